What follows belongs to an exercise in optimizing a design on an open flow for small area, a short achievable clock period and few clock cycles per item; a production flow would make more cautious choices. RTL that was checked went through simulation tests only; none was proved equivalent to the original. Runs are listed by start time; runs that overlapped did not see each other's results, and the first one shown may already differ from the original design. The series may have gaps, and a smaller design here may also do less where the tests do not look. Only the layout flow was run in runs 2 to 7, 10 to 12, 17 and 21; the RTL was not checked for function there.

File: flow/config.mk
export PLATFORM = sky130hd
export DESIGN_NAME = sha256
export DESIGN_NICKNAME = sha256
export VERILOG_FILES = /design/flow/design.v
export SDC_FILE = /design/flow/constraint.sdc
export NUM_CORES = 4
export LEC_CHECK = 0
export CAP_MARGIN = 20
export CORE_MARGIN = 2
export CORE_UTILIZATION = 40
export SLEW_MARGIN = 20
File: flow/constraint.sdc
create_clock -name core_clock -period 10.0 [get_ports {Clk}]
set_input_delay 2.0000 -clock core_clock [delete_from_list [all_inputs] [get_ports {Clk}]]
set_output_delay 2.0000 -clock core_clock [all_outputs]
set_load 0.01 [all_outputs]
File: flow/design.v
module k_constants (Addr, K);    
    input [5:0] Addr;
    output [31:0] K;
    reg [31:0] current_k;
    assign K = current_k;
    always @ (Addr) begin : addr_mux
        case(Addr)
          00: current_k = 32'h428a2f98;    01: current_k = 32'h71374491;
          02: current_k = 32'hb5c0fbcf;    03: current_k = 32'he9b5dba5;
          04: current_k = 32'h3956c25b;    05: current_k = 32'h59f111f1;
          06: current_k = 32'h923f82a4;    07: current_k = 32'hab1c5ed5;
          08: current_k = 32'hd807aa98;    09: current_k = 32'h12835b01;
          10: current_k = 32'h243185be;    11: current_k = 32'h550c7dc3;
          12: current_k = 32'h72be5d74;    13: current_k = 32'h80deb1fe;
          14: current_k = 32'h9bdc06a7;    15: current_k = 32'hc19bf174;
          16: current_k = 32'he49b69c1;    17: current_k = 32'hefbe4786;
          18: current_k = 32'h0fc19dc6;    19: current_k = 32'h240ca1cc;
          20: current_k = 32'h2de92c6f;    21: current_k = 32'h4a7484aa;
          22: current_k = 32'h5cb0a9dc;    23: current_k = 32'h76f988da;
          24: current_k = 32'h983e5152;    25: current_k = 32'ha831c66d;
          26: current_k = 32'hb00327c8;    27: current_k = 32'hbf597fc7;
          28: current_k = 32'hc6e00bf3;    29: current_k = 32'hd5a79147;
          30: current_k = 32'h06ca6351;    31: current_k = 32'h14292967;
          32: current_k = 32'h27b70a85;    33: current_k = 32'h2e1b2138;
          34: current_k = 32'h4d2c6dfc;    35: current_k = 32'h53380d13;
          36: current_k = 32'h650a7354;    37: current_k = 32'h766a0abb;
          38: current_k = 32'h81c2c92e;    39: current_k = 32'h92722c85;
          40: current_k = 32'ha2bfe8a1;    41: current_k = 32'ha81a664b;
          42: current_k = 32'hc24b8b70;    43: current_k = 32'hc76c51a3;
          44: current_k = 32'hd192e819;    45: current_k = 32'hd6990624;
          46: current_k = 32'hf40e3585;    47: current_k = 32'h106aa070;
          48: current_k = 32'h19a4c116;    49: current_k = 32'h1e376c08;
          50: current_k = 32'h2748774c;    51: current_k = 32'h34b0bcb5;
          52: current_k = 32'h391c0cb3;    53: current_k = 32'h4ed8aa4a;
          54: current_k = 32'h5b9cca4f;    55: current_k = 32'h682e6ff3;
          56: current_k = 32'h748f82ee;    57: current_k = 32'h78a5636f;
          58: current_k = 32'h84c87814;    59: current_k = 32'h8cc70208;
          60: current_k = 32'h90befffa;    61: current_k = 32'ha4506ceb;
          62: current_k = 32'hbef9a3f7;    63: current_k = 32'hc67178f2;
        endcase
    end
endmodule
module calc_w (Round, WArray, WOut);
    input       [ 5:0]        Round;
    input       [15:0] [31:0] WArray;
    output reg  [31:0]        WOut;
    wire [31:0]  I, J, K, P, Q, R, S0, S1;
    assign I  = {WArray[ 1][ 6:0], WArray[ 1][31: 7]};  
    assign J  = {WArray[ 1][17:0], WArray[ 1][31:18]};  
    assign K  =  WArray[ 1] >> 3;                       
    assign P  = {WArray[14][16:0], WArray[14][31:17]};  
    assign Q  = {WArray[14][18:0], WArray[14][31:19]};  
    assign R  =  WArray[14] >> 10;                      
    assign S0 = (I ^ J ^ K);
    assign S1 = (P ^ Q ^ R);
    always @(*) begin
        if (Round < 16) begin                           
            WOut <= WArray[Round];                      
        end else begin
            WOut <= (WArray[0] + S0) + (WArray[9] + S1);
        end
    end
endmodule
module hash_algorithm (Clk, Reset, Win, Kin, Ain, Bin, Cin, Din, Ein, Fin, Gin, Hin, Aout, Bout, Cout, Dout, Eout, Fout, Gout, Hout);
    input             Clk, Reset;
    input      [31:0] Win, Kin, Ain, Bin, Cin, Din, Ein, Fin, Gin, Hin;
    output reg [31:0] Aout, Bout, Cout, Dout, Eout, Fout, Gout, Hout;
    wire [31:0] ch_out;
    wire [31:0] E1_out;
    wire [31:0] ma_out;
    wire [31:0] E0_out;
    wire [31:0] add_d;
    wire [31:0] add_step_0;
    wire [31:0] add_step_1;
    wire [31:0] add_step_2;
    wire [31:0] add_step_3;
    wire [31:0] add_step_4;
    wire [31:0] add_step_5;
    assign add_step_0 = Hin        + Win;
    assign add_step_1 = E1_out     + ch_out;
    assign add_step_2 = add_step_0 + add_step_1;
    assign add_step_3 = add_step_2 + Kin;
    assign add_d      = add_step_3 + Din;
    assign add_step_4 = ma_out     + E0_out;
    assign add_step_5 = add_step_3 + add_step_4;
    choose_function   ch (Ein, Fin, Gin, ch_out);
    E1_function       E1 (Ein, E1_out);
    majority_function ma (Ain, Bin, Cin, ma_out);
    E0_function       E0 (Ain, E0_out);
    always @ (posedge Clk ,negedge Reset) begin
        if (!Reset) begin
            {Aout, Bout, Cout, Dout, Eout, Fout, Gout, Hout} <= {8{32'b0}};
        end else begin
            Aout <= add_step_5;  
            Bout <= Ain;         
            Cout <= Bin;         
            Dout <= Cin;         
            Eout <= add_d;       
            Fout <= Ein;         
            Gout <= Fin;         
            Hout <= Gin;         
        end
    end
endmodule
module majority_function (A, B, C, MaOut);
    input [31:0] A, B, C;
    output [31:0] MaOut;
    genvar i;
    generate
        for (i = 0; i < 32; i = i + 1) begin : Bitwise_Majority
            ma_1_bit ma (A[i], B[i], C[i], MaOut[i]);
        end
    endgenerate
endmodule
module ma_1_bit (A, B, C, MaOut);
    input A, B, C;
    output MaOut;
    assign MaOut = (A & B) ^ (A & C) ^ (B & C);
endmodule
module E0_function (A, E0Out);
    input [31:0] A;
    output [31:0] E0Out;
    wire [31:0] rr_2;
    wire [31:0] rr_13;
    wire [31:0] rr_22;
    assign rr_2  = {A[ 1:0], A[31: 2]};  
    assign rr_13 = {A[12:0], A[31:13]};  
    assign rr_22 = {A[21:0], A[31:22]};  
    assign E0Out = (rr_2 ^ rr_13 ^ rr_22);
endmodule
module E1_function (E, E1Out);
    input  [31:0] E;
    output [31:0] E1Out;
    wire [31:0] rr_6;
    wire [31:0] rr_11;
    wire [31:0] rr_25;
    assign rr_6  = {E[ 5:0], E[31: 6]};  
    assign rr_11 = {E[10:0], E[31:11]};  
    assign rr_25 = {E[24:0], E[31:25]};  
    assign E1Out = (rr_6 ^ rr_11 ^ rr_25);
endmodule
module choose_function (E, F, G, ChOut);
    input [31:0] E, F, G;
    output [31:0] ChOut;
    genvar i;
    generate
        for (i = 0; i < 32; i = i + 1) begin : Bitwise_Mux
            mux_1_bit m (E[i], {F[i], G[i]}, ChOut[i]);
        end
    endgenerate
endmodule
module mux_1_bit (s, in, out);
    input s;
    input [1:0] in;
    output out;
    assign out = in[s];
endmodule
module sha256 (Clk, Reset, Start, Chunk, Digest, DigestReady
    );
    parameter   SHA256_A0       =   32'h6a09e667;
    parameter   SHA256_B0       =   32'hbb67ae85;
    parameter   SHA256_C0       =   32'h3c6ef372;
    parameter   SHA256_D0       =   32'ha54ff53a;
    parameter   SHA256_E0       =   32'h510e527f;
    parameter   SHA256_F0       =   32'h9b05688c;
    parameter   SHA256_G0       =   32'h1f83d9ab;
    parameter   SHA256_H0       =   32'h5be0cd19;
    parameter   READY           =   3'b001,
                HASHING         =   3'b010,
                DIGEST_READY    =   3'b100;
    input              Clk;                      
    input              Reset;                    
    input              Start;                    
    input      [511:0] Chunk;                    
    output reg         DigestReady;              
    output reg [255:0] Digest;                   
    reg [2:0] Q_present, Q_next;
    reg  [31:0] a_in, b_in, c_in, d_in, e_in, f_in, g_in, h_in;
    wire [31:0] a_out, b_out, c_out, d_out, e_out, f_out, g_out, h_out;
    reg [5:0] round;                             
    reg [15:0] [31:0] w_array;                   
    wire [31:0] k, w;                            
    reg update_en;                               
    k_constants    kc (round, k);
    calc_w         cw (round, w_array, w);
    hash_algorithm ha (Clk, Reset, w, k, a_in, b_in, c_in, d_in, e_in, f_in, g_in, h_in,
                       a_out, b_out, c_out, d_out, e_out, f_out, g_out, h_out);
    always @ (posedge Clk, negedge Reset) begin
        if (!Reset) begin
            Q_present <= READY;
        end else begin
            Q_present <= Q_next;
        end
    end
    always @(*) begin
        case (Q_present)
            READY        : if (Start)          Q_next <= HASHING;      else Q_next <= READY;
            HASHING      : if (round == 6'd63) Q_next <= DIGEST_READY; else Q_next <= HASHING;
            DIGEST_READY : Q_next <= READY;
            default      : Q_next <= READY;
        endcase
    end
    always @(*) begin
        if (update_en) begin
            {a_in, b_in, c_in, d_in, e_in, f_in, g_in, h_in}
            <= {a_out, b_out, c_out, d_out, e_out, f_out, g_out, h_out};
        end else begin
            {a_in, b_in, c_in, d_in, e_in, f_in, g_in, h_in}
            <= {SHA256_A0, SHA256_B0, SHA256_C0, SHA256_D0, SHA256_E0, SHA256_F0, SHA256_G0, SHA256_H0};
        end
    end
    always @ (posedge Clk, negedge Reset) begin
        if (!Reset) begin
            {w_array, round, Digest, DigestReady, update_en} <= 0;
        end else begin
            case (Q_present)
                READY : begin
                    round <= 6'd0;
                    if (Start) begin
                        DigestReady <= 1'b0;             
                        w_array[00] <= Chunk[511:480];    w_array[01] <= Chunk[479:448];
                        w_array[02] <= Chunk[447:416];    w_array[03] <= Chunk[415:384];
                        w_array[04] <= Chunk[383:352];    w_array[05] <= Chunk[351:320];
                        w_array[06] <= Chunk[319:288];    w_array[07] <= Chunk[287:256];
                        w_array[08] <= Chunk[255:224];    w_array[09] <= Chunk[223:192];
                        w_array[10] <= Chunk[191:160];    w_array[11] <= Chunk[159:128];
                        w_array[12] <= Chunk[127:096];    w_array[13] <= Chunk[095:064];
                        w_array[14] <= Chunk[063:032];    w_array[15] <= Chunk[031:000];
                    end
                end
                HASHING : begin
                    update_en <= (round != 63);          
                    round     <= round + 6'd1;           
                    if (round > 15)                      
                        w_array[15:0] <= {w, w_array[15:1]};
                end
                DIGEST_READY : begin                     
                    Digest <= {(a_out + SHA256_A0), (b_out + SHA256_B0), (c_out + SHA256_C0), (d_out + SHA256_D0),
                               (e_out + SHA256_E0), (f_out + SHA256_F0), (g_out + SHA256_G0), (h_out + SHA256_H0)};
                    DigestReady <= 1'b1;                 
                end
            endcase
        end
    end
endmodule
File: flow/run.sh
#!/bin/bash
# synth_recipe.tcl (not shown) runs the flow's synth.tcl, then flattens the netlist and writes it again
# the make line also repeats each setting of config.mk as NAME=value (left out here)
make -C /OpenROAD-flow-scripts/flow DESIGN_CONFIG=/design/flow/config.mk WORK_HOME=/design/flow/orfs CLKGATE_MAP_FILE= SYNTH_SCRIPT=/design/flow/synth_recipe.tcl finish
==> impl_metrics.yaml, run 1 <==
critical_path:
  end_kind: "flop"
  worstSetupPathType: "reg2reg"
  path_max_fanout: 7
  crit_top_cell: "a21oi_1"
  arrival_ns: 10.16
  reg2reg_slack_ns: 0.50
  cp_slowest_cell: "fa_1"
  start_kind: "flop"
  crit_required_ns: 10.66
  cp_slowest_stage_delay_ns: 0.59
synth:
  ys_warn_count: 4
  ys_seq_area_share_pct: 39.70
  synth_cell_types: 86
  ys.flop_type: "dfrtp_1"
  synth_edf_count: 0
  synth_area_mm2: 0.06525
  synth_seq_cells: 1035
  syn_inst: 7449
  syn-num-nets: 8322
  ys_async_sr_fraction_pct: 100.0
  synth.avg_cell_area_um2: 8.759
placed_design:
  gp_congestion: 0.9779
  portBuffers: 771
  dpl.hpwl_um: 223700
timing:
  tightestPinTransition_ns: 1.139
  finalSetupViolations: 0
  skew_ns: 0.1069
  slew_headroom_pct: 24.05
  min_period_ns: 9.497
  hold_viol: 0
  final_max_slew_viol_count: 0
  fin_crit_sh_pct: 94.97
  fmax_mhz: 105.3
  fin_tns_setup_ns: 0
  rsz0062_at_grt: "no"
clock_tree:
  cts_sinks: 1035
  clock_path_buffers: 3
  cts_hold_buffers: 0
  post_cts_resized: 0
  cts_made_buffers: 114
  clk_pin_slew_ns: 0.07
  htreeDepth: 3
  insertion_delay_ns: 0.81
  post-cts-setup-buffers: 0
  cts_tree: "yes"
  root_buffer: "clkbuf_16"
die:
  num_rows: 148
  start_util_pct: 40.18
  die_area_mm2: 0.1664
  core_area_mm2: 0.1624
  die_w_um: 407.9
  die_h_um: 407.9
  io-pin-count: 772
finish:
  multi_input_area_mm2: 0.03609
  utilization_pct: 48.34
  final_nets: 8762
  drive_above_1_share_pct: 5.623
  fillers: 15610
  syn_to_final_growth_pct: 20.33
  layout_common_cells: "nand2_1 (1489), dfrtp_1 (1028), clkdlybuf4s50_1 (770), nor2_1 (724), a31oi_1 (521)"
  regArea_mm2: 0.02592
  final_common_cell: "nand2_1"
grt:
  antenna_found_initial: 31
  grt_max_degree: 258
  grt_pass1_vias: 55340
  globalRoute.totalOverflow: 0
  grt_use_total_pct: 33.31
  grt_pass1_wl_um: 402600
outcome:
  status: "complete, no violations"
hold_path:
  hold_path.class: "reg2reg"
route:
  ant_nets: 0
  vias_per_cell: 5.643
  route.detailed.wl_per_inst_um: 27.81
  drt_iter0_drc: 6642
  drc: 0
  first_pass_iters: 6
  wl_um: 282900
  vias: 57400
flow_run:
  cap_violations: 0
[final timing paths]
kind                               from           end  cells past startpoint
hold reg to reg              Digest[86]    Digest[86]                      2
setup reg to reg           w_array[468]   ha.Eout[31]                     35
setup / recovery           w_array[468]   ha.Eout[31]                     35
min in group asynchronous         Reset    Digest[50]                      1
hold / removal               Digest[86]    Digest[86]                      2
max in group asynchronous         Reset  w_array[367]                      3
[synth_stat cells (7+ instances only)]
master | count | area, um^2
a31oi_1 | 521 | 3259
buf_2 | 15 | 75.07
fa_1 | 189 | 3784
inv_1 | 315 | 1182
a21boi_1 | 7 | 52.55
nor3_1 | 67 | 335.3
a211oi_1 | 29 | 217.7
a21boi_0 | 9 | 67.56
nand2_1 | 1491 | 5597
ha_1 | 169 | 2115
a211o_1 | 7 | 61.31
nor4_1 | 11 | 68.82
buf_1 | 43 | 161.4
o21bai_1 | 27 | 202.7
o31a_1 | 7 | 61.31
nand3_1 | 41 | 205.2
o21ai_0 | 325 | 1627
a21oi_1 | 259 | 1296
o311ai_0 | 15 | 131.4
xnor2_1 | 379 | 3319
a221o_1 | 7 | 70.07
o21a_1 | 46 | 345.3
o211ai_1 | 17 | 127.6
a21o_1 | 53 | 397.9
o221ai_1 | 34 | 297.8
or2_2 | 7 | 43.79
or3_1 | 24 | 150.1
or4_1 | 9 | 67.56
o31ai_1 | 33 | 247.7
a311oi_1 | 8 | 70.07
nor2_1 | 725 | 2721
dfrtp_1 | 1034 | 25870
nand4_1 | 20 | 125.1
o22ai_1 | 25 | 156.4
xor2_1 | 191 | 1673
mux2_2 | 11 | 123.9
and3_1 | 19 | 118.9
and2_1 | 163 | 1020
nor2b_1 | 50 | 312.8
o21ai_1 | 113 | 565.5
mux2i_1 | 107 | 1071
clkbuf_1 | 494 | 1854
nand3b_1 | 7 | 52.55
nand2b_1 | 140 | 875.8
mux4_2 | 101 | 2275
[state kept, by name (all words and copies together), names as in the netlist]
register	flops
ha.Hout	32
w_array	512
DigestReady	1
ha.Gout	32
ha.Aout	32
update_en	1
round	6
ha.Cout	32
ha.Dout	32
ha.Fout	32
Digest	256
Q_present	3
ha.Eout	32
ha.Bout	32
[stage by stage]
stage | setup WS (ns) | cells | hold WS, ns | area (um^2)
final | 0.5033 | 10170 | 0.4762 | 78510
after global routing | 0.009881 | 10160 | 0.4947 | 78490
after CTS | 0.5602 | 10160 | 0.4777 | 78480
after detailed placement | 0.5910 | 9948 | 0.4620 | 74620
after global placement | 0.4995 | 9948 | 0.4583 | 74620
after floorplan | 1.424 | 7449 | 0.4311 | 65250
[critical path, delay by kind of cell, from the launching register on]
kind / cells / cell delay, ns
xor+xnor: 5 / 1.25
buf+inv: 2 / 0.09
fa+ha+maj: 7 / 3.08
flops: 1 / 0.49
simple gates: 4 / 0.87
compound gates: 17 / 3.60
[kinds of logic after synthesis]
logic type	Yosys count	synth area share [%]
AOI/OAI and AO/OA	1593	14.93
buffers and inverters	873	5.053
adders and majority gates	364	9.132
DFF	1035	39.70
xor gates and xnor gates	571	7.686
muxes	219	5.318
and+or+nand+nor	2794	18.18
[metal layers]
metal | share of wire [%] | track usage, %
met1 | 41 | 44.00
met2 | 45 | 52.72
met3 | 7.5 | 5.941
met4 | 5.8 | 16.52
met5 | 0.071 | 0
[final cells by class]
cell class / instances / area share, %
timing repair buffer: 877 / 11.06
antenna: 12 / 0.03825
sequential: 1035 / 33.02
clock inverter: 58 / 0.8287
inverter: 320 / 1.530
tap: 2175 / 3.466
multi-input combinational: 5541 / 45.97
clock buffer: 154 / 4.093
Testbench counts, summed over its fixed seeds: cycles 16,896, hashes 256.
Power of run 1 is not shown: default switching activity piles up to over one toggle a cycle in this logic, so the estimate is an artifact.
==> run 2, diff against run 1 <==
==> flow/design.v (replaced) <==
module k_constants (Addr, K);    
    input [5:0] Addr;
    output [31:0] K;
    reg [31:0] current_k;
    assign K = current_k;
    always @ (Addr) begin : addr_mux
        case(Addr)
          00: current_k = 32'h428a2f98;    01: current_k = 32'h71374491;
          02: current_k = 32'hb5c0fbcf;    03: current_k = 32'he9b5dba5;
          04: current_k = 32'h3956c25b;    05: current_k = 32'h59f111f1;
          06: current_k = 32'h923f82a4;    07: current_k = 32'hab1c5ed5;
          08: current_k = 32'hd807aa98;    09: current_k = 32'h12835b01;
          10: current_k = 32'h243185be;    11: current_k = 32'h550c7dc3;
          12: current_k = 32'h72be5d74;    13: current_k = 32'h80deb1fe;
          14: current_k = 32'h9bdc06a7;    15: current_k = 32'hc19bf174;
          16: current_k = 32'he49b69c1;    17: current_k = 32'hefbe4786;
          18: current_k = 32'h0fc19dc6;    19: current_k = 32'h240ca1cc;
          20: current_k = 32'h2de92c6f;    21: current_k = 32'h4a7484aa;
          22: current_k = 32'h5cb0a9dc;    23: current_k = 32'h76f988da;
          24: current_k = 32'h983e5152;    25: current_k = 32'ha831c66d;
          26: current_k = 32'hb00327c8;    27: current_k = 32'hbf597fc7;
          28: current_k = 32'hc6e00bf3;    29: current_k = 32'hd5a79147;
          30: current_k = 32'h06ca6351;    31: current_k = 32'h14292967;
          32: current_k = 32'h27b70a85;    33: current_k = 32'h2e1b2138;
          34: current_k = 32'h4d2c6dfc;    35: current_k = 32'h53380d13;
          36: current_k = 32'h650a7354;    37: current_k = 32'h766a0abb;
          38: current_k = 32'h81c2c92e;    39: current_k = 32'h92722c85;
          40: current_k = 32'ha2bfe8a1;    41: current_k = 32'ha81a664b;
          42: current_k = 32'hc24b8b70;    43: current_k = 32'hc76c51a3;
          44: current_k = 32'hd192e819;    45: current_k = 32'hd6990624;
          46: current_k = 32'hf40e3585;    47: current_k = 32'h106aa070;
          48: current_k = 32'h19a4c116;    49: current_k = 32'h1e376c08;
          50: current_k = 32'h2748774c;    51: current_k = 32'h34b0bcb5;
          52: current_k = 32'h391c0cb3;    53: current_k = 32'h4ed8aa4a;
          54: current_k = 32'h5b9cca4f;    55: current_k = 32'h682e6ff3;
          56: current_k = 32'h748f82ee;    57: current_k = 32'h78a5636f;
          58: current_k = 32'h84c87814;    59: current_k = 32'h8cc70208;
          60: current_k = 32'h90befffa;    61: current_k = 32'ha4506ceb;
          62: current_k = 32'hbef9a3f7;    63: current_k = 32'hc67178f2;
        endcase
    end
endmodule
module calc_w (W0, W1, W9, W14, WOut);
    input  [31:0] W0, W1, W9, W14;
    output [31:0] WOut;
    wire [31:0] s0 = {W1[6:0], W1[31:7]} ^ {W1[17:0], W1[31:18]} ^ (W1 >> 3);
    wire [31:0] s1 = {W14[16:0], W14[31:17]} ^ {W14[18:0], W14[31:19]} ^ (W14 >> 10);
    assign WOut = W0 + s0 + W9 + s1;
endmodule
module hash_algorithm (HKW, DHKW, A, B, C, E, F, G, AOut, EOut);
    input  [31:0] HKW, DHKW, A, B, C, E, F, G;
    output [31:0] AOut, EOut;
    wire [31:0] s1  = {E[5:0], E[31:6]} ^ {E[10:0], E[31:11]} ^ {E[24:0], E[31:25]};
    wire [31:0] ch  = (E & F) ^ (~E & G);
    wire [31:0] s0  = {A[1:0], A[31:2]} ^ {A[12:0], A[31:13]} ^ {A[21:0], A[31:22]};
    wire [31:0] maj = (A & B) | (C & (A | B));
    assign EOut = DHKW + s1 + ch;
    assign AOut = HKW + s1 + ch + s0 + maj;
endmodule
module sha256 (Clk, Reset, Start, Chunk, Digest, DigestReady);
    input          Clk;
    input          Reset;
    input          Start;
    input  [511:0] Chunk;
    output [255:0] Digest;
    output reg     DigestReady;
    localparam [31:0] H0A = 32'h6a09e667, H0B = 32'hbb67ae85,
                      H0C = 32'h3c6ef372, H0D = 32'ha54ff53a,
                      H0E = 32'h510e527f, H0F = 32'h9b05688c,
                      H0G = 32'h1f83d9ab, H0H = 32'h5be0cd19;
    reg         busy;                  
    reg  [5:0]  kidx;                  
    reg  [31:0] a, b, c, d, e, f, g, h;
    reg  [31:0] hkw, dhkw;             
    reg  [31:0] w [0:15];              
    wire [31:0] k, w_new, a_new, e_new;
    wire        last = busy && (kidx == 6'd0);    
    k_constants    kc (kidx, k);
    calc_w         cw (w[0], w[1], w[9], w[14], w_new);
    hash_algorithm ha (hkw, dhkw, a, b, c, e, f, g, a_new, e_new);
    wire [31:0] pre_w = busy ? w[1] : Chunk[511:480];
    wire [31:0] pre_h = busy ? g    : H0H;
    wire [31:0] pre_d = busy ? c    : H0D;
    wire [31:0] pre_hkw = pre_h + k + pre_w;
    always @(posedge Clk, negedge Reset) begin
        if (!Reset) begin
            busy        <= 1'b0;
            kidx        <= 6'd0;
            DigestReady <= 1'b0;
        end else begin
            if (busy) begin
                kidx <= kidx + 6'd1;           
                if (last) begin
                    kidx        <= 6'd0;
                    busy        <= 1'b0;
                    DigestReady <= 1'b1;
                end
            end else if (Start) begin
                busy        <= 1'b1;
                kidx        <= 6'd1;
                DigestReady <= 1'b0;
            end
        end
    end
    integer i;
    always @(posedge Clk) begin
        hkw  <= pre_hkw;
        dhkw <= pre_h + k + pre_w + pre_d;
        if (busy) begin
            for (i = 0; i < 15; i = i + 1) w[i] <= w[i + 1];
            w[15] <= w_new;
            {a, b, c, d} <= {a_new, a, b, c};
            {e, f, g, h} <= {e_new, e, f, g};
        end else begin
            for (i = 0; i < 16; i = i + 1) w[i] <= Chunk[511 - 32*i -: 32];
            if (Start) begin
                {a, b, c, d} <= {H0A, H0B, H0C, H0D};
                {e, f, g, h} <= {H0E, H0F, H0G, H0H};
            end
        end
    end
    assign Digest = {a + H0A, b + H0B, c + H0C, d + H0D,
                     e + H0E, f + H0F, g + H0G, h + H0H};
endmodule
--- a/flow/config.mk
+++ b/flow/config.mk
@@ -6,6 +6,8 @@
 export NUM_CORES = 4
 export LEC_CHECK = 0
+export ABC_CLOCK_PERIOD_IN_PS = 3000
 export CAP_MARGIN = 20
 export CORE_MARGIN = 2
 export CORE_UTILIZATION = 40
+export SETUP_SLACK_MARGIN = 5
 export SLEW_MARGIN = 20
==> impl_metrics.yaml, run 2 <==
outcome:
  status: "complete, no violations"
synth:
  synth.avg_cell_area_um2: 10.49
  synth_area_mm2: 0.05051
  ys.flop_type: "dfxtp_1"
  ys_seq_area_share_pct: 38.44
  ys_async_sr_fraction_pct: 0.9524
  synth_seq_cells: 840
  synth_edf_count: 256
  ys_warn_count: 4
  synth_top_area_share_pct: 22.83
  ys_top_cells_by_area: "dfxtp_1 (23%), edfxtp_1 (15%), mux2_2 (12%)"
  synth_most_common_cell: "dfxtp_1"
  syn-num-nets: 5732
  yosys-top-cells-count: "dfxtp_1 (576), mux2_2 (520), inv_1 (417), xnor2_1 (379), edfxtp_1 (256)"
  yosys.area.top_type: "dfxtp_1"
  syn_inst: 4816
  synth_cell_types: 114
die:
  die_area_mm2: 0.1291
  die_h_um: 359.4
  core_area_mm2: 0.1254
  num_rows: 130
  die_w_um: 359.4
  io-pin-count: 772
  start_util_pct: 40.28
clock_tree:
  clk_pin_slew_ns: 0.06
  insertion_delay_ns: 0.74
  root_buffer: "clkbuf_16"
  cts_tree: "yes"
  cts_hold_buffers: 0
  clock_path_buffers: 3
  htreeDepth: 3
  cts_sinks: 840
  cts_made_buffers: 96
critical_path:
  crit_required_ns: 10.63
  start_kind: "flop"
  worstSetupPathType: "reg2reg"
  reg2reg_slack_ns: 3.56
  arrival_ns: 7.07
  path_max_fanout: 5
  cp_slowest_cell: "fa_1"
  end_kind: "flop"
  cp_slowest_stage_delay_ns: 0.45
  crit_top_cell: "buf_6"
route:
  vias: 41510
  route.detailed.wl_per_inst_um: 27.82
  drc: 0
  wl_um: 214600
  first_pass_iters: 6
  drt_iter0_drc: 3878
  vias_per_cell: 5.383
  ant_nets: 0
timing:
  fmax_mhz: 155.4
  min_period_ns: 6.436
  finalWorstSetupSlack_ns: 3.564
  tightestPinTransition_ns: 1.176
  fin_tns_setup_ns: 0
  fin_hold_ws_ns: 0.4247
  finalSetupViolations: 0
  rsz0062_at_grt: "yes"
  skew_ns: 0.07234
  fin_crit_sh_pct: 64.36
  slew_headroom_pct: 21.05
  final_max_slew_viol_count: 0
  hold_viol: 0
grt:
  grt_pass1_vias: 40940
  globalRoute.totalOverflow: 0
  grt_pass1_wl_um: 298200
  grt_use_total_pct: 32.07
  grt_max_degree: 142
  antenna_found_initial: 42
finish:
  final_common_cell: "clkdlybuf4s50_1"
  syn_to_final_growth_pct: 40.58
  largest_reg_flops: 512
  top_register: "w"
  final_nets: 6879
  instances_no_fill: 7711
  layout_common_cells: "clkdlybuf4s50_1 (588), dfxtp_1 (569), mux2_2 (514), inv_1 (398), buf_4 (312)"
  drive_above_1_share_pct: 32.24
placed_design:
  portBuffers: 771
  dp_cells: 7058
  dp_worst_setup_slack_ns: 2.595
  gp_congestion: 0.9557
  dpl.hpwl_um: 164200
flow_run:
  cap_violations: 0
hold_path:
  hold_path.class: "reg2reg"
run 2: worst max-delay path, delay by kind of cell (launching register included):
kind / cells / cell delay [ns]
adder cells (fa/ha/maj): 5 / 1.74
buffers and inverters: 6 / 0.87
XOR/XNOR: 1 / 0.14
AO/OA/AOI/OAI: 9 / 2.07
AND/OR/NAND/NOR: 6 / 1.14
flip-flops: 1 / 0.37
run 2: layout make-up:
class                      count  area, um^2
clock inverter                49       673.1
timing repair buffer        1273       11840
fill                       10880       54390
tap                         1650        2064
multi-input combinational   3333       32610
clock buffer                 129        2743
sequential                   840       19440
timing repair inverter         1       5.005
antenna                       18       45.04
inverter                     418        1600
run 2: path summary, 6_finish.rpt:
path | start | to | depth (start not counted)
min in group asynchronous | Reset | DigestReady | 1
worst max register to register | kidx[1] | dhkw[30] | 27
worst max-delay path | kidx[1] | dhkw[30] | 27
worst min register to register | w[13][5] | w[12][5] | 1
max in group asynchronous | Reset | kidx[4] | 1
worst min-delay path | w[13][5] | w[12][5] | 1
run 2: logic make-up (layout without fill, tap and decap cells):
logic type / count (synthesis) / after routing / synth area share, %
multiplexers: 554 / 554 / 12.47
AND/OR/NAND/NOR: 973 / 973 / 9.675
AO/OA/AOI/OAI: 779 / 779 / 10.28
buffers and inverters: 643 / 1870 / 4.845
flip-flops: 840 / 840 / 38.44
XOR/XNOR: 595 / 595 / 10.48
other: 0 / 18 / 0
adder cells (fa/ha/maj): 432 / 432 / 13.80
run 2: metrics by stage:
stage / util, % / instance area, um^2
6_report: 56.63 / 71010
5_1_grt: 56.61 / 71000
4_1_cts: 54.25 / 68030
3_5_place_dp: 47.91 / 60090
3_3_place_gp: 47.91 / 60080
2_1_floorplan: - / 50800
run 2: what timing repair did:
item                                    in CTS  in global routing
endpoints found under the setup margin     255                236
gates cloned                                 1                  0
setup buffers                              317                139
endpoints found under the hold margin        0                  0
pin swaps                                  230                250
gates resized for setup                   1178                448
run 2: layer usage:
metal	part of all wire (%)	track usage [%]	up-vias	wire length [um]
li1	-	-	18790	-
met1	44	45.41	20850	94560
met2	45	49.30	1628	95490
met3	9.4	8.332	225	20180
met4	2.0	6.304	18	4203
met5	0.060	0	-	128
Power of run 2 is left out for the same reason.
==> run 3, diff against run 2 <==
--- a/flow/design.v
+++ b/flow/design.v
@@ -46,5 +46,8 @@
     wire [31:0] s0 = {W1[6:0], W1[31:7]} ^ {W1[17:0], W1[31:18]} ^ (W1 >> 3);
     wire [31:0] s1 = {W14[16:0], W14[31:17]} ^ {W14[18:0], W14[31:19]} ^ (W14 >> 10);
-    assign WOut = W0 + s0 + W9 + s1;
+    wire [31:0] x1s, x1c, x2s, x2c;
+    csa32 c1 (W0, W9, s0, x1s, x1c);
+    csa32 c2 (x1s, x1c, s1, x2s, x2c);
+    assign WOut = x2s + x2c;
 endmodule
 module hash_algorithm (HKW, DHKW, A, B, C, E, F, G, AOut, EOut);
@@ -55,6 +58,19 @@
     wire [31:0] s0  = {A[1:0], A[31:2]} ^ {A[12:0], A[31:13]} ^ {A[21:0], A[31:22]};
     wire [31:0] maj = (A & B) | (C & (A | B));
-    assign EOut = DHKW + s1 + ch;
-    assign AOut = HKW + s1 + ch + s0 + maj;
+    wire [31:0] es, ec;
+    csa32 ce (DHKW, s1, ch, es, ec);
+    assign EOut = es + ec;
+    wire [31:0] x1s, x1c, x2s, x2c, x3s, x3c;
+    csa32 c1 (HKW, ch, maj, x1s, x1c);
+    csa32 c2 (x1s, x1c, s1, x2s, x2c);
+    csa32 c3 (x2s, x2c, s0, x3s, x3c);
+    assign AOut = x3s + x3c;
+endmodule
+module csa32 (X, Y, Z, S, C);
+    input  [31:0] X, Y, Z;
+    output [31:0] S, C;
+    wire [31:0] m = (X & Y) | (Z & (X | Y));
+    assign S = X ^ Y ^ Z;
+    assign C = {m[30:0], 1'b0};
 endmodule
 module sha256 (Clk, Reset, Start, Chunk, Digest, DigestReady);
@@ -69,28 +85,29 @@
                       H0E = 32'h510e527f, H0F = 32'h9b05688c,
                       H0G = 32'h1f83d9ab, H0H = 32'h5be0cd19;
+    localparam [31:0] K0  = 32'h428a2f98, K1  = 32'h71374491;
     reg         busy;                  
-    reg  [5:0]  kidx;                  
+    reg  [5:0]  cnt;                   
+    reg  [31:0] kreg;                  
     reg  [31:0] a, b, c, d, e, f, g, h;
     reg  [31:0] hkw, dhkw;             
     reg  [31:0] w [0:15];              
     wire [31:0] k, w_new, a_new, e_new;
-    wire        last = busy && (kidx == 6'd0);    
-    k_constants    kc (kidx, k);
+    wire        last = busy && (cnt == 6'd1);     
+    k_constants    kc (cnt, k);
     calc_w         cw (w[0], w[1], w[9], w[14], w_new);
     hash_algorithm ha (hkw, dhkw, a, b, c, e, f, g, a_new, e_new);
-    wire [31:0] pre_w = busy ? w[1] : Chunk[511:480];
-    wire [31:0] pre_h = busy ? g    : H0H;
-    wire [31:0] pre_d = busy ? c    : H0D;
-    wire [31:0] pre_hkw = pre_h + k + pre_w;
+    wire [31:0] p1s, p1c, p2s, p2c;
+    csa32 p1 (g, kreg, w[1], p1s, p1c);
+    csa32 p2 (p1s, p1c, c, p2s, p2c);
+    wire [31:0] w0 = Chunk[511:480];
     always @(posedge Clk, negedge Reset) begin
         if (!Reset) begin
             busy        <= 1'b0;
-            kidx        <= 6'd0;
+            cnt         <= 6'd2;
             DigestReady <= 1'b0;
         end else begin
+            cnt <= busy ? cnt + 6'd1 : 6'd2;
             if (busy) begin
-                kidx <= kidx + 6'd1;           
                 if (last) begin
-                    kidx        <= 6'd0;
                     busy        <= 1'b0;
                     DigestReady <= 1'b1;
@@ -98,5 +115,4 @@
             end else if (Start) begin
                 busy        <= 1'b1;
-                kidx        <= 6'd1;
                 DigestReady <= 1'b0;
             end
@@ -105,7 +121,8 @@
     integer i;
     always @(posedge Clk) begin
-        hkw  <= pre_hkw;
-        dhkw <= pre_h + k + pre_w + pre_d;
         if (busy) begin
+            kreg <= last ? K0 : k;
+            hkw  <= p1s + p1c;
+            dhkw <= p2s + p2c;
             for (i = 0; i < 15; i = i + 1) w[i] <= w[i + 1];
             w[15] <= w_new;
@@ -113,4 +130,7 @@
             {e, f, g, h} <= {e_new, e, f, g};
         end else begin
+            kreg <= Start ? K1 : K0;
+            hkw  <= w0 + (H0H + K0);
+            dhkw <= w0 + (H0D + H0H + K0);
             for (i = 0; i < 16; i = i + 1) w[i] <= Chunk[511 - 32*i -: 32];
             if (Start) begin
--- a/flow/config.mk
+++ b/flow/config.mk
@@ -10,4 +10,4 @@
 export CORE_MARGIN = 2
 export CORE_UTILIZATION = 40
-export SETUP_SLACK_MARGIN = 5
+export SETUP_SLACK_MARGIN = 0
 export SLEW_MARGIN = 20
==> impl_metrics.yaml, run 3 <==
outcome:
  status: "complete, no violations"
route:
  drt_iter0_drc: 3678
  vias_per_cell: 5.426
  wl_um: 222600
  drt-met1-wl_um: 81020
  dr_wl_met3_um: 15140
  first_pass_iters: 6
  route.detailed.wl_per_inst_um: 28.86
  routed.top_layer: "met5"
  drc: 0
  ant_nets: 0
  vias: 41850
  dr_wl_met2_um: 111700
finish:
  multi_input_area_mm2: 0.03086
  layout_common_cells: "clkdlybuf4s50_1 (771), dfxtp_1 (608), mux2_2 (504), xnor2_1 (428), inv_1 (394)"
  final_common_cell: "clkdlybuf4s50_1"
  finalInstanceArea_mm2: 0.06626
  syn_to_final_growth_pct: 24.10
  largest_reg_flops: 512
  fillers: 12280
  instances_no_fill: 7713
  regArea_mm2: 0.02007
  top_register: "w"
  final_nets: 6820
  drive_above_1_share_pct: 12.93
critical_path:
  end_kind: "output port"
  path_cells: "inv_1 > ha_1 > nor2b_1 > o21a_1 > o21ai_1 > a21oi_1 > o31ai_1 > a21oi_1 > or4_1 > o21ai_1 > xnor2_1 > clkdlybuf4s50_1"
  start_kind: "flop"
  worstSetupPathType: "reg2out"
  arrival_ns: 4.36
  cp_slowest_cell: "clkdlybuf4s50_1"
  cp_slowest_stage_delay_ns: 0.56
  crit_required_ns: 8.00
  path_max_fanout: 4
  path_buf_inv: 2
  critPathTopFamily: "compound AO/OA/AOI/OAI gates"
  reg2reg_slack_ns: 4.10
flow_run:
  cap_violations: 0
synth:
  ys_seq_area_share_pct: 37.57
  ys_async_sr_fraction_pct: 0.9174
  synth_area_mm2: 0.05339
  synth_seq_cells: 872
  syn_inst: 5193
  synth_cell_types: 103
  ys.flop_type: "dfxtp_1"
  yosys.area.top_type: "dfxtp_1"
  synth_most_common_cell: "dfxtp_1"
  synth_edf_count: 256
  yosys-top-cells-count: "dfxtp_1 (608), mux2_2 (504), xnor2_1 (428), inv_1 (395), nand2_1 (289)"
  ys_top_cells_by_area: "dfxtp_1 (23%), edfxtp_1 (14%), mux2_2 (11%)"
  ys_warn_count: 4
  syn-num-nets: 6164
  synth_top_area_share_pct: 22.80
  synth.avg_cell_area_um2: 10.28
timing:
  finalSetupViolations: 0
  slew_headroom_pct: 23.68
  finalWorstSetupSlack_ns: 3.642
  fin_crit_sh_pct: 63.58
  final_max_slew_viol_count: 0
  fmax_mhz: 157.3
  fin_tns_setup_ns: 0
  hold_viol: 0
  skew_ns: 0.04335
  min_period_ns: 6.358
  tightestPinTransition_ns: 1.133
  rsz0062_at_grt: "no"
clock_tree:
  cts_sinks: 872
  cts_hold_buffers: 0
  cts_made_buffers: 98
  htreeDepth: 3
  clk_pin_slew_ns: 0.06
  clock_path_buffers: 3
  root_buffer: "clkbuf_16"
  post_cts_resized: 0
  cts_tree: "yes"
  insertion_delay_ns: 0.76
  post-cts-setup-buffers: 0
die:
  die_w_um: 369.4
  core_area_mm2: 0.1330
  die_h_um: 369.4
  start_util_pct: 40.16
  io-pin-count: 772
  die_area_mm2: 0.1364
  num_rows: 134
hold_path:
  hold_path.class: "reg2reg"
placed_design:
  dp_worst_setup_slack_ns: 4.189
  placed_area_mm2: 0.06269
  gp_congestion: 0.9720
  portBuffers: 771
  dpl.hpwl_um: 179100
  dp_cells: 7517
grt:
  grt_pass1_vias: 42110
  grt_use_total_pct: 31.78
  grt_pass1_wl_um: 307900
  globalRoute.totalOverflow: 0
  antenna_found_initial: 35
  grt_max_degree: 228
[run 3: cell count changes after synthesis, moves of 13 or more]
cell	previous run	this run
maj3_1	31	18
mux2_2	520	504
xnor2_1	379	428
ha_1	182	203
nand2_1	246	289
inv_1	417	395
fa_1	219	253
nor2_1	225	270
dfxtp_1	576	608
o21ai_0	167	192
clkbuf_1	196	222
nor3_1	66	79
and3_1	25	38
[run 3: layout make-up]
cell class / count / area share, %
clock inverter: 40 / 0.8403
clock buffer: 143 / 4.494
timing repair buffer: 808 / 12.14
antenna: 13 / 0.04910
inverter: 400 / 2.266
sequential: 872 / 30.29
multi-input combinational: 3669 / 46.58
tap: 1768 / 3.339
[run 3: path summary, 6_finish.rpt]
| kind | end | startpoint | cells past startpoint |
|---|---|---|---|
| worst min register to register | w[12][8] | w[13][8] | 1 |
| worst max register to register | a[30] | e[1] | 16 |
| worst max-delay path | Digest[62] | g[0] | 12 |
| worst min-delay path | w[12][8] | w[13][8] | 1 |
| max in group asynchronous | busy | Reset | 1 |
| min in group asynchronous | DigestReady | Reset | 1 |
[run 3: routing by layer]
metal	global-route usage [%]	up-vias
met1	35.55	20550
li1	-	19090
met2	55.90	1716
met5	0	-
met3	6.289	474
met4	18.67	26
[run 3: metrics by stage]
step / hold slack (ns) / util (%)
2_1_floorplan: 0.4329 / -
3_3_place_gp: 0.4354 / 47.15
3_5_place_dp: 0.4383 / 47.15
4_1_cts: 0.4405 / 49.81
5_1_grt: 0.4533 / 49.83
6_report: 0.4402 / 49.84
[run 3: kinds of logic (layout without fill, tap and decap cells)]
group / count (synthesis) / after routing / share of synthesized area [%]
AO/OA/AOI/OAI: 854 / 854 / 10.48
buffers and inverters: 652 / 1391 / 4.633
XOR/XNOR: 650 / 650 / 10.66
AND/OR/NAND/NOR: 1147 / 1147 / 10.64
adder cells (fa/ha/maj): 474 / 474 / 14.58
multiplexers: 544 / 544 / 11.43
flip-flops: 872 / 872 / 37.57
other: 0 / 13 / 0
Power of run 3 is left out for the same reason.
==> run 4, diff against run 3 <==
--- a/flow/config.mk
+++ b/flow/config.mk
@@ -10,4 +10,4 @@
 export CORE_MARGIN = 2
 export CORE_UTILIZATION = 40
-export SETUP_SLACK_MARGIN = 0
+export SETUP_SLACK_MARGIN = 5
 export SLEW_MARGIN = 20
==> impl_metrics.yaml, run 4 <==
grt:
  grt_use_total_pct: 32.28
  grt_pass1_vias: 43320
  antenna_found_initial: 35
  globalRoute.totalOverflow: 0
  grt_pass1_wl_um: 313500
  grt_max_degree: 226
route:
  vias_per_cell: 5.432
  ant_nets: 0
  wl_um: 229700
  vias: 43780
  drt_iter0_drc: 4245
  route.detailed.wl_per_inst_um: 28.50
  first_pass_iters: 6
  drc: 0
synth:
  synth_seq_cells: 872
  ys_seq_area_share_pct: 37.57
  yosys.area.top_type: "dfxtp_1"
  synth.avg_cell_area_um2: 10.28
  syn-num-nets: 6164
  synth_area_mm2: 0.05339
  ys_top_cells_by_area: "dfxtp_1 (23%), edfxtp_1 (14%), mux2_2 (11%)"
  ys_warn_count: 4
  syn_inst: 5193
  synth_most_common_cell: "dfxtp_1"
  synth_top_area_share_pct: 22.80
  synth_edf_count: 256
  ys.flop_type: "dfxtp_1"
  yosys-top-cells-count: "dfxtp_1 (608), mux2_2 (504), xnor2_1 (428), inv_1 (395), nand2_1 (289)"
  ys_async_sr_fraction_pct: 0.9174
  synth_cell_types: 103
timing:
  skew_ns: 0.05919
  rsz0062_at_grt: "yes"
  fmax_mhz: 182.3
  final_max_slew_viol_count: 0
  min_period_ns: 5.487
  fin_crit_sh_pct: 54.87
  slew_headroom_pct: 21.30
  tightestPinTransition_ns: 1.168
  fin_tns_setup_ns: 0
  hold_viol: 0
  finalSetupViolations: 0
clock_tree:
  htreeDepth: 3
  cts_tree: "yes"
  insertion_delay_ns: 0.75
  clock_path_buffers: 3
  cts_made_buffers: 98
  root_buffer: "clkbuf_16"
  cts_sinks: 872
  cts_hold_buffers: 0
  clk_pin_slew_ns: 0.07
flow_run:
  cap_violations: 0
finish:
  instances_no_fill: 8060
  final_common_cell: "clkdlybuf4s50_1"
  top_register: "w"
  drive_above_1_share_pct: 24.02
  layout_common_cells: "clkdlybuf4s50_1 (609), dfxtp_1 (596), mux2_2 (503), xnor2_1 (400), inv_1 (385)"
  fillers: 11960
  syn_to_final_growth_pct: 31.40
  final_nets: 7165
  largest_reg_flops: 512
critical_path:
  cp_slowest_stage_delay_ns: 0.46
  timing.critical_path.from: "d[1]"
  rr_worst_depth: 22
  cp_slowest_cell: "edfxtp_1"
  timing.rr.end: "a[29]"
  arrival_ns: 3.49
  path_cells: "ha_2 > or4_4 > a311oi_4 > o211ai_2 > a31oi_4 > nor2b_2 > o21a_4 > o211a_4 > o21ai_2 > xor2_1 > buf_2"
  start_kind: "flop"
  end_kind: "output port"
  crit_required_ns: 8.00
  worstSetupPathType: "reg2out"
  reg2reg_slack_ns: 4.65
  path_max_fanout: 3
  r2r-start: "g[1]"
  worstSetupEndpoint: "Digest[159]"
outcome:
  status: "complete, no violations"
placed_design:
  gp_congestion: 0.9932
  dpl.hpwl_um: 177600
  portBuffers: 771
  dp_cells: 7519
hold_path:
  hold_path.class: "reg2reg"
die:
  core_area_mm2: 0.1330
  die_area_mm2: 0.1364
  die_w_um: 369.4
  num_rows: 134
  start_util_pct: 40.16
  die_h_um: 369.4
  io-pin-count: 772
run 4: cell counts after synthesis:
Identical to the previous run, type by type.
run 4: worst min path at each step:
stage	from	endpoint	slack [ns]	cells past startpoint
global placement	w[3][28]	w[2][28]	0.44	1
floorplan	w[11][0]	w[10][0]	0.43	1
global route	w[7][31]	w[6][31]	0.46	1
detailed placement	w[4][22]	w[3][22]	0.44	1
CTS	w[7][31]	w[6][31]	0.45	1
finish	w[13][13]	w[12][13]	0.45	1
run 4: worst max-delay path: cells and delay by family, from the launching register on:
family	cells	cell delay, ns
compound gates	6	1.23
simple gates	2	0.53
flops	1	0.46
fa+ha+maj	1	0.22
xor+xnor	1	0.16
buf+inv	1	0.15
run 4: cell families (layout without fill, tap and decap cells):
group,after synthesis,after routing,share of synthesized area (%)
fa+ha+maj,474,474,14.58
simple gates,1147,1147,10.64
compound gates,854,854,10.48
mux,544,544,11.43
buf+inv,652,1734,4.633
xor+xnor,650,650,10.66
other cells,0,17,0
flops,872,872,37.57
run 4: timing repair:
item | 4_1_cts | 5_1_grt
setup buffers | 233 | 110
endpoints found under the setup margin | 196 | 181
gates resized for setup | 672 | 312
pin swaps | 120 | 136
run 4: through the flow:
step                util (%)  setup slack, ns  instance area [um^2]  hold slack (ns)
floorplan                  -            5.213                 53400           0.4329
global placement       47.14            4.273                 62680           0.4364
detailed placement     47.14            4.186                 62680           0.4384
CTS                    51.43            4.478                 68380           0.4498
global route           52.75            4.363                 70140           0.4610
finish                 52.77            4.513                 70160           0.4536
run 4: area by class of cell:
class	instances	area, um^2	area share, %
Clock buffer	134	2741	3.907
Timing Repair Buffer	1153	10250	14.61
Sequential cell	872	20090	28.63
Multi-Input combinational cell	3669	32660	46.55
Antenna cell	17	42.54	0.06064
Clock inverter	47	663.1	0.9452
Tap cell	1768	2212	3.153
Inverter	400	1501	2.140
run 4: metal layers:
layer | GRT usage, % | vias to the layer above | part of all wire (%)
met1 | 36.98 | 21480 | 37
met2 | 56.04 | 2004 | 50
met5 | 0 | - | 0.057
li1 | - | 19760 | -
met4 | 19.11 | 20 | 6.8
met3 | 5.890 | 518 | 6.8
Power of run 4 is left out for the same reason.
==> run 5, diff against run 4 <==
==> flow/flow/run.sh (new file) <==
#!/bin/bash
# The standard layout (standard.sh), with the port buffers inserted
# before placement made from the smallest buffer instead of the resizer's
# default pick. Everything else is the standard ORFS flow.
set -euo pipefail
bash standard.sh "BUFFER_PORTS_ARGS=-buffer_cell sky130_fd_sc_hd__buf_1" finish > standard_flow.log 2>&1
==> flow/standard.sh (new file) <==
#!/bin/bash
# synth_recipe.tcl (not shown) runs the flow's synth.tcl, then flattens the netlist and writes it again
# the make line also repeats each setting of config.mk as NAME=value (left out here)
make -C /OpenROAD-flow-scripts/flow DESIGN_CONFIG=/design/flow/config.mk WORK_HOME=/design/flow/orfs CLKGATE_MAP_FILE= SYNTH_SCRIPT=/design/flow/synth_recipe.tcl "${@:-finish}"
removed: flow/run.sh
==> impl_metrics.yaml, run 5 <==
route:
  vias_per_cell: 5.453
  dr_wl_met3_um: 16030
  vias: 44110
  route.detailed.wl_per_inst_um: 28.44
  wl_um: 230100
  drc: 0
  first_pass_iters: 8
  ant_nets: 0
  dr_wl_met2_um: 114100
  routed.top_layer: "met5"
  drt_iter0_drc: 4006
  drt-met1-wl_um: 83670
die:
  num_rows: 134
  core_area_mm2: 0.1330
  die_w_um: 369.4
  io-pin-count: 772
  die_area_mm2: 0.1364
  die_h_um: 369.4
  start_util_pct: 40.16
critical_path:
  crit_required_ns: 8.00
  worstSetupPathType: "reg2out"
  path_max_fanout: 4
  start_kind: "flop"
  arrival_ns: 3.45
  end_kind: "output port"
clock_tree:
  htreeDepth: 3
  cts_made_buffers: 98
  cts_hold_buffers: 0
  insertion_delay_ns: 0.79
  cts_sinks: 872
  clock_path_buffers: 3
  root_buffer: "clkbuf_16"
  cts_tree: "yes"
  clk_pin_slew_ns: 0.07
synth:
  ys.flop_type: "dfxtp_1"
  yosys.area.top_type: "dfxtp_1"
  synth_edf_count: 256
  synth_cell_types: 103
  syn-num-nets: 6164
  ys_async_sr_fraction_pct: 0.9174
  synth_top_area_share_pct: 22.80
  synth_most_common_cell: "dfxtp_1"
  yosys-top-cells-count: "dfxtp_1 (608), mux2_2 (504), xnor2_1 (428), inv_1 (395), nand2_1 (289)"
  ys_top_cells_by_area: "dfxtp_1 (23%), edfxtp_1 (14%), mux2_2 (11%)"
  synth_seq_cells: 872
  ys_warn_count: 4
  synth.avg_cell_area_um2: 10.28
  ys_seq_area_share_pct: 37.57
  syn_inst: 5193
  synth_area_mm2: 0.05339
finish:
  layout_common_cells: "buf_1 (680), dfxtp_1 (599), mux2_2 (504), xnor2_1 (407), inv_1 (385)"
  drive_above_1_share_pct: 23.45
  fillers: 12350
  syn_to_final_growth_pct: 23.70
  largest_reg_flops: 512
  multi_input_area_mm2: 0.03237
  regArea_mm2: 0.02008
  final_common_cell: "buf_1"
  top_register: "w"
  final_nets: 7207
flow_run:
  cap_violations: 0
timing:
  tightestPinTransition_ns: 1.282
  skew_ns: 0.1099
  hold_viol: 0
  min_period_ns: 5.448
  rsz0062_at_grt: "yes"
  fmax_mhz: 183.5
  fin_tns_setup_ns: 0
  finalSetupViolations: 0
  final_max_slew_viol_count: 0
  fin_crit_sh_pct: 54.48
  slew_headroom_pct: 13.65
placed_design:
  gp_congestion: 1.016
  portBuffers: 771
  dpl.hpwl_um: 179100
hold_path:
  hold_path.class: "reg2reg"
grt:
  grt_max_degree: 180
  grt_pass1_vias: 43390
  antenna_found_initial: 24
  grt_pass1_wl_um: 314200
  grt_use_total_pct: 32.43
  globalRoute.totalOverflow: 0
outcome:
  status: "complete, no violations"
==> run 5: cell counts after synthesis <==
Identical to the previous run, type by type.
==> run 5: final cells by class <==
type / instances / share of cell area [%]
clock inverter: 54 / 1.070
multi-input combinational: 3669 / 49.01
inverter: 400 / 2.281
tap: 1768 / 3.349
clock buffer: 122 / 4.033
antenna: 10 / 0.03789
timing repair buffer: 1195 / 9.817
sequential: 872 / 30.41
==> run 5: path summary, 6_finish.rpt <==
| kind | startpoint | end | slack (ns) | depth (start not counted) |
|---|---|---|---|---|
| worst max-delay path | d[1] | Digest[159] | 4.55 | 11 |
| max in group asynchronous | Reset | busy | 8.46 | 1 |
| worst min-delay path | w[11][7] | w[10][7] | 0.41 | 1 |
| worst min register to register | w[11][7] | w[10][7] | 0.41 | 1 |
| worst max register to register | g[1] | a[27] | 4.82 | 20 |
| min in group asynchronous | Reset | cnt[4] | 1.15 | 1 |
==> run 5: cell families (layout without fill, tap and decap cells) <==
kind of cell / Yosys count / count (layout) / synth area share (%)
AO/OA/AOI/OAI: 854 / 854 / 10.48
XOR/XNOR: 650 / 650 / 10.66
adder cells (fa/ha/maj): 474 / 474 / 14.58
buffers and inverters: 652 / 1771 / 4.633
flip-flops: 872 / 872 / 37.57
multiplexers: 544 / 544 / 11.43
other: 0 / 10 / 0
AND/OR/NAND/NOR: 1147 / 1147 / 10.64
==> run 5: stage by stage <==
step	instance area, um^2	util [%]	hold slack [ns]	instances	setup slack (ns)
2_1_floorplan	53400	-	0.4329	5193	5.213
3_3_place_gp	57960	43.60	0.4361	7535	4.247
3_5_place_dp	57960	43.60	0.4395	7535	4.159
4_1_cts	64230	48.31	0.4131	7951	4.557
5_1_grt	66030	49.67	0.4381	8085	4.451
6_report	66050	49.68	0.4147	8090	4.552
==> run 5: timing repair <==
item / in CTS / in global routing
pin swaps: 105 / 125
gates cloned: 0 / 0
buffers inserted: 240 / 129
endpoints found under the setup margin: 148 / 125
gates resized for setup: 297 / 230
==> run 5: worst max-delay path, stage by stage (launching register included) <==
cell	delay (ns)
edfxtp_1	0.50
ha_2	0.23
or4_4	0.45
a311oi_4	0.27
o211ai_2	0.16
a31oi_4	0.19
nor2b_2	0.08
o21a_4	0.20
o211a_4	0.24
o21ai_2	0.12
xor2_1	0.15
buf_2	0.15
==> run 5: per-layer routing <==
layer / GRT usage, % / vias up
met5: 0 / -
met4: 18.53 / 8
met3: 5.516 / 555
met2: 56.89 / 2107
met1: 37.16 / 21590
li1: - / 19850
Power of run 5 is left out for the same reason.
==> run 6, diff against run 5 <==
--- a/flow/design.v
+++ b/flow/design.v
@@ -60,10 +60,10 @@
     wire [31:0] es, ec;
     csa32 ce (DHKW, s1, ch, es, ec);
-    assign EOut = es + ec;
+    add32 ae (es, ec, EOut);
     wire [31:0] x1s, x1c, x2s, x2c, x3s, x3c;
     csa32 c1 (HKW, ch, maj, x1s, x1c);
     csa32 c2 (x1s, x1c, s1, x2s, x2c);
     csa32 c3 (x2s, x2c, s0, x3s, x3c);
-    assign AOut = x3s + x3c;
+    add32 aa (x3s, x3c, AOut);
 endmodule
 module csa32 (X, Y, Z, S, C);
@@ -73,4 +73,33 @@
     assign S = X ^ Y ^ Z;
     assign C = {m[30:0], 1'b0};
+endmodule
+module add32 (A, B, S);
+    input  [31:0] A, B;
+    output [31:0] S;
+    wire [31:0] g [1:5];
+    wire [31:0] p [1:5];
+    wire [31:0] t = A | B;
+    wire [31:0] x = A ^ B;
+    assign g[1][0] = A[0] & B[0];
+    assign p[1][0] = t[0];
+    genvar l, i;
+    generate
+        for (i = 1; i < 32; i = i + 1) begin : first
+            assign g[1][i] = (A[i] & B[i]) | ((t[i] & A[i-1]) & B[i-1]);
+            assign p[1][i] = t[i] & t[i-1];
+        end
+        for (l = 1; l < 5; l = l + 1) begin : level
+            for (i = 0; i < 32; i = i + 1) begin : node
+                if (i >= (1 << l)) begin : merge
+                    assign g[l+1][i] = g[l][i] | (p[l][i] & g[l][i - (1 << l)]);
+                    assign p[l+1][i] = p[l][i] & p[l][i - (1 << l)];
+                end else begin : pass
+                    assign g[l+1][i] = g[l][i];
+                    assign p[l+1][i] = p[l][i];
+                end
+            end
+        end
+    endgenerate
+    assign S = x ^ {g[5][30:0], 1'b0};
 endmodule
 module sha256 (Clk, Reset, Start, Chunk, Digest, DigestReady);
==> impl_metrics.yaml, run 6 <==
clock_tree:
  root_buffer: "clkbuf_16"
  cts_hold_buffers: 0
  insertion_delay_ns: 0.79
  clk_pin_slew_ns: 0.06
  cts_made_buffers: 98
  cts_tree: "yes"
  clock_path_buffers: 3
  cts_sinks: 872
  htreeDepth: 3
synth:
  synth_area_mm2: 0.05414
  synth_seq_cells: 872
  syn-num-nets: 6330
  ys_async_sr_fraction_pct: 0.9174
  ys_top_cells_by_area: "dfxtp_1 (22%), edfxtp_1 (14%), mux2_2 (10%)"
  yosys-top-cells-count: "dfxtp_1 (608), mux2_2 (501), inv_1 (463), xnor2_1 (417), nor2_1 (308)"
  synth_most_common_cell: "dfxtp_1"
  synth.avg_cell_area_um2: 10.21
  syn_inst: 5305
  ys_seq_area_share_pct: 37.05
  synth_edf_count: 256
  synth_cell_types: 98
  ys_warn_count: 5
  yosys.area.top_type: "dfxtp_1"
  ys.flop_type: "dfxtp_1"
  synth_top_area_share_pct: 22.48
timing:
  final_max_slew_viol_count: 0
  slew_headroom_pct: 21.52
  fmax_mhz: 182.6
  hold_viol: 0
  rsz0062_at_grt: "yes"
  fin_crit_sh_pct: 54.76
  min_period_ns: 5.476
  fin_tns_setup_ns: 0
  tightestPinTransition_ns: 1.169
  skew_ns: 0.09859
  fin_hold_ws_ns: 0.3952
  finalSetupViolations: 0
finish:
  largest_reg_flops: 512
  final_common_cell: "buf_1"
  finalInstanceArea_mm2: 0.06778
  layout_common_cells: "buf_1 (665), dfxtp_1 (593), mux2_2 (501), inv_1 (449), xnor2_1 (373)"
  drive_above_1_share_pct: 24.15
  regArea_mm2: 0.02011
  fillers: 12270
  multi_input_area_mm2: 0.03374
  final_nets: 7358
  top_register: "w"
  syn_to_final_growth_pct: 25.19
hold_path:
  hp-start: "w[15][1]"
  hold_path.class: "reg2reg"
  whs_endpoint: "w[14][1]"
  min_path_cells: 1
critical_path:
  path_max_fanout: 4
  r2r-start: "b[1]"
  start_kind: "flop"
  reg2reg_slack_ns: 4.62
  end_kind: "output port"
  crit_required_ns: 8.00
  timing.rr.end: "a[26]"
  worstSetupPathType: "reg2out"
  arrival_ns: 3.48
  rr_worst_depth: 20
grt:
  globalRoute.totalOverflow: 0
  grt_pass1_vias: 44100
  antenna_found_initial: 36
  grt_pass1_wl_um: 318300
  grt_max_degree: 194
  grt_use_total_pct: 32.35
die:
  die_h_um: 371.9
  num_rows: 134
  die_area_mm2: 0.1383
  die_w_um: 371.9
  start_util_pct: 40.41
  core_area_mm2: 0.1340
  io-pin-count: 772
route:
  vias_per_cell: 5.380
  first_pass_iters: 6
  wl_um: 232000
  vias: 44120
  route.detailed.wl_per_inst_um: 28.29
  drc: 0
  drt_iter0_drc: 3631
  ant_nets: 0
flow_run:
  cap_violations: 0
outcome:
  status: "complete, no violations"
placed_design:
  gp_congestion: 1.010
  dpl.hpwl_um: 181800
  portBuffers: 771
  placed_area_mm2: 0.05862
run 6: cell types whose count changed after synthesis, moves of 16 or more:
| cell | delta |
|---|---|
| nor2_1 | +38 |
| and3_1 | -16 |
| inv_1 | +68 |
| a21o_1 | -30 |
| ha_1 | +56 |
| xor2_1 | +21 |
| nand3_1 | -19 |
run 6: area by class of cell:
class | instances | area share, %
multi-input cells | 3711 | 49.78
clock inverters | 38 | 0.8381
diodes | 16 | 0.05907
inverters | 465 | 2.592
clock buffers | 146 | 4.152
flip-flops and latches | 872 | 29.66
repair buffers | 1185 | 9.647
well taps | 1768 | 3.264
run 6: per-layer routing:
| layer | global-route usage [%] | share of wire [%] |
|---|---|---|
| met5 | 0 | 0.045 |
| met4 | 18.44 | 6.4 |
| met3 | 6.205 | 6.6 |
| met2 | 56.23 | 50 |
| met1 | 37.12 | 37 |
run 6: cells by family after synthesis:
| kind of cell | after synthesis | share of synthesized area (%) |
|---|---|---|
| compound gates | 849 | 10.04 |
| xor+xnor | 660 | 10.68 |
| fa+ha+maj | 527 | 15.58 |
| buf+inv | 722 | 5.087 |
| flops | 872 | 37.05 |
| mux | 543 | 11.36 |
| simple gates | 1132 | 10.20 |
run 6: repair_timing:
item	4_1_cts	5_1_grt
endpoints found under the setup margin	179	156
pin swaps	126	160
gates cloned	0	0
resized for setup	443	276
setup buffers	241	128
run 6: per-stage QoR:
step                setup WS [ns]  util [%]  instances
finish                      4.524     50.60       8201
global route                4.392     50.59       8197
CTS                         4.423     48.91       8057
detailed placement          3.993     43.76       7632
global placement            4.089     43.76       7632
floorplan                   5.086         -       5305
run 6: how the worst max path moves through the flow:
stage,cells after the start,end,startpoint,slack [ns]
floorplan,13,Digest[254],a[0],5.09
global placement,17,a[30],a[4],4.09
detailed placement,17,a[30],a[4],3.99
CTS,13,Digest[94],f[3],4.42
global route,12,Digest[189],c[2],4.39
finish,12,Digest[189],c[1],4.52
run 6: worst max-delay path: stages, from the launching register on:
cell,delay [ns]
edfxtp_1,0.44
ha_2,0.22
a21oi_2,0.16
nor3b_4,0.29
o21ai_4,0.12
a31oi_4,0.29
a21boi_4,0.10
o41ai_4,0.29
nor3b_4,0.33
nor2_4,0.09
o41ai_2,0.19
o21ai_1,0.11
clkbuf_2,0.14
Power of run 6 is left out for the same reason.
==> run 7, diff against run 6 <==
--- a/flow/design.v
+++ b/flow/design.v
@@ -60,10 +60,10 @@
     wire [31:0] es, ec;
     csa32 ce (DHKW, s1, ch, es, ec);
-    add32 ae (es, ec, EOut);
+    assign EOut = es + ec;
     wire [31:0] x1s, x1c, x2s, x2c, x3s, x3c;
     csa32 c1 (HKW, ch, maj, x1s, x1c);
     csa32 c2 (x1s, x1c, s1, x2s, x2c);
     csa32 c3 (x2s, x2c, s0, x3s, x3c);
-    add32 aa (x3s, x3c, AOut);
+    assign AOut = x3s + x3c;
 endmodule
 module csa32 (X, Y, Z, S, C);
@@ -73,33 +73,4 @@
     assign S = X ^ Y ^ Z;
     assign C = {m[30:0], 1'b0};
-endmodule
-module add32 (A, B, S);
-    input  [31:0] A, B;
-    output [31:0] S;
-    wire [31:0] g [1:5];
-    wire [31:0] p [1:5];
-    wire [31:0] t = A | B;
-    wire [31:0] x = A ^ B;
-    assign g[1][0] = A[0] & B[0];
-    assign p[1][0] = t[0];
-    genvar l, i;
-    generate
-        for (i = 1; i < 32; i = i + 1) begin : first
-            assign g[1][i] = (A[i] & B[i]) | ((t[i] & A[i-1]) & B[i-1]);
-            assign p[1][i] = t[i] & t[i-1];
-        end
-        for (l = 1; l < 5; l = l + 1) begin : level
-            for (i = 0; i < 32; i = i + 1) begin : node
-                if (i >= (1 << l)) begin : merge
-                    assign g[l+1][i] = g[l][i] | (p[l][i] & g[l][i - (1 << l)]);
-                    assign p[l+1][i] = p[l][i] & p[l][i - (1 << l)];
-                end else begin : pass
-                    assign g[l+1][i] = g[l][i];
-                    assign p[l+1][i] = p[l][i];
-                end
-            end
-        end
-    endgenerate
-    assign S = x ^ {g[5][30:0], 1'b0};
 endmodule
 module sha256 (Clk, Reset, Start, Chunk, Digest, DigestReady);
==> flow/flow/run.sh (replaced) <==
#!/bin/bash
# The standard layout (standard.sh), with the port buffers inserted
# before placement made from the smallest buffer instead of the resizer's
# default pick. Everything else is the standard ORFS flow.
set -euo pipefail
bash standard.sh "BUFFER_PORTS_ARGS=-buffer_cell sky130_fd_sc_hd__buf_1" SETUP_SLACK_MARGIN=6.5 finish > standard_flow.log 2>&1
==> impl_metrics.yaml, run 7 <==
outcome:
  status: "complete, no violations"
synth:
  synth_cell_types: 103
  ys_top_cells_by_area: "dfxtp_1 (23%), edfxtp_1 (14%), mux2_2 (11%)"
  yosys-top-cells-count: "dfxtp_1 (608), mux2_2 (504), xnor2_1 (428), inv_1 (395), nand2_1 (289)"
  synth.avg_cell_area_um2: 10.28
  synth_seq_cells: 872
  ys_warn_count: 4
  yosys.area.top_type: "dfxtp_1"
  ys.flop_type: "dfxtp_1"
  synth_top_area_share_pct: 22.80
  synth_edf_count: 256
  ys_async_sr_fraction_pct: 0.9174
  ys_seq_area_share_pct: 37.57
  synth_most_common_cell: "dfxtp_1"
  synth_area_mm2: 0.05339
  syn-num-nets: 6164
  syn_inst: 5193
clock_tree:
  root_buffer: "clkbuf_16"
  clk_pin_slew_ns: 0.06
  htreeDepth: 3
  cts_hold_buffers: 0
  cts_made_buffers: 96
  cts_sinks: 872
  clock_path_buffers: 3
  cts_tree: "yes"
  insertion_delay_ns: 0.75
critical_path:
  cp_slowest_cell: "or4_4"
  r2r-start: "a[1]"
  cp_slowest_stage_delay_ns: 0.46
  start_kind: "flop"
  path_buf_inv: 1
  path_max_fanout: 2
  critPathTopFamily: "compound AO/OA/AOI/OAI gates"
  timing.critical_path.from: "d[2]"
  worstSetupEndpoint: "Digest[159]"
  crit_required_ns: 8.00
  rr_worst_depth: 23
  worstSetupPathType: "reg2out"
  end_kind: "output port"
  arrival_ns: 3.61
  cp.depth: 11
  reg2reg_slack_ns: 4.78
  path_cells: "ha_2 > or4_4 > a311oi_4 > o211ai_2 > a31oi_4 > nor2b_2 > o21a_4 > o211a_4 > o21ai_4 > xor2_4 > buf_6"
  timing.rr.end: "a[27]"
grt:
  globalRoute.totalOverflow: 0
  antenna_found_initial: 42
  grt_pass1_vias: 45050
  grt_use_total_pct: 32.89
  grt_pass1_wl_um: 321100
  grt_max_degree: 202
finish:
  finalInstanceArea_mm2: 0.07345
  top_register: "w"
  largest_reg_flops: 512
  instances_no_fill: 8337
  syn_to_final_growth_pct: 37.56
  final_common_cell: "dfxtp_1"
  layout_common_cells: "dfxtp_1 (577), buf_1 (523), mux2_2 (492), buf_4 (391), inv_1 (369)"
  drive_above_1_share_pct: 36.89
  final_nets: 7441
timing:
  tightestPinTransition_ns: 1.191
  fin_hold_ws_ns: 0.4517
  slew_headroom_pct: 20.62
  fin_tns_setup_ns: 0
  min_period_ns: 5.611
  skew_ns: 0.06219
  fin_crit_sh_pct: 56.11
  rsz0062_at_grt: "yes"
  finalSetupViolations: 0
  fmax_mhz: 178.2
  final_max_slew_viol_count: 0
  hold_viol: 0
die:
  io-pin-count: 772
  start_util_pct: 40.16
  die_w_um: 369.4
  num_rows: 134
  die_area_mm2: 0.1364
  core_area_mm2: 0.1330
  die_h_um: 369.4
route:
  drc: 0
  vias: 45250
  route.detailed.wl_per_inst_um: 28.17
  drt_iter0_drc: 4047
  first_pass_iters: 8
  ant_nets: 0
  vias_per_cell: 5.427
  wl_um: 234900
placed_design:
  dpl.hpwl_um: 173900
  gp_congestion: 0.9919
  placed_area_mm2: 0.05943
  dp_cells: 7519
  portBuffers: 771
hold_path:
  hold_path.class: "reg2reg"
flow_run:
  cap_violations: 0
==> run 7: cell families (layout without fill, tap and decap cells) <==
| kind of cell | count (synthesis) | count (layout) | synth area share [%] |
|---|---|---|---|
| muxes | 544 | 544 | 11.43 |
| adders and majority gates | 474 | 474 | 14.58 |
| AOI/OAI and AO/OA | 854 | 854 | 10.48 |
| xor gates and xnor gates | 650 | 650 | 10.66 |
| buffers and inverters | 652 | 2004 | 4.633 |
| and+or+nand+nor | 1147 | 1149 | 10.64 |
| DFF | 872 | 872 | 37.57 |
| other | 0 | 22 | 0 |
==> run 7: worst register-to-register path, stage by stage (launching register included) <==
cell      delay [ns]
edfxtp_1        0.45
buf_4           0.17
buf_6           0.10
buf_6           0.12
buf_6           0.12
nand2_4         0.06
nand2_4         0.05
o21ai_4         0.07
fa_1            0.48
fa_1            0.50
fa_1            0.49
inv_1           0.04
ha_2            0.19
inv_2           0.06
fa_2            0.23
nor2b_4         0.05
o31a_1          0.27
o41a_1          0.36
o2111a_2        0.35
a31o_4          0.29
nand3_4         0.10
a31oi_4         0.09
nor3_2          0.19
o21ai_1         0.09
==> run 7: metrics by stage <==
step	setup WS, ns	util (%)
global placement	4.783	44.70
global route	4.288	55.23
floorplan	5.503	-
detailed placement	4.720	44.70
finish	4.389	55.24
CTS	4.373	52.73
==> run 7: worst min-delay path by stage <==
stage                    from         to  slack [ns]  cells past startpoint
floorplan             w[2][8]    w[1][8]        0.43                      1
global placement     w[4][31]   w[3][31]        0.44                      1
detailed placement  w[13][22]  w[12][22]        0.44                      1
CTS                 w[12][10]  w[11][10]        0.45                      1
global route          w[5][2]    w[4][2]        0.46                      1
finish              w[12][10]  w[11][10]        0.45                      1
==> run 7: final cells by class <==
type	instances	area (um^2)
clock inverter	43	474.2
fill	11500	59510
multi-input combinational	3671	36750
sequential	872	20170
inverter	400	1524
timing repair buffer	1429	9548
tap	1768	2212
antenna	22	55.05
clock buffer	132	2720
==> run 7: what timing repair did <==
action,in CTS,in global routing
cloned,4,0
setup endpoints to repair,541,512
setup buffers,429,188
pin swaps,372,255
resized for setup,1043,405
==> run 7: routing by layer <==
layer / share of wire [%] / track usage [%] / vias up
met2: 49 / 56.10 / 2153
met4: 6.9 / 20.19 / 14
li1: - / - / 20280
met1: 36 / 37.85 / 22160
met3: 7.4 / 6.606 / 642
met5: 0.037 / 0 / -
Power of run 7 is left out for the same reason.
==> run 8, diff against run 7 <==
--- a/flow/design.v
+++ b/flow/design.v
@@ -85,5 +85,6 @@
                       H0E = 32'h510e527f, H0F = 32'h9b05688c,
                       H0G = 32'h1f83d9ab, H0H = 32'h5be0cd19;
-    localparam [31:0] K0  = 32'h428a2f98, K1  = 32'h71374491;
+    localparam [31:0] K0  = 32'h428a2f98, K1  = 32'h71374491,
+                      K63 = 32'hc67178f2;
     reg         busy;                  
     reg  [5:0]  cnt;                   
@@ -97,7 +98,9 @@
     calc_w         cw (w[0], w[1], w[9], w[14], w_new);
     hash_algorithm ha (hkw, dhkw, a, b, c, e, f, g, a_new, e_new);
-    wire [31:0] p1s, p1c, p2s, p2c;
+    wire [31:0] p1s, p1c, p2s, p2c, p3s, p3c;
+    wire [31:0] dfix = (cnt == 6'd0) ? H0E - H0A : 32'd0;
     csa32 p1 (g, kreg, w[1], p1s, p1c);
     csa32 p2 (p1s, p1c, c, p2s, p2c);
+    csa32 p3 (p2s, p2c, dfix, p3s, p3c);
     wire [31:0] w0 = Chunk[511:480];
     always @(posedge Clk, negedge Reset) begin
@@ -122,11 +125,16 @@
     always @(posedge Clk) begin
         if (busy) begin
-            kreg <= last ? K0 : k;
+            kreg <= last ? K0 : (cnt == 6'd63) ? K63 + H0A : k;
             hkw  <= p1s + p1c;
-            dhkw <= p2s + p2c;
+            dhkw <= p3s + p3c;
             for (i = 0; i < 15; i = i + 1) w[i] <= w[i + 1];
             w[15] <= w_new;
-            {a, b, c, d} <= {a_new, a, b, c};
-            {e, f, g, h} <= {e_new, e, f, g};
+            if (last) begin
+                {a, b, c, d} <= {a_new, a + H0B, b + H0C, c + H0D};
+                {e, f, g, h} <= {e_new, e + H0F, f + H0G, g + H0H};
+            end else begin
+                {a, b, c, d} <= {a_new, a, b, c};
+                {e, f, g, h} <= {e_new, e, f, g};
+            end
         end else begin
             kreg <= Start ? K1 : K0;
@@ -140,5 +148,4 @@
         end
     end
-    assign Digest = {a + H0A, b + H0B, c + H0C, d + H0D,
-                     e + H0E, f + H0F, g + H0G, h + H0H};
+    assign Digest = {a, b, c, d, e, f, g, h};
 endmodule
==> flow/flow/run.sh (replaced) <==
#!/bin/bash
# The standard layout (standard.sh), with the port buffers inserted
# before placement made from the smallest buffer instead of the resizer's
# default pick. Everything else is the standard ORFS flow.
set -euo pipefail
bash standard.sh "BUFFER_PORTS_ARGS=-buffer_cell sky130_fd_sc_hd__buf_1" finish > standard_flow.log 2>&1
--- a/flow/config.mk
+++ b/flow/config.mk
@@ -9,5 +9,7 @@
 export CAP_MARGIN = 20
 export CORE_MARGIN = 2
-export CORE_UTILIZATION = 40
+export CORE_UTILIZATION = 45
+export CTS_CLUSTER_DIAMETER = 80
+export CTS_CLUSTER_SIZE = 20
 export SETUP_SLACK_MARGIN = 5
 export SLEW_MARGIN = 20
==> impl_metrics.yaml, run 8 <==
route:
  ant_nets: 0
  vias_per_cell: 5.675
  wl_um: 222600
  drt_iter0_drc: 4286
  route.detailed.wl_per_inst_um: 28.90
  drc: 0
  vias: 43720
  first_pass_iters: 6
clock_tree:
  cts_tree: "yes"
  cts_sinks: 872
  cts_made_buffers: 59
  htreeDepth: 2
  insertion_delay_ns: 0.73
  cts_hold_buffers: 0
  clk_pin_slew_ns: 0.09
  root_buffer: "clkbuf_16"
  clock_path_buffers: 3
hold_path:
  hold_path.class: "reg2reg"
  min_path_cells: 1
  whs_endpoint: "w[6][6]"
  hp-start: "w[7][6]"
synth:
  syn-num-nets: 6353
  ys_top_cells_by_area: "dfxtp_1 (23%), edfxtp_1 (14%), mux2_2 (11%)"
  synth_area_mm2: 0.05367
  synth_edf_count: 256
  synth_most_common_cell: "dfxtp_1"
  yosys-top-cells-count: "dfxtp_1 (608), mux2_2 (508), inv_1 (467), xnor2_1 (396), nand2_1 (359)"
  ys_async_sr_fraction_pct: 0.9174
  yosys.area.top_type: "dfxtp_1"
  ys_seq_area_share_pct: 37.37
  ys_warn_count: 4
  synth_cell_types: 102
  synth_top_area_share_pct: 22.68
  syn_inst: 5365
  synth_seq_cells: 872
  ys.flop_type: "dfxtp_1"
  synth.avg_cell_area_um2: 10.00
critical_path:
  crit_required_ns: 10.46
  path_max_fanout: 8
  cp_slowest_cell: "edfxtp_1"
  cp_slowest_stage_delay_ns: 0.65
  crit_top_cell: "xnor2_1"
  r2r-start: "e[30]"
  end_kind: "flop"
  rr_worst_depth: 14
  arrival_ns: 5.38
  start_kind: "flop"
  path_buf_inv: 1
  critPathTopFamily: "simple AND/OR/NAND/NOR gates"
  reg2reg_slack_ns: 5.08
  timing.rr.end: "e[30]"
  worstSetupPathType: "reg2reg"
  path_cells: "xnor2_1 > xnor2_1 > fa_1 > ha_1 > nand3_1 > a2bb2oi_1 > a2111oi_0 > buf_4 > nor4_1 > o21ai_0 > nor2_1 > o21ai_0 > xnor2_1 > nand2_1"
grt:
  globalRoute.totalOverflow: 0
  grt_use_total_pct: 35.33
  grt_pass1_wl_um: 308700
  antenna_found_initial: 31
  grt_max_degree: 186
  grt_pass1_vias: 42560
timing:
  fmax_mhz: 203.3
  fin_crit_sh_pct: 49.19
  final_max_slew_viol_count: 0
  rsz0062_at_grt: "yes"
  fin_tns_setup_ns: 0
  slew_headroom_pct: 26.09
  finalWorstSetupSlack_ns: 5.081
  finalSetupViolations: 0
  skew_ns: 0.05089
  min_period_ns: 4.919
  hold_viol: 0
  tightestPinTransition_ns: 1.109
outcome:
  status: "complete, no violations"
finish:
  final_nets: 7098
  syn_to_final_growth_pct: 13.82
  drive_above_1_share_pct: 14.70
  layout_common_cells: "buf_1 (771), dfxtp_1 (598), mux2_2 (508), inv_1 (456), xnor2_1 (396)"
  largest_reg_flops: 512
  final_common_cell: "buf_1"
  instances_no_fill: 7704
  top_register: "w"
placed_design:
  dp_worst_setup_slack_ns: 4.734
  portBuffers: 771
  gp_congestion: 1.005
  dpl.hpwl_um: 175900
  dp_cells: 7438
die:
  die_w_um: 349.4
  io-pin-count: 772
  start_util_pct: 45.39
  num_rows: 126
  die_h_um: 349.4
  core_area_mm2: 0.1182
  die_area_mm2: 0.1221
flow_run:
  cap_violations: 0
run 8: cell count changes in the layout (fill, tap and decap cells not counted), sizes merged, moves of 31 or more:
cell,previous run,this run
and2,99,24
inv,399,478
nand2,289,359
nor2,271,305
clkbuf,137,69
xnor2,428,396
buf,1422,968
o21ai,216,298
xor2,222,160
a21oi,224,304
nand2b,147,36
or3,23,54
run 8: layout make-up:
type / instances / area, um^2
Antenna cell: 24 / 60.06
Clock buffer: 69 / 1568
Clock inverter: 26 / 317.8
Fill cell: 11060 / 57150
Inverter: 469 / 1780
Multi-Input combinational cell: 3740 / 30950
Sequential cell: 872 / 20080
Tap cell: 1536 / 1922
Timing Repair Buffer: 968 / 4409
run 8: what timing repair did:
| action | in CTS | in global routing |
|---|---|---|
| setup buffers | 27 | 120 |
| setup endpoints to repair | 23 | 30 |
| gates resized for setup | 14 | 54 |
| pin swaps | 1 | 6 |
run 8: how the worst max path moves through the flow:
stage	endpoint	slack, ns	start	depth (start not counted)
after floorplan	a[27]	5.20	e[18]	18
after global placement	a[27]	4.75	e[18]	17
after detailed placement	a[27]	4.73	g[3]	17
after CTS	a[27]	4.98	e[19]	16
after global routing	a[29]	4.99	g[20]	16
final	e[30]	5.08	e[30]	14
run 8: layer usage:
layer / wire (um) / vias up / global-route usage (%)
li1: - / 19910 / -
met1: 82540 / 21250 / 40.87
met2: 107400 / 2050 / 60.66
met3: 17000 / 503 / 6.793
met4: 15650 / 10 / 21.09
met5: 67 / - / 0
run 8: cells by family after synthesis:
logic type                 after synthesis  synth area share [%]
xor gates and xnor gates               556                 9.073
and+or+nand+nor                       1126                 9.756
buffers and inverters                  753                 5.315
muxes                                  555                 11.63
AOI/OAI and AO/OA                     1014                 11.85
DFF                                    872                 37.37
adders and majority gates              489                 15.00
run 8: stage by stage:
stage	area [um^2]	utilization [%]	hold WS [ns]
6_report	61090	51.67	0.4432
5_1_grt	61080	51.66	0.4553
4_1_cts	59980	50.73	0.4556
3_5_place_dp	57830	48.91	0.4385
3_3_place_gp	57830	48.91	0.4354
2_1_floorplan	53680	-	0.4329
Testbench counts for the RTL of run 8, summed over its fixed seeds: cycles 16,640, hashes 256.
Power of run 8 is left out for the same reason.
==> run 9, diff against run 8 <==
--- a/flow/config.mk
+++ b/flow/config.mk
@@ -9,7 +9,5 @@
 export CAP_MARGIN = 20
 export CORE_MARGIN = 2
-export CORE_UTILIZATION = 45
-export CTS_CLUSTER_DIAMETER = 80
-export CTS_CLUSTER_SIZE = 20
+export CORE_UTILIZATION = 40
 export SETUP_SLACK_MARGIN = 5
 export SLEW_MARGIN = 20
==> impl_metrics.yaml, run 9 <==
placed_design:
  dp_cells: 7667
  dpl.hpwl_um: 174500
  gp_congestion: 1.029
  portBuffers: 771
finish:
  layout_common_cells: "buf_1 (771), dfxtp_1 (602), mux2_2 (508), inv_1 (457), xnor2_1 (393)"
  largest_reg_flops: 512
  top_register: "w"
  final_nets: 7127
  instances_no_fill: 8014
  final_common_cell: "buf_1"
  syn_to_final_growth_pct: 17.39
  drive_above_1_share_pct: 15.55
hold_path:
  whs_endpoint: "w[14][19]"
  hold_path.class: "reg2reg"
  min_path_cells: 1
  hp-start: "w[15][19]"
synth:
  synth_most_common_cell: "dfxtp_1"
  synth.avg_cell_area_um2: 10.00
  syn_inst: 5365
  ys_top_cells_by_area: "dfxtp_1 (23%), edfxtp_1 (14%), mux2_2 (11%)"
  yosys-top-cells-count: "dfxtp_1 (608), mux2_2 (508), inv_1 (467), xnor2_1 (396), nand2_1 (359)"
  synth_seq_cells: 872
  synth_edf_count: 256
  ys_seq_area_share_pct: 37.37
  syn-num-nets: 6353
  ys_warn_count: 4
  yosys.area.top_type: "dfxtp_1"
  ys_async_sr_fraction_pct: 0.9174
  synth_area_mm2: 0.05367
  synth_top_area_share_pct: 22.68
  ys.flop_type: "dfxtp_1"
  synth_cell_types: 102
die:
  start_util_pct: 40.27
  die_area_mm2: 0.1371
  die_h_um: 370.3
  die_w_um: 370.3
  io-pin-count: 772
  core_area_mm2: 0.1333
  num_rows: 134
timing:
  fin_hold_ws_ns: 0.4343
  fmax_mhz: 203.4
  slew_headroom_pct: 28.06
  finalSetupViolations: 0
  tightestPinTransition_ns: 1.079
  min_period_ns: 4.917
  final_max_slew_viol_count: 0
  skew_ns: 0.08636
  fin_tns_setup_ns: 0
  rsz0062_at_grt: "yes"
  hold_viol: 0
  fin_crit_sh_pct: 49.17
grt:
  globalRoute.totalOverflow: 0
  antenna_found_initial: 30
  grt_pass1_wl_um: 307900
  grt_use_total_pct: 31.36
  grt_pass1_vias: 43200
  grt_max_degree: 161
clock_tree:
  root_buffer: "clkbuf_16"
  insertion_delay_ns: 0.78
  cts_made_buffers: 99
  clock_path_buffers: 3
  clk_pin_slew_ns: 0.07
  cts_tree: "yes"
  cts_sinks: 872
  htreeDepth: 3
route:
  drt_iter0_drc: 4268
  route.detailed.wl_per_inst_um: 27.71
  ant_nets: 0
  vias_per_cell: 5.493
  wl_um: 222100
  first_pass_iters: 6
  drc: 0
  vias: 44020
critical_path:
  reg2reg_slack_ns: 5.08
  path_max_fanout: 8
  arrival_ns: 5.38
  worstSetupPathType: "reg2reg"
  r2r-start: "e[30]"
  start_kind: "flop"
  end_kind: "flop"
  timing.rr.end: "e[30]"
  crit_required_ns: 10.46
  rr_worst_depth: 14
flow_run:
  cap_violations: 0
outcome:
  status: "complete, no violations"
-- run 9: cells by family (layout without fill, tap and decap cells) --
kind of cell    count (synthesis)  after routing  share of synthesized area, %
flops                         872            872                         37.37
fa+ha+maj                     489            489                         15.00
xor+xnor                      556            556                         9.073
other cells                     0             22                             0
compound gates               1014           1014                         11.85
buf+inv                       753           1612                         5.315
mux                           555            555                         11.63
simple gates                 1126           1126                         9.756
-- run 9: critical path: stages (launching register included) --
cell       delay, ns
edfxtp_1        0.75
xnor2_1         0.22
xnor2_2         0.35
fa_1            0.49
ha_1            0.36
nand3_1         0.10
a2bb2oi_1       0.35
a2111oi_0       0.19
buf_4           0.19
nor4_1          0.54
o21ai_0         0.21
nor2_1          0.39
o21ai_0         0.24
xnor2_1         0.18
nand2_1         0.07
-- run 9: layout make-up --
type                       instances  area (um^2)
fill                           12780        70280
multi-input combinational       3740        31000
sequential                       872        20080
timing repair buffer             957         4319
clock buffer                     127         2736
tap                             1768         2212
inverter                         469         1784
clock inverter                    59        824.5
antenna                           22        55.05
-- run 9: worst max path at each step --
stage,from,end,slack [ns],cells past startpoint
6_report,e[30],e[30],5.08,14
5_1_grt,b[1],a[27],4.96,18
4_1_cts,g[11],a[28],4.95,18
3_5_place_dp,g[13],a[28],4.58,17
3_3_place_gp,g[13],a[28],4.68,17
2_1_floorplan,e[18],a[27],5.20,18
-- run 9: what timing repair did --
action	CTS	global route
pin swaps	3	3
endpoints found under the setup margin	29	36
hold buffers	0	0
gates resized for setup	18	53
buffers inserted	43	96
-- run 9: routing by layer --
layer / global-route usage [%] / vias to the layer above / wire (um)
met4: 19.35 / 6 / 15510
met3: 6.304 / 504 / 17540
li1: - / 20020 / -
met5: 0 / - / 44
met2: 52.34 / 2210 / 105800
met1: 37.00 / 21290 / 83210
-- run 9: through the flow --
stage | cell area (um^2) | setup WS [ns] | utilization, %
final | 63010 | 5.083 | 47.27
after global routing | 63000 | 4.961 | 47.27
after CTS | 62050 | 4.955 | 46.55
after detailed placement | 58100 | 4.582 | 43.59
after global placement | 58100 | 4.684 | 43.59
after floorplan | 53680 | 5.198 | -
Power of run 9 is left out for the same reason.
==> run 10, diff against run 9 <==
--- a/flow/design.v
+++ b/flow/design.v
@@ -131,9 +131,9 @@
             w[15] <= w_new;
             if (last) begin
-                {a, b, c, d} <= {a_new, a + H0B, b + H0C, c + H0D};
-                {e, f, g, h} <= {e_new, e + H0F, f + H0G, g + H0H};
+                {b, c, d} <= {a + H0B, b + H0C, c + H0D};
+                {f, g, h} <= {e + H0F, f + H0G, g + H0H};
             end else begin
-                {a, b, c, d} <= {a_new, a, b, c};
-                {e, f, g, h} <= {e_new, e, f, g};
+                {b, c, d} <= {a, b, c};
+                {f, g, h} <= {e, f, g};
             end
         end else begin
@@ -143,9 +143,15 @@
             for (i = 0; i < 16; i = i + 1) w[i] <= Chunk[511 - 32*i -: 32];
             if (Start) begin
-                {a, b, c, d} <= {H0A, H0B, H0C, H0D};
-                {e, f, g, h} <= {H0E, H0F, H0G, H0H};
+                {b, c, d} <= {H0B, H0C, H0D};
+                {f, g, h} <= {H0F, H0G, H0H};
             end
         end
     end
+    wire [31:0] a_idle = (a & ~{32{Start}}) | (H0A & {32{Start}});
+    wire [31:0] e_idle = (e & ~{32{Start}}) | (H0E & {32{Start}});
+    always @(posedge Clk) begin
+        a <= busy ? a_new : a_idle;
+        e <= busy ? e_new : e_idle;
+    end
     assign Digest = {a, b, c, d, e, f, g, h};
 endmodule
--- a/flow/config.mk
+++ b/flow/config.mk
@@ -9,5 +9,7 @@
 export CAP_MARGIN = 20
 export CORE_MARGIN = 2
-export CORE_UTILIZATION = 40
+export CORE_UTILIZATION = 45
+export CTS_CLUSTER_DIAMETER = 80
+export CTS_CLUSTER_SIZE = 20
 export SETUP_SLACK_MARGIN = 5
 export SLEW_MARGIN = 20
==> impl_metrics.yaml, run 10 <==
clock_tree:
  cts_hold_buffers: 0
  clk_pin_slew_ns: 0.09
  cts_made_buffers: 60
  cts_tree: "yes"
  clock_path_buffers: 3
  htreeDepth: 2
  root_buffer: "clkbuf_16"
  cts_sinks: 872
  insertion_delay_ns: 0.75
placed_design:
  gp_congestion: 1.062
  dp_worst_setup_slack_ns: 4.505
  dp_cells: 7496
  portBuffers: 771
  dpl.hpwl_um: 179100
critical_path:
  crit_required_ns: 10.59
  timing.rr.end: "a[24]"
  arrival_ns: 5.55
  path_buf_inv: 3
  start_kind: "flop"
  rr_worst_depth: 18
  critPathTopFamily: "compound AO/OA/AOI/OAI gates"
  timing.critical_path.from: "b[2]"
  end_kind: "flop"
  cp.depth: 18
  cp_slowest_stage_delay_ns: 0.53
  reg2reg_slack_ns: 5.04
  r2r-start: "b[2]"
  path_max_fanout: 3
  worstSetupPathType: "reg2reg"
  path_cells: "a21o_1 > o21ai_2 > fa_1 > inv_1 > fa_1 > inv_1 > fa_1 > inv_1 > ha_1 > a211o_1 > a21oi_4 > o211ai_4 > a221o_1 > a311oi_2 > or3_4 > a21oi_2 > or3_1 > a32o_1"
  cp_slowest_cell: "fa_1"
  worstSetupEndpoint: "a[24]"
synth:
  yosys.area.top_type: "dfxtp_1"
  synth_top_area_share_pct: 25.20
  ys_seq_area_share_pct: 36.38
  ys_warn_count: 4
  synth_most_common_cell: "dfxtp_1"
  synth.avg_cell_area_um2: 9.851
  ys_top_cells_by_area: "dfxtp_1 (25%), edfxtp_1 (11%), mux2_2 (11%)"
  synth_edf_count: 192
  syn_inst: 5419
  synth_cell_types: 100
  synth_seq_cells: 872
  yosys-top-cells-count: "dfxtp_1 (672), mux2_2 (499), inv_1 (497), xnor2_1 (338), nand2_1 (318)"
  synth_area_mm2: 0.05338
  ys_async_sr_fraction_pct: 0.9174
  ys.flop_type: "dfxtp_1"
  syn-num-nets: 6407
timing:
  finalWorstSetupSlack_ns: 5.039
  fmax_mhz: 201.6
  fin_tns_setup_ns: 0
  fin_crit_sh_pct: 49.61
  skew_ns: 0.06698
  slew_headroom_pct: 19.74
  finalSetupViolations: 0
  min_period_ns: 4.961
  hold_viol: 0
  tightestPinTransition_ns: 1.204
  fin_hold_ws_ns: 0.4542
  final_max_slew_viol_count: 0
  rsz0062_at_grt: "yes"
die:
  die_w_um: 348.4
  num_rows: 126
  core_area_mm2: 0.1179
  die_h_um: 348.4
  io-pin-count: 772
  start_util_pct: 45.27
  die_area_mm2: 0.1214
grt:
  grt_pass1_vias: 43200
  globalRoute.totalOverflow: 0
  grt_pass1_wl_um: 313600
  grt_use_total_pct: 36.29
  grt_max_degree: 203
  global_route.usage.met1_pct: 42.42
  antenna_found_initial: 39
  grt_use_met2_pct: 60.13
  grtUsageMet3_pct: 7.029
  grt-busiest-layer: "met2"
route:
  ant_nets: 0
  vias: 44380
  route.detailed.wl_per_inst_um: 29.22
  wl_um: 226300
  drt_iter0_drc: 4137
  drc: 0
  first_pass_iters: 5
  vias_per_cell: 5.729
finish:
  layout_common_cells: "buf_1 (771), dfxtp_1 (630), mux2_2 (499), inv_1 (488), xnor2_1 (338)"
  drive_above_1_share_pct: 15.62
  final_nets: 7142
  instances_no_fill: 7747
  fillers: 11100
  syn_to_final_growth_pct: 14.84
  final_common_cell: "buf_1"
  largest_reg_flops: 512
  top_register: "w"
flow_run:
  cap_violations: 0
hold_path:
  hold_path.class: "reg2reg"
outcome:
  status: "complete, no violations"
-- run 10: changes by cell type after synthesis, moves of 11 or more --
| cell | before | now |
|---|---|---|
| inv_1 | 467 | 497 |
| edfxtp_1 | 256 | 192 |
| o31ai_1 | 13 | 24 |
| dfxtp_1 | 608 | 672 |
| a21o_1 | 66 | 92 |
| nand2_1 | 359 | 318 |
| mux2i_1 | 43 | 57 |
| o21ai_1 | 16 | 32 |
| xnor2_1 | 396 | 338 |
| xor2_1 | 160 | 210 |
| and3_1 | 51 | 35 |
-- run 10: how the worst min path moves through the flow --
stage | to | start | slack (ns) | cells past startpoint
floorplan | w[10][0] | w[11][0] | 0.43 | 1
global placement | w[7][31] | w[8][31] | 0.44 | 1
detailed placement | w[5][28] | w[6][28] | 0.44 | 1
CTS | w[12][28] | w[13][28] | 0.45 | 1
global route | w[9][29] | w[10][29] | 0.47 | 1
finish | w[12][28] | w[13][28] | 0.45 | 1
-- run 10: final cells by class --
class                   instances  area (um^2)  share of cell area, %
well taps                    1536         1922                  3.135
inverters                     500         1897                  3.094
clock inverters                30        434.2                 0.7082
flip-flops and latches        872        19520                  31.84
clock buffers                  68         1541                  2.514
multi-input cells            3750        31430                  51.27
diodes                         21        52.55                0.08572
repair buffers                970         4509                  7.355
-- run 10: repair_timing --
action | in CTS | in global routing
pin swaps | 1 | 28
setup endpoints to repair | 32 | 33
buffers inserted | 64 | 68
resized for setup | 66 | 122
-- run 10: logic make-up (layout without fill, tap and decap cells) --
| group | count (synthesis) | in the layout | share of synthesized area, % |
|---|---|---|---|
| fa+ha+maj | 490 | 490 | 15.10 |
| xor+xnor | 548 | 548 | 8.991 |
| other cells | 0 | 21 | 0 |
| mux | 562 | 562 | 11.83 |
| buf+inv | 797 | 1568 | 5.695 |
| compound gates | 1067 | 1067 | 12.53 |
| flops | 872 | 872 | 36.38 |
| simple gates | 1083 | 1083 | 9.478 |
-- run 10: stage by stage --
step | utilization [%] | area [um^2]
floorplan | - | 53390
global placement | 48.87 | 57630
detailed placement | 48.87 | 57630
CTS | 51.14 | 60300
global route | 51.98 | 61300
finish | 51.99 | 61310
-- run 10: routing by layer --
metal / vias to the layer above / wire (um)
met1: 21650 / 83710
met3: 550 / 17870
li1: 20000 / -
met2: 2178 / 106200
met4: 6 / 18530
met5: - / 35
Power of run 10 is left out for the same reason.
==> run 11, diff against run 10 <==
==> flow/flow/run.sh (replaced) <==
#!/bin/bash
# The standard layout (standard.sh), with the port buffers inserted
# before placement made from the smallest buffer instead of the resizer's
# default pick. Everything else is the standard ORFS flow.
set -euo pipefail
bash standard.sh "BUFFER_PORTS_ARGS=-buffer_cell sky130_fd_sc_hd__buf_1" SETUP_SLACK_MARGIN=6 finish > standard_flow.log 2>&1
==> impl_metrics.yaml, run 11 <==
finish:
  syn_to_final_growth_pct: 22.44
  layout_common_cells: "buf_1 (768), dfxtp_1 (606), mux2_2 (496), inv_1 (459), buf_4 (316)"
  drive_above_1_share_pct: 23.36
  final_common_cell: "buf_1"
  top_register: "w"
  final_nets: 7326
  largest_reg_flops: 512
  fillers: 10830
die:
  die_w_um: 348.4
  io-pin-count: 772
  core_area_mm2: 0.1179
  num_rows: 126
  die_h_um: 348.4
  die_area_mm2: 0.1214
  start_util_pct: 45.27
clock_tree:
  cts_hold_buffers: 0
  cts_sinks: 872
  root_buffer: "clkbuf_16"
  htreeDepth: 2
  clock_path_buffers: 3
  cts_tree: "yes"
  clk_pin_slew_ns: 0.09
  cts_made_buffers: 60
  insertion_delay_ns: 0.73
synth:
  yosys.area.top_type: "dfxtp_1"
  ys.flop_type: "dfxtp_1"
  ys_async_sr_fraction_pct: 0.9174
  ys_top_cells_by_area: "dfxtp_1 (25%), edfxtp_1 (11%), mux2_2 (11%)"
  synth_top_area_share_pct: 25.20
  synth_seq_cells: 872
  synth_cell_types: 100
  ys_warn_count: 4
  synth.avg_cell_area_um2: 9.851
  synth_edf_count: 192
  syn_inst: 5419
  ys_seq_area_share_pct: 36.38
  syn-num-nets: 6407
  synth_most_common_cell: "dfxtp_1"
  yosys-top-cells-count: "dfxtp_1 (672), mux2_2 (499), inv_1 (497), xnor2_1 (338), nand2_1 (318)"
  synth_area_mm2: 0.05338
critical_path:
  cp_slowest_stage_delay_ns: 0.53
  cp_slowest_cell: "fa_1"
  rr_worst_depth: 18
  worstSetupPathType: "reg2reg"
  start_kind: "flop"
  path_cells: "a21o_1 > o21ai_0 > fa_1 > inv_1 > fa_1 > inv_1 > fa_1 > inv_1 > ha_4 > nand2_1 > o21ai_1 > a221o_1 > a221o_1 > a311oi_2 > or3_1 > a21oi_1 > or3_1 > a32o_1"
  crit_required_ns: 10.61
  path_max_fanout: 6
  reg2reg_slack_ns: 5.20
  arrival_ns: 5.41
  end_kind: "flop"
  timing.rr.end: "a[24]"
  r2r-start: "c[12]"
timing:
  fmax_mhz: 208.4
  skew_ns: 0.04727
  tightestPinTransition_ns: 1.084
  rsz0062_at_grt: "yes"
  hold_viol: 0
  fin_crit_sh_pct: 47.98
  finalSetupViolations: 0
  fin_tns_setup_ns: 0
  min_period_ns: 4.798
  final_max_slew_viol_count: 0
  slew_headroom_pct: 27.70
route:
  first_pass_iters: 6
  drt_iter0_drc: 3704
  route.detailed.wl_per_inst_um: 30.80
  ant_nets: 0
  drc: 0
  wl_um: 244300
  vias_per_cell: 5.739
  vias: 45530
grt:
  antenna_found_initial: 42
  grt_max_degree: 171
  globalRoute.totalOverflow: 0
  grt_pass1_vias: 44710
  grt_pass1_wl_um: 334900
  grt_use_total_pct: 38.99
hold_path:
  whs_endpoint: "w[7][26]"
  hold_path.class: "reg2reg"
  hp-start: "w[8][26]"
  min_path_cells: 1
placed_design:
  portBuffers: 771
  gp_congestion: 1.044
  dpl.hpwl_um: 188300
flow_run:
  cap_violations: 0
outcome:
  status: "complete, no violations"
run 11: cell counts after synthesis:
No cell type changed its count.
run 11: worst max-delay path, delay by kind of cell, from the launching register on:
kind,cells,cell delay (ns)
adder cells (fa/ha/maj),4,1.82
AND/OR/NAND/NOR,3,0.54
AO/OA/AOI/OAI,8,1.63
buffers and inverters,3,0.20
flip-flops,1,0.47
run 11: routing by layer:
layer / up-vias / track usage [%] / routed length [um]
li1: 20370 / - / -
met1: 22340 / 44.20 / 89040
met2: 2178 / 65.90 / 117000
met3: 622 / 7.605 / 17430
met4: 20 / 27.67 / 20710
met5: - / 0 / 126
run 11: layout make-up:
class	instances	area [um^2]	share of cell area [%]
timing repair buffer	1154	6145	9.400
multi-input combinational	3750	33770	51.67
inverter	500	1894	2.898
clock inverter	25	349.1	0.5341
antenna	26	65.06	0.09954
tap	1536	1922	2.940
sequential	872	19650	30.06
clock buffer	70	1569	2.400
run 11: cell families after synthesis:
family          synth area share, %
flops                         36.38
simple gates                  9.478
mux                           11.83
buf+inv                       5.695
xor+xnor                      8.991
compound gates                12.53
fa+ha+maj                     15.10
run 11: worst max-delay path by stage:
stage	cells after the start	to	startpoint	slack, ns
2_1_floorplan	18	a[24]	c[2]	5.31
3_3_place_gp	17	a[30]	g[2]	4.44
3_5_place_dp	18	a[24]	c[6]	4.46
4_1_cts	18	a[24]	e[10]	5.17
5_1_grt	17	a[24]	g[2]	5.02
6_report	18	a[24]	c[12]	5.20
run 11: metrics by stage:
| step | util, % | hold WS [ns] | cell area, um^2 | worst slack (ns) | instances |
|---|---|---|---|---|---|
| final | 55.43 | 0.4527 | 65370 | 5.202 | 7933 |
| after global routing | 55.42 | 0.4632 | 65360 | 5.021 | 7929 |
| after CTS | 54.14 | 0.4570 | 63850 | 5.165 | 7842 |
| after detailed placement | 49.03 | 0.4387 | 57820 | 4.459 | 7492 |
| after global placement | 49.02 | 0.4353 | 57810 | 4.441 | 7492 |
| after floorplan | - | 0.4329 | 53750 | 5.312 | 5419 |
run 11: what timing repair did:
action / CTS / global route
hold endpoints to repair: 0 / 0
pin swaps: 189 / 140
setup buffers: 255 / 65
gates resized for setup: 526 / 183
endpoints found under the setup margin: 143 / 177
Power of run 11 is left out for the same reason.
==> run 12, diff against run 11 <==
==> flow/flow/run.sh (replaced) <==
#!/bin/bash
# The standard layout (standard.sh), with the port buffers inserted
# before placement made from the smallest buffer instead of the resizer's
# default pick. Everything else is the standard ORFS flow.
set -euo pipefail
bash standard.sh "BUFFER_PORTS_ARGS=-buffer_cell sky130_fd_sc_hd__buf_1" finish > standard_flow.log 2>&1
--- a/flow/config.mk
+++ b/flow/config.mk
@@ -12,4 +12,4 @@
 export CTS_CLUSTER_DIAMETER = 80
 export CTS_CLUSTER_SIZE = 20
-export SETUP_SLACK_MARGIN = 5
+export SETUP_SLACK_MARGIN = 4.5
 export SLEW_MARGIN = 20
==> impl_metrics.yaml, run 12 <==
die:
  core_area_mm2: 0.1179
  die_h_um: 348.4
  start_util_pct: 45.27
  die_w_um: 348.4
  die_area_mm2: 0.1214
  io-pin-count: 772
  num_rows: 126
critical_path:
  path_cells: "mux2i_1 > fa_1 > inv_1 > fa_1 > inv_1 > fa_1 > inv_1 > ha_1 > and4_1 > a2bb2oi_2 > o211ai_2 > a221o_1 > a311oi_1 > or3_1 > a21oi_1 > or3_1 > a32o_1"
  cp.depth: 17
  end_kind: "flop"
  worstSetupEndpoint: "a[24]"
  cp_slowest_cell: "dfxtp_1"
  arrival_ns: 6.02
  reg2reg_slack_ns: 4.58
  rr_worst_depth: 17
  crit_required_ns: 10.59
  timing.critical_path.from: "e[5]"
  critPathTopFamily: "adder cells"
  r2r-start: "e[5]"
  timing.rr.end: "a[24]"
  worstSetupPathType: "reg2reg"
  path_buf_inv: 3
  path_max_fanout: 10
  cp_slowest_stage_delay_ns: 0.81
  start_kind: "flop"
grt:
  grt_use_total_pct: 36.67
  antenna_found_initial: 33
  grt_max_degree: 197
  grt_pass1_vias: 42630
  grt_pass1_wl_um: 316500
  globalRoute.totalOverflow: 0
synth:
  ys_top_cells_by_area: "dfxtp_1 (25%), edfxtp_1 (11%), mux2_2 (11%)"
  synth_cell_types: 100
  synth.avg_cell_area_um2: 9.851
  synth_seq_cells: 872
  synth_edf_count: 192
  synth_top_area_share_pct: 25.20
  synth_most_common_cell: "dfxtp_1"
  syn-num-nets: 6407
  yosys.area.top_type: "dfxtp_1"
  ys_async_sr_fraction_pct: 0.9174
  syn_inst: 5419
  yosys-top-cells-count: "dfxtp_1 (672), mux2_2 (499), inv_1 (497), xnor2_1 (338), nand2_1 (318)"
  ys_warn_count: 4
  ys_seq_area_share_pct: 36.38
  ys.flop_type: "dfxtp_1"
  synth_area_mm2: 0.05338
route:
  dr_wl_met3_um: 18300
  first_pass_iters: 5
  ant_nets: 0
  drt-met1-wl_um: 84360
  dr_wl_met2_um: 109800
  drc: 0
  vias_per_cell: 5.711
  vias: 43590
  drt_iter0_drc: 4158
  wl_um: 228700
  routed.top_layer: "met5"
  route.detailed.wl_per_inst_um: 29.96
clock_tree:
  insertion_delay_ns: 0.75
  cts_sinks: 872
  clk_pin_slew_ns: 0.09
  htreeDepth: 2
  clock_path_buffers: 3
  root_buffer: "clkbuf_16"
  cts_made_buffers: 60
  cts_tree: "yes"
  cts_hold_buffers: 0
placed_design:
  dpl.hpwl_um: 183500
  gp_congestion: 1.058
  portBuffers: 771
  dp_worst_setup_slack_ns: 4.008
finish:
  drive_above_1_share_pct: 12.28
  syn_to_final_growth_pct: 12.10
  final_common_cell: "buf_1"
  layout_common_cells: "buf_1 (771), dfxtp_1 (669), mux2_2 (499), inv_1 (496), xnor2_1 (338)"
  final_nets: 7032
  largest_reg_flops: 512
  top_register: "w"
  utilization_pct: 50.75
timing:
  fin_crit_sh_pct: 54.24
  hold_viol: 0
  finalSetupViolations: 0
  fin_tns_setup_ns: 0
  rsz0062_at_grt: "yes"
  finalWorstSetupSlack_ns: 4.576
  slew_headroom_pct: 21.71
  tightestPinTransition_ns: 1.174
  final_max_slew_viol_count: 0
  skew_ns: 0.06655
  min_period_ns: 5.424
  fmax_mhz: 184.4
flow_run:
  cap_violations: 0
outcome:
  status: "complete, no violations"
hold_path:
  hold_path.class: "reg2reg"
==> run 12: cell types whose count changed in the layout (fill, tap and decap cells not counted), sizes merged <==
cell | previous run | this run
clkinv | 11 | 10
clkinvlp | 5 | 0
clkbuf | 71 | 70
diode | 26 | 20
inv | 508 | 514
buf | 1153 | 860
==> run 12: how the worst min path moves through the flow <==
stage | cells past startpoint | start | end
final | 1 | w[2][29] | w[1][29]
after global routing | 1 | w[11][1] | w[10][1]
after CTS | 1 | w[2][29] | w[1][29]
after detailed placement | 1 | w[13][8] | w[12][8]
after global placement | 1 | w[15][27] | w[14][27]
after floorplan | 1 | w[11][0] | w[10][0]
==> run 12: per-stage QoR <==
step                      instance area, um^2  hold slack [ns]  std cells
after floorplan                         53390           0.4329       5419
after global placement                  57670           0.4364       7501
after detailed placement                57670           0.4388       7501
after CTS                               59630           0.4576       7596
after global routing                    59830           0.4643       7627
final                                   59840           0.4553       7633
==> run 12: cell type report <==
type                    count  area [um^2]
diodes                     20        50.05
repair buffers            860         3612
fillers                 11370        58080
multi-input cells        3750        30980
well taps                1536         1922
flip-flops and latches    872        19430
inverters                 500         1889
clock inverters            25        379.1
clock buffers              70         1579
==> run 12: layer usage <==
metal,up-vias,track usage [%]
met2,2080,61.92
li1,19760,-
met3,505,7.733
met1,21230,42.55
met4,14,22.68
met5,-,0
==> run 12: worst reg2reg max path, delay by kind of cell (launching register included) <==
kind,cells,cell delay [ns]
AOI/OAI and AO/OA,6,1.38
adders and majority gates,4,1.63
buffers and inverters,3,0.15
DFF,1,0.81
muxes,1,0.62
and+or+nand+nor,3,0.73
==> run 12: cells by family after synthesis <==
logic type               synth area share (%)
AND/OR/NAND/NOR                         9.478
AO/OA/AOI/OAI                           12.53
flip-flops                              36.38
buffers and inverters                   5.695
multiplexers                            11.83
XOR/XNOR                                8.991
adder cells (fa/ha/maj)                 15.10
==> run 12: timing repair <==
action / in CTS / in global routing
pin swaps: 0 / 0
gates resized for setup: 2 / 12
buffers inserted: 0 / 17
endpoints found under the setup margin: 10 / 15
Power of run 12 is left out for the same reason.
==> run 13, diff against run 12 <==
--- a/flow/design.v
+++ b/flow/design.v
@@ -51,6 +51,6 @@
     assign WOut = x2s + x2c;
 endmodule
-module hash_algorithm (HKW, DHKW, A, B, C, E, F, G, AOut, EOut);
-    input  [31:0] HKW, DHKW, A, B, C, E, F, G;
+module hash_algorithm (HKW, A, B, C, D, E, F, G, AOut, EOut);
+    input  [31:0] HKW, A, B, C, D, E, F, G;
     output [31:0] AOut, EOut;
     wire [31:0] s1  = {E[5:0], E[31:6]} ^ {E[10:0], E[31:11]} ^ {E[24:0], E[31:25]};
@@ -58,7 +58,8 @@
     wire [31:0] s0  = {A[1:0], A[31:2]} ^ {A[12:0], A[31:13]} ^ {A[21:0], A[31:22]};
     wire [31:0] maj = (A & B) | (C & (A | B));
-    wire [31:0] es, ec;
-    csa32 ce (DHKW, s1, ch, es, ec);
-    assign EOut = es + ec;
+    wire [31:0] e1s, e1c, e2s, e2c;
+    csa32 ce1 (HKW, s1, ch, e1s, e1c);
+    csa32 ce2 (e1s, e1c, D, e2s, e2c);
+    assign EOut = e2s + e2c;
     wire [31:0] x1s, x1c, x2s, x2c, x3s, x3c;
     csa32 c1 (HKW, ch, maj, x1s, x1c);
@@ -87,20 +88,20 @@
     localparam [31:0] K0  = 32'h428a2f98, K1  = 32'h71374491,
                       K63 = 32'hc67178f2;
+    localparam [31:0] DFIX = H0E - H0A;    
     reg         busy;                  
     reg  [5:0]  cnt;                   
     reg  [31:0] kreg;                  
     reg  [31:0] a, b, c, d, e, f, g, h;
-    reg  [31:0] hkw, dhkw;             
+    reg  [31:0] hkw;                   
     reg  [31:0] w [0:15];              
     wire [31:0] k, w_new, a_new, e_new;
     wire        last = busy && (cnt == 6'd1);     
+    wire        r62  = busy && (cnt == 6'd0);     
     k_constants    kc (cnt, k);
     calc_w         cw (w[0], w[1], w[9], w[14], w_new);
-    hash_algorithm ha (hkw, dhkw, a, b, c, e, f, g, a_new, e_new);
-    wire [31:0] p1s, p1c, p2s, p2c, p3s, p3c;
-    wire [31:0] dfix = (cnt == 6'd0) ? H0E - H0A : 32'd0;
+    hash_algorithm ha (hkw, a, b, c, d, e, f, g, a_new, e_new);
+    wire [31:0] p1s, p1c;
     csa32 p1 (g, kreg, w[1], p1s, p1c);
-    csa32 p2 (p1s, p1c, c, p2s, p2c);
-    csa32 p3 (p2s, p2c, dfix, p3s, p3c);
+    wire [31:0] d_add = c + (last ? H0D : DFIX);
     wire [31:0] w0 = Chunk[511:480];
     always @(posedge Clk, negedge Reset) begin
@@ -127,10 +128,12 @@
             kreg <= last ? K0 : (cnt == 6'd63) ? K63 + H0A : k;
             hkw  <= p1s + p1c;
-            dhkw <= p3s + p3c;
             for (i = 0; i < 15; i = i + 1) w[i] <= w[i + 1];
             w[15] <= w_new;
             if (last) begin
-                {b, c, d} <= {a + H0B, b + H0C, c + H0D};
+                {b, c, d} <= {a + H0B, b + H0C, d_add};
                 {f, g, h} <= {e + H0F, f + H0G, g + H0H};
+            end else if (r62) begin
+                {b, c, d} <= {a, b, d_add};
+                {f, g, h} <= {e, f, g};
             end else begin
                 {b, c, d} <= {a, b, c};
@@ -140,5 +143,4 @@
             kreg <= Start ? K1 : K0;
             hkw  <= w0 + (H0H + K0);
-            dhkw <= w0 + (H0D + H0H + K0);
             for (i = 0; i < 16; i = i + 1) w[i] <= Chunk[511 - 32*i -: 32];
             if (Start) begin
--- a/flow/config.mk
+++ b/flow/config.mk
@@ -12,4 +12,4 @@
 export CTS_CLUSTER_DIAMETER = 80
 export CTS_CLUSTER_SIZE = 20
-export SETUP_SLACK_MARGIN = 4.5
+export SETUP_SLACK_MARGIN = 5
 export SLEW_MARGIN = 20
==> impl_metrics.yaml, run 13 <==
synth:
  ys_warn_count: 4
  ys_seq_area_share_pct: 37.61
  synth_cell_types: 92
  syn_inst: 4941
  synth_area_mm2: 0.04994
  synth_top_area_share_pct: 25.66
  synth_most_common_cell: "dfxtp_1"
  synth_edf_count: 192
  synth_seq_cells: 840
  synth.avg_cell_area_um2: 10.11
  ys_top_cells_by_area: "dfxtp_1 (26%), edfxtp_1 (12%), mux2_2 (11%)"
  ys.flop_type: "dfxtp_1"
  syn-num-nets: 5880
  ys_async_sr_fraction_pct: 0.9524
  yosys-top-cells-count: "dfxtp_1 (640), mux2_2 (502), inv_1 (407), nand2_1 (309), xnor2_1 (304)"
  yosys.area.top_type: "dfxtp_1"
finish:
  utilization_pct: 51.96
  top_register: "w"
  instances_no_fill: 7201
  largest_reg_flops: 512
  final_nets: 6593
  layout_common_cells: "buf_1 (771), dfxtp_1 (586), mux2_2 (502), inv_1 (401), nand2_1 (306)"
  drive_above_1_share_pct: 15.89
  syn_to_final_growth_pct: 14.83
  final_common_cell: "buf_1"
placed_design:
  portBuffers: 771
  dpl.hpwl_um: 158600
  dp_cells: 6977
  gp_congestion: 0.9901
critical_path:
  worstSetupPathType: "reg2reg"
  path_buf_inv: 3
  path_max_fanout: 5
  timing.rr.end: "a[27]"
  path_cells: "mux2i_2 > inv_1 > fa_1 > inv_1 > fa_1 > fa_1 > inv_1 > ha_1 > o211ai_1 > o21a_1 > or2_2 > a31oi_2 > o21ai_2 > nand2_2 > a2111o_1 > o221a_2"
  rr_worst_depth: 16
  arrival_ns: 5.50
  end_kind: "flop"
  cp_slowest_cell: "edfxtp_1"
  reg2reg_slack_ns: 5.09
  critPathTopFamily: "adder cells"
  r2r-start: "g[20]"
  crit_required_ns: 10.59
  start_kind: "flop"
  cp_slowest_stage_delay_ns: 0.65
timing:
  slew_headroom_pct: 21.99
  hold_viol: 0
  fin_tns_setup_ns: 0
  fin_hold_ws_ns: 0.4506
  fin_crit_sh_pct: 49.07
  tightestPinTransition_ns: 1.166
  min_period_ns: 4.907
  finalSetupViolations: 0
  rsz0062_at_grt: "yes"
  final_max_slew_viol_count: 0
  fmax_mhz: 203.8
  skew_ns: 0.02379
clock_tree:
  root_buffer: "clkbuf_16"
  cts_tree: "yes"
  clock_path_buffers: 3
  htreeDepth: 2
  cts_sinks: 840
  clk_pin_slew_ns: 0.09
  cts_made_buffers: 55
  cts_hold_buffers: 0
  insertion_delay_ns: 0.70
die:
  core_area_mm2: 0.1104
  die_area_mm2: 0.1136
  die_w_um: 337.1
  start_util_pct: 45.25
  io-pin-count: 772
  num_rows: 122
  die_h_um: 337.1
route:
  ant_nets: 0
  vias_per_cell: 5.691
  wl_um: 202700
  drc: 0
  first_pass_iters: 7
  drt_iter0_drc: 3995
  vias: 40980
  route.detailed.wl_per_inst_um: 28.15
grt:
  antenna_found_initial: 43
  grt_use_total_pct: 34.73
  grt_max_degree: 186
  grt_pass1_wl_um: 282800
  grt_pass1_vias: 39590
  globalRoute.totalOverflow: 0
outcome:
  status: "complete, no violations"
hold_path:
  min_path_cells: 1
  whs_endpoint: "w[11][6]"
  hp-start: "w[12][6]"
  hold_path.class: "reg2reg"
flow_run:
  cap_violations: 0
## run 13: logic make-up (layout without fill, tap and decap cells)
logic type / after synthesis / count (layout) / share of synthesized area, %
AND/OR/NAND/NOR: 971 / 971 / 9.073
XOR/XNOR: 503 / 503 / 8.822
other: 0 / 31 / 0
AO/OA/AOI/OAI: 962 / 962 / 12.17
flip-flops: 840 / 840 / 37.61
adder cells (fa/ha/maj): 442 / 442 / 14.74
buffers and inverters: 671 / 1412 / 5.059
multiplexers: 552 / 552 / 12.52
## run 13: worst max-delay path by stage
stage	to	slack, ns	cells after the start	from
floorplan	a[28]	5.08	19	e[15]
global placement	d[29]	4.32	18	cnt[1]
detailed placement	d[29]	4.12	18	cnt[1]
CTS	a[28]	4.92	16	e[19]
global route	a[27]	4.94	16	b[18]
finish	a[27]	5.09	16	g[20]
## run 13: final cells by class
| type | count | area, um^2 |
|---|---|---|
| inverter | 411 | 1574 |
| clock inverter | 22 | 295.3 |
| fill | 10430 | 53020 |
| clock buffer | 63 | 1459 |
| antenna | 31 | 77.57 |
| multi-input combinational | 3430 | 29130 |
| timing repair buffer | 916 | 4045 |
| tap | 1488 | 1862 |
| sequential | 840 | 18900 |
## run 13: metrics by stage
step	cell area [um^2]	setup slack [ns]
2_1_floorplan	49940	5.083
3_3_place_gp	54060	4.315
3_5_place_dp	54060	4.119
4_1_cts	56390	4.922
5_1_grt	57340	4.939
6_report	57340	5.093
## run 13: what timing repair did
item / in CTS / in global routing
setup endpoints to repair: 46 / 33
cloned: 0 / 0
gates resized for setup: 94 / 92
buffers inserted: 30 / 77
pin swaps: 0 / 15
## run 13: metal layers
metal	wire length, um	vias up	GRT usage (%)
met1	75210	20170	40.77
li1	-	18460	-
met2	100200	1919	59.40
met4	11650	8	19.39
met3	15570	426	6.843
met5	57	-	0
Testbench counts for the RTL of run 13, summed over its fixed seeds: cycles 16,640, hashes 256.
Power of run 13 is left out for the same reason.
==> run 14, diff against run 13 <==
--- a/flow/config.mk
+++ b/flow/config.mk
@@ -9,5 +9,5 @@
 export CAP_MARGIN = 20
 export CORE_MARGIN = 2
-export CORE_UTILIZATION = 45
+export CORE_UTILIZATION = 50
 export CTS_CLUSTER_DIAMETER = 80
 export CTS_CLUSTER_SIZE = 20
==> impl_metrics.yaml, run 14 <==
timing:
  fmax_mhz: 201.3
  final_max_slew_viol_count: 0
  tightestPinTransition_ns: 1.128
  slew_headroom_pct: 24.77
  min_period_ns: 4.968
  skew_ns: 0.06043
  fin_crit_sh_pct: 49.68
  fin_tns_setup_ns: 0
  rsz0062_at_grt: "yes"
  finalSetupViolations: 0
  hold_viol: 0
finish:
  instances_no_fill: 6959
  drive_above_1_share_pct: 15.23
  finalInstanceArea_mm2: 0.05674
  top_register: "w"
  layout_common_cells: "buf_1 (771), dfxtp_1 (579), mux2_2 (502), inv_1 (402), nand2_1 (308)"
  syn_to_final_growth_pct: 13.63
  final_common_cell: "buf_1"
  final_nets: 6553
  largest_reg_flops: 512
synth:
  ys_async_sr_fraction_pct: 0.9524
  ys_seq_area_share_pct: 37.61
  synth.avg_cell_area_um2: 10.11
  syn-num-nets: 5880
  ys_top_cells_by_area: "dfxtp_1 (26%), edfxtp_1 (12%), mux2_2 (11%)"
  synth_most_common_cell: "dfxtp_1"
  syn_inst: 4941
  yosys-top-cells-count: "dfxtp_1 (640), mux2_2 (502), inv_1 (407), nand2_1 (309), xnor2_1 (304)"
  synth_edf_count: 192
  yosys.area.top_type: "dfxtp_1"
  synth_area_mm2: 0.04994
  ys.flop_type: "dfxtp_1"
  synth_top_area_share_pct: 25.66
  ys_warn_count: 4
  synth_cell_types: 92
  synth_seq_cells: 840
grt:
  grt_max_degree: 178
  antenna_found_initial: 41
  globalRoute.totalOverflow: 0
  grt_use_total_pct: 37.67
  grt_pass1_vias: 39380
  grt_pass1_wl_um: 277900
critical_path:
  path_max_fanout: 8
  arrival_ns: 5.54
  worstSetupPathType: "reg2reg"
  reg2reg_slack_ns: 5.03
  worstSetupEndpoint: "a[28]"
  start_kind: "flop"
  r2r-start: "b[13]"
  timing.rr.end: "a[28]"
  end_kind: "flop"
  crit_required_ns: 10.57
  rr_worst_depth: 15
  timing.critical_path.from: "b[13]"
flow_run:
  cap_violations: 0
route:
  first_pass_iters: 6
  drc: 0
  vias_per_cell: 5.828
  drt_iter0_drc: 4310
  wl_um: 198100
  vias: 40560
  ant_nets: 0
  route.detailed.wl_per_inst_um: 28.46
clock_tree:
  clock_path_buffers: 3
  htreeDepth: 2
  cts_made_buffers: 55
  cts_sinks: 840
  clk_pin_slew_ns: 0.09
  insertion_delay_ns: 0.71
  cts_tree: "yes"
  root_buffer: "clkbuf_16"
placed_design:
  dpl.hpwl_um: 156000
  portBuffers: 771
  dp_cells: 6779
  gp_congestion: 1.010
  placed_area_mm2: 0.05382
die:
  start_util_pct: 50.59
  io-pin-count: 772
  num_rows: 115
  core_area_mm2: 0.09871
  die_h_um: 320.0
  die_area_mm2: 0.1024
  die_w_um: 320.0
hold_path:
  min_path_cells: 1
  hold_path.class: "reg2reg"
outcome:
  status: "complete, no violations"
==> run 14: cell count changes in the layout (fill, tap and decap cells not counted), moves of 4 or more <==
cell,before,now
buf_4,138,101
ha_1,168,172
o21ai_1,21,15
inv_4,6,1
dfxtp_1,586,579
dfxtp_2,41,50
==> run 14: area by class of cell <==
type | count | area (um^2)
inverters | 411 | 1564
repair buffers | 876 | 3719
flip-flops and latches | 840 | 18890
clock buffers | 63 | 1449
multi-input cells | 3430 | 29120
diodes | 31 | 77.57
clock inverters | 21 | 310.3
fillers | 8996 | 41970
well taps | 1287 | 1610
==> run 14: metrics by stage <==
step                      util (%)  hold WS (ns)  worst slack, ns
after floorplan                  -        0.4329            5.083
after global placement       54.52        0.4362            4.225
after detailed placement     54.53        0.4395            4.322
after CTS                    56.88        0.4593            4.984
after global routing         57.48        0.4667            4.921
final                        57.48        0.4565            5.032
==> run 14: cell families after synthesis <==
logic type                 count (synthesis)  share of synthesized area, %
and+or+nand+nor                          971                         9.073
AOI/OAI and AO/OA                        962                         12.17
DFF                                      840                         37.61
buffers and inverters                    671                         5.059
muxes                                    552                         12.52
xor gates and xnor gates                 503                         8.822
adders and majority gates                442                         14.74
==> run 14: worst min-delay path by stage <==
stage	to	slack (ns)	from
finish	w[14][8]	0.46	w[15][8]
floorplan	w[1][31]	0.43	w[2][31]
CTS	w[4][14]	0.46	w[5][14]
global placement	w[3][25]	0.44	w[4][25]
detailed placement	w[3][21]	0.44	w[4][21]
global route	w[1][7]	0.47	w[2][7]
==> run 14: metal layers <==
layer / share of wire (%) / routed length [um] / vias up / GRT usage (%)
li1: - / - / 18390 / -
met1: 37 / 72930 / 19840 / 43.69
met2: 48 / 95780 / 1892 / 63.79
met3: 8.1 / 16050 / 428 / 7.763
met4: 6.7 / 13230 / 14 / 23.33
met5: 0.049 / 97 / - / 0
==> run 14: timing repair <==
item,CTS,global route
endpoints found under the hold margin,0,0
gates resized for setup,109,73
pin swaps,3,12
endpoints found under the setup margin,31,23
hold buffers,0,0
buffers inserted,29,36
==> run 14: critical path, cell delays in order (launching register included) <==
cell and delay, ns:
edfxtp_1 0.53, o21ai_1 0.48, fa_1 0.53, fa_1 0.48
fa_1 0.49, inv_1 0.04, ha_1 0.32, and4_1 0.20
nand2_1 0.17, nor3_4 0.09, nor4b_4 0.35, nor3_2 0.10
o311ai_2 0.36, a21boi_2 0.12, or3_1 0.35, a32o_1 0.25
Power of run 14 is left out for the same reason.
==> run 15, diff against run 14 <==
==> flow/flow/run.sh (replaced) <==
#!/bin/bash
# The standard layout (standard.sh) with two changes:
#  - the port buffers inserted before placement are made from the smallest
#    buffer instead of the resizer's default pick;
#  - Yosys's synth skips its internal quick ABC pass (-noabc), so that the
#    full adders ORFS extracts from the carry-save logic keep the polarity
#    the RTL gives them instead of gaining inverters between them. ORFS's
#    own ABC mapping after adder extraction runs as usual.
set -euo pipefail
bash standard.sh "BUFFER_PORTS_ARGS=-buffer_cell sky130_fd_sc_hd__buf_1" "SYNTH_ARGS=-noabc" finish > standard_flow.log 2>&1
==> impl_metrics.yaml, run 15 <==
placed_design:
  dpl.hpwl_um: 142900
  gp_congestion: 0.9623
  portBuffers: 771
clock_tree:
  root_buffer: "clkbuf_16"
  cts_sinks: 840
  cts_hold_buffers: 0
  cts_tree: "yes"
  insertion_delay_ns: 0.70
  cts_made_buffers: 55
  clk_pin_slew_ns: 0.09
  htreeDepth: 2
  clock_path_buffers: 3
synth:
  ys_warn_count: 4
  synth_area_mm2: 0.04794
  syn_inst: 4551
  ys_top_cells_by_area: "dfxtp_1 (27%), mux2_2 (12%), edfxtp_1 (12%)"
  synth_cell_types: 94
  synth_edf_count: 192
  synth_seq_cells: 840
  ys_async_sr_fraction_pct: 0.9524
  syn-num-nets: 5461
  yosys.area.top_type: "dfxtp_1"
  synth.avg_cell_area_um2: 10.53
  synth_most_common_cell: "dfxtp_1"
  yosys-top-cells-count: "dfxtp_1 (640), mux2_2 (532), xnor2_1 (393), nand2_1 (320), a21oi_1 (296)"
  ys_seq_area_share_pct: 39.17
  ys.flop_type: "dfxtp_1"
  synth_top_area_share_pct: 26.72
critical_path:
  end_kind: "flop"
  worstSetupEndpoint: "a[31]"
  reg2reg_slack_ns: 5.03
  timing.rr.end: "a[31]"
  timing.critical_path.from: "c[1]"
  rr_worst_depth: 16
  crit_required_ns: 10.60
  arrival_ns: 5.57
  path_max_fanout: 4
  start_kind: "flop"
  worstSetupPathType: "reg2reg"
  r2r-start: "c[1]"
die:
  die_h_um: 313.7
  start_util_pct: 50.46
  die_area_mm2: 0.09838
  io-pin-count: 772
  die_w_um: 313.7
  core_area_mm2: 0.09501
  num_rows: 113
timing:
  finalSetupViolations: 0
  fin_tns_setup_ns: 0
  fin_crit_sh_pct: 49.72
  tightestPinTransition_ns: 1.199
  slew_headroom_pct: 19.77
  min_period_ns: 4.972
  fmax_mhz: 201.1
  hold_viol: 0
  final_max_slew_viol_count: 0
  skew_ns: 0.03765
  rsz0062_at_grt: "yes"
grt:
  grt_use_total_pct: 36.27
  antenna_found_initial: 24
  globalRoute.totalOverflow: 0
  grt_pass1_wl_um: 259400
  grt_max_degree: 202
  grt_pass1_vias: 36280
route:
  route.detailed.wl_per_inst_um: 28.15
  drc: 0
  vias_per_cell: 5.898
  first_pass_iters: 6
  drt_iter0_drc: 4706
  wl_um: 185100
  vias: 38780
  ant_nets: 0
hold_path:
  hold_path.class: "reg2reg"
finish:
  top_register: "w"
  final_common_cell: "buf_1"
  layout_common_cells: "buf_1 (771), dfxtp_1 (593), mux2_2 (531), xnor2_1 (366), nand2_1 (319)"
  syn_to_final_growth_pct: 14.84
  fillers: 8524
  drive_above_1_share_pct: 17.43
  largest_reg_flops: 512
  final_nets: 6184
outcome:
  status: "complete, no violations"
flow_run:
  cap_violations: 0
==> run 15: cells by family after synthesis <==
kind of cell	count (synthesis)	synth area share [%]
AOI/OAI and AO/OA	940	12.16
xor gates and xnor gates	525	9.591
adders and majority gates	427	14.86
buffers and inverters	325	2.552
DFF	840	39.17
muxes	537	12.60
and+or+nand+nor	957	9.064
==> run 15: what timing repair did <==
item / CTS / global route
endpoints found under the setup margin: 58 / 26
setup buffers: 28 / 65
pin swaps: 7 / 26
gates resized for setup: 75 / 82
==> run 15: critical path: stages (launching register included) <==
cell	delay (ns)
edfxtp_1	0.42
maj3_2	0.35
fa_1	0.56
fa_1	0.44
fa_1	0.47
ha_2	0.22
fa_2	0.41
a211oi_4	0.26
o21ai_1	0.11
or3b_4	0.28
a21oi_4	0.09
o211ai_1	0.36
a31oi_2	0.20
a211o_1	0.31
a21oi_2	0.15
xnor2_1	0.07
a22o_1	0.17
==> run 15: layer usage <==
layer	vias to the layer above	GRT usage (%)	part of all wire, %
met3	223	9.737	11
met1	19070	55.28	45
met2	1977	51.00	42
met5	-	0	0.068
li1	17500	-	-
met4	20	7.753	2.2
==> run 15: area by class of cell <==
| cell class | count | area, um^2 | share of cell area (%) |
|---|---|---|---|
| multi-input combinational | 3386 | 28470 | 51.72 |
| sequential | 840 | 18890 | 34.31 |
| timing repair buffer | 929 | 4120 | 7.483 |
| tap | 1265 | 1583 | 2.875 |
| clock buffer | 65 | 1444 | 2.622 |
| clock inverter | 18 | 269.0 | 0.4886 |
| inverter | 62 | 249.0 | 0.4522 |
| antenna | 11 | 27.53 | 0.05000 |
==> run 15: worst min path at each step <==
stage	endpoint	from	cells after the start	slack, ns
5_1_grt	w[9][16]	w[10][16]	1	0.46
3_5_place_dp	w[14][18]	w[15][18]	1	0.44
6_report	e[27]	e[27]	2	0.45
4_1_cts	w[9][16]	w[10][16]	1	0.43
3_3_place_gp	e[27]	e[27]	2	0.43
2_1_floorplan	w[1][31]	w[2][31]	1	0.43
==> run 15: stage by stage <==
| stage | area (um^2) | instances | util [%] | setup WS [ns] | hold WS (ns) |
|---|---|---|---|---|---|
| after floorplan | 47950 | 4551 | - | 5.040 | 0.4329 |
| after global placement | 51970 | 6388 | 54.70 | 3.508 | 0.4321 |
| after detailed placement | 51980 | 6389 | 54.71 | 3.400 | 0.4390 |
| after CTS | 54200 | 6500 | 57.04 | 4.904 | 0.4338 |
| after global routing | 55050 | 6573 | 57.94 | 4.862 | 0.4578 |
| final | 55060 | 6576 | 57.95 | 5.028 | 0.4511 |
Power of run 15 is left out for the same reason.
==> run 16, diff against run 15 <==
--- a/flow/design.v
+++ b/flow/design.v
@@ -71,5 +71,5 @@
     input  [31:0] X, Y, Z;
     output [31:0] S, C;
-    wire [31:0] m = (X & Y) | (Z & (X | Y));
+    wire [31:0] m = (X & Y) | (X & Z) | (Y & Z);
     assign S = X ^ Y ^ Z;
     assign C = {m[30:0], 1'b0};
==> flow/flow/run.sh (replaced) <==
#!/bin/bash
# The standard layout (standard.sh), with the port buffers inserted
# before placement made from the smallest buffer instead of the resizer's
# default pick. Everything else is the standard ORFS flow.
set -euo pipefail
bash standard.sh "BUFFER_PORTS_ARGS=-buffer_cell sky130_fd_sc_hd__buf_1" finish > standard_flow.log 2>&1
==> impl_metrics.yaml, run 16 <==
clock_tree:
  clk_pin_slew_ns: 0.09
  insertion_delay_ns: 0.72
  cts_hold_buffers: 0
  htreeDepth: 2
  root_buffer: "clkbuf_16"
  cts_tree: "yes"
  cts_made_buffers: 55
  cts_sinks: 840
  clock_path_buffers: 3
grt:
  grt_pass1_wl_um: 272600
  grt_pass1_vias: 39020
  antenna_found_initial: 44
  grt_use_total_pct: 36.95
  grt_max_degree: 219
  globalRoute.totalOverflow: 0
synth:
  yosys-top-cells-count: "dfxtp_1 (640), mux2_2 (497), xnor2_1 (384), nor2_1 (300), nand2_1 (291)"
  ys_top_cells_by_area: "dfxtp_1 (26%), edfxtp_1 (12%), mux2_2 (11%)"
  ys_seq_area_share_pct: 37.92
  synth_most_common_cell: "dfxtp_1"
  synth_area_mm2: 0.04953
  synth_edf_count: 192
  ys_warn_count: 4
  synth_seq_cells: 840
  syn-num-nets: 5786
  ys.flop_type: "dfxtp_1"
  synth_cell_types: 96
  ys_async_sr_fraction_pct: 0.9524
  synth_top_area_share_pct: 25.87
  syn_inst: 4847
  synth.avg_cell_area_um2: 10.22
  yosys.area.top_type: "dfxtp_1"
timing:
  rsz0062_at_grt: "no"
  fin_tns_setup_ns: 0
  finalSetupViolations: 0
  tightestPinTransition_ns: 1.096
  skew_ns: 0.04955
  hold_viol: 0
  fin_crit_sh_pct: 49.08
  min_period_ns: 4.908
  final_max_slew_viol_count: 0
  slew_headroom_pct: 26.91
  fmax_mhz: 203.7
critical_path:
  worstSetupPathType: "reg2reg"
  start_kind: "flop"
  end_kind: "flop"
  arrival_ns: 5.57
  path_max_fanout: 6
  crit_required_ns: 10.66
outcome:
  status: "complete, no violations"
route:
  vias: 39870
  drc: 0
  vias_per_cell: 5.840
  drt_iter0_drc: 3861
  wl_um: 192300
  first_pass_iters: 5
  route.detailed.wl_per_inst_um: 28.17
  ant_nets: 0
finish:
  drive_above_1_share_pct: 14.27
  final_nets: 6427
  largest_reg_flops: 512
  layout_common_cells: "buf_1 (771), dfxtp_1 (604), mux2_2 (497), xnor2_1 (367), nor2_1 (299)"
  top_register: "w"
  final_common_cell: "buf_1"
  syn_to_final_growth_pct: 12.66
die:
  start_util_pct: 50.40
  die_h_um: 318.7
  core_area_mm2: 0.09828
  die_w_um: 318.7
  num_rows: 115
  die_area_mm2: 0.1016
  io-pin-count: 772
flow_run:
  cap_violations: 0
placed_design:
  gp_congestion: 1.013
  portBuffers: 771
  dpl.hpwl_um: 151200
hold_path:
  hold_path.class: "reg2reg"
-- run 16: cell count changes in the layout (fill, tap and decap cells not counted), sizes merged, moves of 29 or more --
cell / previous run / this run
buf: 929 / 848
inv: 67 / 288
maj3: 32 / 3
mux2: 533 / 497
mux2i: 4 / 45
nand2: 320 / 291
-- run 16: stage by stage --
step	hold WS, ns	setup WS, ns	cells	util, %	area, um^2
3_5_place_dp	0.4389	3.641	6676	54.28	53340
2_1_floorplan	0.4329	5.429	4847	-	49530
3_3_place_gp	0.4355	3.808	6676	54.28	53340
5_1_grt	0.4547	5.003	6820	56.76	55780
6_report	0.4493	5.092	6827	56.78	55800
4_1_cts	0.4474	5.003	6764	56.24	55270
-- run 16: timing repair --
action                                  CTS  global route
gates cloned                              0             0
endpoints found under the setup margin   45            28
hold endpoints to repair                  0             0
gates resized for setup                  57            56
setup buffers                             5            36
pin swaps                                 0             2
-- run 16: routing by layer --
metal  share of wire, %  global-route usage [%]
met5              0.062                       0
met4                5.8                   19.59
met3                7.7                   7.632
met2                 49                   63.00
met1                 38                   43.78
-- run 16: area by class of cell --
class,instances,area (um^2)
inverter,277,1064
clock buffer,62,1423
sequential,840,18850
multi-input combinational,3466,29020
fill,9113,42480
tap,1287,1610
antenna,26,65.06
timing repair buffer,848,3525
clock inverter,21,246.5
-- run 16: critical path, stage by stage, from the launching register on --
cell	delay, ns
edfxtp_1	0.70
a21o_1	0.19
o21ai_1	0.17
fa_1	0.56
inv_1	0.05
fa_1	0.54
fa_1	0.46
ha_1	0.40
nor2_1	0.06
o21ai_0	0.34
o2111ai_2	0.27
a31oi_1	0.37
a221oi_2	0.17
or4_1	0.49
nand3_1	0.07
-- run 16: logic make-up after synthesis --
group / Yosys count / share of synthesized area [%]
AND/OR/NAND/NOR: 999 / 9.421
adder cells (fa/ha/maj): 427 / 14.56
AO/OA/AOI/OAI: 986 / 12.61
flip-flops: 840 / 37.92
multiplexers: 545 / 12.35
buffers and inverters: 541 / 4.146
XOR/XNOR: 509 / 9.001
-- run 16: worst paths after layout --
check                          start        end  slack (ns)  depth (start not counted)
max                             c[7]      a[28]        5.09                         14
min                        w[12][17]  w[11][17]        0.45                          1
max reg2reg                     c[7]      a[28]        5.09                         14
min reg2reg                w[12][17]  w[11][17]        0.45                          1
max in group asynchronous      Reset       busy        8.23                          1
min in group asynchronous      Reset     cnt[3]        1.30                          1
Testbench counts for the RTL of run 16, summed over its fixed seeds: cycles 16,640, hashes 256.
Power of run 16 is left out for the same reason.
==> run 17, diff against run 16 <==
--- a/flow/design.v
+++ b/flow/design.v
@@ -86,21 +86,21 @@
                       H0E = 32'h510e527f, H0F = 32'h9b05688c,
                       H0G = 32'h1f83d9ab, H0H = 32'h5be0cd19;
-    localparam [31:0] K0  = 32'h428a2f98, K1  = 32'h71374491,
+    localparam [31:0] K0  = 32'h428a2f98,
                       K63 = 32'hc67178f2;
     localparam [31:0] DFIX = H0E - H0A;    
     reg         busy;                  
     reg  [5:0]  cnt;                   
-    reg  [31:0] kreg;                  
     reg  [31:0] a, b, c, d, e, f, g, h;
     reg  [31:0] hkw;                   
     reg  [31:0] w [0:15];              
     wire [31:0] k, w_new, a_new, e_new;
-    wire        last = busy && (cnt == 6'd1);     
-    wire        r62  = busy && (cnt == 6'd0);     
+    wire        last = busy && (cnt == 6'd0);     
+    wire        r62  = busy && (cnt == 6'd63);    
     k_constants    kc (cnt, k);
     calc_w         cw (w[0], w[1], w[9], w[14], w_new);
     hash_algorithm ha (hkw, a, b, c, d, e, f, g, a_new, e_new);
+    wire [31:0] kn = (cnt == 6'd63) ? K63 + H0A : k;
     wire [31:0] p1s, p1c;
-    csa32 p1 (g, kreg, w[1], p1s, p1c);
+    csa32 p1 (g, kn, w[1], p1s, p1c);
     wire [31:0] d_add = c + (last ? H0D : DFIX);
     wire [31:0] w0 = Chunk[511:480];
@@ -108,8 +108,8 @@
         if (!Reset) begin
             busy        <= 1'b0;
-            cnt         <= 6'd2;
+            cnt         <= 6'd1;
             DigestReady <= 1'b0;
         end else begin
-            cnt <= busy ? cnt + 6'd1 : 6'd2;
+            cnt <= busy ? cnt + 6'd1 : 6'd1;
             if (busy) begin
                 if (last) begin
@@ -126,5 +126,4 @@
     always @(posedge Clk) begin
         if (busy) begin
-            kreg <= last ? K0 : (cnt == 6'd63) ? K63 + H0A : k;
             hkw  <= p1s + p1c;
             for (i = 0; i < 15; i = i + 1) w[i] <= w[i + 1];
@@ -141,5 +140,4 @@
             end
         end else begin
-            kreg <= Start ? K1 : K0;
             hkw  <= w0 + (H0H + K0);
             for (i = 0; i < 16; i = i + 1) w[i] <= Chunk[511 - 32*i -: 32];
==> flow/flow/run.sh (replaced) <==
#!/bin/bash
# The standard layout (standard.sh) with two changes:
#  - the port buffers inserted before placement are made from the smallest
#    buffer instead of the resizer's default pick;
#  - Yosys's synth skips its internal quick ABC pass (-noabc), so that the
#    full adders ORFS extracts from the carry-save logic keep the polarity
#    the RTL gives them instead of gaining inverters between them. ORFS's
#    own ABC mapping after adder extraction runs as usual.
set -euo pipefail
bash standard.sh "BUFFER_PORTS_ARGS=-buffer_cell sky130_fd_sc_hd__buf_1" "SYNTH_ARGS=-noabc" finish > standard_flow.log 2>&1
==> impl_metrics.yaml, run 17 <==
critical_path:
  arrival_ns: 5.76
  path_max_fanout: 35
  crit_required_ns: 10.65
  end_kind: "flop"
  start_kind: "flop"
  worstSetupPathType: "reg2reg"
clock_tree:
  cts_tree: "yes"
  htreeDepth: 2
  insertion_delay_ns: 0.71
  root_buffer: "clkbuf_16"
  cts_made_buffers: 52
  cts_hold_buffers: 0
  cts_sinks: 808
  clk_pin_slew_ns: 0.08
  clock_path_buffers: 3
timing:
  rsz0062_at_grt: "yes"
  fin_crit_sh_pct: 51.11
  fin_tns_setup_ns: 0
  tightestPinTransition_ns: 1.130
  fmax_mhz: 195.7
  min_period_ns: 5.111
  finalSetupViolations: 0
  skew_ns: 0.04411
  final_max_slew_viol_count: 0
  slew_headroom_pct: 24.53
  hold_viol: 0
finish:
  layout_common_cells: "buf_1 (770), dfxtp_1 (568), mux2_2 (532), xnor2_1 (386), a21oi_1 (291)"
  drive_above_1_share_pct: 18.09
  final_nets: 6186
  top_register: "w"
  final_common_cell: "buf_1"
  syn_to_final_growth_pct: 15.34
  largest_reg_flops: 512
  regArea_mm2: 0.01823
  fillers: 8543
  multi_input_area_mm2: 0.02906
placed_design:
  dpl.hpwl_um: 147700
  gp_congestion: 1.024
  portBuffers: 771
die:
  die_h_um: 313.2
  start_util_pct: 50.39
  core_area_mm2: 0.09487
  die_area_mm2: 0.09809
  num_rows: 113
  die_w_um: 313.2
  io-pin-count: 772
route:
  vias_per_cell: 6.024
  first_pass_iters: 6
  vias: 39670
  drc: 0
  drt_iter0_drc: 4659
  wl_um: 190800
  ant_nets: 0
  route.detailed.wl_per_inst_um: 28.98
synth:
  ys_seq_area_share_pct: 37.95
  syn-num-nets: 5492
  synth.avg_cell_area_um2: 10.43
  ys_top_cells_by_area: "dfxtp_1 (25%), mux2_2 (13%), edfxtp_1 (12%)"
  synth_seq_cells: 808
  yosys.area.top_type: "dfxtp_1"
  ys.flop_type: "dfxtp_1"
  ys_warn_count: 4
  ys_async_sr_fraction_pct: 0.9901
  synth_edf_count: 192
  syn_inst: 4583
  synth_area_mm2: 0.04780
  synth_top_area_share_pct: 25.46
  yosys-top-cells-count: "dfxtp_1 (608), mux2_2 (533), xnor2_1 (391), nand2_1 (301), a21oi_1 (300)"
  synth_cell_types: 92
  synth_most_common_cell: "dfxtp_1"
grt:
  globalRoute.totalOverflow: 0
  grt_pass1_vias: 37300
  grt_pass1_wl_um: 266000
  antenna_found_initial: 26
  grt_max_degree: 175
  grt_use_total_pct: 37.33
outcome:
  status: "complete, no violations"
flow_run:
  cap_violations: 0
hold_path:
  hold_path.class: "reg2reg"
==> run 17: repair_timing <==
item / in CTS / in global routing
cloned: 2 / 5
endpoints found under the hold margin: 0 / 0
pin swaps: 7 / 41
setup endpoints to repair: 58 / 45
setup buffers: 30 / 47
resized for setup: 113 / 144
==> run 17: worst max-delay path: stages, from the launching register on <==
cell	delay, ns
dfrtp_2	0.43
buf_12	0.15
buf_16	0.19
nand2b_1	0.26
a21oi_1	0.11
a21oi_1	0.16
a21oi_1	0.09
a311oi_1	0.30
a31oi_1	0.09
a311oi_2	0.33
fa_1	0.49
ha_1	0.25
or3_1	0.41
o2111ai_2	0.26
nand3_2	0.18
o31ai_4	0.36
a31oi_4	0.14
a41o_1	0.28
or4_1	0.50
nand3_1	0.07
==> run 17: final timing paths <==
| kind | start | to | depth (start not counted) | slack, ns |
|---|---|---|---|---|
| max | cnt[2] | hkw[31] | 19 | 4.89 |
| min | w[12][27] | w[11][27] | 1 | 0.45 |
| max reg2reg | cnt[2] | hkw[31] | 19 | 4.89 |
| min reg2reg | w[12][27] | w[11][27] | 1 | 0.45 |
| max in group asynchronous | Reset | cnt[3] | 1 | 8.32 |
| min in group asynchronous | Reset | busy | 1 | 1.29 |
==> run 17: cell families after synthesis <==
logic type	after synthesis	share of synthesized area, %
fa+ha+maj	427	14.90
xor+xnor	515	9.436
compound gates	979	12.83
simple gates	971	9.480
mux	540	12.70
flops	808	37.95
buf+inv	343	2.704
==> run 17: metal layers <==
metal	global-route usage (%)	up-vias	share of wire, %
li1	-	17660	-
met1	48.98	19510	39
met2	59.34	2075	46
met3	9.184	401	9.9
met4	14.64	18	4.6
met5	0	-	0.064
==> run 17: area by class of cell <==
cell class | count | share of cell area (%)
inverter | 68 | 0.5151
timing repair buffer | 915 | 7.822
sequential | 808 | 33.05
clock inverter | 18 | 0.4743
clock buffer | 65 | 2.505
tap | 1265 | 2.871
antenna | 13 | 0.05900
multi-input combinational | 3432 | 52.70
==> run 17: through the flow <==
stage	cell area [um^2]	instances	util [%]	worst slack (ns)	hold WS (ns)
6_report	55140	6584	58.12	4.889	0.4474
5_1_grt	55130	6581	58.11	4.876	0.4616
2_1_floorplan	47830	4583	-	5.001	0.4329
3_5_place_dp	51760	6404	54.56	3.779	0.4389
3_3_place_gp	51760	6404	54.55	3.746	0.4341
4_1_cts	54110	6519	57.04	4.933	0.4548
Power of run 17 is left out for the same reason.
==> run 18, diff against run 17 <==
--- a/flow/design.v
+++ b/flow/design.v
@@ -86,21 +86,21 @@
                       H0E = 32'h510e527f, H0F = 32'h9b05688c,
                       H0G = 32'h1f83d9ab, H0H = 32'h5be0cd19;
-    localparam [31:0] K0  = 32'h428a2f98,
+    localparam [31:0] K0  = 32'h428a2f98, K1  = 32'h71374491,
                       K63 = 32'hc67178f2;
     localparam [31:0] DFIX = H0E - H0A;    
     reg         busy;                  
     reg  [5:0]  cnt;                   
+    reg  [31:0] kreg;                  
     reg  [31:0] a, b, c, d, e, f, g, h;
     reg  [31:0] hkw;                   
     reg  [31:0] w [0:15];              
     wire [31:0] k, w_new, a_new, e_new;
-    wire        last = busy && (cnt == 6'd0);     
-    wire        r62  = busy && (cnt == 6'd63);    
+    wire        last = busy && (cnt == 6'd1);     
+    wire        r62  = busy && (cnt == 6'd0);     
     k_constants    kc (cnt, k);
     calc_w         cw (w[0], w[1], w[9], w[14], w_new);
     hash_algorithm ha (hkw, a, b, c, d, e, f, g, a_new, e_new);
-    wire [31:0] kn = (cnt == 6'd63) ? K63 + H0A : k;
     wire [31:0] p1s, p1c;
-    csa32 p1 (g, kn, w[1], p1s, p1c);
+    csa32 p1 (g, kreg, w[1], p1s, p1c);
     wire [31:0] d_add = c + (last ? H0D : DFIX);
     wire [31:0] w0 = Chunk[511:480];
@@ -108,8 +108,8 @@
         if (!Reset) begin
             busy        <= 1'b0;
-            cnt         <= 6'd1;
+            cnt         <= 6'd2;
             DigestReady <= 1'b0;
         end else begin
-            cnt <= busy ? cnt + 6'd1 : 6'd1;
+            cnt <= busy ? cnt + 6'd1 : 6'd2;
             if (busy) begin
                 if (last) begin
@@ -126,4 +126,5 @@
     always @(posedge Clk) begin
         if (busy) begin
+            kreg <= last ? K0 : (cnt == 6'd63) ? K63 + H0A : k;
             hkw  <= p1s + p1c;
             for (i = 0; i < 15; i = i + 1) w[i] <= w[i + 1];
@@ -140,4 +141,5 @@
             end
         end else begin
+            kreg <= Start ? K1 : K0;
             hkw  <= w0 + (H0H + K0);
             for (i = 0; i < 16; i = i + 1) w[i] <= Chunk[511 - 32*i -: 32];
==> impl_metrics.yaml, run 18 <==
synth:
  yosys-top-cells-count: "dfxtp_1 (640), mux2_2 (534), xnor2_1 (399), nand2_1 (307), a21oi_1 (296)"
  synth_top_area_share_pct: 26.56
  synth_cell_types: 94
  synth_edf_count: 192
  synth_top_family_by_area: "adder cells"
  synth_area_mm2: 0.04823
  yosys.area.top_type: "dfxtp_1"
  synth.avg_cell_area_um2: 10.54
  ys_warn_count: 4
  ys_top_cells_by_area: "dfxtp_1 (27%), mux2_2 (12%), edfxtp_1 (12%)"
  synth-compound-area-share_pct: 12.45
  ys_async_sr_fraction_pct: 0.9524
  ys_seq_area_share_pct: 38.93
  synth_seq_cells: 840
  muxShareOfSynthArea_pct: 12.65
  synthSimpleGateAreaFrac_pct: 9.115
  synth-adder-area-share_pct: 14.79
  synthXorXnorAreaFrac_pct: 9.460
  syn-num-nets: 5487
  ys.flop_type: "dfxtp_1"
  synth_most_common_cell: "dfxtp_1"
  syn_inst: 4577
finish:
  final_nets: 6155
  syn_to_final_growth_pct: 13.34
  largest_reg_flops: 512
  top_register: "w"
  final_common_cell: "buf_1"
  drive_above_1_share_pct: 15.92
  layout_common_cells: "buf_1 (771), dfxtp_1 (594), mux2_2 (534), xnor2_1 (396), nand2_1 (307)"
critical_path:
  r2r-start: "c[1]"
  rr_worst_depth: 16
  path_cells: "maj3_2 > fa_1 > fa_1 > fa_1 > ha_2 > fa_2 > a21o_1 > a221oi_4 > o221ai_4 > a311oi_4 > nor3_2 > o41a_1 > buf_4 > nand4_1 > a211o_1 > nand3_1"
  worstSetupPathType: "reg2reg"
  reg2reg_slack_ns: 5.11
  timing.rr.end: "a[31]"
  crit_top_cell: "fa_1"
  end_kind: "flop"
  start_kind: "flop"
  path_max_fanout: 3
  crit_required_ns: 10.57
  cp_slowest_cell: "fa_1"
  cp_slowest_stage_delay_ns: 0.51
  arrival_ns: 5.46
clock_tree:
  clock_path_buffers: 3
  cts_sinks: 840
  cts_hold_buffers: 0
  insertion_delay_ns: 0.69
  clk_pin_slew_ns: 0.09
  cts_tree: "yes"
  root_buffer: "clkbuf_16"
  htreeDepth: 2
  cts_made_buffers: 55
die:
  core_area_mm2: 0.09529
  die_h_um: 314.6
  num_rows: 113
  io-pin-count: 772
  die_area_mm2: 0.09897
  start_util_pct: 50.62
  die_w_um: 314.6
timing:
  rsz0062_at_grt: "yes"
  fin_tns_setup_ns: 0
  final_max_slew_viol_count: 0
  min_period_ns: 4.889
  fmax_mhz: 204.6
  tightestPinTransition_ns: 1.078
  skew_ns: 0.02443
  slew_headroom_pct: 28.11
  finalSetupViolations: 0
  hold_viol: 0
  fin_crit_sh_pct: 48.89
route:
  wl_um: 188100
  drc: 0
  route.detailed.wl_per_inst_um: 28.72
  ant_nets: 0
  vias_per_cell: 5.930
  vias: 38840
  drt_iter0_drc: 4708
  first_pass_iters: 9
outcome:
  status: "complete, no violations"
hold_path:
  min_path_cells: 1
  hold_path.class: "reg2reg"
  hp-start: "w[6][31]"
  whs_endpoint: "w[5][31]"
grt:
  antenna_found_initial: 37
  grt_pass1_vias: 37350
  grt_pass1_wl_um: 264000
  grt_max_degree: 166
  grt_use_total_pct: 36.78
  globalRoute.totalOverflow: 0
placed_design:
  dpl.hpwl_um: 147200
  portBuffers: 771
  gp_congestion: 0.9716
flow_run:
  cap_violations: 0
## run 18: cell count changes after synthesis, moves of 8 or more
cell,before,now
a21boi_0,18,9
nand3_1,100,77
o22ai_1,19,27
xnor2_1,391,399
o21ai_1,2,29
o221ai_1,16,6
nor2_1,263,272
dfxtp_1,608,640
a31oi_1,22,33
inv_1,67,57
o21ai_0,266,244
a211o_1,6,15
## run 18: cell type report
class,count,area [um^2]
fill,8558,40620
multi-input combinational,3408,28400
sequential,840,18870
timing repair buffer,882,3802
tap,1265,1583
clock buffer,68,1468
clock inverter,19,289.0
inverter,58,231.5
antenna,9,22.52
## run 18: repair_timing
item / 4_1_cts / 5_1_grt
pin swaps: 17 / 14
buffers inserted: 40 / 25
gates resized for setup: 70 / 28
gates cloned: 2 / 1
endpoints found under the setup margin: 36 / 26
## run 18: worst max-delay path, delay by kind of cell (launching register included)
kind                     cells  cell delay, ns
adder cells (fa/ha/maj)      6            2.34
AO/OA/AOI/OAI                6            1.58
flip-flops                   1            0.43
AND/OR/NAND/NOR              3            0.26
buffers and inverters        1            0.17
## run 18: worst max-delay path by stage
stage | cells after the start | end | slack (ns) | startpoint
final | 16 | a[31] | 5.11 | c[1]
after global routing | 16 | a[31] | 4.92 | c[1]
after CTS | 15 | a[29] | 4.98 | c[1]
after detailed placement | 16 | d[30] | 4.14 | cnt[4]
after global placement | 16 | d[30] | 4.26 | cnt[4]
after floorplan | 16 | a[29] | 5.02 | e[1]
## run 18: per-layer routing
layer / vias to the layer above / global-route usage (%) / share of wire, %
met2: 1820 / 57.49 / 45
met3: 323 / 8.959 / 9.4
met5: - / 0 / 0.13
met1: 19120 / 50.97 / 42
met4: 36 / 9.740 / 3.2
li1: 17540 / - / -
## run 18: stage by stage
| stage | instance area [um^2] | cells | utilization, % | hold slack (ns) | setup slack, ns |
|---|---|---|---|---|---|
| CTS | 54340 | 6514 | 57.03 | 0.4542 | 4.976 |
| finish | 54670 | 6549 | 57.37 | 0.4518 | 5.111 |
| floorplan | 48240 | 4577 | - | 0.4329 | 5.025 |
| detailed placement | 52070 | 6385 | 54.64 | 0.4390 | 4.140 |
| global route | 54660 | 6546 | 57.36 | 0.4676 | 4.920 |
| global placement | 52070 | 6385 | 54.64 | 0.4360 | 4.263 |
## run 18: cell families (layout without fill, tap and decap cells)
family	count (synthesis)	in the layout
and+or+nand+nor	949	950
other	0	9
AOI/OAI and AO/OA	966	966
DFF	840	840
buffers and inverters	330	1027
muxes	543	543
adders and majority gates	428	428
xor gates and xnor gates	521	521
Testbench counts for the RTL of run 18, summed over its fixed seeds: cycles 16,640, hashes 256.
Power of run 18 is left out for the same reason.
==> run 19, diff against run 18 <==
--- a/flow/flow/run.sh
+++ b/flow/flow/run.sh
@@ -8,3 +8,3 @@
 #    own ABC mapping after adder extraction runs as usual.
 set -euo pipefail
-bash standard.sh "BUFFER_PORTS_ARGS=-buffer_cell sky130_fd_sc_hd__buf_1" "SYNTH_ARGS=-noabc" finish > standard_flow.log 2>&1
+bash standard.sh "BUFFER_PORTS_ARGS=-buffer_cell sky130_fd_sc_hd__buf_1" "SYNTH_ARGS=-noabc" SETUP_SLACK_MARGIN=5.5 finish > standard_flow.log 2>&1
--- a/flow/config.mk
+++ b/flow/config.mk
@@ -9,5 +9,5 @@
 export CAP_MARGIN = 20
 export CORE_MARGIN = 2
-export CORE_UTILIZATION = 50
+export CORE_UTILIZATION = 55
 export CTS_CLUSTER_DIAMETER = 80
 export CTS_CLUSTER_SIZE = 20
==> impl_metrics.yaml, run 19 <==
outcome:
  status: "complete, no violations"
route:
  first_pass_iters: 9
  vias: 39720
  ant_nets: 0
  vias_per_cell: 6.087
  drt_iter0_drc: 4181
  route.detailed.wl_per_inst_um: 28.38
  drc: 0
  wl_um: 185200
grt:
  grt_use_total_pct: 39.42
  antenna_found_initial: 27
  grt_max_degree: 178
  grt_pass1_vias: 37640
  globalRoute.totalOverflow: 0
  grt_pass1_wl_um: 258300
die:
  num_rows: 108
  start_util_pct: 55.51
  die_area_mm2: 0.09008
  io-pin-count: 772
  die_w_um: 300.1
  die_h_um: 300.1
  core_area_mm2: 0.08689
clock_tree:
  cts_hold_buffers: 0
  root_buffer: "clkbuf_16"
  cts_made_buffers: 54
  cts_tree: "yes"
  clock_path_buffers: 3
  insertion_delay_ns: 0.67
  htreeDepth: 2
  clk_pin_slew_ns: 0.08
  cts_sinks: 840
synth:
  yosys.area.top_type: "dfxtp_1"
  ys_top_cells_by_area: "dfxtp_1 (27%), mux2_2 (12%), edfxtp_1 (12%)"
  synth_most_common_cell: "dfxtp_1"
  ys.flop_type: "dfxtp_1"
  syn_inst: 4577
  synth_seq_cells: 840
  synth_area_mm2: 0.04823
  ys_async_sr_fraction_pct: 0.9524
  synth_cell_types: 94
  synth.avg_cell_area_um2: 10.54
  synth_top_area_share_pct: 26.56
  synth_edf_count: 192
  ys_warn_count: 4
  ys_seq_area_share_pct: 38.93
  syn-num-nets: 5487
  yosys-top-cells-count: "dfxtp_1 (640), mux2_2 (534), xnor2_1 (399), nand2_1 (307), a21oi_1 (296)"
finish:
  finalInstanceArea_mm2: 0.05606
  instances_no_fill: 6526
  multi_input_area_mm2: 0.02914
  fillers: 7314
  syn_to_final_growth_pct: 16.23
  final_common_cell: "buf_1"
  largest_reg_flops: 512
  final_nets: 6246
  drive_above_1_share_pct: 19.82
  layout_common_cells: "buf_1 (771), dfxtp_1 (564), mux2_2 (526), xnor2_1 (367), nand2_1 (304)"
  top_register: "w"
  regArea_mm2: 0.01897
critical_path:
  crit_required_ns: 10.56
  reg2reg_slack_ns: 5.13
  path_cells: "maj3_2 > fa_1 > fa_1 > fa_1 > ha_2 > fa_2 > a21o_1 > a221oi_4 > o221ai_4 > a311oi_4 > nor3_2 > o41a_1 > buf_4 > nand4_1 > a211o_1 > nand3_1"
  end_kind: "flop"
  rr_worst_depth: 16
  path_max_fanout: 2
  timing.rr.end: "a[31]"
  r2r-start: "c[1]"
  arrival_ns: 5.43
  worstSetupPathType: "reg2reg"
  cp_slowest_cell: "fa_1"
  start_kind: "flop"
  cp_slowest_stage_delay_ns: 0.51
  crit_top_cell: "fa_1"
timing:
  skew_ns: 0.03859
  rsz0062_at_grt: "yes"
  final_max_slew_viol_count: 0
  finalSetupViolations: 0
  hold_viol: 0
  fin_crit_sh_pct: 48.68
  tightestPinTransition_ns: 1.148
  fin_tns_setup_ns: 0
  fmax_mhz: 205.4
  slew_headroom_pct: 22.93
  min_period_ns: 4.868
hold_path:
  hp-start: "w[4][30]"
  whs_endpoint: "w[3][30]"
  hold_path.class: "reg2reg"
  min_path_cells: 1
placed_design:
  gp_congestion: 0.9789
  dpl.hpwl_um: 141500
  portBuffers: 771
  placed_area_mm2: 0.05194
  dp_cells: 6267
flow_run:
  cap_violations: 0
## run 19: metrics by stage
stage	hold slack [ns]	worst slack, ns	utilization, %
6_report	0.4473	5.132	64.52
5_1_grt	0.4639	5.005	64.51
4_1_cts	0.4465	5.120	63.09
3_5_place_dp	0.4384	4.045	59.78
3_3_place_gp	0.4362	4.182	59.78
2_1_floorplan	0.4329	5.239	-
## run 19: worst max-delay path: cells and delay by family, from the launching register on
kind / cells / cell delay (ns)
AOI/OAI and AO/OA: 6 / 1.60
and+or+nand+nor: 3 / 0.27
adders and majority gates: 6 / 2.30
DFF: 1 / 0.43
buffers and inverters: 1 / 0.17
## run 19: kinds of logic (layout without fill, tap and decap cells)
group / after synthesis / count (layout) / share of synthesized area (%)
xor gates and xnor gates: 521 / 521 / 9.460
and+or+nand+nor: 949 / 949 / 9.115
muxes: 543 / 543 / 12.65
other: 0 / 8 / 0
adders and majority gates: 428 / 428 / 14.79
AOI/OAI and AO/OA: 966 / 966 / 12.45
buffers and inverters: 330 / 1116 / 2.591
DFF: 840 / 840 / 38.93
## run 19: worst max-delay path by stage
stage	startpoint	endpoint	slack, ns	cells after the start
after floorplan	g[1]	a[29]	5.24	15
after detailed placement	cnt[5]	d[29]	4.04	17
final	c[1]	a[31]	5.13	16
after CTS	c[1]	a[29]	5.12	15
after global routing	g[0]	a[29]	5.01	15
after global placement	cnt[5]	d[30]	4.18	16
## run 19: final cells by class
class                      instances  area share [%]
multi-input combinational       3407           51.97
clock buffer                      64           2.495
tap                             1155           2.578
timing repair buffer             975           8.273
antenna                            8         0.03571
clock inverter                    19          0.4084
sequential                       840           33.83
inverter                          58          0.4107
## run 19: repair_timing
| item | CTS | global route |
|---|---|---|
| cloned | 3 | 2 |
| setup endpoints to repair | 73 | 42 |
| setup buffers | 90 | 73 |
| gates resized for setup | 159 | 132 |
| pin swaps | 18 | 58 |
## run 19: layer usage
metal,track usage [%],wire (um),vias up
li1,-,-,17700
met1,52.18,73160,19380
met2,61.94,84190,2192
met3,10.17,19160,429
met4,15.36,8533,28
met5,0,177,-
Power of run 19 is left out for the same reason.
==> run 20, diff against run 19 <==
--- a/flow/flow/run.sh
+++ b/flow/flow/run.sh
@@ -8,3 +8,3 @@
 #    own ABC mapping after adder extraction runs as usual.
 set -euo pipefail
-bash standard.sh "BUFFER_PORTS_ARGS=-buffer_cell sky130_fd_sc_hd__buf_1" "SYNTH_ARGS=-noabc" SETUP_SLACK_MARGIN=5.5 finish > standard_flow.log 2>&1
+bash standard.sh "BUFFER_PORTS_ARGS=-buffer_cell sky130_fd_sc_hd__buf_1" "SYNTH_ARGS=-noabc" finish > standard_flow.log 2>&1
--- a/flow/config.mk
+++ b/flow/config.mk
@@ -10,6 +10,6 @@
 export CORE_MARGIN = 2
 export CORE_UTILIZATION = 55
-export CTS_CLUSTER_DIAMETER = 80
-export CTS_CLUSTER_SIZE = 20
+export CTS_CLUSTER_DIAMETER = 60
+export CTS_CLUSTER_SIZE = 30
 export SETUP_SLACK_MARGIN = 5
 export SLEW_MARGIN = 20
==> impl_metrics.yaml, run 20 <==
finish:
  regArea_mm2: 0.01886
  largest_reg_flops: 512
  syn_to_final_growth_pct: 14.69
  final_common_cell: "buf_1"
  layout_common_cells: "buf_1 (771), dfxtp_1 (604), mux2_2 (534), xnor2_1 (396), nand2_1 (307)"
  utilization_pct: 63.67
  top_register: "w"
  finalInstanceArea_mm2: 0.05532
  drive_above_1_share_pct: 16.04
  fillers: 7436
  multi_input_area_mm2: 0.02836
  final_nets: 6141
die:
  io-pin-count: 772
  core_area_mm2: 0.08689
  die_h_um: 300.1
  die_w_um: 300.1
  num_rows: 108
  start_util_pct: 55.51
  die_area_mm2: 0.09008
route:
  ant_nets: 0
  first_pass_iters: 6
  vias: 38980
  route.detailed.wl_per_inst_um: 28.18
  vias_per_cell: 6.032
  wl_um: 182100
  drt_iter0_drc: 4435
  drc: 0
timing:
  slew_headroom_pct: 24.74
  finalSetupViolations: 0
  tightestPinTransition_ns: 1.121
  fin_tns_setup_ns: 0
  skew_ns: 0.03961
  finalWorstSetupSlack_ns: 5.077
  hold_viol: 0
  rsz0062_at_grt: "yes"
  min_period_ns: 4.923
  fmax_mhz: 203.1
  final_max_slew_viol_count: 0
  fin_crit_sh_pct: 49.23
synth:
  synth_seq_cells: 840
  synth_top_area_share_pct: 26.56
  ys_warn_count: 4
  synth_area_mm2: 0.04823
  syn_inst: 4577
  synth_most_common_cell: "dfxtp_1"
  yosys-top-cells-count: "dfxtp_1 (640), mux2_2 (534), xnor2_1 (399), nand2_1 (307), a21oi_1 (296)"
  synth.avg_cell_area_um2: 10.54
  synth_edf_count: 192
  ys_seq_area_share_pct: 38.93
  ys.flop_type: "dfxtp_1"
  syn-num-nets: 5487
  ys_top_cells_by_area: "dfxtp_1 (27%), mux2_2 (12%), edfxtp_1 (12%)"
  yosys.area.top_type: "dfxtp_1"
  synth_cell_types: 94
  ys_async_sr_fraction_pct: 0.9524
critical_path:
  crit_top_cell: "fa_1"
  path_max_fanout: 3
  path_cells: "maj3_2 > fa_1 > fa_1 > fa_1 > ha_2 > fa_2 > a21o_1 > a221oi_4 > o221ai_4 > a311oi_4 > nor3_2 > o41a_1 > buf_4 > nand4_1 > a211o_1 > nand3_1"
  reg2reg_slack_ns: 5.08
  start_kind: "flop"
  critPathTopFamily: "adder cells"
  rr_worst_depth: 16
  path_buf_inv: 1
  r2r-start: "c[1]"
  timing.rr.end: "a[31]"
  cp_slowest_cell: "fa_1"
  worstSetupPathType: "reg2reg"
  end_kind: "flop"
  arrival_ns: 5.45
  crit_required_ns: 10.53
  timing.critical_path.from: "c[1]"
  cp_slowest_stage_delay_ns: 0.56
clock_tree:
  cts_sinks: 840
  cts_made_buffers: 74
  clock_path_buffers: 3
  htreeDepth: 3
  insertion_delay_ns: 0.67
  cts_tree: "yes"
  clk_pin_slew_ns: 0.10
  root_buffer: "clkbuf_16"
hold_path:
  hp-start: "w[7][22]"
  min_path_cells: 1
  whs_endpoint: "w[6][22]"
  hold_path.class: "reg2reg"
grt:
  globalRoute.totalOverflow: 0
  grt_pass1_wl_um: 256000
  grt_max_degree: 181
  grt_use_total_pct: 39.08
  antenna_found_initial: 35
  grt_pass1_vias: 37210
placed_design:
  dp_worst_setup_slack_ns: 4.295
  placed_area_mm2: 0.05187
  dpl.hpwl_um: 140700
  gp_congestion: 0.9875
  portBuffers: 771
flow_run:
  cap_violations: 0
outcome:
  status: "complete, no violations"
-- run 20: worst max-delay path by stage --
| stage | to | slack [ns] | depth (start not counted) |
|---|---|---|---|
| 2_1_floorplan | a[29] | 5.02 | 16 |
| 3_3_place_gp | d[30] | 4.34 | 16 |
| 3_5_place_dp | d[30] | 4.29 | 16 |
| 4_1_cts | a[29] | 4.99 | 15 |
| 5_1_grt | a[29] | 4.95 | 15 |
| 6_report | a[31] | 5.08 | 16 |
-- run 20: area by class of cell --
cell class | count | share of cell area [%]
Multi-Input combinational cell | 3408 | 51.27
Tap cell | 1155 | 2.612
Clock inverter | 56 | 1.561
Sequential cell | 840 | 34.09
Timing Repair Buffer | 849 | 6.396
Antenna cell | 14 | 0.06333
Clock buffer | 82 | 3.594
Inverter | 58 | 0.4184
-- run 20: cells by family after synthesis --
logic type / synth area share (%)
AOI/OAI and AO/OA: 12.45
and+or+nand+nor: 9.115
DFF: 38.93
muxes: 12.65
xor gates and xnor gates: 9.460
adders and majority gates: 14.79
buffers and inverters: 2.591
-- run 20: routing by layer --
metal,track usage [%],up-vias,share of wire [%]
met5,0,-,0.089
met4,15.35,24,4.4
met3,9.047,411,9.8
met2,60.57,2106,45
met1,53.08,18870,41
li1,-,17570,-
-- run 20: metrics by stage --
step                hold slack (ns)  instances
finish                       0.4451       6462
global route                 0.4539       6457
CTS                          0.4416       6439
detailed placement           0.4388       6265
global placement             0.4348       6265
floorplan                    0.4329       4577
-- run 20: what timing repair did --
action                     CTS  global route
hold buffers                 0             0
resized for setup           51            27
gates cloned                 1             1
setup buffers               35             8
pin swaps                   13             6
setup endpoints to repair   31            22
Power of run 20 is left out for the same reason.
==> run 21, diff against run 20 <==
--- a/flow/design.v
+++ b/flow/design.v
@@ -61,10 +61,10 @@
     csa32 ce1 (HKW, s1, ch, e1s, e1c);
     csa32 ce2 (e1s, e1c, D, e2s, e2c);
-    assign EOut = e2s + e2c;
+    add32 ae (e2s, e2c, EOut);
     wire [31:0] x1s, x1c, x2s, x2c, x3s, x3c;
     csa32 c1 (HKW, ch, maj, x1s, x1c);
     csa32 c2 (x1s, x1c, s1, x2s, x2c);
     csa32 c3 (x2s, x2c, s0, x3s, x3c);
-    assign AOut = x3s + x3c;
+    add32 aa (x3s, x3c, AOut);
 endmodule
 module csa32 (X, Y, Z, S, C);
@@ -74,4 +74,33 @@
     assign S = X ^ Y ^ Z;
     assign C = {m[30:0], 1'b0};
+endmodule
+module add32 (A, B, S);
+    input  [31:0] A, B;
+    output [31:0] S;
+    wire [31:0] g [1:5];
+    wire [31:0] p [1:5];
+    wire [31:0] t = A | B;
+    wire [31:0] x = A ^ B;
+    assign g[1][0] = A[0] & B[0];
+    assign p[1][0] = t[0];
+    genvar l, i;
+    generate
+        for (i = 1; i < 32; i = i + 1) begin : first
+            assign g[1][i] = (A[i] & B[i]) | ((t[i] & A[i-1]) & B[i-1]);
+            assign p[1][i] = t[i] & t[i-1];
+        end
+        for (l = 1; l < 5; l = l + 1) begin : level
+            for (i = 0; i < 32; i = i + 1) begin : node
+                if (i >= (1 << l)) begin : merge
+                    assign g[l+1][i] = g[l][i] | (p[l][i] & g[l][i - (1 << l)]);
+                    assign p[l+1][i] = p[l][i] & p[l][i - (1 << l)];
+                end else begin : pass
+                    assign g[l+1][i] = g[l][i];
+                    assign p[l+1][i] = p[l][i];
+                end
+            end
+        end
+    endgenerate
+    assign S = x ^ {g[5][30:0], 1'b0};
 endmodule
 module sha256 (Clk, Reset, Start, Chunk, Digest, DigestReady);
--- a/flow/config.mk
+++ b/flow/config.mk
@@ -10,6 +10,6 @@
 export CORE_MARGIN = 2
 export CORE_UTILIZATION = 55
-export CTS_CLUSTER_DIAMETER = 60
-export CTS_CLUSTER_SIZE = 30
+export CTS_CLUSTER_DIAMETER = 80
+export CTS_CLUSTER_SIZE = 20
 export SETUP_SLACK_MARGIN = 5
 export SLEW_MARGIN = 20
==> impl_metrics.yaml, run 21 <==
outcome:
  status: "complete, no violations"
placed_design:
  dp_cells: 6484
  dpl.hpwl_um: 144200
  gp_congestion: 0.9809
  placed_area_mm2: 0.05330
  portBuffers: 771
route:
  drt-met1-wl_um: 74950
  route.detailed.wl_per_inst_um: 27.38
  drt_iter0_drc: 3994
  routed.top_layer: "met5"
  drc: 0
  dr_wl_met2_um: 81370
  vias_per_cell: 5.954
  dr_wl_met3_um: 18180
  ant_nets: 0
  wl_um: 183500
  vias: 39900
  first_pass_iters: 5
finish:
  final_common_cell: "buf_1"
  finalInstanceArea_mm2: 0.05621
  top_register: "w"
  multi_input_area_mm2: 0.02932
  layout_common_cells: "buf_1 (771), dfxtp_1 (599), mux2_2 (533), xnor2_1 (392), nand2_1 (303)"
  regArea_mm2: 0.01887
  fillers: 7715
  syn_to_final_growth_pct: 13.47
  final_nets: 6446
  instances_no_fill: 6701
  largest_reg_flops: 512
  drive_above_1_share_pct: 16.39
synth:
  ys_async_sr_fraction_pct: 0.9524
  synthXorXnorAreaFrac_pct: 9.406
  synth_top_area_share_pct: 25.87
  synth.avg_cell_area_um2: 10.41
  synth_cell_types: 100
  synth-adder-area-share_pct: 15.79
  synth_top_family_by_area: "adder cells"
  synth_seq_cells: 840
  synth_edf_count: 192
  synthSimpleGateAreaFrac_pct: 9.048
  ys_seq_area_share_pct: 37.91
  syn-num-nets: 5724
  yosys.area.top_type: "dfxtp_1"
  ys_top_cells_by_area: "dfxtp_1 (26%), mux2_2 (12%), edfxtp_1 (12%)"
  synth-compound-area-share_pct: 12.10
  synth_area_mm2: 0.04954
  muxShareOfSynthArea_pct: 12.28
  ys_warn_count: 5
  ys.flop_type: "dfxtp_1"
  yosys-top-cells-count: "dfxtp_1 (640), mux2_2 (534), xnor2_1 (397), nand2_1 (303), nor2_1 (295)"
  synth_most_common_cell: "dfxtp_1"
  syn_inst: 4758
die:
  die_h_um: 304.1
  start_util_pct: 55.29
  num_rows: 110
  die_w_um: 304.1
  io-pin-count: 772
  die_area_mm2: 0.09248
  core_area_mm2: 0.08960
critical_path:
  rr_worst_depth: 18
  r2r-start: "cnt[1]"
  reg2reg_slack_ns: 5.00
  path_max_fanout: 45
  arrival_ns: 5.40
  end_kind: "flop"
  timing.rr.end: "d[29]"
  crit_required_ns: 10.40
  start_kind: "flop"
  worstSetupPathType: "reg2reg"
grt:
  grt_use_total_pct: 38.28
  globalRoute.totalOverflow: 0
  antenna_found_initial: 30
  grt_pass1_vias: 37940
  grt_max_degree: 173
  grt_pass1_wl_um: 259100
flow_run:
  cap_violations: 0
timing:
  tightestPinTransition_ns: 1.156
  fin_hold_ws_ns: 0.4488
  fin_tns_setup_ns: 0
  hold_viol: 0
  skew_ns: 0.04090
  slew_headroom_pct: 20.95
  fmax_mhz: 200.0
  min_period_ns: 5.000
  finalSetupViolations: 0
  final_max_slew_viol_count: 0
  fin_crit_sh_pct: 50.00
  rsz0062_at_grt: "yes"
clock_tree:
  insertion_delay_ns: 0.68
  cts_tree: "yes"
  htreeDepth: 2
  clock_path_buffers: 3
  cts_hold_buffers: 0
  cts_made_buffers: 53
  root_buffer: "clkbuf_16"
  clk_pin_slew_ns: 0.09
  cts_sinks: 840
hold_path:
  hold_path.class: "reg2reg"
  whs_endpoint: "w[2][7]"
  hp-start: "w[3][7]"
  min_path_cells: 1
## run 21: cell types whose count changed after synthesis, moves of 11 or more
cell      previous run  this run
nor2_1             272       295
xor2_1             122       135
o22ai_1             27        42
o31ai_1             19        31
clkbuf_1           239       223
a21oi_1            296       285
o21ai_0            244       231
a21o_1              62        23
ha_1               147       205
inv_1               57       194
nor3_1              61        75
## run 21: per-layer routing
layer	GRT usage (%)	up-vias
met5	0	-
met4	15.47	28
met2	59.07	1931
met1	51.32	19420
met3	9.945	429
li1	-	18090
## run 21: cell families after synthesis
group	count (synthesis)
compound gates	941
fa+ha+maj	484
buf+inv	454
simple gates	966
xor+xnor	532
mux	541
flops	840
## run 21: worst max-delay path by stage
| stage | startpoint | to | depth (start not counted) |
|---|---|---|---|
| floorplan | e[11] | a[30] | 16 |
| global placement | cnt[1] | d[29] | 18 |
| detailed placement | cnt[1] | d[29] | 18 |
| CTS | cnt[1] | d[29] | 18 |
| global route | cnt[1] | d[29] | 18 |
| finish | cnt[1] | d[29] | 18 |
## run 21: final cells by class
type | instances | share of cell area [%]
Timing Repair inverter | 1 | 0.008905
Clock buffer | 68 | 2.516
Timing Repair Buffer | 925 | 7.308
Multi-Input combinational cell | 3464 | 52.16
Inverter | 195 | 1.333
Clock inverter | 16 | 0.4052
Antenna cell | 16 | 0.07124
Sequential cell | 840 | 33.58
Tap cell | 1176 | 2.618
## run 21: through the flow
step / utilization [%] / worst slack (ns)
after floorplan: - / 5.185
after global placement: 59.48 / 4.266
after detailed placement: 59.48 / 4.135
after CTS: 61.48 / 4.960
after global routing: 62.72 / 4.874
final: 62.73 / 5.000
## run 21: critical path, stage by stage (launching register included)
cell and delay [ns]:
dfstp_2 0.55, buf_12 0.24, clkinvlp_4 0.17, ha_1 0.30, and3_4 0.23, nand2_1 0.17, buf_4 0.27, clkinvlp_4 0.22
ha_1 0.26, ha_1 0.25, o31ai_2 0.44, o21ai_2 0.17, a21boi_2 0.25, o21ai_2 0.12, a311o_1 0.46, a31oi_1 0.26
o21ai_1 0.11, xor2_1 0.19, nand2_1 0.06
## run 21: what timing repair did
action                                  in CTS  in global routing
gates cloned                                 1                  0
buffers inserted                             6                110
endpoints found under the setup margin      31                 21
gates resized for setup                     31                 87
pin swaps                                    3                 23
Power of run 21 is left out for the same reason.
==> run 22, diff against run 21 <==
--- a/flow/design.v
+++ b/flow/design.v
@@ -61,10 +61,10 @@
     csa32 ce1 (HKW, s1, ch, e1s, e1c);
     csa32 ce2 (e1s, e1c, D, e2s, e2c);
-    add32 ae (e2s, e2c, EOut);
+    assign EOut = e2s + e2c;
     wire [31:0] x1s, x1c, x2s, x2c, x3s, x3c;
     csa32 c1 (HKW, ch, maj, x1s, x1c);
     csa32 c2 (x1s, x1c, s1, x2s, x2c);
     csa32 c3 (x2s, x2c, s0, x3s, x3c);
-    add32 aa (x3s, x3c, AOut);
+    assign AOut = x3s + x3c;
 endmodule
 module csa32 (X, Y, Z, S, C);
@@ -74,33 +74,4 @@
     assign S = X ^ Y ^ Z;
     assign C = {m[30:0], 1'b0};
-endmodule
-module add32 (A, B, S);
-    input  [31:0] A, B;
-    output [31:0] S;
-    wire [31:0] g [1:5];
-    wire [31:0] p [1:5];
-    wire [31:0] t = A | B;
-    wire [31:0] x = A ^ B;
-    assign g[1][0] = A[0] & B[0];
-    assign p[1][0] = t[0];
-    genvar l, i;
-    generate
-        for (i = 1; i < 32; i = i + 1) begin : first
-            assign g[1][i] = (A[i] & B[i]) | ((t[i] & A[i-1]) & B[i-1]);
-            assign p[1][i] = t[i] & t[i-1];
-        end
-        for (l = 1; l < 5; l = l + 1) begin : level
-            for (i = 0; i < 32; i = i + 1) begin : node
-                if (i >= (1 << l)) begin : merge
-                    assign g[l+1][i] = g[l][i] | (p[l][i] & g[l][i - (1 << l)]);
-                    assign p[l+1][i] = p[l][i] & p[l][i - (1 << l)];
-                end else begin : pass
-                    assign g[l+1][i] = g[l][i];
-                    assign p[l+1][i] = p[l][i];
-                end
-            end
-        end
-    endgenerate
-    assign S = x ^ {g[5][30:0], 1'b0};
 endmodule
 module sha256 (Clk, Reset, Start, Chunk, Digest, DigestReady);
==> impl_metrics.yaml, run 22 <==
timing:
  fin_hold_ws_ns: 0.4484
  hold_viol: 0
  finalSetupViolations: 0
  final_max_slew_viol_count: 0
  slew_headroom_pct: 29.23
  min_period_ns: 4.959
  rsz0062_at_grt: "yes"
  fmax_mhz: 201.6
  skew_ns: 0.03407
  fin_crit_sh_pct: 49.59
  tightestPinTransition_ns: 1.054
  fin_tns_setup_ns: 0
synth:
  syn-num-nets: 5487
  ys_seq_area_share_pct: 38.93
  synth_seq_cells: 840
  synth_most_common_cell: "dfxtp_1"
  synth_area_mm2: 0.04823
  ys_warn_count: 4
  synth_edf_count: 192
  ys.flop_type: "dfxtp_1"
  yosys.area.top_type: "dfxtp_1"
  synth_cell_types: 94
  syn_inst: 4577
  yosys-top-cells-count: "dfxtp_1 (640), mux2_2 (534), xnor2_1 (399), nand2_1 (307), a21oi_1 (296)"
  synth_top_area_share_pct: 26.56
  synth.avg_cell_area_um2: 10.54
  ys_async_sr_fraction_pct: 0.9524
  ys_top_cells_by_area: "dfxtp_1 (27%), mux2_2 (12%), edfxtp_1 (12%)"
route:
  vias: 38820
  route.detailed.wl_per_inst_um: 28.40
  vias_per_cell: 6.066
  first_pass_iters: 7
  drc: 0
  wl_um: 181800
  ant_nets: 0
  drt_iter0_drc: 4335
die:
  die_w_um: 300.1
  core_area_mm2: 0.08689
  start_util_pct: 55.51
  die_area_mm2: 0.09008
  die_h_um: 300.1
  num_rows: 108
  io-pin-count: 772
placed_design:
  placed_area_mm2: 0.05187
  gp_congestion: 0.9875
  portBuffers: 771
  dpl.hpwl_um: 140700
outcome:
  status: "complete, no violations"
finish:
  fillers: 7560
  final_common_cell: "buf_1"
  finalInstanceArea_mm2: 0.05402
  largest_reg_flops: 512
  layout_common_cells: "buf_1 (771), dfxtp_1 (605), mux2_2 (534), xnor2_1 (396), nand2_1 (307)"
  top_register: "w"
  syn_to_final_growth_pct: 12.00
  final_nets: 6120
  drive_above_1_share_pct: 14.96
grt:
  antenna_found_initial: 32
  grt_use_total_pct: 38.83
  grt_max_degree: 181
  grt_pass1_vias: 36920
  grt_pass1_wl_um: 255100
  globalRoute.totalOverflow: 0
critical_path:
  crit_required_ns: 10.40
  end_kind: "flop"
  path_max_fanout: 26
  worstSetupPathType: "reg2reg"
  start_kind: "flop"
  arrival_ns: 5.36
flow_run:
  cap_violations: 0
clock_tree:
  clock_path_buffers: 3
  htreeDepth: 2
  cts_sinks: 840
  root_buffer: "clkbuf_16"
  clk_pin_slew_ns: 0.09
  insertion_delay_ns: 0.68
  cts_made_buffers: 53
  cts_tree: "yes"
hold_path:
  hold_path.class: "reg2reg"
## run 22: cell count changes in the layout (fill, tap and decap cells not counted), sizes merged, moves of 9 or more
cell | before | now
nor2 | 295 | 272
xor2 | 135 | 122
inv | 199 | 66
ha | 205 | 147
nor3 | 78 | 63
o22ai | 42 | 27
or4 | 12 | 2
a211o | 6 | 15
o31ai | 33 | 19
a21o | 23 | 63
o21ai | 252 | 273
buf | 925 | 848
## run 22: repair_timing
| action | CTS | global route |
|---|---|---|
| gates resized for setup | 45 | 25 |
| cloned | 1 | 1 |
| setup endpoints to repair | 31 | 27 |
| buffers inserted | 29 | 14 |
| pin swaps | 12 | 6 |
| hold buffers | 0 | 0 |
## run 22: stage by stage
stage,utilization [%],instances,setup WS [ns]
floorplan,-,4577,5.025
global placement,59.69,6265,4.337
detailed placement,59.69,6265,4.295
CTS,61.91,6375,4.928
global route,62.17,6398,4.941
finish,62.17,6399,5.041
## run 22: final timing paths
kind / from / to / slack, ns / cells after the start
setup / recovery: cnt[1] / d[31] / 5.04 / 18
min in group asynchronous: Reset / DigestReady / 1.33 / 1
hold reg to reg: w[4][1] / w[3][1] / 0.45 / 1
setup reg to reg: cnt[1] / d[31] / 5.04 / 18
hold / removal: w[4][1] / w[3][1] / 0.45 / 1
max in group asynchronous: Reset / busy / 8.17 / 1
## run 22: logic make-up (layout without fill, tap and decap cells)
logic type,Yosys count,after routing,share of synthesized area (%)
AND/OR/NAND/NOR,949,950,9.115
XOR/XNOR,521,521,9.460
buffers and inverters,330,987,2.591
AO/OA/AOI/OAI,966,966,12.45
multiplexers,543,543,12.65
flip-flops,840,840,38.93
adder cells (fa/ha/maj),428,428,14.79
other,0,9,0
## run 22: cell type report
class / instances / area [um^2] / share of cell area (%)
tap: 1155 / 1445 / 2.675
multi-input combinational: 3408 / 28340 / 52.46
clock buffer: 63 / 1395 / 2.582
sequential: 840 / 18850 / 34.89
clock inverter: 17 / 198.9 / 0.3683
antenna: 9 / 22.52 / 0.04169
timing repair buffer: 849 / 3538 / 6.550
inverter: 58 / 231.5 / 0.4285
## run 22: worst max-delay path, cell delays in order, from the launching register on
cell,delay [ns]
dfstp_2,0.63
buf_12,0.21
inv_1,0.08
ha_2,0.27
and3_4,0.23
nand2_1,0.08
buf_6,0.20
clkinvlp_4,0.26
ha_1,0.30
ha_1,0.22
o31a_1,0.35
o2111ai_2,0.29
a21oi_1,0.16
nor4b_2,0.43
o31ai_2,0.16
a211o_1,0.30
a211o_1,0.30
xor2_1,0.14
nand2_1,0.08
## run 22: layer usage
| metal | track usage [%] | wire, um |
|---|---|---|
| met5 | 0 | 187 |
| met4 | 14.18 | 7239 |
| met3 | 8.642 | 18110 |
| met2 | 60.77 | 82780 |
| met1 | 52.88 | 73430 |
Testbench counts for the RTL of run 22, summed over its fixed seeds: cycles 16,640, hashes 256.
Power of run 22 is left out for the same reason.
==> run 23, diff against run 22 <==
--- a/flow/config.mk
+++ b/flow/config.mk
@@ -14,2 +14,3 @@
 export SETUP_SLACK_MARGIN = 5
 export SLEW_MARGIN = 20
+export TNS_END_PERCENT = 20
==> impl_metrics.yaml, run 23 <==
clock_tree:
  insertion_delay_ns: 0.67
  clk_pin_slew_ns: 0.09
  cts_sinks: 840
  clock_path_buffers: 3
  cts_made_buffers: 53
  cts_tree: "yes"
  cts_hold_buffers: 0
  root_buffer: "clkbuf_16"
  htreeDepth: 2
timing:
  fin_crit_sh_pct: 50.20
  rsz0062_at_grt: "yes"
  skew_ns: 0.03125
  finalWorstSetupSlack_ns: 4.980
  fmax_mhz: 199.2
  slew_headroom_pct: 26.72
  final_max_slew_viol_count: 0
  hold_viol: 0
  fin_tns_setup_ns: 0
  tightestPinTransition_ns: 1.099
  min_period_ns: 5.020
  finalSetupViolations: 0
die:
  die_h_um: 300.1
  io-pin-count: 772
  num_rows: 108
  die_w_um: 300.1
  core_area_mm2: 0.08689
  start_util_pct: 55.51
  die_area_mm2: 0.09008
critical_path:
  start_kind: "flop"
  crit_top_cell: "fa_1"
  crit_required_ns: 10.54
  cp_slowest_cell: "fa_1"
  path_cells: "maj3_2 > fa_1 > fa_1 > fa_1 > ha_2 > fa_2 > a21o_1 > a221oi_4 > o221ai_4 > a311oi_4 > buf_4 > buf_4 > o21bai_1 > a31o_1 > a21oi_1 > xor2_1 > o21ai_1"
  reg2reg_slack_ns: 4.98
  cp_slowest_stage_delay_ns: 0.56
  worstSetupPathType: "reg2reg"
  path_max_fanout: 3
  end_kind: "flop"
  arrival_ns: 5.56
grt:
  grt_pass1_wl_um: 254700
  grt_use_total_pct: 38.80
  antenna_found_initial: 27
  globalRoute.totalOverflow: 0
  grt_max_degree: 169
  grt_pass1_vias: 37240
synth:
  synth.avg_cell_area_um2: 10.54
  yosys.area.top_type: "dfxtp_1"
  synth_cell_types: 94
  ys_top_cells_by_area: "dfxtp_1 (27%), mux2_2 (12%), edfxtp_1 (12%)"
  ys_async_sr_fraction_pct: 0.9524
  synth_area_mm2: 0.04823
  synth_seq_cells: 840
  synth_most_common_cell: "dfxtp_1"
  ys_warn_count: 4
  synth_edf_count: 192
  synth_top_area_share_pct: 26.56
  ys.flop_type: "dfxtp_1"
  yosys-top-cells-count: "dfxtp_1 (640), mux2_2 (534), xnor2_1 (399), nand2_1 (307), a21oi_1 (296)"
  syn-num-nets: 5487
  ys_seq_area_share_pct: 38.93
  syn_inst: 4577
finish:
  top_register: "w"
  drive_above_1_share_pct: 15.27
  final_nets: 6136
  largest_reg_flops: 512
  syn_to_final_growth_pct: 12.39
  final_common_cell: "buf_1"
  layout_common_cells: "buf_1 (771), dfxtp_1 (608), mux2_2 (534), xnor2_1 (397), nand2_1 (307)"
  fillers: 7415
route:
  vias: 38810
  wl_um: 181300
  first_pass_iters: 8
  vias_per_cell: 6.048
  route.detailed.wl_per_inst_um: 28.26
  ant_nets: 0
  drc: 0
  drt_iter0_drc: 4170
flow_run:
  cap_violations: 0
hold_path:
  hold_path.class: "reg2reg"
placed_design:
  dp_worst_setup_slack_ns: 3.815
  portBuffers: 771
  gp_congestion: 1.001
  dpl.hpwl_um: 141300
outcome:
  status: "complete, no violations"
==> run 23: area by class of cell <==
type	instances	area, um^2	share of cell area, %
clock buffers	66	1416	2.613
flip-flops and latches	840	18860	34.78
clock inverters	16	182.7	0.3370
well taps	1155	1445	2.666
repair buffers	865	3659	6.749
diodes	9	22.52	0.04155
inverters	58	235.2	0.4339
multi-input cells	3408	28390	52.38
==> run 23: layer usage <==
| metal | global-route usage (%) | routed length, um | up-vias |
|---|---|---|---|
| li1 | - | - | 17470 |
| met1 | 52.19 | 73600 | 18900 |
| met2 | 60.81 | 81810 | 2026 |
| met3 | 9.242 | 17750 | 385 |
| met4 | 14.62 | 8008 | 28 |
| met5 | 0 | 171 | - |
==> run 23: worst paths after layout <==
check	startpoint	end	depth (start not counted)
worst max-delay path	b[1]	a[23]	17
worst max register to register	b[1]	a[23]	17
worst min-delay path	w[4][30]	w[3][30]	1
min in group asynchronous	Reset	DigestReady	1
max in group asynchronous	Reset	busy	1
worst min register to register	w[4][30]	w[3][30]	1
==> run 23: logic make-up after synthesis <==
kind of cell,Yosys count,share of synthesized area [%]
muxes,543,12.65
DFF,840,38.93
xor gates and xnor gates,521,9.460
and+or+nand+nor,949,9.115
buffers and inverters,330,2.591
AOI/OAI and AO/OA,966,12.45
adders and majority gates,428,14.79
==> run 23: through the flow <==
stage | hold slack [ns] | utilization (%) | cells | instance area [um^2]
2_1_floorplan | 0.4329 | - | 4577 | 48240
3_3_place_gp | 0.4358 | 59.74 | 6270 | 51910
3_5_place_dp | 0.4385 | 59.74 | 6270 | 51910
4_1_cts | 0.4522 | 61.89 | 6374 | 53780
5_1_grt | 0.4659 | 62.38 | 6414 | 54200
6_report | 0.4530 | 62.39 | 6417 | 54210
==> run 23: worst max-delay path, delay by kind of cell, from the launching register on <==
kind            cells  cell delay (ns)
buf+inv             2             0.29
xor+xnor            1             0.18
fa+ha+maj           6             2.34
flops               1             0.43
compound gates      8             1.66
==> run 23: timing repair <==
item                       4_1_cts  5_1_grt
gates resized for setup         40       39
cloned                           1        1
setup buffers                   21       32
pin swaps                        6       16
setup endpoints to repair       42       33
Power of run 23 is left out for the same reason.
==> run 24, diff against run 23 <==
--- a/flow/config.mk
+++ b/flow/config.mk
@@ -14,3 +14,3 @@
 export SETUP_SLACK_MARGIN = 5
 export SLEW_MARGIN = 20
-export TNS_END_PERCENT = 20
+export TNS_END_PERCENT = 5
==> impl_metrics.yaml, run 24 <==
grt:
  antenna_found_initial: 27
  globalRoute.totalOverflow: 0
  grt_max_degree: 169
  grt_use_total_pct: 38.80
  grt_pass1_wl_um: 254700
  grt_pass1_vias: 37240
critical_path:
  start_kind: "flop"
  r2r-start: "b[1]"
  end_kind: "flop"
  worstSetupPathType: "reg2reg"
  reg2reg_slack_ns: 4.97
  rr_worst_depth: 17
  crit_required_ns: 10.53
  arrival_ns: 5.57
  timing.rr.end: "a[23]"
  path_max_fanout: 3
clock_tree:
  insertion_delay_ns: 0.67
  htreeDepth: 2
  clock_path_buffers: 3
  root_buffer: "clkbuf_16"
  cts_made_buffers: 53
  cts_hold_buffers: 0
  cts_sinks: 840
  clk_pin_slew_ns: 0.09
  cts_tree: "yes"
route:
  ant_nets: 0
  vias_per_cell: 6.075
  vias: 38990
  route.detailed.wl_per_inst_um: 28.24
  drc: 0
  first_pass_iters: 9
  wl_um: 181200
  drt_iter0_drc: 4109
finish:
  layout_common_cells: "buf_1 (771), dfxtp_1 (612), mux2_2 (534), xnor2_1 (398), nand2_1 (307)"
  final_common_cell: "buf_1"
  largest_reg_flops: 512
  top_register: "w"
  drive_above_1_share_pct: 15.12
  syn_to_final_growth_pct: 12.29
  final_nets: 6136
timing:
  hold_viol: 0
  fin_crit_sh_pct: 50.35
  fmax_mhz: 198.6
  fin_tns_setup_ns: 0
  slew_headroom_pct: 27.65
  skew_ns: 0.02770
  final_max_slew_viol_count: 0
  finalSetupViolations: 0
  min_period_ns: 5.035
  rsz0062_at_grt: "yes"
  tightestPinTransition_ns: 1.085
synth:
  yosys.area.top_type: "dfxtp_1"
  syn_inst: 4577
  ys_warn_count: 4
  ys_top_cells_by_area: "dfxtp_1 (27%), mux2_2 (12%), edfxtp_1 (12%)"
  synth_top_area_share_pct: 26.56
  synth.avg_cell_area_um2: 10.54
  synth_area_mm2: 0.04823
  synth_seq_cells: 840
  synth_edf_count: 192
  synth_most_common_cell: "dfxtp_1"
  synth_cell_types: 94
  yosys-top-cells-count: "dfxtp_1 (640), mux2_2 (534), xnor2_1 (399), nand2_1 (307), a21oi_1 (296)"
  ys.flop_type: "dfxtp_1"
  ys_seq_area_share_pct: 38.93
  syn-num-nets: 5487
  ys_async_sr_fraction_pct: 0.9524
placed_design:
  portBuffers: 771
  dpl.hpwl_um: 141300
  gp_congestion: 1.001
die:
  die_h_um: 300.1
  die_w_um: 300.1
  core_area_mm2: 0.08689
  num_rows: 108
  die_area_mm2: 0.09008
  start_util_pct: 55.51
  io-pin-count: 772
hold_path:
  whs_endpoint: "w[4][1]"
  hp-start: "w[5][1]"
  min_path_cells: 1
  hold_path.class: "reg2reg"
flow_run:
  cap_violations: 0
outcome:
  status: "complete, no violations"
run 24: layout make-up:
cell class | count | area, um^2
antenna | 10 | 25.02
clock inverter | 16 | 182.7
timing repair buffer | 865 | 3659
inverter | 58 | 235.2
multi-input combinational | 3408 | 28350
fill | 7420 | 32730
tap | 1155 | 1445
clock buffer | 66 | 1416
sequential | 840 | 18850
run 24: kinds of logic (layout without fill, tap and decap cells):
group | after synthesis | count (layout) | share of synthesized area (%)
AOI/OAI and AO/OA | 966 | 966 | 12.45
and+or+nand+nor | 949 | 950 | 9.115
DFF | 840 | 840 | 38.93
muxes | 543 | 543 | 12.65
xor gates and xnor gates | 521 | 521 | 9.460
adders and majority gates | 428 | 428 | 14.79
buffers and inverters | 330 | 1005 | 2.591
other | 0 | 10 | 0
run 24: worst max path at each step:
stage | start | to | slack (ns)
after floorplan | e[1] | a[29] | 4.80
after global placement | cnt[1] | d[31] | 3.89
after detailed placement | cnt[1] | d[31] | 3.81
after CTS | e[10] | a[29] | 4.95
after global routing | b[1] | a[29] | 4.83
final | b[1] | a[23] | 4.97
run 24: what timing repair did:
item                                    in CTS  in global routing
endpoints found under the setup margin      42                 33
setup buffers                               21                 32
pin swaps                                    6                 16
resized for setup                           40                 28
hold endpoints to repair                     0                  0
cloned                                       1                  1
run 24: worst max-delay path: stages (launching register included):
cell	delay (ns)
edfxtp_1	0.43
maj3_2	0.37
fa_1	0.56
fa_1	0.42
fa_1	0.44
ha_2	0.20
fa_2	0.35
a21o_1	0.23
a221oi_4	0.33
o221ai_4	0.18
a311oi_4	0.39
buf_4	0.17
buf_4	0.11
o21bai_1	0.08
a31o_1	0.22
a21oi_1	0.16
xor2_1	0.18
o21ai_1	0.07
run 24: per-stage QoR:
| stage | instance area [um^2] | instances | util, % | setup slack [ns] | hold slack (ns) |
|---|---|---|---|---|---|
| 6_report | 54160 | 6418 | 62.33 | 4.965 | 0.4512 |
| 5_1_grt | 54150 | 6414 | 62.32 | 4.825 | 0.4659 |
| 3_5_place_dp | 51910 | 6270 | 59.74 | 3.815 | 0.4385 |
| 4_1_cts | 53780 | 6374 | 61.89 | 4.949 | 0.4522 |
| 3_3_place_gp | 51910 | 6270 | 59.74 | 3.888 | 0.4358 |
| 2_1_floorplan | 48240 | 4577 | - | 4.802 | 0.4329 |
run 24: routing by layer:
metal | part of all wire [%] | up-vias | routed length, um | global-route usage (%)
li1 | - | 17480 | - | -
met1 | 41 | 19050 | 73400 | 52.19
met2 | 45 | 2047 | 82020 | 60.81
met3 | 9.8 | 384 | 17710 | 9.242
met4 | 4.4 | 26 | 7936 | 14.62
met5 | 0.089 | - | 161 | 0
Power of run 24 is left out for the same reason.
==> run 25, diff against run 24 <==
--- a/flow/config.mk
+++ b/flow/config.mk
@@ -9,8 +9,7 @@
 export CAP_MARGIN = 20
 export CORE_MARGIN = 2
-export CORE_UTILIZATION = 55
+export CORE_UTILIZATION = 58
 export CTS_CLUSTER_DIAMETER = 80
 export CTS_CLUSTER_SIZE = 20
 export SETUP_SLACK_MARGIN = 5
 export SLEW_MARGIN = 20
-export TNS_END_PERCENT = 5
==> impl_metrics.yaml, run 25 <==
timing:
  hold_viol: 0
  rsz0062_at_grt: "yes"
  min_period_ns: 4.886
  fmax_mhz: 204.7
  skew_ns: 0.03019
  finalWorstSetupSlack_ns: 5.114
  final_max_slew_viol_count: 0
  fin_crit_sh_pct: 48.86
  finalSetupViolations: 0
  slew_headroom_pct: 20.24
  fin_tns_setup_ns: 0
  tightestPinTransition_ns: 1.188
route:
  wl_um: 178700
  vias: 39170
  first_pass_iters: 8
  ant_nets: 0
  route.detailed.wl_per_inst_um: 28.10
  drc: 0
  drt_iter0_drc: 4448
  vias_per_cell: 6.159
placed_design:
  dp_cells: 6184
  portBuffers: 771
  dpl.hpwl_um: 138500
  dp_worst_setup_slack_ns: 3.924
  gp_congestion: 1.013
grt:
  grt_max_degree: 188
  globalRoute.totalOverflow: 0
  grt_use_total_pct: 40.25
  grt_pass1_wl_um: 251900
  grt_pass1_vias: 37210
  antenna_found_initial: 25
critical_path:
  end_kind: "flop"
  start_kind: "flop"
  timing.rr.end: "e[28]"
  worstSetupPathType: "reg2reg"
  rr_worst_depth: 15
  reg2reg_slack_ns: 5.11
  crit_required_ns: 10.52
  r2r-start: "e[30]"
  arrival_ns: 5.40
  path_max_fanout: 12
synth:
  synth_cell_types: 94
  yosys.area.top_type: "dfxtp_1"
  synth_top_area_share_pct: 26.56
  syn-num-nets: 5487
  synth_seq_cells: 840
  ys_warn_count: 4
  yosys-top-cells-count: "dfxtp_1 (640), mux2_2 (534), xnor2_1 (399), nand2_1 (307), a21oi_1 (296)"
  synth_edf_count: 192
  ys_seq_area_share_pct: 38.93
  ys_async_sr_fraction_pct: 0.9524
  ys_top_cells_by_area: "dfxtp_1 (27%), mux2_2 (12%), edfxtp_1 (12%)"
  syn_inst: 4577
  synth_area_mm2: 0.04823
  synth.avg_cell_area_um2: 10.54
  synth_most_common_cell: "dfxtp_1"
  ys.flop_type: "dfxtp_1"
die:
  io-pin-count: 772
  die_h_um: 292.4
  core_area_mm2: 0.08224
  start_util_pct: 58.65
  die_area_mm2: 0.08548
  die_w_um: 292.4
  num_rows: 105
hold_path:
  hp-start: "w[8][28]"
  min_path_cells: 1
  whs_endpoint: "w[7][28]"
  hold_path.class: "reg2reg"
clock_tree:
  root_buffer: "clkbuf_16"
  clock_path_buffers: 3
  htreeDepth: 2
  cts_sinks: 840
  cts_made_buffers: 53
  cts_hold_buffers: 0
  cts_tree: "yes"
  insertion_delay_ns: 0.66
  clk_pin_slew_ns: 0.09
finish:
  final_common_cell: "buf_1"
  fillers: 6729
  final_nets: 6161
  layout_common_cells: "buf_1 (771), dfxtp_1 (599), mux2_2 (533), xnor2_1 (395), nand2_1 (306)"
  largest_reg_flops: 512
  utilization_pct: 66.19
  top_register: "w"
  syn_to_final_growth_pct: 12.86
  instances_no_fill: 6359
  drive_above_1_share_pct: 15.97
flow_run:
  cap_violations: 0
outcome:
  status: "complete, no violations"
-- run 25: cell counts after synthesis --
No cell type changed its count.
-- run 25: cell families (layout without fill, tap and decap cells) --
kind of cell	Yosys count	count (layout)	synth area share, %
other	0	10	0
AOI/OAI and AO/OA	966	966	12.45
xor gates and xnor gates	521	521	9.460
DFF	840	840	38.93
muxes	543	543	12.65
adders and majority gates	428	428	14.79
buffers and inverters	330	1032	2.591
and+or+nand+nor	949	949	9.115
-- run 25: what timing repair did --
item	CTS	global route
pin swaps	11	15
cloned	1	1
setup endpoints to repair	30	29
buffers inserted	34	46
resized for setup	52	51
hold endpoints to repair	0	0
-- run 25: worst max path at each step --
stage          startpoint    end  slack, ns  depth (start not counted)
3_3_place_gp       cnt[4]  d[30]       4.05                         17
5_1_grt             e[30]  e[28]       4.93                         15
2_1_floorplan        e[1]  a[29]       5.02                         16
4_1_cts              f[6]  a[29]       5.00                         14
6_report            e[30]  e[28]       5.11                         15
3_5_place_dp       cnt[4]  d[30]       3.92                         17
-- run 25: routing by layer --
layer  global-route usage, %  wire length (um)  vias to the layer above
li1                        -                 -                    17520
met5                       0               227                        -
met1                   52.62             69170                    18910
met4                   16.31              8450                       36
met3                   11.88             20480                      460
met2                   62.70             80380                     2241
-- run 25: stage by stage --
stage               hold WS (ns)  instance area [um^2]
floorplan                 0.4329                 48240
global placement          0.4354                 51790
detailed placement        0.4389                 51790
CTS                       0.4510                 53880
global route              0.4623                 54420
finish                    0.4519                 54440
-- run 25: cell type report --
cell class | instances | area [um^2] | area share [%]
Inverter | 58 | 231.5 | 0.4252
Timing Repair Buffer | 891 | 3899 | 7.162
Clock buffer | 68 | 1434 | 2.634
Antenna cell | 10 | 25.02 | 0.04597
Multi-Input combinational cell | 3407 | 28420 | 52.21
Clock inverter | 15 | 221.5 | 0.4068
Sequential cell | 840 | 18870 | 34.66
Tap cell | 1070 | 1339 | 2.459
-- run 25: worst max-delay path, stage by stage (launching register included) --
cell      delay [ns]
dfxtp_1         0.80
xnor2_1         0.19
xnor2_1         0.56
fa_1            0.55
fa_1            0.48
ha_1            0.38
nand3_1         0.11
nor2_1          0.29
and4_1          0.24
nand3_1         0.09
o21ai_0         0.21
o31ai_2         0.14
buf_4           0.17
a21boi_0        0.24
mux2i_1         0.21
a311oi_1        0.06
Power of run 25 is left out for the same reason.

[static timing again, ports no longer ideal]
In the flow no input, the clock included, has a driving cell. The finished layouts below were timed again as built, in two steps. Step 1 sets driving cells, clkbuf_16 on the clock port and buf_2 on the other inputs (assumed; they add their load-dependent delay and slew). Step 2 also shifts input and output timing later by t, the mid clock arrival at the registers, as if the neighbouring blocks saw the same clock. Three values: ideal ports, drivers, drivers and shift; two values: the first two.
run	t (ns)	setup WS [ns]	clock arrival spread, ns	pins driven straight from the clock port
run 1	0.840	0.503 / 0.503 / 0.503	0.107 / 0.107	1
run 2	0.787	3.564 / 3.564 / 2.924	0.078 / 0.078	1
run 3	0.811	3.642 / 3.570 / 4.099	0.046 / 0.047	1
run 4	0.800	4.513 / 4.437 / 4.446	0.070 / 0.070	1
run 5	0.818	4.552 / 4.474 / 4.817	0.111 / 0.111	1
run 6	0.828	4.524 / 4.438 / 4.476	0.101 / 0.101	1
run 7	0.797	4.389 / 4.306 / 4.775	0.066 / 0.065	1
run 8	0.766	5.081 / 5.081 / 5.072	0.059 / 0.059	1
run 9	0.818	5.083 / 5.083 / 5.083	0.089 / 0.089	1
run 10	0.795	5.039 / 5.039 / 4.999	0.068 / 0.068	1
run 11	0.766	5.202 / 5.202 / 5.056	0.048 / 0.047	1
run 12	0.801	4.576 / 4.576 / 4.576	0.067 / 0.067	1
run 13	0.762	5.093 / 5.093 / 5.049	0.028 / 0.029	1
run 14	0.764	5.032 / 5.032 / 4.987	0.061 / 0.061	1
run 15	0.754	5.028 / 5.028 / 5.028	0.042 / 0.042	1
run 16	0.775	5.092 / 5.092 / 5.092	0.050 / 0.050	1
run 17	0.757	4.889 / 4.889 / 4.889	0.046 / 0.046	1
run 18	0.750	5.111 / 5.111 / 4.831	0.029 / 0.029	1
run 19	0.724	5.132 / 5.132 / 5.132	0.044 / 0.043	1
run 20	0.718	5.077 / 5.077 / 5.077	0.042 / 0.043	1
run 21	0.728	5.000 / 5.000 / 5.000	0.042 / 0.042	1
run 22	0.728	5.041 / 5.041 / 5.041	0.041 / 0.041	1
run 23	0.724	4.980 / 4.980 / 4.563	0.031 / 0.031	1
run 24	0.724	4.965 / 4.965 / 4.572	0.028 / 0.028	1
run 25	0.716	5.114 / 5.114 / 5.114	0.034 / 0.033	1
After both steps every run listed still meets setup and hold. For run 2, which loses most, drivers alone change the setup slack by 0.000 ns; drivers and shift together by -0.640 ns.
